This design comes from an exercise in tuning for small area on the open sky130 flow, not from production work. Function was checked by simulation only, so behaviour that the tests miss may differ from the original. Runs are listed by start time; runs that overlapped did not see each other's results, and the first one shown may already differ from the original design. Some runs may be left out. An edit can pass the tests and still lose a function that they never use. Power is estimated from default activity; no workload was simulated.

File: design/flow/design.v
module alu(
    input[31:0] in1,
    input[31:0] in2,
    input[3:0] alu_control,
    output reg [31:0] out,
    output reg zero_flag);
    always@(*)begin
        case(alu_control)
            4'b0000: out = in1 & in2;
            4'b0001: out = in1 | in2;
            4'b0010: out = in1 + in2;
            4'b0011: out = in1 << in2;
            4'b0100: out = in1 - in2;
            4'b0101: out = in1 >> in2;
            4'b0110: out = in1 * in2;
            4'b0111: out  = in1 ^ in2;
            4'b1000: begin
                if(in1 < in2) out = 1;
                else out = 0;
            end
            default: out = 32'b0;
        endcase
        if(out == 0) zero_flag = 1'b1;
        else zero_flag = 1'b0;
    end
endmodule
module decode(
    input [6:0] func7,
    input [2:0] func3,
    input [6:0] opcode,
    output reg [3:0] alu_control,
    output reg write_en);
    always @(*) begin
        alu_control = 4'b0010;
        write_en = 0;
        if (opcode == 7'b0110011) begin  
            write_en = 1;
            case (func3)
                3'b000: begin
                    if(func7 == 0) alu_control = 4'b0010;  
                    else if (func7 == 32) alu_control = 4'b0100;  
                    else write_en = 0;  
                end
                3'b001: alu_control = 4'b0011;  
                3'b010: alu_control = 4'b0110;  
                3'b100: alu_control = 4'b0111;  
                3'b101: alu_control = 4'b0101;  
                3'b110: alu_control = 4'b0001;  
                3'b111: alu_control = 4'b0000;  
                default: write_en = 0;  
            endcase
        end
    end
endmodule
module execute(
    input [4:0] rs1,
    input [4:0] rs2,
    input [4:0] rd,
    input [3:0] alu_control,
    input write_en,
    input clk,
    input reset,
    output [31:0] rd_data,
    output zero_flag);
    wire [31:0] rs1_data;
    wire [31:0] rs2_data;
    reg [31:0] reg_file [31:0];  
    integer i;
    assign rs1_data = reg_file[rs1];
    assign rs2_data = reg_file[rs2];
    always @(posedge clk) begin
        if (reset) begin
            for (i=0; i<32; i = i+1) begin
                reg_file[i] <= i;
            end
        end
        else if(write_en) begin
            reg_file[rd] <= rd_data;
        end
    end
    alu alu_unit(.in1 (rs1_data), .in2(rs2_data), .alu_control (alu_control),
                 .out (rd_data), .zero_flag (zero_flag));
endmodule
module processor(
    input clk,
    input reset,
    input [31:0] instr,
    output reg [31:0] result,
    output reg zero_flag);
    wire [3:0] alu_control;
    wire write_en;
    wire [31:0] alu_out;
    wire alu_zero;
    wire [6:0] func7;
    wire [2:0] func3;
    wire [6:0] opcode;
    wire [4:0] rs1;
    wire [4:0] rs2;
    wire [4:0] rd;
    assign func7 = instr[31:25];
    assign func3 = instr[14:12];
    assign opcode = instr[6:0];
    assign rs1 = instr[19:15];
    assign rs2 = instr[24:20];
    assign rd = instr[11:7];
    decode decode_unit(.func7 (func7), .func3 (func3), .opcode (opcode),
                       .alu_control (alu_control), .write_en(write_en));
    execute execute_unit(.rs1 (rs1), .rs2 (rs2), .rd (rd), .alu_control (alu_control),
                         .write_en (write_en), .clk (clk), .reset (reset),
                         .rd_data (alu_out), .zero_flag (alu_zero));
    always @(posedge clk) begin
        if (reset) begin
            result <= 32'b0;
            zero_flag <= 1'b1;
        end
        else if (write_en) begin
            result <= alu_out;
            zero_flag <= alu_zero;
        end
    end
endmodule
File: design/flow/run.sh
#!/bin/bash
# synth_recipe.tcl (not shown) runs the flow's synth.tcl, then flattens the netlist and writes it again
# the make line also repeats each setting of config.mk as NAME=value (left out here)
make -C /OpenROAD-flow-scripts/flow DESIGN_CONFIG=/design/flow/config.mk WORK_HOME=/design/flow/orfs CLKGATE_MAP_FILE= SYNTH_SCRIPT=/design/flow/synth_recipe.tcl finish
File: design/flow/config.mk
export PLATFORM = sky130hd
export DESIGN_NAME = processor
export DESIGN_NICKNAME = processor
export VERILOG_FILES = /design/flow/design.v
export SDC_FILE = /design/flow/constraint.sdc
export NUM_CORES = 4
export LEC_CHECK = 0
export CAP_MARGIN = 20
export CORE_MARGIN = 2
export CORE_UTILIZATION = 40
export SETUP_SLACK_MARGIN = 0.3
export SLEW_MARGIN = 20
File: design/flow/constraint.sdc
create_clock -name core_clock -period 13.0 [get_ports {clk}]
set_input_delay 2.6000 -clock core_clock [delete_from_list [all_inputs] [get_ports {clk}]]
set_output_delay 2.6000 -clock core_clock [all_outputs]
set_load 0.01 [all_outputs]
==> summary.md, run 1 <==
| Metric | Value |
|---|---|
| Global placer's final weighted congestion | `1.05` |
| DRC Markers | `0` |
| Final Max Tran Viols | `0` |
| Grt ovf | `0` |
| CTS resizes | `0` |
| Die height | `445 um` |
| Core box area | `slightly below 0.2 mm^2` |
| Max_slew headroom | `0.138` |
| Fin. Hold Viols | `0` |
| Overall routing resource usage | `0.341` |
| Synth warn | `4` |
| Synth Cell Area | `around 0.078 mm^2` |
| Yosys top cell area share | `0.396` |
| Starting Density | `0.403` |
| Max-Cap Viols | `0` |
| Asr flop ratio synth | `0` |
| Vias in the first global route | `62400` |
| First-pass GRT wire length | `478 mm` |
| Initial drt markers | `about 10000` |
| Worst Hold Depth | `2` |
| Post-CTS Setup Inserts | `0` |
| Worst reg2reg path depth | `35` |
| Die W | `approximately 440 um` |
| EDFF count, synth | `1024` |
| Pin count of the biggest net entering global routing | `66` |
| Fin Setup TNS | `0 ns` |
| CTS root buf | `clkbuf_16` |
| Htree depth | `3` |
| Yosys cell types | `105` |
| RSZ-0062 raised after global routing | `no` |
| Post-CTS Hold Buffers | `0` |
| Period minus WS final | `12.10 ns` |
| Share of cells above drive strength 1 | `0.155` |
| Fin nets | `roughly 8000` |
| CP max stage cell | `clkdlybuf4s50_1` |
| Crit path DAT | `12.77 ns` |
| Clk sinks | `between 1000 and 1500` |
| Post-synthesis cell count | `7147` |
| Worst path max stage delay | `0.86 ns` |
| Worst-path maximum fanout | `16` |
| Fin crit share | `0.931` |
| Syn_area_per_cell | `10.9 um^2` |
| I/O pin count | `67` |
| Initial antenna violation count | `11` |
| Worst-path clk slew | `0.06 ns` |
| Crit path launch type | `input port` |
| Num rows | `~160` |
| Setup-failing EPs final | `0` |
| Worst setup EP type | `flip-flop` |
| Vias post-DR | `~63000` |
| Post-DR vias/cell | `6.45` |
| Worst-Skew Late Latency | `0.75 ns` |
| Clock Skew | `0.0376 ns` |
| Fillers | `17700` |
| Num CTS Buffers | `around 100` |
| Min-delay worst type | `flip-flop to flip-flop` |
| Worst endpoint required time | `13.67 ns` |
| CTS tree | `yes` |
| Critical path type | `input port to flip-flop` |
| Seq cells post-synth | `1057` |
| Cell taking the most area after synthesis | `edfxtp_1` |
| Pre-Repair DR Iteration Count | `9` |
| Register area share after synthesis | `0.404` |
| PortBufs | `66` |
| FMAX | `82.7 MHz` |
| Status | `finished clean` |
| Placed wire-length estimate | `about 240 mm` |
| Worst slew pin tran | `about 1.3 ns` |
| Ranking of synthesized cells by area | `edfxtp_1 (40%), fa_1 (11%), mux2i_1 (8.1%), mux4_2 (8.1%), nor2_1 (7.0%)` |
| Clock Path Buffers | `3` |
| Wire length per cell | `between 30 and 40 um` |
| Synth-to-layout area growth | `11.9%` |
| Post-route ant nets | `0` |
| Die Area | `approximately 0.20 mm^2` |
| Final Routed Wirelength | `343 mm` |
| Main flop type after synthesis | `edfxtp_1` |
[final timing paths]
path	from	endpoint	slack, ns
worst max-delay path	instr[18]	zero_flag$_SDFFE_PP1P_	0.90
worst min-delay path	result[11]$_SDFFE_PP0P_	result[11]$_SDFFE_PP0P_	0.50
worst max register to register	execute_unit.reg_file[11][5]$_SDFFCE_PN0P_	zero_flag$_SDFFE_PP1P_	2.98
worst min register to register	result[11]$_SDFFE_PP0P_	result[11]$_SDFFE_PP0P_	0.50
[cells in the mapped netlist, types with 10 or more instances]
| library cell | number |
|---|---|
| a2111oi_0 | 10 |
| a211oi_1 | 59 |
| a21o_1 | 25 |
| a21oi_1 | 116 |
| a221oi_1 | 28 |
| a22o_1 | 34 |
| a22oi_1 | 284 |
| a31oi_1 | 27 |
| and2_1 | 18 |
| and3_1 | 34 |
| and4_1 | 38 |
| buf_1 | 44 |
| buf_2 | 101 |
| buf_4 | 55 |
| buf_6 | 37 |
| clkbuf_1 | 383 |
| dfxtp_1 | 33 |
| edfxtp_1 | 1024 |
| fa_1 | 409 |
| ha_1 | 219 |
| inv_1 | 505 |
| inv_2 | 10 |
| mux2_2 | 26 |
| mux2i_1 | 630 |
| mux4_2 | 279 |
| nand2_1 | 423 |
| nand2b_1 | 52 |
| nand3_1 | 167 |
| nand3b_1 | 14 |
| nand4_1 | 21 |
| nor2_1 | 1450 |
| nor2b_1 | 36 |
| nor3_1 | 64 |
| nor3b_1 | 20 |
| o21a_1 | 15 |
| o21ai_0 | 117 |
| o221ai_1 | 13 |
| o22ai_1 | 33 |
| o31ai_1 | 10 |
| or2_2 | 11 |
| xnor2_1 | 111 |
| xor2_1 | 15 |
[sequential cells by signal, summed over array words and instances (netlist names)]
register,flops
zero_flag,1
result,32
execute_unit.reg_file,1024
[through the flow]
step / std cells / area [um^2] / util / hold slack (ns) / setup slack [ns]
after floorplan: 7147 / 77800 / - / 0.511 / 0.305
after global placement: 9617 / 83600 / 0.434 / 0.483 / 0.203
after detailed placement: 9618 / 83600 / 0.434 / 0.493 / 0.327
after CTS: 9814 / 87000 / 0.451 / 0.501 / 1.03
after global routing: 9816 / 87000 / 0.451 / 0.517 / 0.587
final: 9822 / 87000 / 0.451 / 0.497 / 0.902
[per-layer routing]
| metal | part of all wire | up-vias | global-route usage |
|---|---|---|---|
| met5 | 0.000079 | - | 0 |
| met4 | 0.065 | 6 | 0.178 |
| met3 | 0.14 | 959 | 0.0913 |
| met2 | 0.42 | 5095 | 0.492 |
| met1 | 0.38 | 31900 | 0.469 |
| li1 | - | 25400 | - |
[cells by family (layout without fill, tap and decap cells)]
| logic type | count (synthesis) | after routing | synth area share |
|---|---|---|---|
| simple gates | 2396 | 2396 | 0.133 |
| buf+inv | 1143 | 1284 | 0.0631 |
| flops | 1057 | 1057 | 0.404 |
| mux | 939 | 939 | 0.167 |
| compound gates | 857 | 857 | 0.0778 |
| fa+ha+maj | 628 | 628 | 0.141 |
| xor+xnor | 127 | 127 | 0.0145 |
| other cells | 0 | 8 | 0 |
[area by class of cell]
cell class / count / area (um^2) / area share
Inverter: 523 / 1970 / 0.0226
Sequential cell: 1057 / 31400 / 0.361
Timing Repair Buffer: 565 / 5100 / 0.0586
Tap cell: 2526 / 3160 / 0.0363
Clock inverter: 59 / 566 / 0.00650
Multi-Input combinational cell: 4947 / 42000 / 0.482
Clock buffer: 137 / 2820 / 0.0324
Antenna cell: 8 / 20.0 / 0.000230
[layout by cell type (no fill, tap or decap), types with 56 or more instances in the layout]
cell type,n
nor2_1,1442
edfxtp_1,1024
mux2i_1,629
inv_1,505
buf_4,445
fa_1,409
nand2_1,396
a22oi_1,284
mux4_2,279
ha_1,219
nand3_1,167
o21ai_0,116
a21oi_1,113
xnor2_1,111
clkbuf_16,107
nor3_1,61
a211oi_1,56
clkdlybuf4s50_1,56
[worst max-delay path, delay by kind of cell]
family | cells | cell delay [ns]
adders and majority gates | 9 | 3.84
AOI/OAI and AO/OA | 9 | 2.18
buffers and inverters | 12 | 2.13
and+or+nand+nor | 9 | 1.95
Power of run 1 is not shown: the default activity estimate is doubtful for this run.
==> run 2: too many edits to list; what changed since run 1 <==
design/flow/design.v: 121 -> 1063 lines; modules unchanged: 0
  ma_fa: new, 4 lines
  ma_ha: new, 4 lines
  ma_x2: new, 3 lines
  ma_oai22: new, 3 lines
  ma_pp: new, 5 lines
  ma_pp0: new, 3 lines
  al_ao22: new, 3 lines
  al_ao221: new, 3 lines
  al_mux2i: new, 3 lines
  ma_cpa: new, 130 lines
  muladd: new, 734 lines, shown in part
  alu: edited, 26 -> 44 lines
  decode: edited, 28 -> 27 lines
  rf_hold: new, 8 lines
  rf_aoi3: new, 6 lines
  rf_nand11: new, 5 lines
  rf_read: new, 28 lines
  processor: edited, 38 -> 50 lines
  removed: execute
==> module ma_fa as of run 2 <==
module ma_fa(input a, input b, input c, output s, output co);
  assign s = a ^ b ^ c;
  assign co = (a & b) | (c & (a ^ b));
endmodule
==> module ma_ha as of run 2 <==
module ma_ha(input a, input b, output s, output co);
  assign s = a ^ b;
  assign co = a & b;
endmodule
==> module ma_x2 as of run 2 <==
module ma_x2(input a, input b, output y);
  assign y = a ^ b;
endmodule
==> module ma_oai22 as of run 2 <==
module ma_oai22(input a, input b, input c, input d, output y);
  assign y = ~((a | b) & (c | d));
endmodule
==> module ma_pp as of run 2 <==
module ma_pp(input x1n, input x2n, input ng, input a1n, input a0n, output p);
  wire t;
  ma_oai22 s(.a(x1n), .b(a1n), .c(x2n), .d(a0n), .y(t));
  ma_x2 x(.a(ng), .b(t), .y(p));
endmodule
==> module ma_pp0 as of run 2 <==
module ma_pp0(input x1n, input ng, input a1n, output p);
  assign p = ng ^ ~(x1n | a1n);
endmodule
==> module al_ao22 as of run 2 <==
module al_ao22(input a, input b, input c, input d, output y);
  assign y = (a & b) | (c & d);
endmodule
==> module al_ao221 as of run 2 <==
module al_ao221(input a, input b, input c, input d, input e, output y);
  assign y = (a & b) | (c & d) | e;
endmodule
==> module al_mux2i as of run 2 <==
module al_mux2i(input s, input d0, input d1, output y);
  assign y = ~(s ? d1 : d0);
endmodule
==> module ma_cpa as of run 2 <==
module ma_cpa(input [31:0] x, input [31:0] y, output [31:0] s);
  wire [31:0] g, p;
  genvar i;
  generate for (i = 0; i < 32; i = i + 1) begin : g_pg
    ma_ha h(.a(x[i]), .b(y[i]), .s(p[i]), .co(g[i]));
  end endgenerate
  wire bg0, bg1, bp1, bg2, bp2, bg3, bp3, bg4, bp4, bg5, bp5, bg6, bp6, bg7, bp7, bg8;
  wire bp8, bg9, bp9, bg10, bp10, bg11, bp11, bg12, bp12, bg13, bp13, bg14, bp14, bg15, bp15, bg16;
  wire bg17, bp17, bg18, bp18, bg19, bp19, bg20, bp20, bg21, bp21, bg22, bp22, bg23, bp23, bg24, bg25;
  wire bp25, bg26, bp26, bg27, bp27, bg28, bg29, bp29, bg30, bg31, bg32, bg33, bg34, bg35, bg36, bg37;
  wire bg38, bg39, bg40, bg41, bg42, bg43, bg44, bg45, bg46, bg47, bg48, bg49, bg50, bg51, bg52, bg53;
  wire bg54, bg55, bg56;
  assign bg0 = g[1] | (p[1] & g[0]);
  assign bg1 = g[3] | (p[3] & g[2]);
  assign bp1 = p[3] & p[2];
  assign bg2 = g[5] | (p[5] & g[4]);
  assign bp2 = p[5] & p[4];
  assign bg3 = g[7] | (p[7] & g[6]);
  assign bp3 = p[7] & p[6];
  assign bg4 = g[9] | (p[9] & g[8]);
  assign bp4 = p[9] & p[8];
  assign bg5 = g[11] | (p[11] & g[10]);
  assign bp5 = p[11] & p[10];
  assign bg6 = g[13] | (p[13] & g[12]);
  assign bp6 = p[13] & p[12];
  assign bg7 = g[15] | (p[15] & g[14]);
  assign bp7 = p[15] & p[14];
  assign bg8 = g[17] | (p[17] & g[16]);
  assign bp8 = p[17] & p[16];
  assign bg9 = g[19] | (p[19] & g[18]);
  assign bp9 = p[19] & p[18];
  assign bg10 = g[21] | (p[21] & g[20]);
  assign bp10 = p[21] & p[20];
  assign bg11 = g[23] | (p[23] & g[22]);
  assign bp11 = p[23] & p[22];
  assign bg12 = g[25] | (p[25] & g[24]);
  assign bp12 = p[25] & p[24];
  assign bg13 = g[27] | (p[27] & g[26]);
  assign bp13 = p[27] & p[26];
  assign bg14 = g[29] | (p[29] & g[28]);
  assign bp14 = p[29] & p[28];
  assign bg15 = g[31] | (p[31] & g[30]);
  assign bp15 = p[31] & p[30];
  assign bg16 = bg1 | (bp1 & bg0);
  assign bg17 = bg3 | (bp3 & bg2);
  assign bp17 = bp3 & bp2;
  assign bg18 = bg5 | (bp5 & bg4);
  assign bp18 = bp5 & bp4;
  assign bg19 = bg7 | (bp7 & bg6);
  assign bp19 = bp7 & bp6;
  assign bg20 = bg9 | (bp9 & bg8);
  assign bp20 = bp9 & bp8;
  assign bg21 = bg11 | (bp11 & bg10);
  assign bp21 = bp11 & bp10;
  assign bg22 = bg13 | (bp13 & bg12);
  assign bp22 = bp13 & bp12;
  assign bg23 = bg15 | (bp15 & bg14);
  assign bp23 = bp15 & bp14;
  assign bg24 = bg17 | (bp17 & bg16);
  assign bg25 = bg19 | (bp19 & bg18);
  assign bp25 = bp19 & bp18;
  assign bg26 = bg21 | (bp21 & bg20);
  assign bp26 = bp21 & bp20;
  assign bg27 = bg23 | (bp23 & bg22);
  assign bp27 = bp23 & bp22;
  assign bg28 = bg25 | (bp25 & bg24);
  assign bg29 = bg27 | (bp27 & bg26);
  assign bp29 = bp27 & bp26;
  assign bg30 = bg29 | (bp29 & bg28);
  assign bg31 = bg26 | (bp26 & bg28);
  assign bg32 = bg18 | (bp18 & bg24);
  assign bg33 = bg20 | (bp20 & bg28);
  assign bg34 = bg22 | (bp22 & bg31);
  assign bg35 = bg2 | (bp2 & bg16);
  assign bg36 = bg4 | (bp4 & bg24);
  assign bg37 = bg6 | (bp6 & bg32);
  assign bg38 = bg8 | (bp8 & bg28);
  assign bg39 = bg10 | (bp10 & bg33);
  assign bg40 = bg12 | (bp12 & bg31);
  assign bg41 = bg14 | (bp14 & bg34);
  assign bg42 = g[2] | (p[2] & bg0);
  assign bg43 = g[4] | (p[4] & bg16);
  assign bg44 = g[6] | (p[6] & bg35);
  assign bg45 = g[8] | (p[8] & bg24);
  assign bg46 = g[10] | (p[10] & bg36);
  assign bg47 = g[12] | (p[12] & bg32);
  assign bg48 = g[14] | (p[14] & bg37);
  assign bg49 = g[16] | (p[16] & bg28);
  assign bg50 = g[18] | (p[18] & bg38);
  assign bg51 = g[20] | (p[20] & bg33);
  assign bg52 = g[22] | (p[22] & bg39);
  assign bg53 = g[24] | (p[24] & bg31);
  assign bg54 = g[26] | (p[26] & bg40);
  assign bg55 = g[28] | (p[28] & bg34);
  assign bg56 = g[30] | (p[30] & bg41);
  wire [31:0] cc;
  assign cc[0] = 1'b0;
  assign cc[1] = g[0];
  assign cc[2] = bg0;
  assign cc[3] = bg42;
  assign cc[4] = bg16;
  assign cc[5] = bg43;
  assign cc[6] = bg35;
  assign cc[7] = bg44;
  assign cc[8] = bg24;
  assign cc[9] = bg45;
  assign cc[10] = bg36;
  assign cc[11] = bg46;
  assign cc[12] = bg32;
  assign cc[13] = bg47;
  assign cc[14] = bg37;
  assign cc[15] = bg48;
  assign cc[16] = bg28;
  assign cc[17] = bg49;
  assign cc[18] = bg38;
  assign cc[19] = bg50;
  assign cc[20] = bg33;
  assign cc[21] = bg51;
  assign cc[22] = bg39;
  assign cc[23] = bg52;
  assign cc[24] = bg31;
  assign cc[25] = bg53;
  assign cc[26] = bg40;
  assign cc[27] = bg54;
  assign cc[28] = bg34;
  assign cc[29] = bg55;
  assign cc[30] = bg41;
  assign cc[31] = bg56;
  assign s = p ^ cc;
endmodule
==> module muladd as of run 2, first 17 of 734 lines <==
module muladd(
    input  [31:0] aan,    
    input  [31:0] bb,
    input  [31:0] ee,
    input         c0,
    output [31:0] prod);
  wire x1n_0, x2n_0, ng_0, pp_0_0, pp_0_1, pp_0_2, pp_0_3, pp_0_4, pp_0_5, pp_0_6, pp_0_7, pp_0_8, pp_0_9, pp_0_10, pp_0_11, pp_0_12;
  wire pp_0_13, pp_0_14, pp_0_15, pp_0_16, pp_0_17, pp_0_18, pp_0_19, pp_0_20, pp_0_21, pp_0_22, pp_0_23, pp_0_24, pp_0_25, pp_0_26, pp_0_27, pp_0_28;
  wire pp_0_29, pp_0_30, pp_0_31, x1n_1, x2n_1, ng_1, pp_1_0, pp_1_1, pp_1_2, pp_1_3, pp_1_4, pp_1_5, pp_1_6, pp_1_7, pp_1_8, pp_1_9;
  wire pp_1_10, pp_1_11, pp_1_12, pp_1_13, pp_1_14, pp_1_15, pp_1_16, pp_1_17, pp_1_18, pp_1_19, pp_1_20, pp_1_21, pp_1_22, pp_1_23, pp_1_24, pp_1_25;
  wire pp_1_26, pp_1_27, pp_1_28, pp_1_29, x1n_2, x2n_2, ng_2, pp_2_0, pp_2_1, pp_2_2, pp_2_3, pp_2_4, pp_2_5, pp_2_6, pp_2_7, pp_2_8;
  wire pp_2_9, pp_2_10, pp_2_11, pp_2_12, pp_2_13, pp_2_14, pp_2_15, pp_2_16, pp_2_17, pp_2_18, pp_2_19, pp_2_20, pp_2_21, pp_2_22, pp_2_23, pp_2_24;
  wire pp_2_25, pp_2_26, pp_2_27, x1n_3, x2n_3, ng_3, pp_3_0, pp_3_1, pp_3_2, pp_3_3, pp_3_4, pp_3_5, pp_3_6, pp_3_7, pp_3_8, pp_3_9;
  wire pp_3_10, pp_3_11, pp_3_12, pp_3_13, pp_3_14, pp_3_15, pp_3_16, pp_3_17, pp_3_18, pp_3_19, pp_3_20, pp_3_21, pp_3_22, pp_3_23, pp_3_24, pp_3_25;
  wire x1n_4, x2n_4, ng_4, pp_4_0, pp_4_1, pp_4_2, pp_4_3, pp_4_4, pp_4_5, pp_4_6, pp_4_7, pp_4_8, pp_4_9, pp_4_10, pp_4_11, pp_4_12;
  wire pp_4_13, pp_4_14, pp_4_15, pp_4_16, pp_4_17, pp_4_18, pp_4_19, pp_4_20, pp_4_21, pp_4_22, pp_4_23, x1n_5, x2n_5, ng_5, pp_5_0, pp_5_1;
  wire pp_5_2, pp_5_3, pp_5_4, pp_5_5, pp_5_6, pp_5_7, pp_5_8, pp_5_9, pp_5_10, pp_5_11, pp_5_12, pp_5_13, pp_5_14, pp_5_15, pp_5_16, pp_5_17;
==> module alu as of run 2 <==
module alu(
    input  [31:0] a,
    input  [31:0] b,
    input         op_as,     
    input         op_sub,    
    input         op_mul,
    input         op_sh,     
    input         op_srl,
    input         op_xor,
    input         op_or,
    input         op_and,
    output [31:0] out);
    genvar i;
    wire big = |b[31:5];
    wire [3:0] lo;
    wire [7:0] hi;
    assign lo[0] = op_sh & ~b[1] & ~b[0];
    assign lo[1] = op_sh & ~b[1] &  b[0];
    assign lo[2] = op_sh &  b[1] & ~b[0];
    assign lo[3] = op_sh &  b[1] &  b[0];
    generate for (i = 0; i < 8; i = i + 1) begin : g_hi
        assign hi[i] = (b[4:2] == i);
    end endgenerate
    wire op_add_n = ~(op_as & ~op_sub);
    wire op_sub_n = ~op_sub;
    wire sx = op_xor | op_or;            
    wire st = op_or | op_and;            
    wire op_ar = op_as | op_mul | (op_sh & ~op_srl & ~big);
    wire op_sr = op_srl & ~big;
    wire [31:0] aan, bb, ee, prod, x, t, f;
    generate for (i = 0; i < 32; i = i + 1) begin : g_bit
        al_mux2i am(.s(op_srl), .d0(a[i]), .d1(a[31 - i]), .y(aan[i]));
        if (i == 0)
            al_ao221 bm(.a(op_mul), .b(b[i]), .c(lo[0]), .d(hi[0]), .e(op_as), .y(bb[i]));
        else
            al_ao22 bm(.a(op_mul), .b(b[i]), .c(lo[i % 4]), .d(hi[i / 4]), .y(bb[i]));
        al_mux2i em(.s(b[i]), .d0(op_sub_n), .d1(op_add_n), .y(ee[i]));
        ma_ha lg(.a(a[i]), .b(b[i]), .s(x[i]), .co(t[i]));
        al_ao22 lm(.a(sx), .b(x[i]), .c(st), .d(t[i]), .y(f[i]));
        al_ao221 om(.a(op_ar), .b(prod[i]), .c(op_sr), .d(prod[31 - i]), .e(f[i]), .y(out[i]));
    end endgenerate
    wire c0 = bb[1] | op_sub;    
    muladd mu(.aan(aan), .bb(bb), .ee(ee), .c0(c0), .prod(prod));
endmodule
==> module decode as of run 2 <==
module decode(
    input  [31:0] instr,
    output        valid,     
    output        op_as,     
    output        op_sub,
    output        op_mul,
    output        op_sh,     
    output        op_srl,
    output        op_xor,
    output        op_or,
    output        op_and);
    wire [6:0] opcode = instr[6:0];
    wire [2:0] func3  = instr[14:12];
    wire [6:0] func7  = instr[31:25];
    wire is_r  = (opcode == 7'b0110011);
    wire f7_0  = (func7 == 7'b0000000);
    wire f7_32 = (func7 == 7'b0100000);
    assign valid  = is_r & (func3 != 3'b011) & ((func3 != 3'b000) | f7_0 | f7_32);
    assign op_as  = (func3 == 3'b000);
    assign op_sub = (func3 == 3'b000) & func7[5];
    assign op_sh  = (func3 == 3'b001) | (func3 == 3'b101);
    assign op_mul = (func3 == 3'b010);
    assign op_xor = (func3 == 3'b100);
    assign op_srl = (func3 == 3'b101);
    assign op_or  = (func3 == 3'b110);
    assign op_and = (func3 == 3'b111);
endmodule
==> module rf_hold as of run 2 <==
module rf_hold(
    input         s,
    input         sn,
    input  [31:0] d,
    input  [31:0] q,
    output [31:0] y);
    assign y = ({32{s}} & d) | ({32{sn}} & q);
endmodule
==> module rf_aoi3 as of run 2 <==
module rf_aoi3(
    input         s0, s1, s2,
    input  [31:0] d0, d1, d2,
    output [31:0] y);
    assign y = ~(({32{s0}} & d0) | ({32{s1}} & d1) | ({32{s2}} & d2));
endmodule
==> module rf_nand11 as of run 2 <==
module rf_nand11(
    input  [31:0] t0, t1, t2, t3, t4, t5, t6, t7, t8, t9, t10,
    output [31:0] y);
    assign y = ~(t0 & t1 & t2 & t3 & t4 & t5 & t6 & t7 & t8 & t9 & t10);
endmodule
==> module rf_read as of run 2 <==
module rf_read(
    input  [31:0]   sel,
    input  [1023:0] q,
    output [31:0]   out);
    wire [31:0] t0;
    wire [31:0] t1;
    wire [31:0] t2;
    wire [31:0] t3;
    wire [31:0] t4;
    wire [31:0] t5;
    wire [31:0] t6;
    wire [31:0] t7;
    wire [31:0] t8;
    wire [31:0] t9;
    wire [31:0] t10;
    rf_aoi3 a0(.s0(sel[0]), .s1(sel[1]), .s2(sel[2]), .d0(q[31:0]), .d1(q[63:32]), .d2(q[95:64]), .y(t0));
    rf_aoi3 a1(.s0(sel[3]), .s1(sel[4]), .s2(sel[5]), .d0(q[127:96]), .d1(q[159:128]), .d2(q[191:160]), .y(t1));
    rf_aoi3 a2(.s0(sel[6]), .s1(sel[7]), .s2(sel[8]), .d0(q[223:192]), .d1(q[255:224]), .d2(q[287:256]), .y(t2));
    rf_aoi3 a3(.s0(sel[9]), .s1(sel[10]), .s2(sel[11]), .d0(q[319:288]), .d1(q[351:320]), .d2(q[383:352]), .y(t3));
    rf_aoi3 a4(.s0(sel[12]), .s1(sel[13]), .s2(sel[14]), .d0(q[415:384]), .d1(q[447:416]), .d2(q[479:448]), .y(t4));
    rf_aoi3 a5(.s0(sel[15]), .s1(sel[16]), .s2(sel[17]), .d0(q[511:480]), .d1(q[543:512]), .d2(q[575:544]), .y(t5));
    rf_aoi3 a6(.s0(sel[18]), .s1(sel[19]), .s2(sel[20]), .d0(q[607:576]), .d1(q[639:608]), .d2(q[671:640]), .y(t6));
    rf_aoi3 a7(.s0(sel[21]), .s1(sel[22]), .s2(sel[23]), .d0(q[703:672]), .d1(q[735:704]), .d2(q[767:736]), .y(t7));
    rf_aoi3 a8(.s0(sel[24]), .s1(sel[25]), .s2(sel[26]), .d0(q[799:768]), .d1(q[831:800]), .d2(q[863:832]), .y(t8));
    rf_aoi3 a9(.s0(sel[27]), .s1(sel[28]), .s2(sel[29]), .d0(q[895:864]), .d1(q[927:896]), .d2(q[959:928]), .y(t9));
    rf_aoi3 a10(.s0(sel[30]), .s1(sel[31]), .s2(1'b0), .d0(q[991:960]), .d1(q[1023:992]), .d2(q[1023:992]), .y(t10));
    rf_nand11 n(.t0(t0), .t1(t1), .t2(t2), .t3(t3), .t4(t4), .t5(t5), .t6(t6), .t7(t7), .t8(t8), .t9(t9), .t10(t10), .y(out));
endmodule
==> module processor as of run 2 <==
module processor(
    input             clk,
    input             reset,
    input      [31:0] instr,
    output reg [31:0] result,
    output            zero_flag);
    wire [4:0] rs1 = instr[19:15];
    wire [4:0] rs2 = instr[24:20];
    wire [4:0] rd  = instr[11:7];
    wire valid, op_as, op_sub, op_mul, op_sh, op_srl, op_xor, op_or, op_and;
    decode decode_unit(.instr(instr), .valid(valid), .op_as(op_as), .op_sub(op_sub),
                       .op_mul(op_mul), .op_sh(op_sh), .op_srl(op_srl),
                       .op_xor(op_xor), .op_or(op_or), .op_and(op_and));
    wire [1023:0] q;
    wire [31:0] sel1, sel2;
    genvar k;
    generate for (k = 0; k < 32; k = k + 1) begin : g_sel
        assign sel1[k] = (rs1 == k);
        assign sel2[k] = (rs2 == k);
    end endgenerate
    wire [31:0] rs1_data, rs2_data;
    rf_read read1(.sel(sel1), .q(q), .out(rs1_data));
    rf_read read2(.sel(sel2), .q(q), .out(rs2_data));
    wire [31:0] alu_out;
    alu alu_unit(.a(rs1_data), .b(rs2_data), .op_as(op_as), .op_sub(op_sub),
                 .op_mul(op_mul), .op_sh(op_sh), .op_srl(op_srl),
                 .op_xor(op_xor), .op_or(op_or), .op_and(op_and), .out(alu_out));
    wire [31:0] wd0 = alu_out & ~{32{reset}};
    wire [4:0]  wd1 = alu_out[4:0] | {5{reset}};
    generate for (k = 0; k < 32; k = k + 1) begin : g_rf
        reg  [31:0] r;
        wire        we = reset | (valid & (rd == k));
        wire [31:0] wd;
        wire [31:0] d;
        assign wd[31:5] = wd0[31:5];
        assign wd[0] = ((k >> 0) & 1) ? wd1[0] : wd0[0];
        assign wd[1] = ((k >> 1) & 1) ? wd1[1] : wd0[1];
        assign wd[2] = ((k >> 2) & 1) ? wd1[2] : wd0[2];
        assign wd[3] = ((k >> 3) & 1) ? wd1[3] : wd0[3];
        assign wd[4] = ((k >> 4) & 1) ? wd1[4] : wd0[4];
        rf_hold hold(.s(we), .sn(~we), .d(wd), .q(r), .y(d));
        always @(posedge clk) r <= d;
        assign q[32*k+31 : 32*k] = r;
    end endgenerate
    wire        res_we = reset | valid;
    wire [31:0] res_d;
    rf_hold res_hold(.s(res_we), .sn(~res_we), .d(wd0), .q(result), .y(res_d));
    always @(posedge clk) result <= res_d;
    assign zero_flag = (result == 32'b0);
endmodule
==> design/flow/config.mk (replaced) <==
export PLATFORM = sky130hd
export DESIGN_NAME = processor
export DESIGN_NICKNAME = processor
export VERILOG_FILES = /design/flow/design.v
export SDC_FILE = /design/flow/constraint.sdc
export NUM_CORES = 4
export LEC_CHECK = 0
export ABC_CLOCK_PERIOD_IN_PS = 13000
export CAP_MARGIN = 0
export CORE_MARGIN = 2
export CORE_UTILIZATION = 55
export CTS_BUF_LIST = sky130_fd_sc_hd__clkbuf_4 sky130_fd_sc_hd__clkbuf_8
export CTS_CLUSTER_SIZE = 20
export PLACE_DENSITY = 0.7
export SLEW_MARGIN = 0
export SYNTH_HIERARCHICAL = 1
export SYNTH_MINIMUM_KEEP_SIZE = 0
==> summary.md, run 2 <==
| Metric | Value |
|---|---|
| Fin Setup TNS | `0 ns (unchanged)` |
| Fillers | `8478 (-52%)` |
| Finished Layout Cells | `6742 (-31%)` |
| Worst slew pin tran | `1.48 ns (+0.195 ns)` |
| Vias post-DR | `54700 (-14%)` |
| Clk sinks | `1056 (-0.095%)` |
| Initial drt markers | `14000 (+37%)` |
| VDD IR max | `0.000180 V` |
| Final Routed Wirelength | `255 mm (-26%)` |
| P_leak | `27.2 nW` |
| Most common cell after layout, fill and taps aside | `dfxtp_1` |
| CTS root buf | `clkbuf_8` |
| Pin count of the biggest net entering global routing | `43 (-35%)` |
| Largest register FFs | `1024 (unchanged)` |
| Clock Path Buffers | `3 (unchanged)` |
| Yosys top cell area share | `0.368 (-0.0278)` |
| Synth-to-layout area growth | `11.9% (about the same)` |
| Fin. Hold Viols | `0 (unchanged)` |
| Synth Cell Area | `0.0575 mm^2 (-26%)` |
| Worst endpoint required time | `13.82 ns (+0.15 ns)` |
| Fin nets | `5585 (-29%)` |
| Crit path buffers/inverters | `7 (-5)` |
| First-pass GRT wire length | `363 mm (-24%)` |
| Worst-Skew Late Latency | `0.90 ns (+0.15 ns)` |
| Worst Hold Depth | `1 (-1)` |
| Die Area | `0.107 mm^2 (-46%)` |
| Post-route ant nets | `0 (unchanged)` |
| Wire length per cell | `37.8 um (+8.4%)` |
| Commonest non-fill, non-tap cells in the layout | `dfxtp_1 (1056), a22o_1 (1049), a222oi_1 (704), buf_4 (347), xor2_1 (303)` |
| Asr flop ratio synth | `0 (unchanged)` |
| Crit. path cell count | `33 (-15%)` |
| Global placer's final weighted congestion | `1.02 (-2.0%)` |
| Yosys cell types | `60 (-43%)` |
| # placed instances | `6425 (-33%)` |
| Min-delay worst type | `flip-flop to flip-flop` |
| Core box area | `0.104 mm^2 (-46%)` |
| Initial antenna violation count | `36 (+25)` |
| Crit path DAT | `13.51 ns (+0.74 ns)` |
| Synth top cells by count | `dfxtp_1 (1056), a22o_1 (1054), a222oi_1 (704)` |
| Worst path max stage delay | `0.80 ns (-0.06 ns)` |
| Critical path type | `input port to flip-flop` |
| Worst setup EP type | `flip-flop` |
| Pre-Repair DR Iteration Count | `17 (+8)` |
| Synth warn | `7 (+3)` |
| Cell taking the most area after synthesis | `dfxtp_1` |
| Post-synthesis cell count | `4982 (-30%)` |
| Most numerous cell in the Yosys netlist | `dfxtp_1` |
| Flop2flop setup slack | `3.08 ns (+0.10 ns)` |
| I/O pin count | `67 (unchanged)` |
| Die height | `327 um (-26%)` |
| Crit-path leading delay family | `simple AND/OR/NAND/NOR gates` |
| Share of cells above drive strength 1 | `0.184 (+0.0292)` |
| Worst reg2reg path depth | `28 (-20%)` |
| CTS tree | `yes` |
| Pwr dens | `approximately 240 mW/mm^2` |
| Period minus WS final | `12.69 ns (+0.588 ns)` |
| Die W | `327 um (-26%)` |
| Vias in the first global route | `51500 (-17%)` |
| Register area share after synthesis | `0.368 (-0.0363)` |
| Main flop type after synthesis | `dfxtp_1` |
| Placed wire-length estimate | `163 mm (-32%)` |
| Worst-path clk slew | `0.06 ns (about the same)` |
| Final Hold Slack | `0.497 ns (-0.000287 ns)` |
| EDFF count, synth | `0 (-100%)` |
| Crit path launch type | `input port` |
| Post-DR vias/cell | `8.12 (+26%)` |
| Status | `finished clean` |
| Top reg by flops | `g_rf.r` |
| Most used cell, CP | `buf_4` |
| Setup-failing EPs final | `0 (unchanged)` |
| Fin crit share | `0.976 (+0.0453)` |
| Num CTS Buffers | `166 (+60%)` |
| Num rows | `118 (-27%)` |
| Seq cells post-synth | `1056 (-0.095%)` |
| Htree depth | `4 (+1)` |
| Design Area, Final | `0.0643 mm^2 (-26%)` |
| Placed instance area | `0.0607 mm^2 (-27%)` |
| Ranking of synthesized cells by area | `dfxtp_1 (37%), a22o_1 (16%), a222oi_1 (12%), fa_1 (7.8%), buf_6 (6.5%)` |
| PortBufs | `66 (unchanged)` |
| Max-Cap Viols | `0 (unchanged)` |
| RSZ-0062 raised after global routing | `no` |
| CP max stage cell | `nor2b_4` |
| Grt ovf | `0 (unchanged)` |
| FMAX | `78.8 MHz (-4.6%)` |
| Regs by FF count | `g_rf.r (1024), result (32)` |
| DRC Markers | `0 (unchanged)` |
| Max_slew headroom | `0.0114 (-0.127)` |
| Starting Density | `0.554 (+0.151)` |
| Overall routing resource usage | `0.457 (+0.116)` |
| Final Max Tran Viols | `0 (unchanged)` |
| Worst-path maximum fanout | `14 (-2)` |
| Clock Skew | `0.0626 ns (+0.0250 ns)` |
| Syn_area_per_cell | `11.5 um^2 (+6.1%)` |
==> run 2: cell types whose count changed in the layout (fill, tap and decap cells not counted), sizes merged, moves of 121 or more <==
cell    change
nor2     -1324
a22o     +1086
edfxtp   -1024
dfxtp    +1023
a222oi    +702
mux2i     -569
inv       -503
nand2     -408
xor2      +288
a22oi     -285
mux4      -280
o22ai     +223
fa        -184
o21ai     -121
==> run 2: layer usage <==
layer	track usage	vias to the layer above	wire, um
met5	0.0124	-	276
met2	0.633	5331	102000
met1	0.561	26400	87900
met4	0.319	30	21800
li1	-	21700	-
met3	0.208	1241	43200
==> run 2: area by class of cell <==
type                            count  area [um^2]  share of cell area
Sequential cell                  1056        21100               0.329
Multi-Input combinational cell   3507        33300               0.517
Inverter                            8         30.0            0.000467
Antenna cell                       16         40.0            0.000622
Tap cell                         1380         1730              0.0268
Clock buffer                      254         3150              0.0490
Timing Repair Buffer              476         4530              0.0704
Clock inverter                     45          425             0.00661
==> run 2: per-stage QoR <==
stage          worst slack [ns]   util  total power [mW]
5_1_grt                   0.120  0.620              16.1
6_report                  0.314  0.621              15.6
2_1_floorplan           0.00435      -              9.41
4_1_cts                   0.359  0.620              15.2
3_3_place_gp             -0.418  0.585              12.0
3_5_place_dp             -0.489  0.585              12.2
==> run 2: modules after synthesis (local to each module, per instance), excerpt <==
module     cell area, um^2  cells
rf_aoi3                403     41
rf_nand11              761    128
al_ao221              10.0      1
ma_ha                 12.5      1
ma_cpa                 761    102
al_mux2i              10.0      1
rf_hold                350     38
ma_fa                 20.0      1
alu                    201     33
processor            22500   1300
muladd                 403     62
rf_read               3.75      1
ma_pp0                12.5      2
==> run 2: repair_timing <==
item / CTS / global route
hold buffers: 0 / 0
buffers inserted: 0 / 0
resized for setup: 0 / 3
endpoints found under the setup margin: 0 / 56
==> run 2: report_power, final <==
part | internal [mW] | leakage, nW | switching [mW] | total, mW
clock network | 1.64 | 1.90 | 1.42 | 3.06
registers | 4.27 | 8.62 | 0.815 | 5.09
logic | 3.11 | 16.6 | 4.37 | 7.47
total | 9.02 | 27.2 | 6.60 | 15.6
==> run 2: kinds of logic (layout without fill, tap and decap cells) <==
group,Yosys count,after routing,synth area share
other cells,2,26,0.000131
mux,64,64,0.0111
compound gates,2229,2229,0.342
buf+inv,429,783,0.0729
simple gates,533,535,0.0531
fa+ha+maj,336,336,0.103
xor+xnor,333,333,0.0508
flops,1056,1056,0.368
==> run 2: final timing paths <==
path | start | to
worst min-delay path | g_rf[29].r[11]$_DFF_P_ | g_rf[29].r[11]$_DFF_P_
worst min register to register | g_rf[29].r[11]$_DFF_P_ | g_rf[29].r[11]$_DFF_P_
worst max register to register | g_rf[18].r[3]$_DFF_P_ | g_rf[25].r[21]$_DFF_P_
worst max-delay path | instr[22] | g_rf[25].r[21]$_DFF_P_
==> run 2: worst reg2reg max path, delay by kind of cell, from the launching register on <==
family                   cells  cell delay [ns]
adder cells (fa/ha/maj)      7             3.07
AO/OA/AOI/OAI                9             2.65
AND/OR/NAND/NOR              6             2.37
buffers and inverters        4             0.98
XOR/XNOR                     2             0.54
flip-flops                   1             0.32
==> inputs of run 3 (changes only) <==
--- a/design/flow/design.v
+++ b/design/flow/design.v
@@ -164,6 +164,8 @@
     input  [31:0] bb,
     input  [31:0] ee,
     input         c0,
+    output [31:0] lx,     
+    output [31:0] lt,     
     output [31:0] prod);
   wire x1n_0, x2n_0, ng_0, pp_0_0, pp_0_1, pp_0_2, pp_0_3, pp_0_4, pp_0_5, pp_0_6, pp_0_7, pp_0_8, pp_0_9, pp_0_10, pp_0_11, pp_0_12;
   wire pp_0_13, pp_0_14, pp_0_15, pp_0_16, pp_0_17, pp_0_18, pp_0_19, pp_0_20, pp_0_21, pp_0_22, pp_0_23, pp_0_24, pp_0_25, pp_0_26, pp_0_27, pp_0_28;
@@ -185,40 +187,40 @@
   wire pp_10_9, pp_10_10, pp_10_11, x1n_11, x2n_11, ng_11, pp_11_0, pp_11_1, pp_11_2, pp_11_3, pp_11_4, pp_11_5, pp_11_6, pp_11_7, pp_11_8, pp_11_9;
   wire x1n_12, x2n_12, ng_12, pp_12_0, pp_12_1, pp_12_2, pp_12_3, pp_12_4, pp_12_5, pp_12_6, pp_12_7, x1n_13, x2n_13, ng_13, pp_13_0, pp_13_1;
   wire pp_13_2, pp_13_3, pp_13_4, pp_13_5, x1n_14, x2n_14, ng_14, pp_14_0, pp_14_1, pp_14_2, pp_14_3, x1n_15, x2n_15, ng_15, pp_15_0, pp_15_1;
-  wire hs0, hc0, hs1, hc1, fs0, fc0, hs2, hc2, fs1, fc1, hs3, hc3, fs2, fc2, fs3, fc3;
-  wire hs4, hc4, fs4, fc4, fs5, fc5, hs5, hc5, fs6, fc6, fs7, fc7, fs8, fc8, hs6, hc6;
-  wire fs9, fc9, fs10, fc10, fs11, fc11, hs7, hc7, fs12, fc12, fs13, fc13, fs14, fc14, fs15, fc15;
-  wire hs8, hc8, fs16, ft16, fs17, ft17, fs18, ft18, fs19, ft19, hs9, hs10, hc10, hs11, hc11, fs20;
-  wire fc20, hs12, hc12, fs21, fc21, hs13, hc13, fs22, fc22, fs23, fc23, hs14, hc14, fs24, fc24, fs25;
-  wire fc25, hs15, hc15, fs26, fc26, fs27, fc27, fs28, fc28, hs16, hc16, fs29, fc29, fs30, fc30, fs31;
-  wire fc31, hs17, hc17, fs32, fc32, fs33, fc33, fs34, fc34, fs35, fc35, fs36, fc36, fs37, fc37, fs38;
-  wire fc38, fs39, fc39, fs40, fc40, fs41, fc41, fs42, fc42, fs43, fc43, fs44, fc44, fs45, fc45, fs46;
-  wire fc46, fs47, fc47, fs48, fc48, fs49, fc49, fs50, fc50, fs51, fc51, fs52, fc52, fs53, fc53, fs54;
-  wire fc54, fs55, fc55, fs56, fc56, fs57, fc57, fs58, fc58, fs59, fc59, fs60, fc60, fs61, fc61, fs62;
-  wire fc62, fs63, fc63, fs64, fc64, fs65, fc65, fs66, fc66, fs67, fc67, fs68, ft68, fs69, ft69, fs70;
-  wire ft70, fs71, ft71, hs18, hc18, hs19, hc19, fs72, fc72, hs20, hc20, fs73, fc73, hs21, hc21, fs74;
-  wire fc74, fs75, fc75, hs22, hc22, fs76, fc76, fs77, fc77, hs23, hc23, fs78, fc78, fs79, fc79, fs80;
-  wire fc80, fs81, fc81, fs82, fc82, fs83, fc83, fs84, fc84, fs85, fc85, fs86, fc86, fs87, fc87, fs88;
-  wire fc88, fs89, fc89, fs90, fc90, fs91, fc91, fs92, fc92, fs93, fc93, fs94, fc94, fs95, fc95, fs96;
-  wire fc96, fs97, fc97, fs98, fc98, fs99, fc99, fs100, fc100, fs101, fc101, fs102, fc102, fs103, fc103, fs104;
-  wire fc104, fs105, fc105, fs106, fc106, fs107, fc107, fs108, fc108, fs109, fc109, fs110, fc110, fs111, fc111, fs112;
-  wire fc112, fs113, fc113, fs114, fc114, fs115, fc115, fs116, fc116, fs117, fc117, fs118, fc118, fs119, fc119, fs120;
-  wire fc120, fs121, fc121, fs122, fc122, fs123, fc123, fs124, fc124, fs125, fc125, fs126, fc126, fs127, fc127, fs128;
-  wire fc128, fs129, ft129, fs130, ft130, fs131, ft131, hs24, hc24, hs25, hc25, fs132, fc132, hs26, hc26, fs133;
-  wire fc133, hs27, hc27, fs134, fc134, fs135, fc135, fs136, fc136, fs137, fc137, fs138, fc138, fs139, fc139, fs140;
-  wire fc140, fs141, fc141, fs142, fc142, fs143, fc143, fs144, fc144, fs145, fc145, fs146, fc146, fs147, fc147, fs148;
-  wire fc148, fs149, fc149, fs150, fc150, fs151, fc151, fs152, fc152, fs153, fc153, fs154, fc154, fs155, fc155, fs156;
-  wire fc156, fs157, fc157, fs158, fc158, fs159, fc159, fs160, fc160, fs161, fc161, fs162, fc162, fs163, fc163, fs164;
-  wire fc164, fs165, fc165, fs166, fc166, fs167, fc167, fs168, fc168, fs169, fc169, fs170, fc170, fs171, fc171, fs172;
-  wire fc172, fs173, fc173, fs174, fc174, fs175, fc175, fs176, fc176, fs177, fc177, fs178, fc178, fs179, fc179, fs180;
-  wire ft180, fs181, ft181, hs28, hc28, hs29, hc29, fs182, fc182, fs183, fc183, fs184, fc184, fs185, fc185, fs186;
-  wire fc186, fs187, fc187, fs188, fc188, fs189, fc189, fs190, fc190, fs191, fc191, fs192, fc192, fs193, fc193, fs194;
-  wire fc194, fs195, fc195, fs196, fc196, fs197, fc197, fs198, fc198, fs199, fc199, fs200, fc200, fs201, fc201, fs202;
-  wire fc202, fs203, fc203, fs204, fc204, fs205, fc205, fs206, fc206, fs207, fc207, fs208, fc208, fs209, ft209, hs30;
-  wire hc30, hs31, hc31, fs210, fc210, fs211, fc211, fs212, fc212, fs213, fc213, fs214, fc214, fs215, fc215, fs216;
-  wire fc216, fs217, fc217, fs218, fc218, fs219, fc219, fs220, fc220, fs221, fc221, fs222, fc222, fs223, fc223, fs224;
-  wire fc224, fs225, fc225, fs226, fc226, fs227, fc227, fs228, fc228, fs229, fc229, fs230, fc230, fs231, fc231, fs232;
-  wire fc232, fs233, fc233, fs234, fc234, fs235, fc235, fs236, fc236, fs237, fc237, fs238, fc238, fs239, ft239;
+  wire fs0, fc0, hs0, hc0, fs1, fc1, fs2, fc2, fs3, fc3, fs4, fc4, fs5, fc5, fs6, fc6;
+  wire fs7, fc7, fs8, fc8, fs9, fc9, fs10, fc10, fs11, fc11, fs12, fc12, fs13, fc13, fs14, fc14;
+  wire fs15, fc15, fs16, fc16, fs17, fc17, fs18, fc18, fs19, fc19, fs20, fc20, fs21, fc21, fs22, fc22;
+  wire fs23, fc23, fs24, fc24, fs25, fc25, fs26, fc26, fs27, fc27, fs28, fc28, fs29, fc29, fs30, fc30;
+  wire hs1, hc1, hs2, hc2, fs31, fc31, hs3, hc3, fs32, fc32, hs4, hc4, fs33, fc33, fs34, fc34;
+  wire hs5, hc5, fs35, fc35, fs36, fc36, hs6, hc6, fs37, fc37, fs38, fc38, fs39, fc39, hs7, hc7;
+  wire fs40, ft40, fs41, ft41, fs42, ft42, hs8, hs9, hc9, hs10, hc10, fs43, fc43, hs11, hc11, fs44;
+  wire fc44, hs12, hc12, fs45, fc45, fs46, fc46, hs13, hc13, fs47, fc47, fs48, fc48, hs14, hc14, fs49;
+  wire fc49, fs50, fc50, fs51, fc51, hs15, hc15, fs52, fc52, fs53, fc53, fs54, fc54, hs16, hc16, fs55;
+  wire fc55, fs56, fc56, fs57, fc57, fs58, fc58, fs59, fc59, fs60, fc60, fs61, fc61, fs62, fc62, fs63;
+  wire fc63, fs64, fc64, fs65, fc65, fs66, fc66, fs67, fc67, fs68, fc68, fs69, fc69, fs70, fc70, fs71;
+  wire fc71, fs72, fc72, fs73, fc73, fs74, fc74, fs75, fc75, fs76, fc76, fs77, fc77, fs78, fc78, fs79;
+  wire fc79, fs80, fc80, fs81, fc81, fs82, fc82, fs83, ft83, fs84, ft84, fs85, ft85, fs86, ft86, hs17;
+  wire hc17, hs18, hc18, fs87, fc87, hs19, hc19, fs88, fc88, hs20, hc20, fs89, fc89, fs90, fc90, hs21;
+  wire hc21, fs91, fc91, fs92, fc92, hs22, hc22, fs93, fc93, fs94, fc94, fs95, fc95, fs96, fc96, fs97;
+  wire fc97, fs98, fc98, fs99, fc99, fs100, fc100, fs101, fc101, fs102, fc102, fs103, fc103, fs104, fc104, fs105;
+  wire fc105, fs106, fc106, fs107, fc107, fs108, fc108, fs109, fc109, fs110, fc110, fs111, fc111, fs112, fc112, fs113;
+  wire fc113, fs114, fc114, fs115, fc115, fs116, fc116, fs117, fc117, fs118, fc118, fs119, fc119, fs120, fc120, fs121;
+  wire fc121, fs122, fc122, fs123, fc123, fs124, fc124, fs125, fc125, fs126, fc126, fs127, fc127, fs128, fc128, fs129;
+  wire fc129, fs130, fc130, fs131, fc131, fs132, fc132, fs133, fc133, fs134, fc134, fs135, fc135, fs136, fc136, fs137;
+  wire fc137, fs138, ft138, fs139, ft139, fs140, ft140, hs23, hc23, hs24, hc24, fs141, fc141, hs25, hc25, fs142;
+  wire fc142, hs26, hc26, fs143, fc143, fs144, fc144, fs145, fc145, fs146, fc146, fs147, fc147, fs148, fc148, fs149;
+  wire fc149, fs150, fc150, fs151, fc151, fs152, fc152, fs153, fc153, fs154, fc154, fs155, fc155, fs156, fc156, fs157;
+  wire fc157, fs158, fc158, fs159, fc159, fs160, fc160, fs161, fc161, fs162, fc162, fs163, fc163, fs164, fc164, fs165;
+  wire fc165, fs166, fc166, fs167, fc167, fs168, fc168, fs169, fc169, fs170, fc170, fs171, fc171, fs172, fc172, fs173;
+  wire fc173, fs174, fc174, fs175, fc175, fs176, fc176, fs177, fc177, fs178, fc178, fs179, fc179, fs180, fc180, fs181;
+  wire fc181, fs182, fc182, fs183, fc183, fs184, fc184, fs185, ft185, fs186, ft186, hs27, hc27, hs28, hc28, fs187;
+  wire fc187, fs188, fc188, fs189, fc189, fs190, fc190, fs191, fc191, fs192, fc192, fs193, fc193, fs194, fc194, fs195;
+  wire fc195, fs196, fc196, fs197, fc197, fs198, fc198, fs199, fc199, fs200, fc200, fs201, fc201, fs202, fc202, fs203;
+  wire fc203, fs204, fc204, fs205, fc205, fs206, fc206, fs207, fc207, fs208, fc208, fs209, fc209, fs210, fc210, fs211;
+  wire fc211, fs212, ft212, hs29, hc29, hs30, hc30, fs213, fc213, fs214, fc214, fs215, fc215, fs216, fc216, fs217;
+  wire fc217, fs218, fc218, fs219, fc219, fs220, fc220, fs221, fc221, fs222, fc222, fs223, fc223, fs224, fc224, fs225;
+  wire fc225, fs226, fc226, fs227, fc227, fs228, fc228, fs229, fc229, fs230, fc230, fs231, fc231, fs232, fc232, fs233;
+  wire fc233, fs234, fc234, fs235, fc235, fs236, fc236, fs237, fc237, fs238, fc238, fs239, fc239, fs240, ft240;
   assign x1n_0 = ~(bb[0] ^ 1'b0);
   assign x2n_0 = ~((bb[1] & ~bb[0] & ~1'b0) | (~bb[1] & bb[0] & 1'b0));
   assign ng_0 = bb[1];
@@ -539,358 +541,421 @@
   assign ng_15 = bb[31];
   ma_pp0 p15_0(.x1n(x1n_15), .ng(ng_15), .a1n(aan[0]), .p(pp_15_0));
   ma_pp p15_1(.x1n(x1n_15), .x2n(x2n_15), .ng(ng_15), .a1n(aan[1]), .a0n(aan[0]), .p(pp_15_1));
-  ma_ha h0(.a(pp_0_22), .b(pp_1_20), .s(hs0), .co(hc0));
-  ma_ha h1(.a(pp_0_23), .b(pp_1_21), .s(hs1), .co(hc1));
-  ma_fa f0(.a(pp_0_24), .b(pp_1_22), .c(pp_2_20), .s(fs0), .co(fc0));
-  ma_ha h2(.a(pp_3_18), .b(pp_4_16), .s(hs2), .co(hc2));
-  ma_fa f1(.a(pp_0_25), .b(pp_1_23), .c(pp_2_21), .s(fs1), .co(fc1));
-  ma_ha h3(.a(pp_3_19), .b(pp_4_17), .s(hs3), .co(hc3));
-  ma_fa f2(.a(pp_0_26), .b(pp_1_24), .c(pp_2_22), .s(fs2), .co(fc2));
-  ma_fa f3(.a(pp_3_20), .b(pp_4_18), .c(pp_5_16), .s(fs3), .co(fc3));
-  ma_ha h4(.a(pp_6_14), .b(pp_7_12), .s(hs4), .co(hc4));
-  ma_fa f4(.a(pp_0_27), .b(pp_1_25), .c(pp_2_23), .s(fs4), .co(fc4));
-  ma_fa f5(.a(pp_3_21), .b(pp_4_19), .c(pp_5_17), .s(fs5), .co(fc5));
-  ma_ha h5(.a(pp_6_15), .b(pp_7_13), .s(hs5), .co(hc5));
-  ma_fa f6(.a(pp_0_28), .b(pp_1_26), .c(pp_2_24), .s(fs6), .co(fc6));
-  ma_fa f7(.a(pp_3_22), .b(pp_4_20), .c(pp_5_18), .s(fs7), .co(fc7));
-  ma_fa f8(.a(pp_6_16), .b(pp_7_14), .c(pp_8_12), .s(fs8), .co(fc8));
-  ma_ha h6(.a(pp_9_10), .b(pp_10_8), .s(hs6), .co(hc6));
-  ma_fa f9(.a(pp_0_29), .b(pp_1_27), .c(pp_2_25), .s(fs9), .co(fc9));
-  ma_fa f10(.a(pp_3_23), .b(pp_4_21), .c(pp_5_19), .s(fs10), .co(fc10));
-  ma_fa f11(.a(pp_6_17), .b(pp_7_15), .c(pp_8_13), .s(fs11), .co(fc11));
-  ma_ha h7(.a(pp_9_11), .b(pp_10_9), .s(hs7), .co(hc7));
-  ma_fa f12(.a(pp_0_30), .b(pp_1_28), .c(pp_2_26), .s(fs12), .co(fc12));
-  ma_fa f13(.a(pp_3_24), .b(pp_4_22), .c(pp_5_20), .s(fs13), .co(fc13));
-  ma_fa f14(.a(pp_6_18), .b(pp_7_16), .c(pp_8_14), .s(fs14), .co(fc14));
-  ma_fa f15(.a(pp_9_12), .b(pp_10_10), .c(pp_11_8), .s(fs15), .co(fc15));
-  ma_ha h8(.a(pp_12_6), .b(pp_13_4), .s(hs8), .co(hc8));
-  ma_x2 f16a(.a(pp_0_31), .b(pp_1_29), .y(ft16));
-  ma_x2 f16b(.a(ft16), .b(pp_2_27), .y(fs16));
-  ma_x2 f17a(.a(pp_3_25), .b(pp_4_23), .y(ft17));
-  ma_x2 f17b(.a(ft17), .b(pp_5_21), .y(fs17));
-  ma_x2 f18a(.a(pp_6_19), .b(pp_7_17), .y(ft18));
-  ma_x2 f18b(.a(ft18), .b(pp_8_15), .y(fs18));
-  ma_x2 f19a(.a(pp_9_13), .b(pp_10_11), .y(ft19));
-  ma_x2 f19b(.a(ft19), .b(pp_11_9), .y(fs19));
-  ma_x2 h9(.a(pp_12_7), .b(pp_13_5), .y(hs9));
-  ma_ha h10(.a(pp_0_14), .b(pp_1_12), .s(hs10), .co(hc10));
-  ma_ha h11(.a(pp_0_15), .b(pp_1_13), .s(hs11), .co(hc11));
-  ma_fa f20(.a(pp_0_16), .b(pp_1_14), .c(pp_2_12), .s(fs20), .co(fc20));
-  ma_ha h12(.a(pp_3_10), .b(pp_4_8), .s(hs12), .co(hc12));
-  ma_fa f21(.a(pp_0_17), .b(pp_1_15), .c(pp_2_13), .s(fs21), .co(fc21));
-  ma_ha h13(.a(pp_3_11), .b(pp_4_9), .s(hs13), .co(hc13));
-  ma_fa f22(.a(pp_0_18), .b(pp_1_16), .c(pp_2_14), .s(fs22), .co(fc22));
-  ma_fa f23(.a(pp_3_12), .b(pp_4_10), .c(pp_5_8), .s(fs23), .co(fc23));
-  ma_ha h14(.a(pp_6_6), .b(pp_7_4), .s(hs14), .co(hc14));
-  ma_fa f24(.a(pp_0_19), .b(pp_1_17), .c(pp_2_15), .s(fs24), .co(fc24));
-  ma_fa f25(.a(pp_3_13), .b(pp_4_11), .c(pp_5_9), .s(fs25), .co(fc25));
-  ma_ha h15(.a(pp_6_7), .b(pp_7_5), .s(hs15), .co(hc15));
-  ma_fa f26(.a(pp_0_20), .b(pp_1_18), .c(pp_2_16), .s(fs26), .co(fc26));
-  ma_fa f27(.a(pp_3_14), .b(pp_4_12), .c(pp_5_10), .s(fs27), .co(fc27));
-  ma_fa f28(.a(pp_6_8), .b(pp_7_6), .c(pp_8_4), .s(fs28), .co(fc28));
-  ma_ha h16(.a(pp_9_2), .b(pp_10_0), .s(hs16), .co(hc16));
-  ma_fa f29(.a(pp_0_21), .b(pp_1_19), .c(pp_2_17), .s(fs29), .co(fc29));
-  ma_fa f30(.a(pp_3_15), .b(pp_4_13), .c(pp_5_11), .s(fs30), .co(fc30));
-  ma_fa f31(.a(pp_6_9), .b(pp_7_7), .c(pp_8_5), .s(fs31), .co(fc31));
-  ma_ha h17(.a(pp_9_3), .b(pp_10_1), .s(hs17), .co(hc17));
-  ma_fa f32(.a(hs0), .b(pp_2_18), .c(pp_3_16), .s(fs32), .co(fc32));
-  ma_fa f33(.a(pp_4_14), .b(pp_5_12), .c(pp_6_10), .s(fs33), .co(fc33));
-  ma_fa f34(.a(pp_7_8), .b(pp_8_6), .c(pp_9_4), .s(fs34), .co(fc34));
-  ma_fa f35(.a(pp_10_2), .b(pp_11_0), .c(ng_11), .s(fs35), .co(fc35));
-  ma_fa f36(.a(hs1), .b(pp_2_19), .c(pp_3_17), .s(fs36), .co(fc36));
-  ma_fa f37(.a(pp_4_15), .b(pp_5_13), .c(pp_6_11), .s(fs37), .co(fc37));
-  ma_fa f38(.a(pp_7_9), .b(pp_8_7), .c(pp_9_5), .s(fs38), .co(fc38));
-  ma_fa f39(.a(pp_10_3), .b(pp_11_1), .c(ee[23]), .s(fs39), .co(fc39));
-  ma_fa f40(.a(fs0), .b(hs2), .c(pp_5_14), .s(fs40), .co(fc40));
-  ma_fa f41(.a(pp_6_12), .b(pp_7_10), .c(pp_8_8), .s(fs41), .co(fc41));
-  ma_fa f42(.a(pp_9_6), .b(pp_10_4), .c(pp_11_2), .s(fs42), .co(fc42));
-  ma_fa f43(.a(pp_12_0), .b(ng_12), .c(ee[24]), .s(fs43), .co(fc43));
-  ma_fa f44(.a(fs1), .b(hs3), .c(pp_5_15), .s(fs44), .co(fc44));
-  ma_fa f45(.a(pp_6_13), .b(pp_7_11), .c(pp_8_9), .s(fs45), .co(fc45));
-  ma_fa f46(.a(pp_9_7), .b(pp_10_5), .c(pp_11_3), .s(fs46), .co(fc46));
-  ma_fa f47(.a(pp_12_1), .b(ee[25]), .c(fc0), .s(fs47), .co(fc47));
-  ma_fa f48(.a(fs2), .b(fs3), .c(hs4), .s(fs48), .co(fc48));
-  ma_fa f49(.a(pp_8_10), .b(pp_9_8), .c(pp_10_6), .s(fs49), .co(fc49));
-  ma_fa f50(.a(pp_11_4), .b(pp_12_2), .c(pp_13_0), .s(fs50), .co(fc50));
-  ma_fa f51(.a(ng_13), .b(ee[26]), .c(fc1), .s(fs51), .co(fc51));
-  ma_fa f52(.a(fs4), .b(fs5), .c(hs5), .s(fs52), .co(fc52));
-  ma_fa f53(.a(pp_8_11), .b(pp_9_9), .c(pp_10_7), .s(fs53), .co(fc53));
-  ma_fa f54(.a(pp_11_5), .b(pp_12_3), .c(pp_13_1), .s(fs54), .co(fc54));
-  ma_fa f55(.a(ee[27]), .b(fc2), .c(fc3), .s(fs55), .co(fc55));
-  ma_fa f56(.a(fs6), .b(fs7), .c(fs8), .s(fs56), .co(fc56));
-  ma_fa f57(.a(hs6), .b(pp_11_6), .c(pp_12_4), .s(fs57), .co(fc57));
-  ma_fa f58(.a(pp_13_2), .b(pp_14_0), .c(ng_14), .s(fs58), .co(fc58));
-  ma_fa f59(.a(ee[28]), .b(fc4), .c(fc5), .s(fs59), .co(fc59));
-  ma_fa f60(.a(fs9), .b(fs10), .c(fs11), .s(fs60), .co(fc60));
-  ma_fa f61(.a(hs7), .b(pp_11_7), .c(pp_12_5), .s(fs61), .co(fc61));
-  ma_fa f62(.a(pp_13_3), .b(pp_14_1), .c(ee[29]), .s(fs62), .co(fc62));
-  ma_fa f63(.a(fc6), .b(fc7), .c(fc8), .s(fs63), .co(fc63));
-  ma_fa f64(.a(fs12), .b(fs13), .c(fs14), .s(fs64), .co(fc64));
-  ma_fa f65(.a(fs15), .b(hs8), .c(pp_14_2), .s(fs65), .co(fc65));
-  ma_fa f66(.a(pp_15_0), .b(ng_15), .c(ee[30]), .s(fs66), .co(fc66));
-  ma_fa f67(.a(fc9), .b(fc10), .c(fc11), .s(fs67), .co(fc67));
-  ma_x2 f68a(.a(fs16), .b(fs17), .y(ft68));
-  ma_x2 f68b(.a(ft68), .b(fs18), .y(fs68));
-  ma_x2 f69a(.a(fs19), .b(hs9), .y(ft69));
-  ma_x2 f69b(.a(ft69), .b(pp_14_3), .y(fs69));
-  ma_x2 f70a(.a(pp_15_1), .b(ee[31]), .y(ft70));
-  ma_x2 f70b(.a(ft70), .b(fc12), .y(fs70));
-  ma_x2 f71a(.a(fc13), .b(fc14), .y(ft71));
-  ma_x2 f71b(.a(ft71), .b(fc15), .y(fs71));
-  ma_ha h18(.a(pp_0_8), .b(pp_1_6), .s(hs18), .co(hc18));
-  ma_ha h19(.a(pp_0_9), .b(pp_1_7), .s(hs19), .co(hc19));
-  ma_fa f72(.a(pp_0_10), .b(pp_1_8), .c(pp_2_6), .s(fs72), .co(fc72));
-  ma_ha h20(.a(pp_3_4), .b(pp_4_2), .s(hs20), .co(hc20));
-  ma_fa f73(.a(pp_0_11), .b(pp_1_9), .c(pp_2_7), .s(fs73), .co(fc73));
-  ma_ha h21(.a(pp_3_5), .b(pp_4_3), .s(hs21), .co(hc21));
-  ma_fa f74(.a(pp_0_12), .b(pp_1_10), .c(pp_2_8), .s(fs74), .co(fc74));
-  ma_fa f75(.a(pp_3_6), .b(pp_4_4), .c(pp_5_2), .s(fs75), .co(fc75));
-  ma_ha h22(.a(pp_6_0), .b(ng_6), .s(hs22), .co(hc22));
-  ma_fa f76(.a(pp_0_13), .b(pp_1_11), .c(pp_2_9), .s(fs76), .co(fc76));
-  ma_fa f77(.a(pp_3_7), .b(pp_4_5), .c(pp_5_3), .s(fs77), .co(fc77));
-  ma_ha h23(.a(pp_6_1), .b(ee[13]), .s(hs23), .co(hc23));
-  ma_fa f78(.a(hs10), .b(pp_2_10), .c(pp_3_8), .s(fs78), .co(fc78));
-  ma_fa f79(.a(pp_4_6), .b(pp_5_4), .c(pp_6_2), .s(fs79), .co(fc79));
-  ma_fa f80(.a(pp_7_0), .b(ng_7), .c(ee[14]), .s(fs80), .co(fc80));
-  ma_fa f81(.a(hs11), .b(pp_2_11), .c(pp_3_9), .s(fs81), .co(fc81));
-  ma_fa f82(.a(pp_4_7), .b(pp_5_5), .c(pp_6_3), .s(fs82), .co(fc82));
-  ma_fa f83(.a(pp_7_1), .b(ee[15]), .c(hc10), .s(fs83), .co(fc83));
-  ma_fa f84(.a(fs20), .b(hs12), .c(pp_5_6), .s(fs84), .co(fc84));
-  ma_fa f85(.a(pp_6_4), .b(pp_7_2), .c(pp_8_0), .s(fs85), .co(fc85));
-  ma_fa f86(.a(ng_8), .b(ee[16]), .c(hc11), .s(fs86), .co(fc86));
-  ma_fa f87(.a(fs21), .b(hs13), .c(pp_5_7), .s(fs87), .co(fc87));
-  ma_fa f88(.a(pp_6_5), .b(pp_7_3), .c(pp_8_1), .s(fs88), .co(fc88));
-  ma_fa f89(.a(ee[17]), .b(fc20), .c(hc12), .s(fs89), .co(fc89));
-  ma_fa f90(.a(fs22), .b(fs23), .c(hs14), .s(fs90), .co(fc90));
-  ma_fa f91(.a(pp_8_2), .b(pp_9_0), .c(ng_9), .s(fs91), .co(fc91));
-  ma_fa f92(.a(ee[18]), .b(fc21), .c(hc13), .s(fs92), .co(fc92));
-  ma_fa f93(.a(fs24), .b(fs25), .c(hs15), .s(fs93), .co(fc93));
-  ma_fa f94(.a(pp_8_3), .b(pp_9_1), .c(ee[19]), .s(fs94), .co(fc94));
-  ma_fa f95(.a(fc22), .b(fc23), .c(hc14), .s(fs95), .co(fc95));
-  ma_fa f96(.a(fs26), .b(fs27), .c(fs28), .s(fs96), .co(fc96));
-  ma_fa f97(.a(hs16), .b(ng_10), .c(ee[20]), .s(fs97), .co(fc97));
-  ma_fa f98(.a(fc24), .b(fc25), .c(hc15), .s(fs98), .co(fc98));
-  ma_fa f99(.a(fs29), .b(fs30), .c(fs31), .s(fs99), .co(fc99));
-  ma_fa f100(.a(hs17), .b(ee[21]), .c(fc26), .s(fs100), .co(fc100));
-  ma_fa f101(.a(fc27), .b(fc28), .c(hc16), .s(fs101), .co(fc101));
-  ma_fa f102(.a(fs32), .b(fs33), .c(fs34), .s(fs102), .co(fc102));
-  ma_fa f103(.a(fs35), .b(ee[22]), .c(fc29), .s(fs103), .co(fc103));
-  ma_fa f104(.a(fc30), .b(fc31), .c(hc17), .s(fs104), .co(fc104));
-  ma_fa f105(.a(fs36), .b(fs37), .c(fs38), .s(fs105), .co(fc105));
-  ma_fa f106(.a(fs39), .b(hc0), .c(fc32), .s(fs106), .co(fc106));
-  ma_fa f107(.a(fc33), .b(fc34), .c(fc35), .s(fs107), .co(fc107));
-  ma_fa f108(.a(fs40), .b(fs41), .c(fs42), .s(fs108), .co(fc108));
-  ma_fa f109(.a(fs43), .b(hc1), .c(fc36), .s(fs109), .co(fc109));
-  ma_fa f110(.a(fc37), .b(fc38), .c(fc39), .s(fs110), .co(fc110));
-  ma_fa f111(.a(fs44), .b(fs45), .c(fs46), .s(fs111), .co(fc111));
-  ma_fa f112(.a(fs47), .b(hc2), .c(fc40), .s(fs112), .co(fc112));
-  ma_fa f113(.a(fc41), .b(fc42), .c(fc43), .s(fs113), .co(fc113));
-  ma_fa f114(.a(fs48), .b(fs49), .c(fs50), .s(fs114), .co(fc114));
-  ma_fa f115(.a(fs51), .b(hc3), .c(fc44), .s(fs115), .co(fc115));
-  ma_fa f116(.a(fc45), .b(fc46), .c(fc47), .s(fs116), .co(fc116));
-  ma_fa f117(.a(fs52), .b(fs53), .c(fs54), .s(fs117), .co(fc117));
-  ma_fa f118(.a(fs55), .b(hc4), .c(fc48), .s(fs118), .co(fc118));
-  ma_fa f119(.a(fc49), .b(fc50), .c(fc51), .s(fs119), .co(fc119));
-  ma_fa f120(.a(fs56), .b(fs57), .c(fs58), .s(fs120), .co(fc120));
-  ma_fa f121(.a(fs59), .b(hc5), .c(fc52), .s(fs121), .co(fc121));
-  ma_fa f122(.a(fc53), .b(fc54), .c(fc55), .s(fs122), .co(fc122));
-  ma_fa f123(.a(fs60), .b(fs61), .c(fs62), .s(fs123), .co(fc123));
-  ma_fa f124(.a(fs63), .b(hc6), .c(fc56), .s(fs124), .co(fc124));
-  ma_fa f125(.a(fc57), .b(fc58), .c(fc59), .s(fs125), .co(fc125));
-  ma_fa f126(.a(fs64), .b(fs65), .c(fs66), .s(fs126), .co(fc126));
-  ma_fa f127(.a(fs67), .b(hc7), .c(fc60), .s(fs127), .co(fc127));
-  ma_fa f128(.a(fc61), .b(fc62), .c(fc63), .s(fs128), .co(fc128));
-  ma_x2 f129a(.a(fs68), .b(fs69), .y(ft129));
-  ma_x2 f129b(.a(ft129), .b(fs70), .y(fs129));
-  ma_x2 f130a(.a(fs71), .b(hc8), .y(ft130));
-  ma_x2 f130b(.a(ft130), .b(fc64), .y(fs130));
-  ma_x2 f131a(.a(fc65), .b(fc66), .y(ft131));
-  ma_x2 f131b(.a(ft131), .b(fc67), .y(fs131));
-  ma_ha h24(.a(pp_0_4), .b(pp_1_2), .s(hs24), .co(hc24));
-  ma_ha h25(.a(pp_0_5), .b(pp_1_3), .s(hs25), .co(hc25));
-  ma_fa f132(.a(pp_0_6), .b(pp_1_4), .c(pp_2_2), .s(fs132), .co(fc132));
-  ma_ha h26(.a(pp_3_0), .b(ng_3), .s(hs26), .co(hc26));
-  ma_fa f133(.a(pp_0_7), .b(pp_1_5), .c(pp_2_3), .s(fs133), .co(fc133));
-  ma_ha h27(.a(pp_3_1), .b(ee[7]), .s(hs27), .co(hc27));
-  ma_fa f134(.a(hs18), .b(pp_2_4), .c(pp_3_2), .s(fs134), .co(fc134));
-  ma_fa f135(.a(pp_4_0), .b(ng_4), .c(ee[8]), .s(fs135), .co(fc135));
-  ma_fa f136(.a(hs19), .b(pp_2_5), .c(pp_3_3), .s(fs136), .co(fc136));
-  ma_fa f137(.a(pp_4_1), .b(ee[9]), .c(hc18), .s(fs137), .co(fc137));
-  ma_fa f138(.a(fs72), .b(hs20), .c(pp_5_0), .s(fs138), .co(fc138));
-  ma_fa f139(.a(ng_5), .b(ee[10]), .c(hc19), .s(fs139), .co(fc139));
-  ma_fa f140(.a(fs73), .b(hs21), .c(pp_5_1), .s(fs140), .co(fc140));
-  ma_fa f141(.a(ee[11]), .b(fc72), .c(hc20), .s(fs141), .co(fc141));
-  ma_fa f142(.a(fs74), .b(fs75), .c(hs22), .s(fs142), .co(fc142));
-  ma_fa f143(.a(ee[12]), .b(fc73), .c(hc21), .s(fs143), .co(fc143));
-  ma_fa f144(.a(fs76), .b(fs77), .c(hs23), .s(fs144), .co(fc144));
-  ma_fa f145(.a(fc74), .b(fc75), .c(hc22), .s(fs145), .co(fc145));
-  ma_fa f146(.a(fs78), .b(fs79), .c(fs80), .s(fs146), .co(fc146));
-  ma_fa f147(.a(fc76), .b(fc77), .c(hc23), .s(fs147), .co(fc147));
-  ma_fa f148(.a(fs81), .b(fs82), .c(fs83), .s(fs148), .co(fc148));
-  ma_fa f149(.a(fc78), .b(fc79), .c(fc80), .s(fs149), .co(fc149));
-  ma_fa f150(.a(fs84), .b(fs85), .c(fs86), .s(fs150), .co(fc150));
-  ma_fa f151(.a(fc81), .b(fc82), .c(fc83), .s(fs151), .co(fc151));
-  ma_fa f152(.a(fs87), .b(fs88), .c(fs89), .s(fs152), .co(fc152));
-  ma_fa f153(.a(fc84), .b(fc85), .c(fc86), .s(fs153), .co(fc153));
-  ma_fa f154(.a(fs90), .b(fs91), .c(fs92), .s(fs154), .co(fc154));
-  ma_fa f155(.a(fc87), .b(fc88), .c(fc89), .s(fs155), .co(fc155));
-  ma_fa f156(.a(fs93), .b(fs94), .c(fs95), .s(fs156), .co(fc156));
-  ma_fa f157(.a(fc90), .b(fc91), .c(fc92), .s(fs157), .co(fc157));
-  ma_fa f158(.a(fs96), .b(fs97), .c(fs98), .s(fs158), .co(fc158));
-  ma_fa f159(.a(fc93), .b(fc94), .c(fc95), .s(fs159), .co(fc159));
-  ma_fa f160(.a(fs99), .b(fs100), .c(fs101), .s(fs160), .co(fc160));
-  ma_fa f161(.a(fc96), .b(fc97), .c(fc98), .s(fs161), .co(fc161));
-  ma_fa f162(.a(fs102), .b(fs103), .c(fs104), .s(fs162), .co(fc162));
-  ma_fa f163(.a(fc99), .b(fc100), .c(fc101), .s(fs163), .co(fc163));
-  ma_fa f164(.a(fs105), .b(fs106), .c(fs107), .s(fs164), .co(fc164));
-  ma_fa f165(.a(fc102), .b(fc103), .c(fc104), .s(fs165), .co(fc165));
-  ma_fa f166(.a(fs108), .b(fs109), .c(fs110), .s(fs166), .co(fc166));
-  ma_fa f167(.a(fc105), .b(fc106), .c(fc107), .s(fs167), .co(fc167));
-  ma_fa f168(.a(fs111), .b(fs112), .c(fs113), .s(fs168), .co(fc168));
-  ma_fa f169(.a(fc108), .b(fc109), .c(fc110), .s(fs169), .co(fc169));
-  ma_fa f170(.a(fs114), .b(fs115), .c(fs116), .s(fs170), .co(fc170));
-  ma_fa f171(.a(fc111), .b(fc112), .c(fc113), .s(fs171), .co(fc171));
-  ma_fa f172(.a(fs117), .b(fs118), .c(fs119), .s(fs172), .co(fc172));
-  ma_fa f173(.a(fc114), .b(fc115), .c(fc116), .s(fs173), .co(fc173));
-  ma_fa f174(.a(fs120), .b(fs121), .c(fs122), .s(fs174), .co(fc174));
-  ma_fa f175(.a(fc117), .b(fc118), .c(fc119), .s(fs175), .co(fc175));
-  ma_fa f176(.a(fs123), .b(fs124), .c(fs125), .s(fs176), .co(fc176));
-  ma_fa f177(.a(fc120), .b(fc121), .c(fc122), .s(fs177), .co(fc177));
-  ma_fa f178(.a(fs126), .b(fs127), .c(fs128), .s(fs178), .co(fc178));
-  ma_fa f179(.a(fc123), .b(fc124), .c(fc125), .s(fs179), .co(fc179));
-  ma_x2 f180a(.a(fs129), .b(fs130), .y(ft180));
-  ma_x2 f180b(.a(ft180), .b(fs131), .y(fs180));
-  ma_x2 f181a(.a(fc126), .b(fc127), .y(ft181));
-  ma_x2 f181b(.a(ft181), .b(fc128), .y(fs181));
-  ma_ha h28(.a(pp_0_2), .b(pp_1_0), .s(hs28), .co(hc28));
-  ma_ha h29(.a(pp_0_3), .b(pp_1_1), .s(hs29), .co(hc29));
-  ma_fa f182(.a(hs24), .b(pp_2_0), .c(ng_2), .s(fs182), .co(fc182));
-  ma_fa f183(.a(hs25), .b(pp_2_1), .c(ee[5]), .s(fs183), .co(fc183));
-  ma_fa f184(.a(fs132), .b(hs26), .c(ee[6]), .s(fs184), .co(fc184));
-  ma_fa f185(.a(fs133), .b(hs27), .c(fc132), .s(fs185), .co(fc185));
-  ma_fa f186(.a(fs134), .b(fs135), .c(fc133), .s(fs186), .co(fc186));
-  ma_fa f187(.a(fs136), .b(fs137), .c(fc134), .s(fs187), .co(fc187));
-  ma_fa f188(.a(fs138), .b(fs139), .c(fc136), .s(fs188), .co(fc188));
-  ma_fa f189(.a(fs140), .b(fs141), .c(fc138), .s(fs189), .co(fc189));
-  ma_fa f190(.a(fs142), .b(fs143), .c(fc140), .s(fs190), .co(fc190));
-  ma_fa f191(.a(fs144), .b(fs145), .c(fc142), .s(fs191), .co(fc191));
-  ma_fa f192(.a(fs146), .b(fs147), .c(fc144), .s(fs192), .co(fc192));
-  ma_fa f193(.a(fs148), .b(fs149), .c(fc146), .s(fs193), .co(fc193));
-  ma_fa f194(.a(fs150), .b(fs151), .c(fc148), .s(fs194), .co(fc194));
-  ma_fa f195(.a(fs152), .b(fs153), .c(fc150), .s(fs195), .co(fc195));
-  ma_fa f196(.a(fs154), .b(fs155), .c(fc152), .s(fs196), .co(fc196));
-  ma_fa f197(.a(fs156), .b(fs157), .c(fc154), .s(fs197), .co(fc197));
-  ma_fa f198(.a(fs158), .b(fs159), .c(fc156), .s(fs198), .co(fc198));
-  ma_fa f199(.a(fs160), .b(fs161), .c(fc158), .s(fs199), .co(fc199));
-  ma_fa f200(.a(fs162), .b(fs163), .c(fc160), .s(fs200), .co(fc200));
-  ma_fa f201(.a(fs164), .b(fs165), .c(fc162), .s(fs201), .co(fc201));
-  ma_fa f202(.a(fs166), .b(fs167), .c(fc164), .s(fs202), .co(fc202));
-  ma_fa f203(.a(fs168), .b(fs169), .c(fc166), .s(fs203), .co(fc203));
-  ma_fa f204(.a(fs170), .b(fs171), .c(fc168), .s(fs204), .co(fc204));
-  ma_fa f205(.a(fs172), .b(fs173), .c(fc170), .s(fs205), .co(fc205));
-  ma_fa f206(.a(fs174), .b(fs175), .c(fc172), .s(fs206), .co(fc206));
-  ma_fa f207(.a(fs176), .b(fs177), .c(fc174), .s(fs207), .co(fc207));
-  ma_fa f208(.a(fs178), .b(fs179), .c(fc176), .s(fs208), .co(fc208));
-  ma_x2 f209a(.a(fs180), .b(fs181), .y(ft209));
-  ma_x2 f209b(.a(ft209), .b(fc178), .y(fs209));
-  ma_ha h30(.a(pp_0_0), .b(c0), .s(hs30), .co(hc30));
-  ma_ha h31(.a(pp_0_1), .b(ee[1]), .s(hs31), .co(hc31));
-  ma_fa f210(.a(hs28), .b(ng_1), .c(ee[2]), .s(fs210), .co(fc210));
-  ma_fa f211(.a(hs29), .b(ee[3]), .c(hc28), .s(fs211), .co(fc211));
-  ma_fa f212(.a(fs182), .b(ee[4]), .c(hc29), .s(fs212), .co(fc212));
-  ma_fa f213(.a(fs183), .b(hc24), .c(fc182), .s(fs213), .co(fc213));
-  ma_fa f214(.a(fs184), .b(hc25), .c(fc183), .s(fs214), .co(fc214));
-  ma_fa f215(.a(fs185), .b(hc26), .c(fc184), .s(fs215), .co(fc215));
-  ma_fa f216(.a(fs186), .b(hc27), .c(fc185), .s(fs216), .co(fc216));
-  ma_fa f217(.a(fs187), .b(fc135), .c(fc186), .s(fs217), .co(fc217));
-  ma_fa f218(.a(fs188), .b(fc137), .c(fc187), .s(fs218), .co(fc218));
-  ma_fa f219(.a(fs189), .b(fc139), .c(fc188), .s(fs219), .co(fc219));
-  ma_fa f220(.a(fs190), .b(fc141), .c(fc189), .s(fs220), .co(fc220));
-  ma_fa f221(.a(fs191), .b(fc143), .c(fc190), .s(fs221), .co(fc221));
-  ma_fa f222(.a(fs192), .b(fc145), .c(fc191), .s(fs222), .co(fc222));
-  ma_fa f223(.a(fs193), .b(fc147), .c(fc192), .s(fs223), .co(fc223));
-  ma_fa f224(.a(fs194), .b(fc149), .c(fc193), .s(fs224), .co(fc224));
-  ma_fa f225(.a(fs195), .b(fc151), .c(fc194), .s(fs225), .co(fc225));
-  ma_fa f226(.a(fs196), .b(fc153), .c(fc195), .s(fs226), .co(fc226));
-  ma_fa f227(.a(fs197), .b(fc155), .c(fc196), .s(fs227), .co(fc227));
-  ma_fa f228(.a(fs198), .b(fc157), .c(fc197), .s(fs228), .co(fc228));
-  ma_fa f229(.a(fs199), .b(fc159), .c(fc198), .s(fs229), .co(fc229));
-  ma_fa f230(.a(fs200), .b(fc161), .c(fc199), .s(fs230), .co(fc230));
-  ma_fa f231(.a(fs201), .b(fc163), .c(fc200), .s(fs231), .co(fc231));
-  ma_fa f232(.a(fs202), .b(fc165), .c(fc201), .s(fs232), .co(fc232));
-  ma_fa f233(.a(fs203), .b(fc167), .c(fc202), .s(fs233), .co(fc233));
-  ma_fa f234(.a(fs204), .b(fc169), .c(fc203), .s(fs234), .co(fc234));
-  ma_fa f235(.a(fs205), .b(fc171), .c(fc204), .s(fs235), .co(fc235));
-  ma_fa f236(.a(fs206), .b(fc173), .c(fc205), .s(fs236), .co(fc236));
-  ma_fa f237(.a(fs207), .b(fc175), .c(fc206), .s(fs237), .co(fc237));
-  ma_fa f238(.a(fs208), .b(fc177), .c(fc207), .s(fs238), .co(fc238));
-  ma_x2 f239a(.a(fs209), .b(fc179), .y(ft239));
-  ma_x2 f239b(.a(ft239), .b(fc208), .y(fs239));
+  ma_fa f0(.a(pp_0_0), .b(ee[0]), .c(c0), .s(fs0), .co(fc0));
+  assign lx[0] = fs0;
+  assign lt[0] = fc0;
+  ma_ha h0(.a(pp_0_1), .b(ee[1]), .s(hs0), .co(hc0));
+  assign lx[1] = hs0;
+  assign lt[1] = hc0;
+  ma_fa f1(.a(pp_0_2), .b(ee[2]), .c(pp_1_0), .s(fs1), .co(fc1));
+  assign lx[2] = fs1;
+  assign lt[2] = fc1;
+  ma_fa f2(.a(pp_0_3), .b(ee[3]), .c(pp_1_1), .s(fs2), .co(fc2));
+  assign lx[3] = fs2;
+  assign lt[3] = fc2;
+  ma_fa f3(.a(pp_0_4), .b(ee[4]), .c(pp_1_2), .s(fs3), .co(fc3));
+  assign lx[4] = fs3;
+  assign lt[4] = fc3;
+  ma_fa f4(.a(pp_0_5), .b(ee[5]), .c(pp_1_3), .s(fs4), .co(fc4));
+  assign lx[5] = fs4;
+  assign lt[5] = fc4;
+  ma_fa f5(.a(pp_0_6), .b(ee[6]), .c(pp_1_4), .s(fs5), .co(fc5));
+  assign lx[6] = fs5;
+  assign lt[6] = fc5;
+  ma_fa f6(.a(pp_0_7), .b(ee[7]), .c(pp_1_5), .s(fs6), .co(fc6));
+  assign lx[7] = fs6;
+  assign lt[7] = fc6;
+  ma_fa f7(.a(pp_0_8), .b(ee[8]), .c(pp_1_6), .s(fs7), .co(fc7));
+  assign lx[8] = fs7;
+  assign lt[8] = fc7;
+  ma_fa f8(.a(pp_0_9), .b(ee[9]), .c(pp_1_7), .s(fs8), .co(fc8));
+  assign lx[9] = fs8;
+  assign lt[9] = fc8;
+  ma_fa f9(.a(pp_0_10), .b(ee[10]), .c(pp_1_8), .s(fs9), .co(fc9));
+  assign lx[10] = fs9;
+  assign lt[10] = fc9;
+  ma_fa f10(.a(pp_0_11), .b(ee[11]), .c(pp_1_9), .s(fs10), .co(fc10));
+  assign lx[11] = fs10;
+  assign lt[11] = fc10;
+  ma_fa f11(.a(pp_0_12), .b(ee[12]), .c(pp_1_10), .s(fs11), .co(fc11));
+  assign lx[12] = fs11;
+  assign lt[12] = fc11;
+  ma_fa f12(.a(pp_0_13), .b(ee[13]), .c(pp_1_11), .s(fs12), .co(fc12));
+  assign lx[13] = fs12;
+  assign lt[13] = fc12;
+  ma_fa f13(.a(pp_0_14), .b(ee[14]), .c(pp_1_12), .s(fs13), .co(fc13));
+  assign lx[14] = fs13;
+  assign lt[14] = fc13;
+  ma_fa f14(.a(pp_0_15), .b(ee[15]), .c(pp_1_13), .s(fs14), .co(fc14));
+  assign lx[15] = fs14;
+  assign lt[15] = fc14;
+  ma_fa f15(.a(pp_0_16), .b(ee[16]), .c(pp_1_14), .s(fs15), .co(fc15));
+  assign lx[16] = fs15;
+  assign lt[16] = fc15;
+  ma_fa f16(.a(pp_0_17), .b(ee[17]), .c(pp_1_15), .s(fs16), .co(fc16));
+  assign lx[17] = fs16;
+  assign lt[17] = fc16;
+  ma_fa f17(.a(pp_0_18), .b(ee[18]), .c(pp_1_16), .s(fs17), .co(fc17));
+  assign lx[18] = fs17;
+  assign lt[18] = fc17;
+  ma_fa f18(.a(pp_0_19), .b(ee[19]), .c(pp_1_17), .s(fs18), .co(fc18));
+  assign lx[19] = fs18;
+  assign lt[19] = fc18;
+  ma_fa f19(.a(pp_0_20), .b(ee[20]), .c(pp_1_18), .s(fs19), .co(fc19));
+  assign lx[20] = fs19;
+  assign lt[20] = fc19;
+  ma_fa f20(.a(pp_0_21), .b(ee[21]), .c(pp_1_19), .s(fs20), .co(fc20));
+  assign lx[21] = fs20;
+  assign lt[21] = fc20;
+  ma_fa f21(.a(pp_0_22), .b(ee[22]), .c(pp_1_20), .s(fs21), .co(fc21));
+  assign lx[22] = fs21;
+  assign lt[22] = fc21;
+  ma_fa f22(.a(pp_0_23), .b(ee[23]), .c(pp_1_21), .s(fs22), .co(fc22));
+  assign lx[23] = fs22;
+  assign lt[23] = fc22;
+  ma_fa f23(.a(pp_0_24), .b(ee[24]), .c(pp_1_22), .s(fs23), .co(fc23));
+  assign lx[24] = fs23;
+  assign lt[24] = fc23;
+  ma_fa f24(.a(pp_0_25), .b(ee[25]), .c(pp_1_23), .s(fs24), .co(fc24));
+  assign lx[25] = fs24;
+  assign lt[25] = fc24;
+  ma_fa f25(.a(pp_0_26), .b(ee[26]), .c(pp_1_24), .s(fs25), .co(fc25));
+  assign lx[26] = fs25;
+  assign lt[26] = fc25;
+  ma_fa f26(.a(pp_0_27), .b(ee[27]), .c(pp_1_25), .s(fs26), .co(fc26));
+  assign lx[27] = fs26;
+  assign lt[27] = fc26;
+  ma_fa f27(.a(pp_0_28), .b(ee[28]), .c(pp_1_26), .s(fs27), .co(fc27));
+  assign lx[28] = fs27;
+  assign lt[28] = fc27;
+  ma_fa f28(.a(pp_0_29), .b(ee[29]), .c(pp_1_27), .s(fs28), .co(fc28));
+  assign lx[29] = fs28;
+  assign lt[29] = fc28;
+  ma_fa f29(.a(pp_0_30), .b(ee[30]), .c(pp_1_28), .s(fs29), .co(fc29));
+  assign lx[30] = fs29;
+  assign lt[30] = fc29;
+  ma_fa f30(.a(pp_0_31), .b(ee[31]), .c(pp_1_29), .s(fs30), .co(fc30));
+  assign lx[31] = fs30;
+  assign lt[31] = fc30;
+  ma_ha h1(.a(fs23), .b(pp_2_20), .s(hs1), .co(hc1));
+  ma_ha h2(.a(fs24), .b(pp_2_21), .s(hs2), .co(hc2));
+  ma_fa f31(.a(fs25), .b(pp_2_22), .c(pp_3_20), .s(fs31), .co(fc31));
+  ma_ha h3(.a(pp_4_18), .b(pp_5_16), .s(hs3), .co(hc3));
+  ma_fa f32(.a(fs26), .b(pp_2_23), .c(pp_3_21), .s(fs32), .co(fc32));
+  ma_ha h4(.a(pp_4_19), .b(pp_5_17), .s(hs4), .co(hc4));
+  ma_fa f33(.a(fs27), .b(pp_2_24), .c(pp_3_22), .s(fs33), .co(fc33));
+  ma_fa f34(.a(pp_4_20), .b(pp_5_18), .c(pp_6_16), .s(fs34), .co(fc34));
+  ma_ha h5(.a(pp_7_14), .b(pp_8_12), .s(hs5), .co(hc5));
+  ma_fa f35(.a(fs28), .b(pp_2_25), .c(pp_3_23), .s(fs35), .co(fc35));
+  ma_fa f36(.a(pp_4_21), .b(pp_5_19), .c(pp_6_17), .s(fs36), .co(fc36));
+  ma_ha h6(.a(pp_7_15), .b(pp_8_13), .s(hs6), .co(hc6));
+  ma_fa f37(.a(fs29), .b(pp_2_26), .c(pp_3_24), .s(fs37), .co(fc37));
+  ma_fa f38(.a(pp_4_22), .b(pp_5_20), .c(pp_6_18), .s(fs38), .co(fc38));
+  ma_fa f39(.a(pp_7_16), .b(pp_8_14), .c(pp_9_12), .s(fs39), .co(fc39));
+  ma_ha h7(.a(pp_10_10), .b(pp_11_8), .s(hs7), .co(hc7));
+  ma_x2 f40a(.a(fs30), .b(pp_2_27), .y(ft40));
+  ma_x2 f40b(.a(ft40), .b(pp_3_25), .y(fs40));
+  ma_x2 f41a(.a(pp_4_23), .b(pp_5_21), .y(ft41));
+  ma_x2 f41b(.a(ft41), .b(pp_6_19), .y(fs41));
+  ma_x2 f42a(.a(pp_7_17), .b(pp_8_15), .y(ft42));
+  ma_x2 f42b(.a(ft42), .b(pp_9_13), .y(fs42));
+  ma_x2 h8(.a(pp_10_11), .b(pp_11_9), .y(hs8));
+  ma_ha h9(.a(fs15), .b(pp_2_12), .s(hs9), .co(hc9));
+  ma_ha h10(.a(fs16), .b(pp_2_13), .s(hs10), .co(hc10));
+  ma_fa f43(.a(fs17), .b(pp_2_14), .c(pp_3_12), .s(fs43), .co(fc43));
+  ma_ha h11(.a(pp_4_10), .b(pp_5_8), .s(hs11), .co(hc11));
+  ma_fa f44(.a(fs18), .b(pp_2_15), .c(pp_3_13), .s(fs44), .co(fc44));
+  ma_ha h12(.a(pp_4_11), .b(pp_5_9), .s(hs12), .co(hc12));
+  ma_fa f45(.a(fs19), .b(pp_2_16), .c(pp_3_14), .s(fs45), .co(fc45));
+  ma_fa f46(.a(pp_4_12), .b(pp_5_10), .c(pp_6_8), .s(fs46), .co(fc46));
+  ma_ha h13(.a(pp_7_6), .b(pp_8_4), .s(hs13), .co(hc13));
+  ma_fa f47(.a(fs20), .b(pp_2_17), .c(pp_3_15), .s(fs47), .co(fc47));
+  ma_fa f48(.a(pp_4_13), .b(pp_5_11), .c(pp_6_9), .s(fs48), .co(fc48));
+  ma_ha h14(.a(pp_7_7), .b(pp_8_5), .s(hs14), .co(hc14));
+  ma_fa f49(.a(fs21), .b(pp_2_18), .c(pp_3_16), .s(fs49), .co(fc49));
+  ma_fa f50(.a(pp_4_14), .b(pp_5_12), .c(pp_6_10), .s(fs50), .co(fc50));
+  ma_fa f51(.a(pp_7_8), .b(pp_8_6), .c(pp_9_4), .s(fs51), .co(fc51));
+  ma_ha h15(.a(pp_10_2), .b(pp_11_0), .s(hs15), .co(hc15));
+  ma_fa f52(.a(fs22), .b(pp_2_19), .c(pp_3_17), .s(fs52), .co(fc52));
+  ma_fa f53(.a(pp_4_15), .b(pp_5_13), .c(pp_6_11), .s(fs53), .co(fc53));
+  ma_fa f54(.a(pp_7_9), .b(pp_8_7), .c(pp_9_5), .s(fs54), .co(fc54));
+  ma_ha h16(.a(pp_10_3), .b(pp_11_1), .s(hs16), .co(hc16));
+  ma_fa f55(.a(hs1), .b(pp_3_18), .c(pp_4_16), .s(fs55), .co(fc55));
+  ma_fa f56(.a(pp_5_14), .b(pp_6_12), .c(pp_7_10), .s(fs56), .co(fc56));
+  ma_fa f57(.a(pp_8_8), .b(pp_9_6), .c(pp_10_4), .s(fs57), .co(fc57));
+  ma_fa f58(.a(pp_11_2), .b(pp_12_0), .c(ng_12), .s(fs58), .co(fc58));
+  ma_fa f59(.a(hs2), .b(pp_3_19), .c(pp_4_17), .s(fs59), .co(fc59));
+  ma_fa f60(.a(pp_5_15), .b(pp_6_13), .c(pp_7_11), .s(fs60), .co(fc60));
+  ma_fa f61(.a(pp_8_9), .b(pp_9_7), .c(pp_10_5), .s(fs61), .co(fc61));
+  ma_fa f62(.a(pp_11_3), .b(pp_12_1), .c(fc23), .s(fs62), .co(fc62));
+  ma_fa f63(.a(fs31), .b(hs3), .c(pp_6_14), .s(fs63), .co(fc63));
+  ma_fa f64(.a(pp_7_12), .b(pp_8_10), .c(pp_9_8), .s(fs64), .co(fc64));
+  ma_fa f65(.a(pp_10_6), .b(pp_11_4), .c(pp_12_2), .s(fs65), .co(fc65));
+  ma_fa f66(.a(pp_13_0), .b(ng_13), .c(fc24), .s(fs66), .co(fc66));
+  ma_fa f67(.a(fs32), .b(hs4), .c(pp_6_15), .s(fs67), .co(fc67));
+  ma_fa f68(.a(pp_7_13), .b(pp_8_11), .c(pp_9_9), .s(fs68), .co(fc68));
+  ma_fa f69(.a(pp_10_7), .b(pp_11_5), .c(pp_12_3), .s(fs69), .co(fc69));
+  ma_fa f70(.a(pp_13_1), .b(fc25), .c(fc31), .s(fs70), .co(fc70));
+  ma_fa f71(.a(fs33), .b(fs34), .c(hs5), .s(fs71), .co(fc71));
+  ma_fa f72(.a(pp_9_10), .b(pp_10_8), .c(pp_11_6), .s(fs72), .co(fc72));
+  ma_fa f73(.a(pp_12_4), .b(pp_13_2), .c(pp_14_0), .s(fs73), .co(fc73));
+  ma_fa f74(.a(ng_14), .b(fc26), .c(fc32), .s(fs74), .co(fc74));
+  ma_fa f75(.a(fs35), .b(fs36), .c(hs6), .s(fs75), .co(fc75));
+  ma_fa f76(.a(pp_9_11), .b(pp_10_9), .c(pp_11_7), .s(fs76), .co(fc76));
+  ma_fa f77(.a(pp_12_5), .b(pp_13_3), .c(pp_14_1), .s(fs77), .co(fc77));
+  ma_fa f78(.a(fc27), .b(fc33), .c(fc34), .s(fs78), .co(fc78));
+  ma_fa f79(.a(fs37), .b(fs38), .c(fs39), .s(fs79), .co(fc79));
+  ma_fa f80(.a(hs7), .b(pp_12_6), .c(pp_13_4), .s(fs80), .co(fc80));
+  ma_fa f81(.a(pp_14_2), .b(pp_15_0), .c(ng_15), .s(fs81), .co(fc81));
+  ma_fa f82(.a(fc28), .b(fc35), .c(fc36), .s(fs82), .co(fc82));
+  ma_x2 f83a(.a(fs40), .b(fs41), .y(ft83));
+  ma_x2 f83b(.a(ft83), .b(fs42), .y(fs83));
+  ma_x2 f84a(.a(hs8), .b(pp_12_7), .y(ft84));
+  ma_x2 f84b(.a(ft84), .b(pp_13_5), .y(fs84));
+  ma_x2 f85a(.a(pp_14_3), .b(pp_15_1), .y(ft85));
+  ma_x2 f85b(.a(ft85), .b(fc29), .y(fs85));
+  ma_x2 f86a(.a(fc37), .b(fc38), .y(ft86));
+  ma_x2 f86b(.a(ft86), .b(fc39), .y(fs86));
+  ma_ha h17(.a(fs9), .b(pp_2_6), .s(hs17), .co(hc17));
+  ma_ha h18(.a(fs10), .b(pp_2_7), .s(hs18), .co(hc18));
+  ma_fa f87(.a(fs11), .b(pp_2_8), .c(pp_3_6), .s(fs87), .co(fc87));
+  ma_ha h19(.a(pp_4_4), .b(pp_5_2), .s(hs19), .co(hc19));
+  ma_fa f88(.a(fs12), .b(pp_2_9), .c(pp_3_7), .s(fs88), .co(fc88));
+  ma_ha h20(.a(pp_4_5), .b(pp_5_3), .s(hs20), .co(hc20));
+  ma_fa f89(.a(fs13), .b(pp_2_10), .c(pp_3_8), .s(fs89), .co(fc89));
+  ma_fa f90(.a(pp_4_6), .b(pp_5_4), .c(pp_6_2), .s(fs90), .co(fc90));
+  ma_ha h21(.a(pp_7_0), .b(ng_7), .s(hs21), .co(hc21));
+  ma_fa f91(.a(fs14), .b(pp_2_11), .c(pp_3_9), .s(fs91), .co(fc91));
+  ma_fa f92(.a(pp_4_7), .b(pp_5_5), .c(pp_6_3), .s(fs92), .co(fc92));
+  ma_ha h22(.a(pp_7_1), .b(fc13), .s(hs22), .co(hc22));
+  ma_fa f93(.a(hs9), .b(pp_3_10), .c(pp_4_8), .s(fs93), .co(fc93));
+  ma_fa f94(.a(pp_5_6), .b(pp_6_4), .c(pp_7_2), .s(fs94), .co(fc94));
+  ma_fa f95(.a(pp_8_0), .b(ng_8), .c(fc14), .s(fs95), .co(fc95));
+  ma_fa f96(.a(hs10), .b(pp_3_11), .c(pp_4_9), .s(fs96), .co(fc96));
+  ma_fa f97(.a(pp_5_7), .b(pp_6_5), .c(pp_7_3), .s(fs97), .co(fc97));
+  ma_fa f98(.a(pp_8_1), .b(fc15), .c(hc9), .s(fs98), .co(fc98));
+  ma_fa f99(.a(fs43), .b(hs11), .c(pp_6_6), .s(fs99), .co(fc99));
+  ma_fa f100(.a(pp_7_4), .b(pp_8_2), .c(pp_9_0), .s(fs100), .co(fc100));
+  ma_fa f101(.a(ng_9), .b(fc16), .c(hc10), .s(fs101), .co(fc101));
+  ma_fa f102(.a(fs44), .b(hs12), .c(pp_6_7), .s(fs102), .co(fc102));
+  ma_fa f103(.a(pp_7_5), .b(pp_8_3), .c(pp_9_1), .s(fs103), .co(fc103));
+  ma_fa f104(.a(fc17), .b(fc43), .c(hc11), .s(fs104), .co(fc104));
+  ma_fa f105(.a(fs45), .b(fs46), .c(hs13), .s(fs105), .co(fc105));
+  ma_fa f106(.a(pp_9_2), .b(pp_10_0), .c(ng_10), .s(fs106), .co(fc106));
+  ma_fa f107(.a(fc18), .b(fc44), .c(hc12), .s(fs107), .co(fc107));
+  ma_fa f108(.a(fs47), .b(fs48), .c(hs14), .s(fs108), .co(fc108));
+  ma_fa f109(.a(pp_9_3), .b(pp_10_1), .c(fc19), .s(fs109), .co(fc109));
+  ma_fa f110(.a(fc45), .b(fc46), .c(hc13), .s(fs110), .co(fc110));
+  ma_fa f111(.a(fs49), .b(fs50), .c(fs51), .s(fs111), .co(fc111));
+  ma_fa f112(.a(hs15), .b(ng_11), .c(fc20), .s(fs112), .co(fc112));
+  ma_fa f113(.a(fc47), .b(fc48), .c(hc14), .s(fs113), .co(fc113));
+  ma_fa f114(.a(fs52), .b(fs53), .c(fs54), .s(fs114), .co(fc114));
+  ma_fa f115(.a(hs16), .b(fc21), .c(fc49), .s(fs115), .co(fc115));
+  ma_fa f116(.a(fc50), .b(fc51), .c(hc15), .s(fs116), .co(fc116));
+  ma_fa f117(.a(fs55), .b(fs56), .c(fs57), .s(fs117), .co(fc117));
+  ma_fa f118(.a(fs58), .b(fc22), .c(fc52), .s(fs118), .co(fc118));
+  ma_fa f119(.a(fc53), .b(fc54), .c(hc16), .s(fs119), .co(fc119));
+  ma_fa f120(.a(fs59), .b(fs60), .c(fs61), .s(fs120), .co(fc120));
+  ma_fa f121(.a(fs62), .b(hc1), .c(fc55), .s(fs121), .co(fc121));
+  ma_fa f122(.a(fc56), .b(fc57), .c(fc58), .s(fs122), .co(fc122));
+  ma_fa f123(.a(fs63), .b(fs64), .c(fs65), .s(fs123), .co(fc123));
+  ma_fa f124(.a(fs66), .b(hc2), .c(fc59), .s(fs124), .co(fc124));
+  ma_fa f125(.a(fc60), .b(fc61), .c(fc62), .s(fs125), .co(fc125));
+  ma_fa f126(.a(fs67), .b(fs68), .c(fs69), .s(fs126), .co(fc126));
+  ma_fa f127(.a(fs70), .b(hc3), .c(fc63), .s(fs127), .co(fc127));
+  ma_fa f128(.a(fc64), .b(fc65), .c(fc66), .s(fs128), .co(fc128));
+  ma_fa f129(.a(fs71), .b(fs72), .c(fs73), .s(fs129), .co(fc129));
+  ma_fa f130(.a(fs74), .b(hc4), .c(fc67), .s(fs130), .co(fc130));
+  ma_fa f131(.a(fc68), .b(fc69), .c(fc70), .s(fs131), .co(fc131));
+  ma_fa f132(.a(fs75), .b(fs76), .c(fs77), .s(fs132), .co(fc132));
+  ma_fa f133(.a(fs78), .b(hc5), .c(fc71), .s(fs133), .co(fc133));
+  ma_fa f134(.a(fc72), .b(fc73), .c(fc74), .s(fs134), .co(fc134));
+  ma_fa f135(.a(fs79), .b(fs80), .c(fs81), .s(fs135), .co(fc135));
+  ma_fa f136(.a(fs82), .b(hc6), .c(fc75), .s(fs136), .co(fc136));
+  ma_fa f137(.a(fc76), .b(fc77), .c(fc78), .s(fs137), .co(fc137));
+  ma_x2 f138a(.a(fs83), .b(fs84), .y(ft138));
+  ma_x2 f138b(.a(ft138), .b(fs85), .y(fs138));
+  ma_x2 f139a(.a(fs86), .b(hc7), .y(ft139));
+  ma_x2 f139b(.a(ft139), .b(fc79), .y(fs139));
+  ma_x2 f140a(.a(fc80), .b(fc81), .y(ft140));
+  ma_x2 f140b(.a(ft140), .b(fc82), .y(fs140));
+  ma_ha h23(.a(fs5), .b(pp_2_2), .s(hs23), .co(hc23));
+  ma_ha h24(.a(fs6), .b(pp_2_3), .s(hs24), .co(hc24));
+  ma_fa f141(.a(fs7), .b(pp_2_4), .c(pp_3_2), .s(fs141), .co(fc141));
+  ma_ha h25(.a(pp_4_0), .b(ng_4), .s(hs25), .co(hc25));
+  ma_fa f142(.a(fs8), .b(pp_2_5), .c(pp_3_3), .s(fs142), .co(fc142));
+  ma_ha h26(.a(pp_4_1), .b(fc7), .s(hs26), .co(hc26));
+  ma_fa f143(.a(hs17), .b(pp_3_4), .c(pp_4_2), .s(fs143), .co(fc143));
+  ma_fa f144(.a(pp_5_0), .b(ng_5), .c(fc8), .s(fs144), .co(fc144));
+  ma_fa f145(.a(hs18), .b(pp_3_5), .c(pp_4_3), .s(fs145), .co(fc145));
+  ma_fa f146(.a(pp_5_1), .b(fc9), .c(hc17), .s(fs146), .co(fc146));
+  ma_fa f147(.a(fs87), .b(hs19), .c(pp_6_0), .s(fs147), .co(fc147));
+  ma_fa f148(.a(ng_6), .b(fc10), .c(hc18), .s(fs148), .co(fc148));
+  ma_fa f149(.a(fs88), .b(hs20), .c(pp_6_1), .s(fs149), .co(fc149));
+  ma_fa f150(.a(fc11), .b(fc87), .c(hc19), .s(fs150), .co(fc150));
+  ma_fa f151(.a(fs89), .b(fs90), .c(hs21), .s(fs151), .co(fc151));
+  ma_fa f152(.a(fc12), .b(fc88), .c(hc20), .s(fs152), .co(fc152));
+  ma_fa f153(.a(fs91), .b(fs92), .c(hs22), .s(fs153), .co(fc153));
+  ma_fa f154(.a(fc89), .b(fc90), .c(hc21), .s(fs154), .co(fc154));
+  ma_fa f155(.a(fs93), .b(fs94), .c(fs95), .s(fs155), .co(fc155));
+  ma_fa f156(.a(fc91), .b(fc92), .c(hc22), .s(fs156), .co(fc156));
+  ma_fa f157(.a(fs96), .b(fs97), .c(fs98), .s(fs157), .co(fc157));
+  ma_fa f158(.a(fc93), .b(fc94), .c(fc95), .s(fs158), .co(fc158));
+  ma_fa f159(.a(fs99), .b(fs100), .c(fs101), .s(fs159), .co(fc159));
+  ma_fa f160(.a(fc96), .b(fc97), .c(fc98), .s(fs160), .co(fc160));
+  ma_fa f161(.a(fs102), .b(fs103), .c(fs104), .s(fs161), .co(fc161));
+  ma_fa f162(.a(fc99), .b(fc100), .c(fc101), .s(fs162), .co(fc162));
+  ma_fa f163(.a(fs105), .b(fs106), .c(fs107), .s(fs163), .co(fc163));
+  ma_fa f164(.a(fc102), .b(fc103), .c(fc104), .s(fs164), .co(fc164));
+  ma_fa f165(.a(fs108), .b(fs109), .c(fs110), .s(fs165), .co(fc165));
+  ma_fa f166(.a(fc105), .b(fc106), .c(fc107), .s(fs166), .co(fc166));
+  ma_fa f167(.a(fs111), .b(fs112), .c(fs113), .s(fs167), .co(fc167));
+  ma_fa f168(.a(fc108), .b(fc109), .c(fc110), .s(fs168), .co(fc168));
+  ma_fa f169(.a(fs114), .b(fs115), .c(fs116), .s(fs169), .co(fc169));
+  ma_fa f170(.a(fc111), .b(fc112), .c(fc113), .s(fs170), .co(fc170));
+  ma_fa f171(.a(fs117), .b(fs118), .c(fs119), .s(fs171), .co(fc171));
+  ma_fa f172(.a(fc114), .b(fc115), .c(fc116), .s(fs172), .co(fc172));
+  ma_fa f173(.a(fs120), .b(fs121), .c(fs122), .s(fs173), .co(fc173));
+  ma_fa f174(.a(fc117), .b(fc118), .c(fc119), .s(fs174), .co(fc174));
+  ma_fa f175(.a(fs123), .b(fs124), .c(fs125), .s(fs175), .co(fc175));
+  ma_fa f176(.a(fc120), .b(fc121), .c(fc122), .s(fs176), .co(fc176));
+  ma_fa f177(.a(fs126), .b(fs127), .c(fs128), .s(fs177), .co(fc177));
+  ma_fa f178(.a(fc123), .b(fc124), .c(fc125), .s(fs178), .co(fc178));
+  ma_fa f179(.a(fs129), .b(fs130), .c(fs131), .s(fs179), .co(fc179));
+  ma_fa f180(.a(fc126), .b(fc127), .c(fc128), .s(fs180), .co(fc180));
+  ma_fa f181(.a(fs132), .b(fs133), .c(fs134), .s(fs181), .co(fc181));
+  ma_fa f182(.a(fc129), .b(fc130), .c(fc131), .s(fs182), .co(fc182));
+  ma_fa f183(.a(fs135), .b(fs136), .c(fs137), .s(fs183), .co(fc183));
+  ma_fa f184(.a(fc132), .b(fc133), .c(fc134), .s(fs184), .co(fc184));
+  ma_x2 f185a(.a(fs138), .b(fs139), .y(ft185));
+  ma_x2 f185b(.a(ft185), .b(fs140), .y(fs185));
+  ma_x2 f186a(.a(fc135), .b(fc136), .y(ft186));
+  ma_x2 f186b(.a(ft186), .b(fc137), .y(fs186));
+  ma_ha h27(.a(fs3), .b(pp_2_0), .s(hs27), .co(hc27));
+  ma_ha h28(.a(fs4), .b(pp_2_1), .s(hs28), .co(hc28));
+  ma_fa f187(.a(hs23), .b(pp_3_0), .c(ng_3), .s(fs187), .co(fc187));
+  ma_fa f188(.a(hs24), .b(pp_3_1), .c(fc5), .s(fs188), .co(fc188));
+  ma_fa f189(.a(fs141), .b(hs25), .c(fc6), .s(fs189), .co(fc189));
+  ma_fa f190(.a(fs142), .b(hs26), .c(fc141), .s(fs190), .co(fc190));
+  ma_fa f191(.a(fs143), .b(fs144), .c(fc142), .s(fs191), .co(fc191));
+  ma_fa f192(.a(fs145), .b(fs146), .c(fc143), .s(fs192), .co(fc192));
+  ma_fa f193(.a(fs147), .b(fs148), .c(fc145), .s(fs193), .co(fc193));
+  ma_fa f194(.a(fs149), .b(fs150), .c(fc147), .s(fs194), .co(fc194));
+  ma_fa f195(.a(fs151), .b(fs152), .c(fc149), .s(fs195), .co(fc195));
+  ma_fa f196(.a(fs153), .b(fs154), .c(fc151), .s(fs196), .co(fc196));
+  ma_fa f197(.a(fs155), .b(fs156), .c(fc153), .s(fs197), .co(fc197));
+  ma_fa f198(.a(fs157), .b(fs158), .c(fc155), .s(fs198), .co(fc198));
+  ma_fa f199(.a(fs159), .b(fs160), .c(fc157), .s(fs199), .co(fc199));
+  ma_fa f200(.a(fs161), .b(fs162), .c(fc159), .s(fs200), .co(fc200));
+  ma_fa f201(.a(fs163), .b(fs164), .c(fc161), .s(fs201), .co(fc201));
+  ma_fa f202(.a(fs165), .b(fs166), .c(fc163), .s(fs202), .co(fc202));
+  ma_fa f203(.a(fs167), .b(fs168), .c(fc165), .s(fs203), .co(fc203));
+  ma_fa f204(.a(fs169), .b(fs170), .c(fc167), .s(fs204), .co(fc204));
+  ma_fa f205(.a(fs171), .b(fs172), .c(fc169), .s(fs205), .co(fc205));
+  ma_fa f206(.a(fs173), .b(fs174), .c(fc171), .s(fs206), .co(fc206));
+  ma_fa f207(.a(fs175), .b(fs176), .c(fc173), .s(fs207), .co(fc207));
+  ma_fa f208(.a(fs177), .b(fs178), .c(fc175), .s(fs208), .co(fc208));
+  ma_fa f209(.a(fs179), .b(fs180), .c(fc177), .s(fs209), .co(fc209));
+  ma_fa f210(.a(fs181), .b(fs182), .c(fc179), .s(fs210), .co(fc210));
+  ma_fa f211(.a(fs183), .b(fs184), .c(fc181), .s(fs211), .co(fc211));
+  ma_x2 f212a(.a(fs185), .b(fs186), .y(ft212));
+  ma_x2 f212b(.a(ft212), .b(fc183), .y(fs212));
+  ma_ha h29(.a(fs1), .b(ng_1), .s(hs29), .co(hc29));
+  ma_ha h30(.a(fs2), .b(fc1), .s(hs30), .co(hc30));
+  ma_fa f213(.a(hs27), .b(ng_2), .c(fc2), .s(fs213), .co(fc213));
+  ma_fa f214(.a(hs28), .b(fc3), .c(hc27), .s(fs214), .co(fc214));
+  ma_fa f215(.a(fs187), .b(fc4), .c(hc28), .s(fs215), .co(fc215));
+  ma_fa f216(.a(fs188), .b(hc23), .c(fc187), .s(fs216), .co(fc216));
+  ma_fa f217(.a(fs189), .b(hc24), .c(fc188), .s(fs217), .co(fc217));
+  ma_fa f218(.a(fs190), .b(hc25), .c(fc189), .s(fs218), .co(fc218));
+  ma_fa f219(.a(fs191), .b(hc26), .c(fc190), .s(fs219), .co(fc219));
+  ma_fa f220(.a(fs192), .b(fc144), .c(fc191), .s(fs220), .co(fc220));
+  ma_fa f221(.a(fs193), .b(fc146), .c(fc192), .s(fs221), .co(fc221));
+  ma_fa f222(.a(fs194), .b(fc148), .c(fc193), .s(fs222), .co(fc222));
+  ma_fa f223(.a(fs195), .b(fc150), .c(fc194), .s(fs223), .co(fc223));
+  ma_fa f224(.a(fs196), .b(fc152), .c(fc195), .s(fs224), .co(fc224));
+  ma_fa f225(.a(fs197), .b(fc154), .c(fc196), .s(fs225), .co(fc225));
+  ma_fa f226(.a(fs198), .b(fc156), .c(fc197), .s(fs226), .co(fc226));
+  ma_fa f227(.a(fs199), .b(fc158), .c(fc198), .s(fs227), .co(fc227));
+  ma_fa f228(.a(fs200), .b(fc160), .c(fc199), .s(fs228), .co(fc228));
+  ma_fa f229(.a(fs201), .b(fc162), .c(fc200), .s(fs229), .co(fc229));
+  ma_fa f230(.a(fs202), .b(fc164), .c(fc201), .s(fs230), .co(fc230));
+  ma_fa f231(.a(fs203), .b(fc166), .c(fc202), .s(fs231), .co(fc231));
+  ma_fa f232(.a(fs204), .b(fc168), .c(fc203), .s(fs232), .co(fc232));
+  ma_fa f233(.a(fs205), .b(fc170), .c(fc204), .s(fs233), .co(fc233));
+  ma_fa f234(.a(fs206), .b(fc172), .c(fc205), .s(fs234), .co(fc234));
+  ma_fa f235(.a(fs207), .b(fc174), .c(fc206), .s(fs235), .co(fc235));
+  ma_fa f236(.a(fs208), .b(fc176), .c(fc207), .s(fs236), .co(fc236));
+  ma_fa f237(.a(fs209), .b(fc178), .c(fc208), .s(fs237), .co(fc237));
+  ma_fa f238(.a(fs210), .b(fc180), .c(fc209), .s(fs238), .co(fc238));
+  ma_fa f239(.a(fs211), .b(fc182), .c(fc210), .s(fs239), .co(fc239));
+  ma_x2 f240a(.a(fs212), .b(fc184), .y(ft240));
+  ma_x2 f240b(.a(ft240), .b(fc211), .y(fs240));
   wire [31:0] sx, sy;
-  assign sx[0] = hs30;
-  assign sy[0] = ee[0];
-  assign sx[1] = hs31;
-  assign sy[1] = hc30;
-  assign sx[2] = fs210;
-  assign sy[2] = hc31;
-  assign sx[3] = fs211;
-  assign sy[3] = fc210;
-  assign sx[4] = fs212;
-  assign sy[4] = fc211;
-  assign sx[5] = fs213;
-  assign sy[5] = fc212;
-  assign sx[6] = fs214;
-  assign sy[6] = fc213;
-  assign sx[7] = fs215;
-  assign sy[7] = fc214;
-  assign sx[8] = fs216;
-  assign sy[8] = fc215;
-  assign sx[9] = fs217;
-  assign sy[9] = fc216;
-  assign sx[10] = fs218;
-  assign sy[10] = fc217;
-  assign sx[11] = fs219;
-  assign sy[11] = fc218;
-  assign sx[12] = fs220;
-  assign sy[12] = fc219;
-  assign sx[13] = fs221;
-  assign sy[13] = fc220;
-  assign sx[14] = fs222;
-  assign sy[14] = fc221;
-  assign sx[15] = fs223;
-  assign sy[15] = fc222;
-  assign sx[16] = fs224;
-  assign sy[16] = fc223;
-  assign sx[17] = fs225;
-  assign sy[17] = fc224;
-  assign sx[18] = fs226;
-  assign sy[18] = fc225;
-  assign sx[19] = fs227;
-  assign sy[19] = fc226;
-  assign sx[20] = fs228;
-  assign sy[20] = fc227;
-  assign sx[21] = fs229;
-  assign sy[21] = fc228;
-  assign sx[22] = fs230;
-  assign sy[22] = fc229;
-  assign sx[23] = fs231;
-  assign sy[23] = fc230;
-  assign sx[24] = fs232;
-  assign sy[24] = fc231;
-  assign sx[25] = fs233;
-  assign sy[25] = fc232;
-  assign sx[26] = fs234;
-  assign sy[26] = fc233;
-  assign sx[27] = fs235;
-  assign sy[27] = fc234;
-  assign sx[28] = fs236;
-  assign sy[28] = fc235;
-  assign sx[29] = fs237;
-  assign sy[29] = fc236;
-  assign sx[30] = fs238;
-  assign sy[30] = fc237;
-  assign sx[31] = fs239;
-  assign sy[31] = fc238;
+  assign sx[0] = fs0;
+  assign sy[0] = 1'b0;
+  assign sx[1] = hs0;
+  assign sy[1] = fc0;
+  assign sx[2] = hs29;
+  assign sy[2] = hc0;
+  assign sx[3] = hs30;
+  assign sy[3] = hc29;
+  assign sx[4] = fs213;
+  assign sy[4] = hc30;
+  assign sx[5] = fs214;
+  assign sy[5] = fc213;
+  assign sx[6] = fs215;
+  assign sy[6] = fc214;
+  assign sx[7] = fs216;
+  assign sy[7] = fc215;
+  assign sx[8] = fs217;
+  assign sy[8] = fc216;
+  assign sx[9] = fs218;
+  assign sy[9] = fc217;
+  assign sx[10] = fs219;
+  assign sy[10] = fc218;
+  assign sx[11] = fs220;
+  assign sy[11] = fc219;
+  assign sx[12] = fs221;
+  assign sy[12] = fc220;
+  assign sx[13] = fs222;
+  assign sy[13] = fc221;
+  assign sx[14] = fs223;
+  assign sy[14] = fc222;
+  assign sx[15] = fs224;
+  assign sy[15] = fc223;
+  assign sx[16] = fs225;
+  assign sy[16] = fc224;
+  assign sx[17] = fs226;
+  assign sy[17] = fc225;
+  assign sx[18] = fs227;
+  assign sy[18] = fc226;
+  assign sx[19] = fs228;
+  assign sy[19] = fc227;
+  assign sx[20] = fs229;
+  assign sy[20] = fc228;
+  assign sx[21] = fs230;
+  assign sy[21] = fc229;
+  assign sx[22] = fs231;
+  assign sy[22] = fc230;
+  assign sx[23] = fs232;
+  assign sy[23] = fc231;
+  assign sx[24] = fs233;
+  assign sy[24] = fc232;
+  assign sx[25] = fs234;
+  assign sy[25] = fc233;
+  assign sx[26] = fs235;
+  assign sy[26] = fc234;
+  assign sx[27] = fs236;
+  assign sy[27] = fc235;
+  assign sx[28] = fs237;
+  assign sy[28] = fc236;
+  assign sx[29] = fs238;
+  assign sy[29] = fc237;
+  assign sx[30] = fs239;
+  assign sy[30] = fc238;
+  assign sx[31] = fs240;
+  assign sy[31] = fc239;
   ma_cpa cpa(.x(sx), .y(sy), .s(prod));
 endmodule
 module alu(
@@ -904,6 +969,7 @@
     input         op_xor,
     input         op_or,
     input         op_and,
+    input         clr,       
     output [31:0] out);
     genvar i;
     wire big = |b[31:5];
@@ -916,26 +982,26 @@
     generate for (i = 0; i < 8; i = i + 1) begin : g_hi
         assign hi[i] = (b[4:2] == i);
     end endgenerate
-    wire op_add_n = ~(op_as & ~op_sub);
+    wire op_lg = op_xor | op_or | op_and;
+    wire op_add_n = ~((op_as & ~op_sub) | op_lg);    
     wire op_sub_n = ~op_sub;
-    wire sx = op_xor | op_or;            
-    wire st = op_or | op_and;            
-    wire op_ar = op_as | op_mul | (op_sh & ~op_srl & ~big);
-    wire op_sr = op_srl & ~big;
+    wire sx = ~clr & (op_xor | op_or);   
+    wire st = ~clr & (op_or | op_and);   
+    wire op_ar = ~clr & (op_as | op_mul | (op_sh & ~op_srl & ~big));
+    wire op_sr = ~clr & op_srl & ~big;
     wire [31:0] aan, bb, ee, prod, x, t, f;
     generate for (i = 0; i < 32; i = i + 1) begin : g_bit
         al_mux2i am(.s(op_srl), .d0(a[i]), .d1(a[31 - i]), .y(aan[i]));
         if (i == 0)
-            al_ao221 bm(.a(op_mul), .b(b[i]), .c(lo[0]), .d(hi[0]), .e(op_as), .y(bb[i]));
+            al_ao221 bm(.a(op_mul), .b(b[i]), .c(lo[0]), .d(hi[0]), .e(op_as | op_lg), .y(bb[i]));
         else
             al_ao22 bm(.a(op_mul), .b(b[i]), .c(lo[i % 4]), .d(hi[i / 4]), .y(bb[i]));
         al_mux2i em(.s(b[i]), .d0(op_sub_n), .d1(op_add_n), .y(ee[i]));
-        ma_ha lg(.a(a[i]), .b(b[i]), .s(x[i]), .co(t[i]));
         al_ao22 lm(.a(sx), .b(x[i]), .c(st), .d(t[i]), .y(f[i]));
         al_ao221 om(.a(op_ar), .b(prod[i]), .c(op_sr), .d(prod[31 - i]), .e(f[i]), .y(out[i]));
     end endgenerate
     wire c0 = bb[1] | op_sub;    
-    muladd mu(.aan(aan), .bb(bb), .ee(ee), .c0(c0), .prod(prod));
+    muladd mu(.aan(aan), .bb(bb), .ee(ee), .c0(c0), .lx(x), .lt(t), .prod(prod));
 endmodule
 module decode(
     input  [31:0] instr,
@@ -1037,8 +1103,9 @@
     wire [31:0] alu_out;
     alu alu_unit(.a(rs1_data), .b(rs2_data), .op_as(op_as), .op_sub(op_sub),
                  .op_mul(op_mul), .op_sh(op_sh), .op_srl(op_srl),
-                 .op_xor(op_xor), .op_or(op_or), .op_and(op_and), .out(alu_out));
-    wire [31:0] wd0 = alu_out & ~{32{reset}};
+                 .op_xor(op_xor), .op_or(op_or), .op_and(op_and), .clr(reset),
+                 .out(alu_out));
+    wire [31:0] wd0 = alu_out;
     wire [4:0]  wd1 = alu_out[4:0] | {5{reset}};
     generate for (k = 0; k < 32; k = k + 1) begin : g_rf
         reg  [31:0] r;
==> design/flow/flow/run.sh (new file) <==
#!/bin/bash
# Own layout flow: the standard ORFS flow (standard.sh, unchanged
# synthesis) with extra ORFS settings on the make command line:
#   MATCH_CELL_FOOTPRINT=0  let the resizer change a cell's width when sizing
#                           (the platform sets 1)
#   RECOVER_POWER=100       after global routing, downsize cells off the
#                           critical paths (saves area as well as power)
# and BUFFER_PORTS_ARGS to buffer the ports with a plain buf_2.
# The make output goes to flow_make.log; ORFS's per-step logs stay under orfs/logs.
set -euo pipefail
export BUFFER_PORTS_ARGS="-buffer_cell sky130_fd_sc_hd__buf_2"
bash standard.sh MATCH_CELL_FOOTPRINT=0 RECOVER_POWER=100 finish > flow_make.log 2>&1
==> design/flow/standard.sh (new file) <==
#!/bin/bash
# synth_recipe.tcl (not shown) runs the flow's synth.tcl, then flattens the netlist and writes it again
# the make line also repeats each setting of config.mk as NAME=value (left out here)
make -C /OpenROAD-flow-scripts/flow DESIGN_CONFIG=/design/flow/config.mk WORK_HOME=/design/flow/orfs CLKGATE_MAP_FILE= SYNTH_SCRIPT=/design/flow/synth_recipe.tcl "${@:-finish}"
==> design/flow/config.mk (replaced) <==
export PLATFORM = sky130hd
export DESIGN_NAME = processor
export DESIGN_NICKNAME = processor
export VERILOG_FILES = /design/flow/design.v
export SDC_FILE = /design/flow/constraint.sdc
export NUM_CORES = 4
export LEC_CHECK = 0
export ABC_CLOCK_PERIOD_IN_PS = 13000
export CAP_MARGIN = 0
export CORE_MARGIN = 2
export CORE_UTILIZATION = 62
export CTS_BUF_LIST = sky130_fd_sc_hd__clkbuf_8 sky130_fd_sc_hd__clkbuf_16
export CTS_CLUSTER_DIAMETER = 100
export CTS_CLUSTER_SIZE = 26
export PLACE_DENSITY = 0.74
export SLEW_MARGIN = 0
export SYNTH_HIERARCHICAL = 1
export SYNTH_MINIMUM_KEEP_SIZE = 0
removed: design/flow/run.sh
==> summary.md, run 3 <==
| Metric | Value |
|---|---|
| EDFF count, synth | `0 (unchanged)` |
| FMAX | `76.4 MHz (-3.1%)` |
| Max-Cap Viols | `2 (+2)` |
| Pin count of the biggest net entering global routing | `43 (unchanged)` |
| Vias post-DR | `53100 (-3.0%)` |
| Syn_area_per_cell | `11.5 um^2 (-0.13%)` |
| Most common cell after layout, fill and taps aside | `dfxtp_1` |
| Clk sinks | `1056 (unchanged)` |
| Crit path launch type | `input port` |
| Placed wire-length estimate | `163 mm (about the same)` |
| Num rows | `111 (-5.9%)` |
| Setup-failing EPs final | `54 (+54)` |
| Synth Cell Area | `0.0574 mm^2 (-0.13%)` |
| SO Faults | `capacitance limit, slew limit, setup timing` |
| Post-route setup slack | `-0.0864 ns (-0.400 ns)` |
| Seq cells post-synth | `1056 (unchanged)` |
| CTS root buf | `clkbuf_16` |
| Crit path DAT | `13.68 ns (+0.17 ns)` |
| Top reg by flops | `g_rf.r` |
| Most used cell, CP | `fa_1` |
| Commonest non-fill, non-tap cells in the layout | `dfxtp_1 (1056), a22o_1 (1049), a222oi_1 (704), xor2_1 (301), buf_4 (278)` |
| Starting Density | `0.626 (+0.0717)` |
| Largest register FFs | `1024 (unchanged)` |
| Cell taking the most area after synthesis | `dfxtp_1` |
| Tot Pwr | `15.4 mW (-1.1%)` |
| Finished Layout Cells | `6158 (-8.7%)` |
| Fin. Hold Viols | `0 (unchanged)` |
| Synth-to-layout area growth | `3.47%` |
| PortBufs | `66 (unchanged)` |
| Post-CTS Setup Inserts | `0 (unchanged)` |
| Comb pwr share | `0.530 (+0.051)` |
| Num CTS Buffers | `47 (-72%)` |
| Clock power share | `0.114 (-0.082)` |
| First-pass GRT wire length | `353 mm (-2.6%)` |
| Worst-path maximum fanout | `33 (+19)` |
| Clock Skew | `0.0897 ns (+0.0271 ns)` |
| CTS tree | `yes` |
| Worst-Skew Late Latency | `0.72 ns (-0.18 ns)` |
| Vias in the first global route | `48400 (-6.1%)` |
| Post-synthesis cell count | `4982 (unchanged)` |
| Global placer's final weighted congestion | `1.07 (+4.5%)` |
| Worst path max stage delay | `0.83 ns (+0.03 ns)` |
| Grt ovf | `0 (unchanged)` |
| Synth top cells by count | `dfxtp_1 (1056), a22o_1 (1054), a222oi_1 (704)` |
| Overall routing resource usage | `0.508 (+0.0510)` |
| Post-CTS Hold Buffers | `0 (unchanged)` |
| Period minus WS final | `13.09 ns (+0.400 ns)` |
| DRC Markers | `0 (unchanged)` |
| Switching Fraction | `0.454 (+0.0317)` |
| Worst-path clk slew | `0.10 ns (+0.04 ns)` |
| Regs by FF count | `g_rf.r (1024), result (32)` |
| Final Max Tran Viols | `68 (+68)` |
| Die height | `308 um (-5.8%)` |
| Die Area | `0.0950 mm^2 (-11%)` |
| Initial antenna violation count | `59 (+64%)` |
| Sequential share of power | `0.356 (+0.030)` |
| Internal power component | `8.43 mW (-6.5%)` |
| CP max stage cell | `buf_2` |
| Critical path type | `input port to flip-flop` |
| CTS resizes | `0 (unchanged)` |
| Ranking of synthesized cells by area | `dfxtp_1 (37%), a22o_1 (16%), a222oi_1 (12%), fa_1 (7.9%), buf_6 (6.5%)` |
| Yosys cell types | `61 (+1.7%)` |
| I/O pin count | `67 (unchanged)` |
| Die W | `308 um (-5.8%)` |
| VDD IR max | `0.000175 V (-3.0%)` |
| Worst endpoint required time | `13.59 ns (-0.23 ns)` |
| Share of cells above drive strength 1 | `0.135 (-0.0488)` |
| Status | `finished with violations` |
| Final Routed Wirelength | `250 mm (-1.9%)` |
| Post-DR vias/cell | `8.62 (+6.2%)` |
| Clock Path Buffers | `3 (unchanged)` |
| Fin nets | `5288 (-5.3%)` |
| Switching power | `7.01 mW (+6.3%)` |
| Most numerous cell in the Yosys netlist | `dfxtp_1` |
| RSZ-0062 raised after global routing | `no` |
| P_leak | `24.7 nW (-9.0%)` |
| Pre-Repair DR Iteration Count | `22 (+5)` |
| Max_slew headroom | `-0.571 (-0.583)` |
| Core box area | `0.0917 mm^2 (-12%)` |
| Fin crit share | `1.01 (+0.0308)` |
| Initial drt markers | `13100 (-6.3%)` |
| Asr flop ratio synth | `0 (unchanged)` |
| Min-delay worst type | `flip-flop to flip-flop` |
| Yosys top cell area share | `0.368 (+0.000481)` |
| Worst setup EP type | `flip-flop` |
| Wire length per cell | `40.6 um (+7.4%)` |
| Pwr dens | `260 mW/mm^2 (+7.1%)` |
| # placed instances | `6085 (-5.3%)` |
| Post-route ant nets | `0 (unchanged)` |
| Synth warn | `7 (unchanged)` |
| Register area share after synthesis | `0.368 (+0.000481)` |
| Worst slew pin tran | `2.36 ns (+0.877 ns)` |
| Htree depth | `2 (-2)` |
| Main flop type after synthesis | `dfxtp_1` |
-- run 3: cell types whose count changed after synthesis, moves of 3 or more --
cell      change
ha_1         -33
nor4_2        +3
nand2_1       -3
nor2_1        +5
clkbuf_1      -4
buf_4        +64
nor2b_1      -31
-- run 3: per-stage QoR --
step / TNS, ns / cell area, um^2 / util / setup slack (ns) / hold WS (ns)
after floorplan: 0 / 57400 / - / 0.184 / 0.461
after global placement: -1.73 / 58300 / 0.636 / -0.0572 / 0.473
after detailed placement: -5.25 / 58300 / 0.636 / -0.143 / 0.477
after CTS: 0 / 59600 / 0.650 / 0.490 / 0.503
after global routing: 0 / 59400 / 0.648 / 0.0359 / 0.520
final: -1.82 / 59400 / 0.648 / -0.0864 / 0.507
-- run 3: worst paths after layout --
path         slack, ns                endpoint  cells past startpoint                   start
max              -0.09  g_rf[20].r[25]$_DFF_P_                     30               instr[24]
min               0.51  g_rf[26].r[28]$_DFF_P_                      1  g_rf[26].r[28]$_DFF_P_
max reg2reg       2.58  g_rf[20].r[25]$_DFF_P_                     28    g_rf[0].r[3]$_DFF_P_
min reg2reg       0.51  g_rf[26].r[28]$_DFF_P_                      1  g_rf[26].r[28]$_DFF_P_
-- run 3: routing by layer --
metal  GRT usage  share of wire  routed length [um]  vias to the layer above
li1            -              -                   -                    21000
met4       0.370          0.092               23100                       74
met1       0.631           0.34               85100                    25500
met3       0.224           0.17               43600                     1232
met5      0.0289         0.0035                 880                        -
met2       0.692           0.39               97500                     5241
-- run 3: cell families (layout without fill, tap and decap cells) --
kind of cell             count (synthesis)  after routing  synth area share
AO/OA/AOI/OAI                         2230           2230             0.342
XOR/XNOR                               331            331            0.0505
adder cells (fa/ha/maj)                305            305            0.0962
buffers and inverters                  490            453            0.0812
flip-flops                            1056           1056             0.368
multiplexers                            64             64            0.0112
other                                    3             30          0.000196
AND/OR/NAND/NOR                        503            503            0.0503
-- run 3: cell type report --
| type | instances | area [um^2] |
|---|---|---|
| multi-input combinational | 3444 | 32500 |
| tap | 1186 | 1480 |
| inverter | 8 | 30.0 |
| fill | 7281 | 32300 |
| timing repair buffer | 392 | 2870 |
| clock inverter | 5 | 90.1 |
| sequential | 1056 | 21100 |
| clock buffer | 48 | 1200 |
| antenna | 19 | 47.5 |
-- run 3: per-module statistics from Yosys, one instance, submodules excluded, a selection --
module     flops+latches  times used  cells
rf_hold                0          33     38
ma_x2                  0         285      1
ma_fa                  0         227      1
rf_nand11              0           2    128
ma_cpa                 0           1    102
ma_ha                  0          62      1
muladd                 0           1    127
ma_oai22               0         256      1
rf_read                0           2      1
al_mux2i               0          64      1
-- run 3: critical path, delay by kind of cell --
| family | cells | cell delay, ns |
|---|---|---|
| buffers and inverters | 6 | 1.98 |
| adder cells (fa/ha/maj) | 6 | 2.44 |
| XOR/XNOR | 2 | 0.78 |
| AO/OA/AOI/OAI | 9 | 2.93 |
| AND/OR/NAND/NOR | 7 | 2.87 |
-- run 3: power by group through the flow --
stage	Clock [mW]	Combinational, mW	Sequential [mW]
floorplan	0	5.20	5.26
global placement	0	7.77	5.46
detailed placement	0	7.96	5.49
CTS	1.74	7.99	5.44
global route	1.85	8.57	5.63
finish	1.76	8.19	5.50
==> inputs of run 4 (changes only) <==
==> design/flow/run.sh (new file) <==
#!/bin/bash
# synth_recipe.tcl (not shown) runs the flow's synth.tcl, then flattens the netlist and writes it again
# the make line also repeats each setting of config.mk as NAME=value (left out here)
make -C /OpenROAD-flow-scripts/flow DESIGN_CONFIG=/design/flow/config.mk WORK_HOME=/design/flow/orfs CLKGATE_MAP_FILE= SYNTH_SCRIPT=/design/flow/synth_recipe.tcl finish
--- a/design/flow/config.mk
+++ b/design/flow/config.mk
@@ -10,9 +10,10 @@
 export CORE_MARGIN = 2
 export CORE_UTILIZATION = 62
 export CTS_BUF_LIST = sky130_fd_sc_hd__clkbuf_8 sky130_fd_sc_hd__clkbuf_16
-export CTS_CLUSTER_DIAMETER = 100
-export CTS_CLUSTER_SIZE = 26
+export CTS_CLUSTER_DIAMETER = 80
+export CTS_CLUSTER_SIZE = 20
 export PLACE_DENSITY = 0.74
+export SETUP_SLACK_MARGIN = 0.5
 export SLEW_MARGIN = 0
 export SYNTH_HIERARCHICAL = 1
 export SYNTH_MINIMUM_KEEP_SIZE = 0
removed: design/flow/flow/run.sh
removed: design/flow/standard.sh
==> summary.md, run 4 <==
| Metric | Value |
|---|---|
| Starting Density | `0.626 (unchanged)` |
| Register area share after synthesis | `0.368 (unchanged)` |
| Initial drt markers | `13700 (+4.1%)` |
| Worst Hold Depth | `1 (unchanged)` |
| Routed met3 length | `45.9 mm (+5.2%)` |
| FMAX | `80.4 MHz (+5.2%)` |
| Worst-path clk slew | `0.09 ns (about the same)` |
| Tot Pwr | `16.2 mW (+4.7%)` |
| DRC Markers | `0 (unchanged)` |
| Crit path buffers/inverters | `5 (-1)` |
| Asr flop ratio synth | `0 (unchanged)` |
| Design Area, Final | `0.0616 mm^2 (+3.7%)` |
| Synth top cells by count | `dfxtp_1 (1056), a22o_1 (1054), a222oi_1 (704)` |
| CTS root buf | `clkbuf_16` |
| Fin crit share | `0.957 (-0.0500)` |
| Most used cell, CP | `fa_1` |
| Crit-path leading delay family | `adder cells` |
| Commonest non-fill, non-tap cells in the layout | `dfxtp_1 (1056), a22o_1 (1049), a222oi_1 (704), buf_4 (361), xor2_1 (301)` |
| Wire length per cell | `40.4 um (-0.57%)` |
| Period minus WS final | `12.44 ns (-0.650 ns)` |
| Crit. path cell count | `30 (unchanged)` |
| Regs by FF count | `g_rf.r (1024), result (32)` |
| Worst endpoint required time | `13.59 ns (about the same)` |
| Met2 WL | `98.1 mm (+0.71%)` |
| Main flop type after synthesis | `dfxtp_1` |
| Post-DR vias/cell | `8.60 (-0.22%)` |
| Crit path launch type | `input port` |
| Reg2reg end | `g_rf[21].r[0]$_DFF_P_` |
| Synth-to-layout area growth | `7.26%` |
| Max-Cap Viols | `0 (-2)` |
| Max_slew headroom | `0.0944 (+0.666)` |
| Grt ovf | `0 (unchanged)` |
| FF-to-FF Start | `g_rf[0].r[0]$_DFF_P_` |
| Final Hold Slack | `0.503 ns (-0.00403 ns)` |
| Top reg by flops | `g_rf.r` |
| P_leak | `25.6 nW (+3.8%)` |
| Most common cell after layout, fill and taps aside | `dfxtp_1` |
| Num CTS Buffers | `60 (+28%)` |
| Worst reg2reg path depth | `31 (+11%)` |
| Largest register FFs | `1024 (unchanged)` |
| I/O pin count | `67 (unchanged)` |
| Initial antenna violation count | `47 (-20%)` |
| Cell taking the most area after synthesis | `dfxtp_1` |
| First-pass GRT wire length | `358 mm (+1.3%)` |
| Worst setup path end | `g_rf[21].r[0]$_DFF_P_` |
| Seq cells post-synth | `1056 (unchanged)` |
| CP max stage cell | `nand4_1` |
| Critical path startpoint | `instr[22]` |
| Ranking of synthesized cells by area | `dfxtp_1 (37%), a22o_1 (16%), a222oi_1 (12%), fa_1 (7.9%), buf_6 (6.5%)` |
| Layout Utilization | `0.672 (+0.0237)` |
| Worst-Skew Late Latency | `0.77 ns (+0.05 ns)` |
| Top Layer Used | `met5` |
| Clock Skew | `0.0881 ns (-0.00160 ns)` |
| Status | `finished clean` |
| Synth Cell Area | `0.0574 mm^2 (unchanged)` |
| Most numerous cell in the Yosys netlist | `dfxtp_1` |
| Setup-failing EPs final | `0 (-100%)` |
| Share of cells above drive strength 1 | `0.152 (+0.0168)` |
| Yosys cell types | `61 (unchanged)` |
| Yosys top cell area share | `0.368 (unchanged)` |
| PortBufs | `66 (unchanged)` |
| Vias in the first global route | `50100 (+3.5%)` |
| Fin. Hold Viols | `0 (unchanged)` |
| Num rows | `111 (unchanged)` |
| Clock Path Buffers | `3 (unchanged)` |
| Pre-Repair DR Iteration Count | `15 (-32%)` |
| Pwr dens | `263 mW/mm^2 (+0.98%)` |
| Post-synthesis cell count | `4982 (unchanged)` |
| Placed wire-length estimate | `164 mm (+0.59%)` |
| Crit path DAT | `13.03 ns (-0.65 ns)` |
| Fin nets | `5384 (+1.8%)` |
| VDD IR max | `0.000216 V (+24%)` |
| Die Area | `0.0950 mm^2 (unchanged)` |
| Worst-path maximum fanout | `20 (-39%)` |
| RSZ-0062 raised after global routing | `yes` |
| Wl on met1 | `84.8 mm (-0.33%)` |
| Clk sinks | `1056 (unchanged)` |
| Overall routing resource usage | `0.515 (+0.00714)` |
| Critical path type | `input port to flip-flop` |
| Flop2flop setup slack | `3.38 ns (+0.80 ns)` |
| Worst setup EP type | `flip-flop` |
| EDFF count, synth | `0 (unchanged)` |
| Syn_area_per_cell | `11.5 um^2 (unchanged)` |
| Worst path max stage delay | `0.93 ns (+0.10 ns)` |
| Placed instance area | `0.0595 mm^2 (+2.1%)` |
| Die height | `308 um (unchanged)` |
| Synth warn | `7 (unchanged)` |
| Die W | `308 um (unchanged)` |
| Final Max Tran Viols | `0 (-100%)` |
| Post-route ant nets | `0 (unchanged)` |
| Fillers | `7142 (-1.9%)` |
| Final Routed Wirelength | `253 mm (+1.3%)` |
| Vias post-DR | `53900 (+1.6%)` |
| Htree depth | `2 (unchanged)` |
| Worst slew pin tran | `1.36 ns (-1.00 ns)` |
| Min-delay worst type | `flip-flop to flip-flop` |
| CTS tree | `yes` |
| Core box area | `0.0917 mm^2 (unchanged)` |
| Global placer's final weighted congestion | `1.05 (-2.0%)` |
| Pin count of the biggest net entering global routing | `47 (+9.3%)` |
[run 4: layer usage]
metal | vias up | global-route usage
met5 | - | 0.0269
met1 | 26100 | 0.633
li1 | 21200 | -
met4 | 42 | 0.387
met3 | 1324 | 0.240
met2 | 5302 | 0.694
[run 4: Yosys stat by module, one instance, submodules excluded, a selection]
module    flip-flops and latches  cell area (um^2)  cells inside
ma_cpa                         0               761           102
alu                            0               238            36
al_ao221                       0              10.0             1
muladd                         0               887           127
rf_read                        0              3.75             1
ma_ha                          0              12.5             1
ma_pp0                         0              12.5             2
decode                         0               101            16
[run 4: final cells by class]
type	instances	area, um^2	share of cell area
clock inverter	11	223	0.00362
tap	1186	1480	0.0241
inverter	8	30.0	0.000488
multi-input combinational	3444	32700	0.532
clock buffer	62	1530	0.0248
timing repair buffer	475	4350	0.0706
sequential	1056	21100	0.343
antenna	29	72.6	0.00118
[run 4: where the power goes]
part | switching (mW) | internal (mW)
Combinational | 5.06 | 3.53
Sequential | 0.996 | 4.50
Clock | 1.15 | 0.925
[run 4: metrics by stage]
step / instances / setup TNS [ns] / setup WS, ns
2_1_floorplan: 4990 / 0 / 0.568
3_3_place_gp: 6164 / -8.01 / -0.223
5_1_grt: 6256 / 0 / 0.454
4_1_cts: 6237 / 0 / 0.512
6_report: 6271 / 0 / 0.564
3_5_place_dp: 6164 / -8.98 / -0.244
[run 4: worst reg2reg max path, delay by kind of cell, from the launching register on]
kind | cells | cell delay [ns]
compound gates | 12 | 3.00
buf+inv | 3 | 0.52
fa+ha+maj | 8 | 3.69
flops | 1 | 0.35
xor+xnor | 2 | 0.31
simple gates | 6 | 1.64
[run 4: cells by family (layout without fill, tap and decap cells)]
family          Yosys count  in the layout  share of synthesized area
compound gates         2230           2230                      0.342
flops                  1056           1056                      0.368
simple gates            503            503                     0.0503
buf+inv                 490            556                     0.0812
xor+xnor                331            331                     0.0505
fa+ha+maj               305            305                     0.0962
mux                      64             64                     0.0112
other cells               3             40                   0.000196
[run 4: worst min-delay path by stage]
stage,start,to,slack (ns)
2_1_floorplan,g_rf[10].r[1]$_DFF_P_,g_rf[10].r[1]$_DFF_P_,0.46
3_3_place_gp,g_rf[27].r[28]$_DFF_P_,g_rf[27].r[28]$_DFF_P_,0.47
3_5_place_dp,g_rf[23].r[1]$_DFF_P_,g_rf[23].r[1]$_DFF_P_,0.48
4_1_cts,g_rf[8].r[14]$_DFF_P_,g_rf[8].r[14]$_DFF_P_,0.50
5_1_grt,g_rf[14].r[23]$_DFF_P_,g_rf[14].r[23]$_DFF_P_,0.52
6_report,g_rf[26].r[28]$_DFF_P_,g_rf[26].r[28]$_DFF_P_,0.50
[run 4: repair_timing]
action	CTS	global route
resized for setup	3	30
pin swaps	0	10
setup endpoints to repair	14	311
buffers inserted	0	5
hold buffers	0	0

-- static timing again, ports no longer ideal --
No port has a modelled driver above. Below, the same layouts with a new extraction and two added sets of constraints.
Step 1 (the two cells are an assumption about what drives the block):
set clk [get_ports {clk}]
set_driving_cell -lib_cell sky130_fd_sc_hd__clkbuf_16 $clk
set_driving_cell -lib_cell sky130_fd_sc_hd__buf_2 [delete_from_list [all_inputs] $clk]
Step 2 moves the port delays by t, midway between the first and last clock arrival at a register: inputs arrive t later, outputs are due t later. That takes back most of the time a late clock gives input paths.
Three values: ideal, step 1, step 2; two values: the first two.
run | shift t [ns] | setup WS [ns] | worst setup path after step 2
run 1 | 0.828 | 0.902 / 0.900 / 0.072 | input to register
run 2 | 0.944 | 0.314 / 0.345 / -0.599 | input to register
run 3 | 0.750 | -0.086 / -0.080 / -0.830 | input to register
run 4 | 0.802 | 0.564 / 0.568 / -0.234 | input to register
Met with ideal ports but missed after step 2: setup timing in run 2 and run 4. The setup slack of run 2, which loses most, moves by +0.031 ns with the drivers and by -0.913 ns with both steps.
